From an optimization exercise on the open Yosys and OpenROAD flow, aimed at small area; shortcuts taken in it are not production practice.
At most, simulation tests tie the RTL to the original design; equivalence was not proved.
The runs stand in the order in which they began. Some may have run side by side, so a run need not build on the results above it, and the first need not be the original design.
Some runs may be left out. An edit can pass the tests and still lose a function that they never use.
For runs 3, 8 and 9, only the layout was checked, not whether the RTL still works.
Power is estimated from default activity; no workload was simulated.

**flow/design.v**
```verilog
module RPM_reader(
    clk,
    rstn,
    enc_a,
    enc_b,
    rpm_valid_o,
    rpm_data_o
);
    parameter DATA_WIDTH = 16;
    parameter CLK_FREQ  = 27_000_000;
    parameter PULSE_PER_REV = 27_000;  
    localparam NUMERATOR = 60 * CLK_FREQ / PULSE_PER_REV;
    localparam MIN_RPM = 0.1;
    localparam COUNTER_MAX = NUMERATOR * 10;
    input wire                      clk;
    input wire                      rstn;
    input wire                      enc_a;
    input wire                      enc_b;
    output reg                      rpm_valid_o;
    output reg  [DATA_WIDTH-1:0]    rpm_data_o;
    reg       [31:0]                counter_a;
    reg       [31:0]                counter_a_reg;
    reg       [31:0]                counter_b;
    reg                             enc_a_reg1;
    reg                             enc_a_reg2;
    reg                             enc_a_reg3;
    reg                             enc_b_reg1;
    reg                             enc_b_reg2;
    reg                             enc_b_reg3;
    reg                             current_enc_a;
    reg                             current_enc_b;
    always @(posedge clk or negedge rstn) begin
        if(!rstn) begin
            enc_a_reg1 <= 1'b0;
            enc_a_reg2 <= 1'b0;
            enc_a_reg3 <= 1'b0;
            enc_b_reg1 <= 1'b0;
            enc_b_reg2 <= 1'b0;
            enc_b_reg3 <= 1'b0;
        end
        else begin
            enc_a_reg1 <= enc_a;
            enc_a_reg2 <= enc_a_reg1;
            enc_a_reg3 <= enc_a_reg2;
            enc_b_reg1 <= enc_b;
            enc_b_reg2 <= enc_b_reg1;
            enc_b_reg3 <= enc_b_reg2;
        end
    end
    always @(posedge clk or negedge rstn) begin
        if (!rstn) begin
            current_enc_a    <= 0;
            current_enc_b    <= 0;
        end
        else begin
            current_enc_a <= enc_a_reg3;
            current_enc_b <= enc_b_reg3;
        end
    end
    always @(posedge clk or negedge rstn) begin
        if (!rstn) begin
            counter_a <= 0;
            counter_b <= 0;
            counter_a_reg <= 0;
            rpm_valid_o <= 0;
            rpm_data_o <= 0;
        end
        else begin
            if (enc_a_reg3 && !current_enc_a) begin
                counter_a <= 0;
                counter_a_reg <= counter_a;
                rpm_valid_o <= 0;
            end
            else if (enc_b_reg3 && !current_enc_b) begin
                counter_b <= 0;
                if (counter_a > COUNTER_MAX || counter_b > COUNTER_MAX) begin
                    rpm_valid_o <= 1;
                    rpm_data_o <= 0;
                end else if ((counter_a_reg + counter_b) == 32'd0) begin
                    rpm_valid_o <= 1;
                    rpm_data_o <= 0;     
                end else begin
                    rpm_valid_o <= 1;
                    if (counter_a < (counter_b >> 1)) begin   
                        rpm_data_o <= (NUMERATOR * 2) / (counter_a_reg +  counter_b);
                    end else begin
                        rpm_data_o <= -((NUMERATOR * 2) / (counter_a_reg +  counter_b));
                    end
                end
            end
            else begin
                counter_a <= counter_a + 1;
                counter_b <= counter_b + 1;
                rpm_valid_o <= 0;
            end
        end
    end
endmodule
module rpm_quad (
    input  wire         clk,
    input  wire         rstn,
    input  wire         enc0_a,
    input  wire         enc0_b,
    input  wire         enc1_a,
    input  wire         enc1_b,
    input  wire         enc2_a,
    input  wire         enc2_b,
    input  wire         enc3_a,
    input  wire         enc3_b,
    output wire         rpm0_valid_o,
    output wire [15:0]  rpm0_data_o,
    output wire         rpm1_valid_o,
    output wire [15:0]  rpm1_data_o,
    output wire         rpm2_valid_o,
    output wire [15:0]  rpm2_data_o,
    output wire         rpm3_valid_o,
    output wire [15:0]  rpm3_data_o
);
    RPM_reader RPM_reader_inst0 (
        .clk(clk), .rstn(rstn), .enc_a(enc0_a), .enc_b(enc0_b),
        .rpm_valid_o(rpm0_valid_o), .rpm_data_o(rpm0_data_o)
    );
    RPM_reader RPM_reader_inst1 (
        .clk(clk), .rstn(rstn), .enc_a(enc1_a), .enc_b(enc1_b),
        .rpm_valid_o(rpm1_valid_o), .rpm_data_o(rpm1_data_o)
    );
    RPM_reader RPM_reader_inst2 (
        .clk(clk), .rstn(rstn), .enc_a(enc2_a), .enc_b(enc2_b),
        .rpm_valid_o(rpm2_valid_o), .rpm_data_o(rpm2_data_o)
    );
    RPM_reader RPM_reader_inst3 (
        .clk(clk), .rstn(rstn), .enc_a(enc3_a), .enc_b(enc3_b),
        .rpm_valid_o(rpm3_valid_o), .rpm_data_o(rpm3_data_o)
    );
endmodule
```
**flow/run.sh**
```bash
#!/bin/bash
# synth_recipe.tcl (not shown) runs the flow's synth.tcl, then flattens the netlist and writes it again
# the make line also repeats each setting of config.mk as NAME=value (left out here)
make -C /OpenROAD-flow-scripts/flow DESIGN_CONFIG=/design/flow/config.mk WORK_HOME=/design/flow/orfs CLKGATE_MAP_FILE= SYNTH_SCRIPT=/design/flow/synth_recipe.tcl finish
```
**flow/config.mk**
```make
export PLATFORM = sky130hd
export DESIGN_NAME = rpm_quad
export DESIGN_NICKNAME = rpm_quad
export VERILOG_FILES = /design/flow/design.v
export SDC_FILE = /design/flow/constraint.sdc
export NUM_CORES = 4
export LEC_CHECK = 0
export CAP_MARGIN = 20
export CORE_MARGIN = 2
export CORE_UTILIZATION = 30
export SLEW_MARGIN = 20
```
**flow/constraint.sdc**
```tcl
create_clock -name core_clock -period 120.0 [get_ports {clk}]
set_input_delay 24.0000 -clock core_clock [delete_from_list [all_inputs] [get_ports {clk}]]
set_output_delay 24.0000 -clock core_clock [all_outputs]
set_load 0.01 [all_outputs]
```
==> run notes, run 1 <==
* Initial antenna violation count at 15
* # IOs at 78
* Slew Viols, Final at 0
* Number of max-cap violations at 0
* Iteration-0 DRC count of the detailed router at 16700
* CTS root buf: clkbuf_16
* Area Overhead vs Synth at 8.18%
* Post-DP HPWL at 488000 um
* Largest net degree at the start of global routing at 147
* Clock latency on the worst-skew pair at 0.84 ns
* Final Hold Fails at 0
* TritonRoute pass-1 iters at 7
* WL/cell at 21.6 um
* DRC viols at 0
* Crit path max fanout at 37
* Seq/Total Area, Yosys at 7.80%
* CTS sink cnt at 484
* H-Tree Depth at 3
* Max transition margin at 17.1%
* Routed vias at 172000
* Port bufs at 77
* Layout cell share with drive strength beyond 1 at 6.08%
* Maximum clock rate at 10.0 MHz
* Row cnt at 264
* Clk buf depth at 4
* Post-synthesis register bit count at 484
* Full die area at 0.523 mm2
* Critical path's slowest cell: o41ai_1
* Main synth FF type: dfrtp_1
* Final period util at 83.2%
* Most frequent cells in the layout: nand2_1, nor2_1, ha_1
* CTS Hold Buffers Added at 0
* Number of synthesized flops with an enable pin at 0
* Kind of critical path: register to register
* Final setup vio count at 0
* CP peak stage delay at 0.87 ns
* Clk_skew at 0.0887 ns
* Die H at 723 um
* CTS tree: built
* Reg clk slew, reported paths at 0.06 ns
* Synth cell types at 115
* Post-Synthesis Cells at 22400
* Worst path required time at 120.67 ns
* Crit. End Element: register
* Total CTS buffers at 73
* Worst Setup Start Kind: register
* Commonest non-fill, non-tap cell in the layout: nand2_1
* Core area at 0.516 mm2
* Unrepaired setup endpoints after global routing: false
* Synth top area cells: ha_1, dfrtp_1, xnor2_1, nand2_1, nor2_1
* Post-Syn Area at 0.155 mm2
* HP Class: register to register
* Total gr overflow at 0
* Total GRT Usage at 22.8%
* Worst hold stages at 0
* Area leader, netlist: ha_1
* First-pass GRT wire length at 958000 um
* Vias per cell at 5.91
* Final WL at 629000 um
* R2R depth at 341
* Crit path DAT at 100.51 ns
* Vias in the first global route at 161000
* Syn Area/Cell at 6.94 um2
* Final #Nets at 24400
* Ys async rst share at 100%
* Yosys top cell area share at 18.3%
* Width of the chip at 723 um
* Fin Setup TNS at 0 ns
* Routability cong. at 1.01
* Worst Tran Pin Value at 1.23 ns
* DRT antenna net count at 0
* Post-cts resize count at 0
* Fin crit period at 99.83 ns
* Filler cells at 55900
* Post CTS Setup Buffer Count at 0
* Initial Utilization at 30.1%
* Warnings from Yosys at 1
* Status: no timing/DRC/antenna violations
-- final cells by class --
cell class	count	area [um2]	share of cell area [%]
multi-input combinational	20300	138000	82.2
sequential	484	12100	7.21
tap	6916	8650	5.15
timing repair buffer	454	3630	2.16
inverter	810	3040	1.81
clock buffer	91	1970	1.18
clock inverter	34	524	0.312
antenna	7	17.5	0.0104
-- worst paths after layout --
check / start / end / slack (ns)
min reg2reg: RPM_reader_inst3.enc_b_reg2$_DFF_PN0_ / RPM_reader_inst3.enc_b_reg3$_DFF_PN0_ / 0.35
max: RPM_reader_inst0.counter_b[0]$_DFFE_PN0N_ / RPM_reader_inst0.rpm_data_o[12]$_DFFE_PN0P_ / 20.17
min: RPM_reader_inst3.enc_b_reg2$_DFF_PN0_ / RPM_reader_inst3.enc_b_reg3$_DFF_PN0_ / 0.35
max in group asynchronous: rstn / RPM_reader_inst2.rpm_data_o[7]$_DFFE_PN0P_ / 94.12
min in group asynchronous: rstn / RPM_reader_inst0.rpm_data_o[14]$_DFFE_PN0P_ / 23.12
max reg2reg: RPM_reader_inst0.counter_b[0]$_DFFE_PN0N_ / RPM_reader_inst0.rpm_data_o[12]$_DFFE_PN0P_ / 20.17
-- through the flow --
stage | area [um2] | std cells | setup WS, ns | util (%) | hold slack, ns
floorplan | 155000 | 22400 | 40.54 | - | 0.331
global placement | 165000 | 29000 | 22.26 | 32.0 | 0.334
detailed placement | 165000 | 29000 | 22.30 | 32.0 | 0.335
CTS | 168000 | 29100 | 22.02 | 32.5 | 0.348
global route | 168000 | 29100 | 14.54 | 32.5 | 0.353
finish | 168000 | 29100 | 20.17 | 32.5 | 0.346
-- synth_stat cells (352+ instances only) --
| library cell | instances |
|---|---|
| nand2_1 | 2550 |
| nor2_1 | 2407 |
| ha_1 | 2268 |
| a21oi_1 | 1776 |
| o21ai_0 | 1376 |
| xnor2_1 | 1134 |
| a21o_1 | 884 |
| inv_1 | 799 |
| nor3_1 | 657 |
| nand3_1 | 640 |
| xor2_1 | 620 |
| clkbuf_1 | 551 |
| dfrtp_1 | 484 |
| o21a_1 | 464 |
| a31oi_1 | 381 |
| nand2b_1 | 352 |
-- critical path: cells and delay by family, from the launching register on --
kind | cells | cell delay, ns
mux | 7 | 2.52
flops | 1 | 0.45
buf+inv | 22 | 6.91
fa+ha+maj | 33 | 10.71
simple gates | 100 | 28.34
xor+xnor | 2 | 0.53
compound gates | 177 | 49.92
-- cell families after synthesis --
logic type / count (synthesis) / share of synthesized area (%)
AO/OA/AOI/OAI: 7252 / 31.0
XOR/XNOR: 1754 / 9.90
adder cells (fa/ha/maj): 2272 / 18.3
buffers and inverters: 1548 / 3.81
flip-flops: 484 / 7.80
multiplexers: 416 / 2.94
other: 1 / 0.00242
AND/OR/NAND/NOR: 8644 / 26.2
-- routing by layer --
| layer | share of wire, % | vias to the layer above | GRT usage (%) |
|---|---|---|---|
| li1 | - | 82600 | - |
| met1 | 44 | 81200 | 30.3 |
| met2 | 44 | 6820 | 37.2 |
| met3 | 7.0 | 1470 | 2.48 |
| met4 | 5.1 | 4 | 10.2 |
| met5 | 0.0048 | - | 0 |
Power of run 1 is not shown: default switching activity piles up to over one toggle a cycle in this logic, so the estimate is an artifact.
==> run 2: changes to the inputs <==
==> flow/design.v (replaced) <==
module RPM_reader(
    input  wire        clk,
    input  wire        rstn,
    input  wire        enc_a,
    input  wire        enc_b,
    output wire        edge_a,        
    output wire        edge_b,        
    output reg  [19:0] counter_a,
    output reg  [16:0] counter_b,
    output reg  [16:0] counter_a_reg,
    output reg         counter_a_reg_big,
    input  wire [15:0] mag,           
    output reg         rpm_valid_o,
    output reg  [15:0] rpm_data_o
);
    reg enc_a_reg1, enc_a_reg2, enc_a_reg3, current_enc_a;
    reg enc_b_reg1, enc_b_reg2, enc_b_reg3, current_enc_b;
    always @(posedge clk or negedge rstn) begin
        if (!rstn) begin
            enc_a_reg1 <= 1'b0; enc_a_reg2 <= 1'b0; enc_a_reg3 <= 1'b0; current_enc_a <= 1'b0;
            enc_b_reg1 <= 1'b0; enc_b_reg2 <= 1'b0; enc_b_reg3 <= 1'b0; current_enc_b <= 1'b0;
        end else begin
            enc_a_reg1 <= enc_a; enc_a_reg2 <= enc_a_reg1; enc_a_reg3 <= enc_a_reg2; current_enc_a <= enc_a_reg3;
            enc_b_reg1 <= enc_b; enc_b_reg2 <= enc_b_reg1; enc_b_reg3 <= enc_b_reg2; current_enc_b <= enc_b_reg3;
        end
    end
    assign edge_a = enc_a_reg3 & ~current_enc_a;
    assign edge_b = enc_b_reg3 & ~current_enc_b;
    wire a_over = counter_a > 20'd600000;    
    wire b_over = counter_b > 17'd120000;    
    wire fwd    = counter_a < {4'd0, counter_b[16:1]};
    wire [15:0] reading = a_over ? 16'd0 : (fwd ? mag : -mag);
    always @(posedge clk or negedge rstn) begin
        if (!rstn) begin
            counter_a <= 20'd0;
            counter_b <= 17'd0;
            counter_a_reg <= 17'd0;
            counter_a_reg_big <= 1'b0;
            rpm_valid_o <= 1'b0;
            rpm_data_o <= 16'd0;
        end else if (edge_a) begin
            counter_a <= 20'd0;
            counter_a_reg <= counter_a[16:0];
            counter_a_reg_big <= |counter_a[19:17];
            rpm_valid_o <= 1'b0;
        end else if (edge_b) begin
            counter_b <= 17'd0;
            rpm_valid_o <= 1'b1;
            rpm_data_o <= reading;
        end else begin
            counter_a <= counter_a + {19'd0, ~a_over};
            counter_b <= counter_b + {16'd0, ~b_over};
            rpm_valid_o <= 1'b0;
        end
    end
endmodule
module rpm_div(
    input  wire [17:0] div,
    output wire [15:0] quo
);
    wire [16:0] rem [0:17];
    assign rem[17] = 17'd120000;
    genvar i, j;
    generate
        for (i = 16; i >= 0; i = i - 1) begin : st
            wire          hi_zero = ~|div[17:17-i];
            wire [16-i:0] d;
            wire [17-i:0] bw;
            assign bw[0] = 1'b0;
            for (j = 0; j <= 16-i; j = j + 1) begin : bt
                wire a = rem[i+1][i+j];
                wire b = div[j];
                assign d[j]    = a ^ b ^ bw[j];
                assign bw[j+1] = (~a & b) | (~(a ^ b) & bw[j]);
            end
            wire ok = hi_zero & ~bw[17-i];
            if (i <= 15) begin : qb
                assign quo[i] = ok;
            end
            if (i > 0) begin : up
                assign rem[i] = ok ? {d, rem[i+1][i-1:0]} : rem[i+1];
            end else begin : up
                assign rem[i] = ok ? d : rem[i+1];
            end
        end
    endgenerate
endmodule
module rpm_pair(
    input  wire        clk,
    input  wire        rstn,
    input  wire        enc0_a,
    input  wire        enc0_b,
    input  wire        enc1_a,
    input  wire        enc1_b,
    output wire        rpm0_valid_o,
    output wire [15:0] rpm0_data_o,
    output wire        rpm1_valid_o,
    output wire [15:0] rpm1_data_o
);
    wire        ea0, eb0, ea1, eb1;
    wire [19:0] ca0, ca1;
    wire [16:0] cb0, cb1, car0, car1;
    wire        big0, big1;
    wire [15:0] mag0, mag1;
    RPM_reader ch0 (
        .clk(clk), .rstn(rstn), .enc_a(enc0_a), .enc_b(enc0_b),
        .edge_a(ea0), .edge_b(eb0), .counter_a(ca0), .counter_b(cb0),
        .counter_a_reg(car0), .counter_a_reg_big(big0), .mag(mag0),
        .rpm_valid_o(rpm0_valid_o), .rpm_data_o(rpm0_data_o)
    );
    RPM_reader ch1 (
        .clk(clk), .rstn(rstn), .enc_a(enc1_a), .enc_b(enc1_b),
        .edge_a(ea1), .edge_b(eb1), .counter_a(ca1), .counter_b(cb1),
        .counter_a_reg(car1), .counter_a_reg_big(big1), .mag(mag1),
        .rpm_valid_o(rpm1_valid_o), .rpm_data_o(rpm1_data_o)
    );
    wire        pred0 = ~eb1 & ~eb0;
    wire        use_ca0 = pred0 & ea0;               
    wire [16:0] opa = eb1 ? car1 : (use_ca0 ? ca0[16:0] : car0);
    wire        opa_big = eb1 ? big1 : (use_ca0 ? |ca0[19:17] : big0);
    wire [16:0] opb = eb1 ? cb1 : cb0;
    wire        cin = pred0 & ~ea0;                  
    wire [17:0] div;
    wire [17:0] cy;
    assign cy[0] = cin;
    genvar k;
    generate
        for (k = 0; k < 17; k = k + 1) begin : add
            assign div[k]  = opa[k] ^ opb[k] ^ cy[k];
            assign cy[k+1] = (opa[k] & opb[k]) | ((opa[k] ^ opb[k]) & cy[k]);
        end
    endgenerate
    assign div[17] = cy[17];
    wire [15:0] quo;
    rpm_div u_div (.div(div), .quo(quo));
    wire [15:0] mag = quo & {16{~opa_big & (div != 18'd0)}};
    reg [15:0] hold;
    always @(posedge clk)
        hold <= mag;
    assign mag1 = mag;
    assign mag0 = eb1 ? hold : mag;
endmodule
module rpm_quad (
    input  wire         clk,
    input  wire         rstn,
    input  wire         enc0_a,
    input  wire         enc0_b,
    input  wire         enc1_a,
    input  wire         enc1_b,
    input  wire         enc2_a,
    input  wire         enc2_b,
    input  wire         enc3_a,
    input  wire         enc3_b,
    output wire         rpm0_valid_o,
    output wire [15:0]  rpm0_data_o,
    output wire         rpm1_valid_o,
    output wire [15:0]  rpm1_data_o,
    output wire         rpm2_valid_o,
    output wire [15:0]  rpm2_data_o,
    output wire         rpm3_valid_o,
    output wire [15:0]  rpm3_data_o
);
    rpm_pair pair01 (
        .clk(clk), .rstn(rstn),
        .enc0_a(enc0_a), .enc0_b(enc0_b), .enc1_a(enc1_a), .enc1_b(enc1_b),
        .rpm0_valid_o(rpm0_valid_o), .rpm0_data_o(rpm0_data_o),
        .rpm1_valid_o(rpm1_valid_o), .rpm1_data_o(rpm1_data_o)
    );
    rpm_pair pair23 (
        .clk(clk), .rstn(rstn),
        .enc0_a(enc2_a), .enc0_b(enc2_b), .enc1_a(enc3_a), .enc1_b(enc3_b),
        .rpm0_valid_o(rpm2_valid_o), .rpm0_data_o(rpm2_data_o),
        .rpm1_valid_o(rpm3_valid_o), .rpm1_data_o(rpm3_data_o)
    );
endmodule
--- a/flow/config.mk
+++ b/flow/config.mk
@@ -5,6 +5,7 @@
 export SDC_FILE = /design/flow/constraint.sdc
 export NUM_CORES = 4
 export LEC_CHECK = 0
+export ABC_AREA = 1
 export CAP_MARGIN = 20
 export CORE_MARGIN = 2
 export CORE_UTILIZATION = 30
==> run notes, run 2 <==
* Status: no timing/DRC/antenna violations
* Clock latency on the worst-skew pair at 0.60 ns (-0.24 ns)
* Final #Nets at 4231 (-83%)
* Post-DP HPWL at 66000 um (-86%)
* Post-synthesis register bit count at 352 (-27%)
* DRT antenna net count at 0 (unchanged)
* Core area at 0.0969 mm2 (-81%)
* Reg clk slew, reported paths at 0.06 ns (about the same)
* Vias in the first global route at 25200 (-84%)
* Initial antenna violation count at 2 (-13)
* Row cnt at 114 (-57%)
* Iteration-0 DRC count of the detailed router at 2196 (-87%)
* Filler cells at 10200 (-82%)
* Routability cong. at 0.883 (-12%)
* Width of the chip at 317 um (-56%)
* Max transition margin at 30.4% (+13 points)
* Final setup vio count at 0 (unchanged)
* Slew Viols, Final at 0 (unchanged)
* Fin util at 34.2% (+1.7 points)
* Clk buf depth at 3 (-1)
* Vias per cell at 4.97 (-16%)
* Maximum clock rate at 15.1 MHz (+50%)
* Post-Synthesis Cells at 3789 (-83%)
* Kind of critical path: register to register
* Initial Utilization at 30.3% (+0.22 points)
* Post-Syn Area at 0.0293 mm2 (-81%)
* Synth top area cells: dfrtp_1, fa_1, nand2_1, inv_1, o21ai_0
* Commonest non-fill, non-tap cell in the layout: nand2_1
* CTS Hold Buffers Added at 0 (unchanged)
* Number of max-cap violations at 0 (unchanged)
* Design Area, Final at 0.0331 mm2 (-80%)
* Crit. End Element: register
* Number of synthesized flops with an enable pin at 0 (unchanged)
* Fin Setup TNS at 0 ns (unchanged)
* WHS at 0.344 ns (-0.00194 ns)
* Area Overhead vs Synth at 12.9%
* CTS sink cnt at 352 (-27%)
* Crit path max fanout at 54 (+46%)
* Main synth FF type: dfrtp_1
* Post-cts resize count at 0 (unchanged)
* Post-synth top cells: nand2_1, inv_1, nor2_1, dfrtp_1, o21ai_0
* WL/cell at 16.6 um (-23%)
* Seq/Total Area, Yosys at 29.5% (+22 points)
* CTS tree: built
* Area leader, netlist: dfrtp_1
* Fin crit period at 66.37 ns (-33.46 ns)
* Routed vias at 25600 (-85%)
* Final Hold Fails at 0 (unchanged)
* Layout cell share with drive strength beyond 1 at 5.97% (-0.11 points)
* Worst Tran Pin Value at 1.04 ns (-0.193 ns)
* CP dominant cell by count: fa_1
* Most frequent cells in the layout: nand2_1, inv_1, nor2_1
* Ys async rst share at 90.9% (-9.1 points)
* DRC viols at 0 (unchanged)
* Unrepaired setup endpoints after global routing: false
* CTS root buf: clkbuf_16
* HP Class: register to register
* Placed cell areas at 0.0315 mm2 (-81%)
* Yosys top cell area share at 27.3% (+9.0 points)
* Total gr overflow at 0 (unchanged)
* Most common cell in the netlist: nand2_1
* Full die area at 0.100 mm2 (-81%)
* Total CTS buffers at 44 (-40%)
* Post CTS Setup Buffer Count at 0 (unchanged)
* Synth cell types at 62 (-46%)
* Largest net degree at the start of global routing at 73 (-50%)
* Ant diodes at 0 (-7)
* # IOs at 78 (unchanged)
* Critical path's slowest cell: nor3_2
* Die H at 317 um (-56%)
* First-pass GRT wire length at 138000 um (-86%)
* Total GRT Usage at 17.2% (-5.6 points)
* Worst path required time at 120.43 ns (-0.24 ns)
* Syn Area/Cell at 7.74 um2 (+12%)
* Final WL at 85600 um (-86%)
* CP peak stage delay at 0.80 ns (-0.07 ns)
* Final period util at 55.3% (-28 points)
* TritonRoute pass-1 iters at 6 (-1)
* Crit path DAT at 66.80 ns (-33.71 ns)
* Port bufs at 77 (unchanged)
* H-Tree Depth at 2 (-1)
* Warnings from Yosys at 3 (+2)
* Clk_skew at 0.0368 ns (-0.0519 ns)
* Worst Setup Start Kind: register
## run 2: metrics by stage
stage / setup slack, ns / std cells
finish: 53.63 / 5147
global route: 49.41 / 5147
CTS: 53.66 / 5147
detailed placement: 53.84 / 5065
global placement: 54.07 / 5065
floorplan: 60.20 / 3789
## run 2: worst paths after layout
path | start | to | slack [ns] | depth (start not counted)
worst max-delay path | pair23.ch0.current_enc_a$_DFF_PN0_ | pair23.ch1.rpm_data_o[14]$_DFFE_PN0P_ | 53.63 | 263
worst min-delay path | pair01.ch0.enc_b_reg2$_DFF_PN0_ | pair01.ch0.enc_b_reg3$_DFF_PN0_ | 0.34 | 0
worst max register to register | pair23.ch0.current_enc_a$_DFF_PN0_ | pair23.ch1.rpm_data_o[14]$_DFFE_PN0P_ | 53.63 | 263
worst min register to register | pair01.ch0.enc_b_reg2$_DFF_PN0_ | pair01.ch0.enc_b_reg3$_DFF_PN0_ | 0.34 | 0
max in group asynchronous | rstn | pair23.ch1.rpm_data_o[2]$_DFFE_PN0P_ | 94.46 | 3
min in group asynchronous | rstn | pair01.ch0.rpm_data_o[13]$_DFFE_PN0P_ | 23.35 | 1
## run 2: worst max-delay path, delay by kind of cell, from the launching register on
family / cells / cell delay (ns)
xor gates and xnor gates: 1 / 0.17
adders and majority gates: 131 / 46.61
DFF: 1 / 0.37
AOI/OAI and AO/OA: 8 / 1.31
and+or+nand+nor: 79 / 10.15
buffers and inverters: 44 / 7.42
## run 2: layout make-up
type | count | area (um2) | share of cell area (%)
multi-input cells | 2824 | 18400 | 55.4
flip-flops and latches | 352 | 8650 | 26.1
inverters | 502 | 1880 | 5.69
well taps | 1276 | 1600 | 4.82
clock buffers | 61 | 1270 | 3.85
repair buffers | 111 | 1030 | 3.11
clock inverters | 21 | 332 | 1.00
## run 2: kinds of logic (layout without fill, tap and decap cells)
group	after synthesis	in the layout	synth area share, %
compound gates	694	694	13.5
simple gates	1704	1704	24.7
buf+inv	613	695	7.99
fa+ha+maj	386	386	23.1
flops	352	352	29.5
xor+xnor	31	31	0.926
mux	9	9	0.307
## run 2: routing by layer
layer  part of all wire [%]  GRT usage [%]  vias up
met3                    6.1           2.60      134
met5                      0              0        -
li1                       -              -    12400
met4                    2.4           4.62        0
met1                     46           24.6    12400
met2                     45           27.2      687
Power of run 2 is left out for the same reason.
==> run 3: changes to the inputs <==
--- a/flow/design.v
+++ b/flow/design.v
@@ -9,6 +9,8 @@
     output reg  [16:0] counter_b,
     output reg  [16:0] counter_a_reg,
     output reg         counter_a_reg_big,
+    output wire        a_over,        
+    output wire        a_full,        
     input  wire [15:0] mag,           
     output reg         rpm_valid_o,
     output reg  [15:0] rpm_data_o
@@ -26,10 +28,14 @@
     end
     assign edge_a = enc_a_reg3 & ~current_enc_a;
     assign edge_b = enc_b_reg3 & ~current_enc_b;
-    wire a_over = counter_a > 20'd600000;    
-    wire b_over = counter_b > 17'd120000;    
-    wire fwd    = counter_a < {4'd0, counter_b[16:1]};
-    wire [15:0] reading = a_over ? 16'd0 : (fwd ? mag : -mag);
+    assign a_over = &{counter_a[19], counter_a[16], counter_a[13], counter_a[10:6], counter_a[0]};
+    assign a_full = &{counter_a[19], counter_a[16], counter_a[13], counter_a[10:6]};
+    wire   b_over = &{counter_b[16:14], counter_b[12], counter_b[10], counter_b[7:6], counter_b[0]};
+    wire   fwd    = counter_a < {4'd0, counter_b[16:1]};
+    wire [15:0] reading = fwd ? mag : -mag;
+    wire read = edge_b & ~edge_a;
+    wire [19:0] ca_next = (counter_a + {19'd0, ~edge_b & ~a_over}) & {20{~edge_a}};
+    wire [16:0] cb_next = (counter_b + {16'd0, ~edge_a & ~edge_b & ~b_over}) & {17{~read}};
     always @(posedge clk or negedge rstn) begin
         if (!rstn) begin
             counter_a <= 20'd0;
@@ -38,19 +44,16 @@
             counter_a_reg_big <= 1'b0;
             rpm_valid_o <= 1'b0;
             rpm_data_o <= 16'd0;
-        end else if (edge_a) begin
-            counter_a <= 20'd0;
-            counter_a_reg <= counter_a[16:0];
-            counter_a_reg_big <= |counter_a[19:17];
-            rpm_valid_o <= 1'b0;
-        end else if (edge_b) begin
-            counter_b <= 17'd0;
-            rpm_valid_o <= 1'b1;
-            rpm_data_o <= reading;
         end else begin
-            counter_a <= counter_a + {19'd0, ~a_over};
-            counter_b <= counter_b + {16'd0, ~b_over};
-            rpm_valid_o <= 1'b0;
+            counter_a <= ca_next;
+            counter_b <= cb_next;
+            if (edge_a) begin
+                counter_a_reg <= counter_a[16:0];
+                counter_a_reg_big <= |counter_a[19:17];
+            end
+            rpm_valid_o <= read;
+            if (read)
+                rpm_data_o <= reading;
         end
     end
 endmodule
@@ -101,17 +104,18 @@
     wire [19:0] ca0, ca1;
     wire [16:0] cb0, cb1, car0, car1;
     wire        big0, big1;
+    wire        aov0, aov1, afull0, afull1;
     wire [15:0] mag0, mag1;
     RPM_reader ch0 (
         .clk(clk), .rstn(rstn), .enc_a(enc0_a), .enc_b(enc0_b),
         .edge_a(ea0), .edge_b(eb0), .counter_a(ca0), .counter_b(cb0),
-        .counter_a_reg(car0), .counter_a_reg_big(big0), .mag(mag0),
+        .counter_a_reg(car0), .counter_a_reg_big(big0), .a_over(aov0), .a_full(afull0), .mag(mag0),
         .rpm_valid_o(rpm0_valid_o), .rpm_data_o(rpm0_data_o)
     );
     RPM_reader ch1 (
         .clk(clk), .rstn(rstn), .enc_a(enc1_a), .enc_b(enc1_b),
         .edge_a(ea1), .edge_b(eb1), .counter_a(ca1), .counter_b(cb1),
-        .counter_a_reg(car1), .counter_a_reg_big(big1), .mag(mag1),
+        .counter_a_reg(car1), .counter_a_reg_big(big1), .a_over(aov1), .a_full(afull1), .mag(mag1),
         .rpm_valid_o(rpm1_valid_o), .rpm_data_o(rpm1_data_o)
     );
     wire        pred0 = ~eb1 & ~eb0;
@@ -133,7 +137,8 @@
     assign div[17] = cy[17];
     wire [15:0] quo;
     rpm_div u_div (.div(div), .quo(quo));
-    wire [15:0] mag = quo & {16{~opa_big & (div != 18'd0)}};
+    wire        aov = eb1 ? aov1 : (pred0 ? ~ea0 & afull0 : aov0);
+    wire [15:0] mag = quo & {16{~opa_big & ~aov & (div != 18'd0)}};
     reg [15:0] hold;
     always @(posedge clk)
         hold <= mag;
--- a/flow/config.mk
+++ b/flow/config.mk
@@ -8,5 +8,6 @@
 export ABC_AREA = 1
 export CAP_MARGIN = 20
 export CORE_MARGIN = 2
-export CORE_UTILIZATION = 30
+export CORE_UTILIZATION = 65
+export CTS_BUF_LIST = sky130_fd_sc_hd__clkbuf_4
 export SLEW_MARGIN = 20
==> run notes, run 3 <==
* Port bufs at 77 (unchanged)
* GRT busiest layer: met2
* Worst hold stages at 0 (unchanged)
* Post-Syn Area at 0.0294 mm2 (+0.10%)
* HP Class: register to register
* Final WL at 84400 um (-1.5%)
* Clk buf depth at 3 (unchanged)
* Final #Nets at 4336 (+2.5%)
* Post CTS Setup Buffer Count at 0 (unchanged)
* Hold path start: pair23.ch0.enc_b_reg2$_DFF_PN0_
* Commonest non-fill, non-tap cell in the layout: nand2_1
* Largest family of logic cells by synthesized area: simple AND/OR/NAND/NOR gates
* Initial antenna violation count at 2 (unchanged)
* Post-DP HPWL at 64800 um (-1.7%)
* Crit path DAT at 68.51 ns (+1.71 ns)
* Most common cell in the netlist: nand2_1
* Synth top area cells: dfrtp_1, fa_1, nand2_1, inv_1, o21ai_0
* Total gr overflow at 0 (unchanged)
* Area leader, netlist: dfrtp_1
* Post-synthesis register bit count at 352 (unchanged)
* Kind of critical path: register to register
* Iteration-0 DRC count of the detailed router at 2633 (+20%)
* Total GRT Usage at 37.0% (+20 points)
* Clock latency on the worst-skew pair at 0.77 ns (+0.17 ns)
* Post-Synthesis Cells at 3844 (+1.5%)
* Die H at 217 um (-32%)
* GRT met3 Usage at 6.01% (+3.4 points)
* Met1 Use GR at 49.0% (+24 points)
* CP Buf/Inv Count at 49 (+11%)
* Compound-Gate Fraction of Synth Area at 12.2% (-1.3 points)
* Xor/xnor cell area share of the yosys netlist at 0.835% (-0.090 points)
* Vias in the first global route at 26800 (+6.2%)
* CTS Hold Buffers Added at 0 (unchanged)
* Final Hold Fails at 0 (unchanged)
* Yosys top cell area share at 27.3% (-0.028 points)
* H-Tree Depth at 3 (+1)
* Vias per cell at 5.90 (+19%)
* Design Area, Final at 0.0318 mm2 (-3.9%)
* Fin Setup TNS at 0 ns (unchanged)
* Routability cong. at 0.996 (+13%)
* Post-cts resize count at 0 (unchanged)
* Slew Viols, Final at 0 (unchanged)
* Critical path's slowest cell: nor2_1
* Most frequent cells in the layout: nand2_1, inv_1, nor2_1
* M2 GR Usage at 58.9% (+32 points)
* CTS tree: built
* CP Depth at 270 (+2.7%)
* Adder-Cell Fraction of Synth Area at 23.1% (-0.024 points)
* WL/cell at 18.4 um (+10%)
* CP peak stage delay at 0.82 ns (+0.02 ns)
* WHS at 0.349 ns (+0.00475 ns)
* Routed vias at 27100 (+5.9%)
* R2R depth at 270 (+2.7%)
* Seq/Total Area, Yosys at 29.5% (-0.030 points)
* Largest net degree at the start of global routing at 106 (+45%)
* Row cnt at 77 (-32%)
* Post-synth top cells: nand2_1, inv_1, nor2_1, o21ai_0, dfrtp_1
* Final period util at 56.5% (+1.2 points)
* Crit. End Element: register
* Final setup vio count at 0 (unchanged)
* Initial Utilization at 66.1% (+36 points)
* Status: no timing/DRC/antenna violations
* Placed cell areas at 0.0307 mm2 (-2.5%)
* Warnings from Yosys at 3 (unchanged)
* Max transition margin at 30.2% (-0.27 points)
* Clk_skew at 0.0419 ns (+0.00507 ns)
* Crit path from: pair23.ch0.current_enc_a$_DFF_PN0_
* # IOs at 78 (unchanged)
* Reg clk slew, reported paths at 0.07 ns (about the same)
* Mux contribution to synthesized area at 0.477% (+0.17 points)
* CTS root buf: clkbuf_4
* Number of max-cap violations at 0 (unchanged)
* Area Overhead vs Synth at 8.40%
* Ys async rst share at 90.9% (unchanged)
* TritonRoute pass-1 iters at 7 (+1)
* Worst Setup Start Kind: register
* CTS sink cnt at 352 (unchanged)
* Worst Tran Pin Value at 1.05 ns (+0.00668 ns)
* Full die area at 0.0469 mm2 (-53%)
* First-pass GRT wire length at 138000 um (-0.36%)
* Number of synthesized flops with an enable pin at 0 (unchanged)
* Unrepaired setup endpoints after global routing: false
* Fin crit period at 67.81 ns (+1.44 ns)
* CP dominant cell by count: fa_1
* Maximum clock rate at 14.7 MHz (-2.1%)
* Main synth FF type: dfrtp_1
* Core area at 0.0444 mm2 (-54%)
* DRT antenna net count at 0 (unchanged)
* Critical R2R Launch: pair23.ch0.current_enc_a$_DFF_PN0_
* Total CTS buffers at 87 (+98%)
* Layout cell share with drive strength beyond 1 at 7.37% (+1.4 points)
* Post-Synth Simple-Gate Area at 25.8% (+1.2 points)
* Dominant delay contributor by cell family on the critical path: adder cells
* Width of the chip at 217 um (-32%)
* Worst path required time at 120.70 ns (+0.27 ns)
* Syn Area/Cell at 7.64 um2 (-1.3%)
* Crit path max fanout at 23 (-57%)
* DRC viols at 0 (unchanged)
* Synth cell types at 65 (+4.8%)
-- run 3: cell families (layout without fill, tap and decap cells) --
| kind of cell | after synthesis | after routing |
|---|---|---|
| compound gates | 655 | 655 |
| xor+xnor | 28 | 28 |
| fa+ha+maj | 386 | 386 |
| buf+inv | 621 | 779 |
| flops | 352 | 352 |
| mux | 14 | 14 |
| other cells | 0 | 1 |
| simple gates | 1788 | 1788 |
-- run 3: stage by stage --
step	utilization (%)	instances	worst slack, ns
CTS	71.6	4593	52.53
floorplan	-	3844	60.51
global placement	69.2	4442	53.56
finish	71.7	4595	52.19
detailed placement	69.2	4442	52.89
global route	71.7	4595	48.64
-- run 3: worst paths after layout --
| path | end | slack (ns) |
|---|---|---|
| worst min-delay path | pair23.ch0.enc_b_reg3$_DFF_PN0_ | 0.35 |
| worst max register to register | pair23.ch1.rpm_data_o[14]$_DFFE_PN0P_ | 52.19 |
| min in group asynchronous | pair01.ch1.rpm_data_o[15]$_DFFE_PN0P_ | 23.25 |
| worst min register to register | pair23.ch0.enc_b_reg3$_DFF_PN0_ | 0.35 |
| worst max-delay path | pair23.ch1.rpm_data_o[14]$_DFFE_PN0P_ | 52.19 |
| max in group asynchronous | pair23.ch0.enc_b_reg2$_DFF_PN0_ | 94.63 |
-- run 3: per-layer routing --
layer / share of wire, % / up-vias / wire length, um
met5: 0 / - / 0
met1: 40 / 12900 / 34000
li1: - / 12600 / -
met3: 7.7 / 285 / 6500
met2: 47 / 1239 / 39300
met4: 5.4 / 0 / 4520
-- run 3: layout make-up --
cell class                      count  area (um2)
Clock inverter                     25         123
Clock buffer                      126         946
Fill cell                        3667       12600
Multi-Input combinational cell   2871       18400
Tap cell                          592         741
Antenna cell                        1        2.50
Sequential cell                   352        8650
Timing Repair Buffer              113        1070
Inverter                          515        1940
Power of run 3 is not shown: the default activity estimate is doubtful for this run.
==> run 4: changes to the inputs <==
--- a/flow/design.v
+++ b/flow/design.v
@@ -58,7 +58,7 @@
     end
 endmodule
 module rpm_div(
-    input  wire [17:0] div,
+    input  wire [17:0] divn,          
     output wire [15:0] quo
 );
     wire [16:0] rem [0:17];
@@ -66,17 +66,17 @@
     genvar i, j;
     generate
         for (i = 16; i >= 0; i = i - 1) begin : st
-            wire          hi_zero = ~|div[17:17-i];
+            wire          hi_zero = &divn[17:17-i];
             wire [16-i:0] d;
-            wire [17-i:0] bw;
-            assign bw[0] = 1'b0;
+            wire [17-i:0] c;                  
+            assign c[0] = 1'b1;
             for (j = 0; j <= 16-i; j = j + 1) begin : bt
                 wire a = rem[i+1][i+j];
-                wire b = div[j];
-                assign d[j]    = a ^ b ^ bw[j];
-                assign bw[j+1] = (~a & b) | (~(a ^ b) & bw[j]);
+                wire b = divn[j];
+                assign d[j]   = a ^ b ^ c[j];
+                assign c[j+1] = (a & b) | (a & c[j]) | (b & c[j]);
             end
-            wire ok = hi_zero & ~bw[17-i];
+            wire ok = hi_zero & c[17-i];
             if (i <= 15) begin : qb
                 assign quo[i] = ok;
             end
@@ -136,7 +136,7 @@
     endgenerate
     assign div[17] = cy[17];
     wire [15:0] quo;
-    rpm_div u_div (.div(div), .quo(quo));
+    rpm_div u_div (.divn(~div), .quo(quo));
     wire        aov = eb1 ? aov1 : (pred0 ? ~ea0 & afull0 : aov0);
     wire [15:0] mag = quo & {16{~opa_big & ~aov & (div != 18'd0)}};
     reg [15:0] hold;
==> flow/flow/run.sh (new file) <==
#!/bin/bash
# Own layout flow: the standard flow (standard.sh) with
#  - the area-oriented ABC mapping of flow/synth.tcl,
#  - the smallest buffer (buf_1) on every input and output port,
#  - clock tree synthesis without dummy loads.
# Each make run's full output goes to a log file in this folder.
set -euo pipefail
here=$(pwd)
export OWN_ABC_SCRIPT="$here/flow/area.abc"
export BUFFER_PORTS_ARGS="-buffer_cell sky130_fd_sc_hd__buf_1"
cts="-sink_clustering_enable -repair_clock_nets -dont_use_dummy_load"
for k in CTS_CLUSTER_SIZE:-sink_clustering_size CTS_CLUSTER_DIAMETER:-sink_clustering_max_diameter CTS_BUF_LIST:-buf_list; do
  v=$(sed -n "s/^export ${k%%:*} = //p" config.mk)
  if [[ -n "$v" ]]; then cts="$cts ${k#*:} $v"; fi
done
export CTS_ARGS="$cts"
sed "s|SYNTH_SCRIPT=[^ ]*|SYNTH_SCRIPT=$here/flow/synth.tcl|" standard.sh > own_standard.sh
grep -q "SYNTH_SCRIPT=$here/flow/synth.tcl" own_standard.sh
echo "CTS_ARGS=$CTS_ARGS" > own_flow.log
bash own_standard.sh finish > make_finish.log 2>&1
test -f out/final.def
==> flow/flow/area.abc (new file) <==
strash
dc2
dch -f
amap
strash
dc2
dch -f
amap
topo
==> flow/flow/synth.tcl (new file) <==
proc synth {args} { yosys synth -nofsm -noshare {*}$args }
proc abc {args} {
  set i [lsearch -exact $args -script]
  if { $i >= 0 } { lset args [expr {$i + 1}] $::env(OWN_ABC_SCRIPT) }
  yosys abc {*}$args
}
source $::env(SCRIPTS_DIR)/synth.tcl
# left out here: clear keep_hierarchy, flatten, clean up, hide names made inside functions, write 1_2_yosys.v
==> flow/standard.sh (new file) <==
#!/bin/bash
# synth_recipe.tcl (not shown) runs the flow's synth.tcl, then flattens the netlist and writes it again
# the make line also repeats each setting of config.mk as NAME=value (left out here)
make -C /OpenROAD-flow-scripts/flow DESIGN_CONFIG=/design/flow/config.mk WORK_HOME=/design/flow/orfs CLKGATE_MAP_FILE= SYNTH_SCRIPT=/design/flow/synth_recipe.tcl "${@:-finish}"
--- a/flow/config.mk
+++ b/flow/config.mk
@@ -9,5 +9,7 @@
 export CAP_MARGIN = 20
 export CORE_MARGIN = 2
 export CORE_UTILIZATION = 65
-export CTS_BUF_LIST = sky130_fd_sc_hd__clkbuf_4
+export CTS_BUF_LIST = sky130_fd_sc_hd__clkbuf_8
+export CTS_CLUSTER_DIAMETER = 60
+export CTS_CLUSTER_SIZE = 12
 export SLEW_MARGIN = 20
removed: flow/run.sh
==> run notes, run 4 <==
* Final WL at 63500 um (-25%)
* CTS root buf: clkbuf_8
* Clk buf depth at 3 (unchanged)
* Post-DP HPWL at 47900 um (-26%)
* Full die area at 0.0402 mm2 (-14%)
* CTS sink cnt at 352 (unchanged)
* Slew Viols, Final at 0 (unchanged)
* Number of max-cap violations at 0 (unchanged)
* Area Overhead vs Synth at 7.33%
* Warnings from Yosys at 3 (unchanged)
* Row cnt at 71 (-7.8%)
* Routability cong. at 0.928 (-6.7%)
* Final Hold Fails at 0 (unchanged)
* Commonest non-fill, non-tap cell in the layout: dfrtp_1
* Fin crit period at 70.72 ns (+2.91 ns)
* CP dominant cell by count: fa_1
* Initial Utilization at 66.3% (+0.17 points)
* Worst path required time at 120.51 ns (-0.19 ns)
* Layout Cells excl Fill at 3214 (-30%)
* DRC viols at 0 (unchanged)
* Area leader, netlist: dfrtp_1
* Kind of critical path: register to register
* Total GRT Usage at 32.6% (-4.4 points)
* Core area at 0.0378 mm2 (-15%)
* Post-synth top cells: dfrtp_1, clkinv_1, nor2_1, fa_1, o22a_1
* Main synth FF type: dfrtp_1
* Dpl cells at 3174 (-29%)
* Final setup vio count at 0 (unchanged)
* Synth cell types at 49 (-25%)
* Vias per cell at 6.37 (+7.9%)
* WL/cell at 19.7 um (+7.5%)
* Reg clk slew, reported paths at 0.08 ns (about the same)
* Post-synthesis register bit count at 352 (unchanged)
* Clock latency on the worst-skew pair at 0.64 ns (-0.13 ns)
* Number of synthesized flops with an enable pin at 0 (unchanged)
* Largest net degree at the start of global routing at 184 (+74%)
* Most common cell in the netlist: dfrtp_1
* Final period util at 58.9% (+2.4 points)
* Layout cell share with drive strength beyond 1 at 3.44% (-3.9 points)
* CTS tree: built
* Port bufs at 77 (unchanged)
* Initial antenna violation count at 0 (-2)
* Critical path's slowest cell: clkinv_1
* Fin Setup TNS at 0 ns (unchanged)
* Crit path max fanout at 31 (+35%)
* CTS Hold Buffers Added at 0 (unchanged)
* Crit. End Element: register
* Routed vias at 20500 (-25%)
* Unrepaired setup endpoints after global routing: false
* Vias in the first global route at 20400 (-24%)
* Post-Synthesis Cells at 2548 (-34%)
* Crit path DAT at 71.23 ns (+2.72 ns)
* Max transition margin at 33.6% (+3.5 points)
* Total gr overflow at 0 (unchanged)
* Maximum clock rate at 14.1 MHz (-4.1%)
* Die H at 200 um (-7.4%)
* Clk_skew at 0.0803 ns (+0.0383 ns)
* Status: no timing/DRC/antenna violations
* DRT antenna net count at 0 (unchanged)
* Most frequent cells in the layout: dfrtp_1, clkinv_1, nor2_1
* Ant diodes at 0 (-1)
* First-pass GRT wire length at 106000 um (-23%)
* Filler cells at 2973 (-19%)
* Synth top area cells: dfrtp_1, fa_1, o22a_1, ha_1, clkinv_1
* CP peak stage delay at 0.73 ns (-0.09 ns)
* H-Tree Depth at 2 (-1)
* Post-Syn Area at 0.0251 mm2 (-15%)
* Ys async rst share at 90.9% (unchanged)
* Total CTS buffers at 40 (-54%)
* HP Class: register to register
* Iteration-0 DRC count of the detailed router at 1973 (-25%)
* Yosys top cell area share at 31.9% (+4.6 points)
* Syn Area/Cell at 9.85 um2 (+29%)
* Seq/Total Area, Yosys at 34.5% (+5.0 points)
* Final #Nets at 3069 (-29%)
* Worst Setup Start Kind: register
* Post CTS Setup Buffer Count at 0 (unchanged)
* Post-cts resize count at 0 (unchanged)
* TritonRoute pass-1 iters at 5 (-2)
* Width of the chip at 200 um (-7.4%)
* Worst Tran Pin Value at 0.995 ns (-0.0510 ns)
* # IOs at 78 (unchanged)
run 4: changes by cell type in the layout (fill, tap and decap cells not counted), sizes merged, moves of 48 or more:
| cell | delta |
|---|---|
| a21oi | -51 |
| o22ai | +160 |
| clkinv | +274 |
| nand2 | -784 |
| nand3 | -87 |
| clkdlybuf4s50 | -76 |
| nor2b | +48 |
| o21ai | -238 |
| buf | +77 |
| nor2 | -179 |
| inv | -511 |
| o22a | +208 |
| a211oi | +53 |
| clkbuf | -85 |
run 4: logic make-up after synthesis:
kind of cell	count (synthesis)	share of synthesized area (%)
AOI/OAI and AO/OA	841	23.1
and+or+nand+nor	694	12.2
adders and majority gates	354	25.5
DFF	352	34.5
buffers and inverters	302	4.52
xor gates and xnor gates	5	0.175
run 4: layout make-up:
class | instances | area, um2 | area share (%)
Timing Repair Buffer | 115 | 591 | 2.19
Tap cell | 511 | 639 | 2.37
Clock buffer | 40 | 551 | 2.04
Multi-Input combinational cell | 1894 | 15400 | 57.1
Sequential cell | 352 | 8650 | 32.1
Inverter | 302 | 1130 | 4.21
run 4: worst paths after layout:
kind / end / slack [ns] / cells after the start / startpoint
worst max-delay path: pair23.ch0.rpm_data_o[14]$_DFFE_PN0P_ / 49.28 / 249 / pair23.ch0.enc_a_reg3$_DFF_PN0_
worst min-delay path: pair01.ch1.enc_b_reg3$_DFF_PN0_ / 0.33 / 0 / pair01.ch1.enc_b_reg2$_DFF_PN0_
worst max register to register: pair23.ch0.rpm_data_o[14]$_DFFE_PN0P_ / 49.28 / 249 / pair23.ch0.enc_a_reg3$_DFF_PN0_
worst min register to register: pair01.ch1.enc_b_reg3$_DFF_PN0_ / 0.33 / 0 / pair01.ch1.enc_b_reg2$_DFF_PN0_
max in group asynchronous: pair01.ch0.counter_b[9]$_DFF_PN0_ / 94.64 / 3 / rstn
min in group asynchronous: pair01.ch1.counter_b[16]$_DFF_PN0_ / 23.34 / 1 / rstn
run 4: per-stage QoR:
stage                     util, %  setup slack [ns]  hold WS, ns  instance area, um2
after floorplan                 -             54.24        0.331               25100
after global placement       69.7             51.07        0.332               26400
after detailed placement     69.7             49.86        0.335               26400
after CTS                    71.1             49.68        0.320               26900
after global routing         71.1             45.09        0.336               26900
final                        71.1             49.28        0.327               26900
run 4: critical path, delay by kind of cell (launching register included):
kind	cells	cell delay, ns
adders and majority gates	131	47.36
and+or+nand+nor	55	11.00
buffers and inverters	33	6.99
AOI/OAI and AO/OA	30	4.78
DFF	1	0.34
run 4: metal layers:
layer / GRT usage, % / routed length (um)
met5: 0 / 0
met4: 10.2 / 1520
met3: 5.32 / 4300
met2: 49.6 / 28900
met1: 48.7 / 28700
Power of run 4 is not shown: the default activity estimate is doubtful for this run.
==> run 5: changes to the inputs <==
--- a/flow/design.v
+++ b/flow/design.v
@@ -1,6 +1,7 @@
 module RPM_reader(
     input  wire        clk,
     input  wire        rstn,
+    input  wire        started,       
     input  wire        enc_a,
     input  wire        enc_b,
     output wire        edge_a,        
@@ -34,23 +35,21 @@
     wire   fwd    = counter_a < {4'd0, counter_b[16:1]};
     wire [15:0] reading = fwd ? mag : -mag;
     wire read = edge_b & ~edge_a;
-    wire [19:0] ca_next = (counter_a + {19'd0, ~edge_b & ~a_over}) & {20{~edge_a}};
-    wire [16:0] cb_next = (counter_b + {16'd0, ~edge_a & ~edge_b & ~b_over}) & {17{~read}};
+    wire [19:0] ca_next = (counter_a + {19'd0, ~edge_b & ~a_over}) & {20{started & ~edge_a}} | {19'd0, ~started};
+    wire [16:0] cb_next = (counter_b + {16'd0, ~edge_a & ~edge_b & ~b_over}) & {17{started & ~read}} | {16'd0, ~started};
+    wire        load_car = started & edge_a;
+    wire        keep_car = started & ~edge_a;
+    always @(posedge clk) begin
+        counter_a <= ca_next;
+        counter_b <= cb_next;
+        counter_a_reg <= (counter_a[16:0] & {17{load_car}}) | (counter_a_reg & {17{keep_car}});
+        counter_a_reg_big <= (|counter_a[19:17] & load_car) | (counter_a_reg_big & keep_car);
+    end
     always @(posedge clk or negedge rstn) begin
         if (!rstn) begin
-            counter_a <= 20'd0;
-            counter_b <= 17'd0;
-            counter_a_reg <= 17'd0;
-            counter_a_reg_big <= 1'b0;
             rpm_valid_o <= 1'b0;
             rpm_data_o <= 16'd0;
         end else begin
-            counter_a <= ca_next;
-            counter_b <= cb_next;
-            if (edge_a) begin
-                counter_a_reg <= counter_a[16:0];
-                counter_a_reg_big <= |counter_a[19:17];
-            end
             rpm_valid_o <= read;
             if (read)
                 rpm_data_o <= reading;
@@ -91,6 +90,7 @@
 module rpm_pair(
     input  wire        clk,
     input  wire        rstn,
+    input  wire        started,
     input  wire        enc0_a,
     input  wire        enc0_b,
     input  wire        enc1_a,
@@ -107,13 +107,13 @@
     wire        aov0, aov1, afull0, afull1;
     wire [15:0] mag0, mag1;
     RPM_reader ch0 (
-        .clk(clk), .rstn(rstn), .enc_a(enc0_a), .enc_b(enc0_b),
+        .clk(clk), .rstn(rstn), .started(started), .enc_a(enc0_a), .enc_b(enc0_b),
         .edge_a(ea0), .edge_b(eb0), .counter_a(ca0), .counter_b(cb0),
         .counter_a_reg(car0), .counter_a_reg_big(big0), .a_over(aov0), .a_full(afull0), .mag(mag0),
         .rpm_valid_o(rpm0_valid_o), .rpm_data_o(rpm0_data_o)
     );
     RPM_reader ch1 (
-        .clk(clk), .rstn(rstn), .enc_a(enc1_a), .enc_b(enc1_b),
+        .clk(clk), .rstn(rstn), .started(started), .enc_a(enc1_a), .enc_b(enc1_b),
         .edge_a(ea1), .edge_b(eb1), .counter_a(ca1), .counter_b(cb1),
         .counter_a_reg(car1), .counter_a_reg_big(big1), .a_over(aov1), .a_full(afull1), .mag(mag1),
         .rpm_valid_o(rpm1_valid_o), .rpm_data_o(rpm1_data_o)
@@ -165,14 +165,18 @@
     output wire         rpm3_valid_o,
     output wire [15:0]  rpm3_data_o
 );
+    reg started;
+    always @(posedge clk or negedge rstn)
+        if (!rstn) started <= 1'b0;
+        else       started <= 1'b1;
     rpm_pair pair01 (
-        .clk(clk), .rstn(rstn),
+        .clk(clk), .rstn(rstn), .started(started),
         .enc0_a(enc0_a), .enc0_b(enc0_b), .enc1_a(enc1_a), .enc1_b(enc1_b),
         .rpm0_valid_o(rpm0_valid_o), .rpm0_data_o(rpm0_data_o),
         .rpm1_valid_o(rpm1_valid_o), .rpm1_data_o(rpm1_data_o)
     );
     rpm_pair pair23 (
-        .clk(clk), .rstn(rstn),
+        .clk(clk), .rstn(rstn), .started(started),
         .enc0_a(enc2_a), .enc0_b(enc2_b), .enc1_a(enc3_a), .enc1_b(enc3_b),
         .rpm0_valid_o(rpm2_valid_o), .rpm0_data_o(rpm2_data_o),
         .rpm1_valid_o(rpm3_valid_o), .rpm1_data_o(rpm3_data_o)
==> run notes, run 5 <==
* Final Hold Fails at 0 (unchanged)
* Worst Tran Pin Value at 1.09 ns (+0.0936 ns)
* Crit path DAT at 71.68 ns (+0.45 ns)
* DRC viols at 0 (unchanged)
* Most frequent cells in the layout: clkinv_1, nor2_1, fa_1
* CTS tree: built
* Main synth FF type: dfxtp_1
* Largest net degree at the start of global routing at 62 (-66%)
* Number of max-cap violations at 0 (unchanged)
* Synth top area cells: fa_1, dfxtp_1, dfrtp_1, o22a_1, clkinv_1
* CP peak stage delay at 0.78 ns (+0.05 ns)
* Area Overhead vs Synth at 7.08%
* Yosys top cell area share at 21.7% (-10 points)
* Post-synth top cells: clkinv_1, nor2_1, fa_1, dfxtp_1, o22a_1
* Vias per cell at 6.48 (+1.8%)
* CP Buf/Inv Count at 32 (-3.0%)
* Warnings from Yosys at 4 (+1)
* Post-Synthesis Cells at 2567 (+0.75%)
* Post-cts resize count at 0 (unchanged)
* DRT antenna net count at 0 (unchanged)
* Routability cong. at 0.944 (+1.7%)
* PwrDens at 22.6 mW/mm2
* TritonRoute pass-1 iters at 6 (+1)
* Final WL at 64900 um (+2.3%)
* Layout cell share with drive strength beyond 1 at 2.94% (-0.50 points)
* Worst Setup Start Kind: register
* CTS sink cnt at 353 (+0.28%)
* Die H at 197 um (-1.9%)
* Full die area at 0.0387 mm2 (-3.7%)
* Clk buf depth at 3 (unchanged)
* Peak supply drop at 0.0161 mV
* Post-Syn Area at 0.0241 mm2 (-3.8%)
* Seq/Total Area, Yosys at 31.4% (-3.1 points)
* Maximum clock rate at 14.0 MHz (-0.72%)
* Worst path required time at 120.44 ns (-0.07 ns)
* Row cnt at 70 (-1.4%)
* Post CTS Setup Buffer Count at 0 (unchanged)
* Initial antenna violation count at 0 (unchanged)
* Ant diodes at 0 (unchanged)
* Synth cell types at 51 (+4.1%)
* Status: no timing/DRC/antenna violations
* CTS Hold Buffers Added at 0 (unchanged)
* Most common cell in the netlist: clkinv_1
* Crit. End Element: register
* Fin Setup TNS at 0 ns (unchanged)
* Slew Viols, Final at 0 (unchanged)
* Width of the chip at 197 um (-1.9%)
* CP dominant cell by count: fa_1
* CTS root buf: clkbuf_8
* Port bufs at 77 (unchanged)
* Post-DP HPWL at 50100 um (+4.6%)
* Max transition margin at 27.1% (-6.5 points)
* Total GRT Usage at 34.8% (+2.2 points)
* Unrepaired setup endpoints after global routing: false
* Routed vias at 20700 (+1.0%)
* Core area at 0.0366 mm2 (-3.3%)
* Final #Nets at 3087 (+0.59%)
* Commonest non-fill, non-tap cell in the layout: clkinv_1
* Number of synthesized flops with an enable pin at 0 (unchanged)
* Total gr overflow at 0 (unchanged)
* Final period util at 59.4% (+0.42 points)
* Post-synthesis register bit count at 353 (+0.28%)
* Clock latency on the worst-skew pair at 0.62 ns (-0.02 ns)
* Vias in the first global route at 20600 (+0.78%)
* H-Tree Depth at 2 (unchanged)
* WL/cell at 20.4 um (+3.1%)
* Total CTS buffers at 38 (-5.0%)
* Ys async rst share at 28.6% (-62 points)
* Dominant delay contributor by cell family on the critical path: adder cells
* Tot Pwr at 584 uW
* Critical path's slowest cell: clkinv_1
* Area leader, netlist: fa_1
* Final setup vio count at 0 (unchanged)
* Leak pwr at 8.98 nW
* Reg clk slew, reported paths at 0.08 ns (about the same)
* First-pass GRT wire length at 107000 um (+1.2%)
* Iteration-0 DRC count of the detailed router at 1734 (-12%)
* Filler cells at 2926 (-1.6%)
* Kind of critical path: register to register
* Initial Utilization at 65.9% (-0.37 points)
* Fin crit period at 71.23 ns (+0.510 ns)
* Crit path max fanout at 51 (+65%)
* HP Class: register to register
* Clk_skew at 0.0942 ns (+0.0140 ns)
* # IOs at 78 (unchanged)
* Syn Area/Cell at 9.40 um2 (-4.5%)
## run 5: changes by cell type after synthesis, moves of 9 or more
cell      before  now
a222oi_1       3   12
a32o_1         0   25
a22o_1        21    3
o22ai_1      162  151
and3_1        24   41
dfrtp_1      320  101
dfxtp_1       32  252
o32a_1        10    0
nor2b_1       48   25
nand3_1       41   54
clkinv_1     302  312
a21oi_1      106  122
## run 5: layout make-up
class,instances,area (um2),share of cell area [%]
clock buffer,38,523,2.02
inverter,312,1170,4.53
multi-input combinational,1902,15400,59.6
sequential,353,7570,29.3
tap,468,586,2.27
timing repair buffer,116,586,2.27
## run 5: cell families after synthesis
family          Yosys count  synth area share (%)
xor+xnor                  9                 0.327
buf+inv                 312                  4.85
flops                   353                  31.4
simple gates            693                  12.7
compound gates          845                  24.2
fa+ha+maj               354                  26.5
other cells               1                0.0155
## run 5: worst register-to-register path, delay by kind of cell (launching register included)
kind,cells,cell delay [ns]
adders and majority gates,130,46.91
and+or+nand+nor,60,11.77
buffers and inverters,32,7.43
AOI/OAI and AO/OA,26,4.65
DFF,1,0.40
## run 5: per-stage QoR
stage / hold slack (ns) / setup WS, ns / cells / area [um2] / util (%)
after floorplan: 0.331 / 53.51 / 2567 / 24100 / -
after global placement: 0.333 / 50.87 / 3150 / 25300 / 69.1
after detailed placement: 0.336 / 49.31 / 3150 / 25300 / 69.1
after CTS: 0.346 / 49.23 / 3188 / 25800 / 70.6
after global routing: 0.346 / 44.54 / 3189 / 25800 / 70.6
final: 0.345 / 48.77 / 3189 / 25800 / 70.6
## run 5: final timing paths
| check | end | cells after the start | slack [ns] | from |
|---|---|---|---|---|
| min in group asynchronous | started$_DFF_PN0_ | 1 | 23.45 | rstn |
| worst min-delay path | pair23.ch0.enc_b_reg2$_DFF_PN0_ | 0 | 0.35 | pair23.ch0.enc_b_reg1$_DFF_PN0_ |
| max in group asynchronous | pair01.ch0.rpm_data_o[0]$_DFFE_PN0P_ | 2 | 95.29 | rstn |
| worst max-delay path | pair23.ch1.rpm_data_o[15]$_DFFE_PN0P_ | 248 | 48.77 | pair23.ch1.current_enc_b$_DFF_PN0_ |
| worst min register to register | pair23.ch0.enc_b_reg2$_DFF_PN0_ | 0 | 0.35 | pair23.ch0.enc_b_reg1$_DFF_PN0_ |
| worst max register to register | pair23.ch1.rpm_data_o[15]$_DFFE_PN0P_ | 248 | 48.77 | pair23.ch1.current_enc_b$_DFF_PN0_ |
## run 5: power breakdown
part           internal (mW)  leakage, nW  switching, mW  total, mW
logic                  0.163         5.51          0.216      0.378
clock network         0.0282        0.273         0.0400     0.0683
registers              0.130         3.20        0.00774      0.137
## run 5: per-layer routing
layer | track usage (%) | vias up | part of all wire, %
met1 | 50.6 | 10200 | 45
met2 | 54.7 | 793 | 45
met3 | 5.94 | 120 | 7.9
li1 | - | 9599 | -
met4 | 9.33 | 0 | 2.3
met5 | 0 | - | 0
==> run 6: changes to the inputs <==
--- a/flow/flow/run.sh
+++ b/flow/flow/run.sh
@@ -1,6 +1,6 @@
 #!/bin/bash
 # Own layout flow: the standard flow (standard.sh) with
-#  - the area-oriented ABC mapping of flow/synth.tcl,
+#  - the area-oriented synthesis of flow/synth.tcl (no adder cells, ABC script flow/area.abc),
 #  - the smallest buffer (buf_1) on every input and output port,
 #  - clock tree synthesis without dummy loads.
 # Each make run's full output goes to a log file in this folder.
==> flow/flow/area.abc (replaced) <==
strash
dc2
dch -f
amap
strash
dch -f
amap
strash
dch -f
amap
topo
--- a/flow/flow/synth.tcl
+++ b/flow/flow/synth.tcl
@@ -4,5 +4,6 @@
   if { $i >= 0 } { lset args [expr {$i + 1}] $::env(OWN_ABC_SCRIPT) }
   yosys abc {*}$args
 }
+proc extract_fa {args} {}
 source $::env(SCRIPTS_DIR)/synth.tcl
 # left out here: clear keep_hierarchy, flatten, clean up, hide names made inside functions, write 1_2_yosys.v
==> run notes, run 6 <==
* Status: no timing/DRC/antenna violations
* Number of synthesized flops with an enable pin at 0 (unchanged)
* Syn Area/Cell at 6.60 um2 (-30%)
* Yosys top cell area share at 21.8% (+0.047 points)
* Fin Setup TNS at 0 ns (unchanged)
* Crit path from: pair01.ch1.current_enc_b$_DFF_PN0_
* CTS tree: built
* Routed vias at 26500 (+28%)
* Seq pwr share at 21.2% (-2.3 points)
* Tot Pwr at 643 uW (+10%)
* Filler cells at 3046 (+4.1%)
* Slew Viols, Final at 0 (unchanged)
* Worst reg2reg endpoint: pair01.ch0.rpm_data_o[15]$_DFFE_PN0P_
* Leak pwr at 8.86 nW (-1.3%)
* HP Class: register to register
* CP endpoint: pair01.ch0.rpm_data_o[15]$_DFFE_PN0P_
* Seq/Total Area, Yosys at 32.7% (+1.3 points)
* Post-Synthesis Cells at 3512 (+37%)
* CP peak stage delay at 0.94 ns (+0.16 ns)
* Post-Syn Area at 0.0232 mm2 (-4.0%)
* TritonRoute pass-1 iters at 10 (+4)
* Area Overhead vs Synth at 7.95%
* First-pass GRT wire length at 112000 um (+4.5%)
* PwrDens at 25.7 mW/mm2 (+14%)
* Initial Utilization at 65.6% (-0.32 points)
* DRC viols at 0 (unchanged)
* Crit path max fanout at 26 (-49%)
* Most frequent cells in the layout: nor2_1, a21oi_1, o22ai_1
* H-Tree Depth at 2 (unchanged)
* Internal reg-to-reg setup slack at 68.76 ns (+20.00 ns)
* Design Area, Final at 0.0250 mm2 (-3.2%)
* Dominant delay contributor by cell family on the critical path: compound AO/OA/AOI/OAI gates
* Final #Nets at 3692 (+20%)
* Most common cell in the netlist: nor2_1
* Max transition margin at 28.6% (+1.4 points)
* Total CTS buffers at 38 (unchanged)
* Combinational Power Share at 68.3% (+3.5 points)
* Post-synthesis register bit count at 353 (unchanged)
* Worst path required time at 120.46 ns (+0.02 ns)
* CTS Hold Buffers Added at 0 (unchanged)
* Total GRT Usage at 36.9% (+2.1 points)
* Critical R2R Launch: pair01.ch1.current_enc_b$_DFF_PN0_
* Worst Setup Start Kind: register
* Vias per cell at 6.41 (-1.1%)
* Routability cong. at 0.950 (+0.67%)
* WL/cell at 16.9 um (-17%)
* Layout Cells excl Fill at 4141 (+30%)
* Unrepaired setup endpoints after global routing: false
* Final WL at 69900 um (+7.6%)
* Iteration-0 DRC count of the detailed router at 2967 (+71%)
* Switch Pwr at 331 uW (+26%)
* Core area at 0.0353 mm2 (-3.6%)
* Maximum clock rate at 19.5 MHz (+39%)
* Worst Tran Pin Value at 1.07 ns (-0.0212 ns)
* Die H at 193 um (-2.0%)
* Clock latency on the worst-skew pair at 0.63 ns (about the same)
* Reg clk slew, reported paths at 0.08 ns (about the same)
* Area leader, netlist: dfxtp_1
* Total gr overflow at 0 (unchanged)
* Fin crit period at 51.24 ns (-20.00 ns)
* Clock share of power at 10.5% (-1.2 points)
* Vias in the first global route at 23400 (+14%)
* Final setup vio count at 0 (unchanged)
* Commonest non-fill, non-tap cell in the layout: nor2_1
* Final Hold Fails at 0 (unchanged)
* Layout cell share with drive strength beyond 1 at 2.72% (-0.22 points)
* Port bufs at 77 (unchanged)
* Post-synth top cells: nor2_1, a21oi_1, o21ai_0, o22ai_1, clkinv_1
* Clk buf depth at 3 (unchanged)
* Critical path's slowest cell: nor2_1
* Warnings from Yosys at 4 (unchanged)
* # IOs at 78 (unchanged)
* Setup ws final at 68.76 ns (+20.00 ns)
* Pre-CTS setup slack at 70.24 ns (+20.93 ns)
* Dpl cells at 4102 (+30%)
* Crit. End Element: register
* Ant diodes at 0 (unchanged)
* CP dominant cell by count: o22ai_1
* CTS sink cnt at 353 (unchanged)
* Post CTS Setup Buffer Count at 0 (unchanged)
* Synth top area cells: dfxtp_1, nor2_1, dfrtp_1, a21oi_1, o22ai_1
* CP Depth at 284 (+15%)
* Peak supply drop at 0.0191 mV (+19%)
* Largest net degree at the start of global routing at 76 (+23%)
* Final period util at 42.7% (-17 points)
* Post-cts resize count at 0 (unchanged)
* Synth cell types at 43 (-16%)
* Width of the chip at 193 um (-2.0%)
* Row cnt at 69 (-1.4%)
* Clk_skew at 0.116 ns (+0.0221 ns)
* R2R depth at 284 (+15%)
* Main synth FF type: dfxtp_1
* Placed cell areas at 0.0245 mm2 (-3.4%)
* Crit path DAT at 51.69 ns (-19.99 ns)
* DRT antenna net count at 0 (unchanged)
* Internal power at 312 uW (-2.6%)
* Sw frac at 51.5% (+6.4 points)
* Full die area at 0.0372 mm2 (-3.9%)
* Kind of critical path: register to register
* Ys async rst share at 28.6% (unchanged)
* CTS root buf: clkbuf_8
* CP Buf/Inv Count at 27 (-16%)
* Initial antenna violation count at 0 (unchanged)
* Number of max-cap violations at 0 (unchanged)
* Post-DP HPWL at 51700 um (+3.2%)
## run 6: cell types whose count changed after synthesis, moves of 92 or more
cell	before	now
nor2_1	268	790
a21oi_1	122	471
fa_1	262	0
o21ai_0	155	363
o22ai_1	151	351
o22a_1	212	48
nand2_1	193	338
ha_1	92	0
## run 6: stage by stage
step	util [%]	hold slack (ns)
after detailed placement	69.3	0.335
after global placement	69.3	0.333
final	70.8	0.343
after floorplan	-	0.331
after CTS	70.7	0.346
after global routing	70.8	0.355
## run 6: metal layers
metal / GRT usage, % / share of wire [%] / wire (um)
met1: 51.0 / 43 / 30300
met2: 57.7 / 44 / 30600
met3: 6.67 / 9.8 / 6870
met4: 13.3 / 3.0 / 2090
met5: 0 / 0 / 0
## run 6: cells by family (layout without fill, tap and decap cells)
group | after synthesis | count (layout) | share of synthesized area, %
AO/OA/AOI/OAI | 1524 | 1524 | 39.4
AND/OR/NAND/NOR | 1286 | 1286 | 22.3
flip-flops | 353 | 353 | 32.7
buffers and inverters | 348 | 516 | 5.64
other | 1 | 1 | 0.0162
## run 6: worst register-to-register path: cells and delay by family (launching register included)
family | cells | cell delay, ns
AO/OA/AOI/OAI | 142 | 25.47
buffers and inverters | 27 | 6.56
flip-flops | 1 | 0.40
AND/OR/NAND/NOR | 115 | 18.68
## run 6: how the worst min path moves through the flow
stage,start,to,slack (ns),cells after the start
after floorplan,pair01.ch0.enc_a_reg1$_DFF_PN0_,pair01.ch0.enc_a_reg2$_DFF_PN0_,0.33,0
after global placement,pair01.ch1.enc_a_reg2$_DFF_PN0_,pair01.ch1.enc_a_reg3$_DFF_PN0_,0.33,0
after detailed placement,pair23.ch0.enc_a_reg1$_DFF_PN0_,pair23.ch0.enc_a_reg2$_DFF_PN0_,0.33,0
after CTS,pair23.ch0.enc_a_reg1$_DFF_PN0_,pair23.ch0.enc_a_reg2$_DFF_PN0_,0.35,0
after global routing,pair23.ch0.enc_b_reg1$_DFF_PN0_,pair23.ch0.enc_b_reg2$_DFF_PN0_,0.36,0
final,pair23.ch0.enc_a_reg1$_DFF_PN0_,pair23.ch0.enc_a_reg2$_DFF_PN0_,0.34,0
## run 6: cell type report
class | count | area, um2 | share of cell area, %
multi-input combinational | 2811 | 14300 | 57.3
sequential | 353 | 7570 | 30.3
inverter | 348 | 1310 | 5.22
timing repair buffer | 130 | 703 | 2.81
tap | 461 | 577 | 2.31
clock buffer | 38 | 523 | 2.09
## run 6: power by group through the flow
| stage | combinational, mW | sequential, mW | clock (mW) |
|---|---|---|---|
| after detailed placement | 0.428 | 0.139 | 0 |
| final | 0.440 | 0.136 | 0.0676 |
| after floorplan | 0.342 | 0.140 | 0 |
| after global placement | 0.415 | 0.138 | 0 |
| after CTS | 0.429 | 0.136 | 0.0681 |
| after global routing | 0.498 | 0.137 | 0.0721 |
==> run 7: changes to the inputs <==
--- a/flow/design.v
+++ b/flow/design.v
@@ -10,9 +10,13 @@
     output reg  [16:0] counter_b,
     output reg  [16:0] counter_a_reg,
     output reg         counter_a_reg_big,
+    output wire [16:0] counter_a_reg_d,       
+    output wire        counter_a_reg_big_d,   
+    output reg         fwd,           
+    output wire        fwd_d,
     output wire        a_over,        
     output wire        a_full,        
-    input  wire [15:0] mag,           
+    input  wire [15:0] reading,       
     output reg         rpm_valid_o,
     output reg  [15:0] rpm_data_o
 );
@@ -32,18 +36,40 @@
     assign a_over = &{counter_a[19], counter_a[16], counter_a[13], counter_a[10:6], counter_a[0]};
     assign a_full = &{counter_a[19], counter_a[16], counter_a[13], counter_a[10:6]};
     wire   b_over = &{counter_b[16:14], counter_b[12], counter_b[10], counter_b[7:6], counter_b[0]};
-    wire   fwd    = counter_a < {4'd0, counter_b[16:1]};
-    wire [15:0] reading = fwd ? mag : -mag;
+    genvar k;
     wire read = edge_b & ~edge_a;
-    wire [19:0] ca_next = (counter_a + {19'd0, ~edge_b & ~a_over}) & {20{started & ~edge_a}} | {19'd0, ~started};
-    wire [16:0] cb_next = (counter_b + {16'd0, ~edge_a & ~edge_b & ~b_over}) & {17{started & ~read}} | {16'd0, ~started};
+    wire [20:0] ca_c;                   
+    wire [17:0] cb_c;
+    assign ca_c[0] = ~edge_b & ~a_over;
+    assign cb_c[0] = ~edge_a & ~edge_b & ~b_over;
+    generate
+        for (k = 0; k < 20; k = k + 1) begin : inca
+            assign ca_c[k+1] = ca_c[k] & counter_a[k];
+        end
+        for (k = 0; k < 17; k = k + 1) begin : incb
+            assign cb_c[k+1] = cb_c[k] & counter_b[k];
+        end
+    endgenerate
+    wire [19:0] ca_next = (counter_a ^ ca_c[19:0]) & {20{started & ~edge_a}} | {19'd0, ~started};
+    wire [16:0] cb_next = (counter_b ^ cb_c[16:0]) & {17{started & ~read}} | {16'd0, ~started};
     wire        load_car = started & edge_a;
     wire        keep_car = started & ~edge_a;
+    assign counter_a_reg_d     = (counter_a[16:0] & {17{load_car}}) | (counter_a_reg & {17{keep_car}});
+    assign counter_a_reg_big_d = (|counter_a[19:17] & load_car) | (counter_a_reg_big & keep_car);
+    wire [16:0] lt;
+    assign lt[0] = 1'b0;
+    generate
+        for (k = 0; k < 16; k = k + 1) begin : cmp
+            assign lt[k+1] = ca_next[k] ? (cb_next[k+1] & lt[k]) : (cb_next[k+1] | lt[k]);
+        end
+    endgenerate
+    assign fwd_d = lt[16] & ~|ca_next[19:16];
     always @(posedge clk) begin
         counter_a <= ca_next;
         counter_b <= cb_next;
-        counter_a_reg <= (counter_a[16:0] & {17{load_car}}) | (counter_a_reg & {17{keep_car}});
-        counter_a_reg_big <= (|counter_a[19:17] & load_car) | (counter_a_reg_big & keep_car);
+        counter_a_reg <= counter_a_reg_d;
+        counter_a_reg_big <= counter_a_reg_big_d;
+        fwd <= fwd_d;
     end
     always @(posedge clk or negedge rstn) begin
         if (!rstn) begin
@@ -57,7 +83,7 @@
     end
 endmodule
 module rpm_div(
-    input  wire [17:0] divn,          
+    input  wire [17:0] div,
     output wire [15:0] quo
 );
     wire [16:0] rem [0:17];
@@ -65,24 +91,24 @@
     genvar i, j;
     generate
         for (i = 16; i >= 0; i = i - 1) begin : st
-            wire          hi_zero = &divn[17:17-i];
-            wire [16-i:0] d;
-            wire [17-i:0] c;                  
-            assign c[0] = 1'b1;
+            wire          hi_zero = ~|div[17:17-i];
+            wire [16-i:0] flip;
+            wire [17-i:0] bw;
+            assign bw[0] = 1'b0;
             for (j = 0; j <= 16-i; j = j + 1) begin : bt
                 wire a = rem[i+1][i+j];
-                wire b = divn[j];
-                assign d[j]   = a ^ b ^ c[j];
-                assign c[j+1] = (a & b) | (a & c[j]) | (b & c[j]);
+                wire b = div[j];
+                assign flip[j] = b ^ bw[j];
+                assign bw[j+1] = (~a & b) | (~(a ^ b) & bw[j]);
             end
-            wire ok = hi_zero & c[17-i];
+            wire ok = hi_zero & ~bw[17-i];
             if (i <= 15) begin : qb
                 assign quo[i] = ok;
             end
             if (i > 0) begin : up
-                assign rem[i] = ok ? {d, rem[i+1][i-1:0]} : rem[i+1];
+                assign rem[i] = {rem[i+1][16:i] ^ (flip & {(17-i){ok}}), rem[i+1][i-1:0]};
             end else begin : up
-                assign rem[i] = ok ? d : rem[i+1];
+                assign rem[i] = rem[i+1] ^ (flip & {17{ok}});
             end
         end
     endgenerate
@@ -102,26 +128,30 @@
 );
     wire        ea0, eb0, ea1, eb1;
     wire [19:0] ca0, ca1;
-    wire [16:0] cb0, cb1, car0, car1;
-    wire        big0, big1;
+    wire [16:0] cb0, cb1, car0, car1, car0_d, car1_d;
+    wire        big0, big1, big0_d, big1_d;
+    wire        fwd0, fwd1, fwd0_d, fwd1_d;
     wire        aov0, aov1, afull0, afull1;
-    wire [15:0] mag0, mag1;
+    wire [15:0] reading0, reading1;
     RPM_reader ch0 (
         .clk(clk), .rstn(rstn), .started(started), .enc_a(enc0_a), .enc_b(enc0_b),
         .edge_a(ea0), .edge_b(eb0), .counter_a(ca0), .counter_b(cb0),
-        .counter_a_reg(car0), .counter_a_reg_big(big0), .a_over(aov0), .a_full(afull0), .mag(mag0),
+        .counter_a_reg(car0), .counter_a_reg_big(big0),
+        .counter_a_reg_d(car0_d), .counter_a_reg_big_d(big0_d), .fwd(fwd0), .fwd_d(fwd0_d),
+        .a_over(aov0), .a_full(afull0), .reading(reading0),
         .rpm_valid_o(rpm0_valid_o), .rpm_data_o(rpm0_data_o)
     );
     RPM_reader ch1 (
         .clk(clk), .rstn(rstn), .started(started), .enc_a(enc1_a), .enc_b(enc1_b),
         .edge_a(ea1), .edge_b(eb1), .counter_a(ca1), .counter_b(cb1),
-        .counter_a_reg(car1), .counter_a_reg_big(big1), .a_over(aov1), .a_full(afull1), .mag(mag1),
+        .counter_a_reg(car1), .counter_a_reg_big(big1),
+        .counter_a_reg_d(car1_d), .counter_a_reg_big_d(big1_d), .fwd(fwd1), .fwd_d(fwd1_d),
+        .a_over(aov1), .a_full(afull1), .reading(reading1),
         .rpm_valid_o(rpm1_valid_o), .rpm_data_o(rpm1_data_o)
     );
     wire        pred0 = ~eb1 & ~eb0;
-    wire        use_ca0 = pred0 & ea0;               
-    wire [16:0] opa = eb1 ? car1 : (use_ca0 ? ca0[16:0] : car0);
-    wire        opa_big = eb1 ? big1 : (use_ca0 ? |ca0[19:17] : big0);
+    wire [16:0] opa = eb1 ? car1 : car0_d;
+    wire        opa_big = eb1 ? big1 : big0_d;
     wire [16:0] opb = eb1 ? cb1 : cb0;
     wire        cin = pred0 & ~ea0;                  
     wire [17:0] div;
@@ -136,14 +166,23 @@
     endgenerate
     assign div[17] = cy[17];
     wire [15:0] quo;
-    rpm_div u_div (.divn(~div), .quo(quo));
+    rpm_div u_div (.div(div), .quo(quo));
     wire        aov = eb1 ? aov1 : (pred0 ? ~ea0 & afull0 : aov0);
+    wire        fwd = eb1 ? fwd1 : (pred0 ? fwd0_d : fwd0);
     wire [15:0] mag = quo & {16{~opa_big & ~aov & (div != 18'd0)}};
+    wire [15:0] below;
+    assign below[0] = 1'b0;
+    generate
+        for (k = 1; k < 16; k = k + 1) begin : ng
+            assign below[k] = below[k-1] | mag[k-1];
+        end
+    endgenerate
+    wire [15:0] reading = mag ^ (below & {16{~fwd}});
     reg [15:0] hold;
     always @(posedge clk)
-        hold <= mag;
-    assign mag1 = mag;
-    assign mag0 = eb1 ? hold : mag;
+        hold <= reading;
+    assign reading1 = reading;
+    assign reading0 = eb1 ? hold : reading;
 endmodule
 module rpm_quad (
     input  wire         clk,
==> run notes, run 7 <==
* Status: no timing/DRC/antenna violations
* Total GRT Usage at 36.6% (-0.32 points)
* Setup ws final at 60.17 ns (-8.60 ns)
* Post-cts resize count at 0 (unchanged)
* Post-synth top cells: nor2_1, nand2_1, clkinv_1, o21ai_0, dfxtp_1
* Synth top area cells: dfxtp_1, nor2_1, dfrtp_1, nand2_1, o21ai_0
* DRC viols at 0 (unchanged)
* Unrepaired setup endpoints after global routing: false
* CTS tree: built
* Total gr overflow at 0 (unchanged)
* Met2 wire len at 30300 um (-1.0%)
* Total CTS buffers at 36 (-5.3%)
* Post-DP HPWL at 48400 um (-6.4%)
* Area Overhead vs Synth at 7.95% (about the same)
* TritonRoute pass-1 iters at 6 (-4)
* Initial antenna violation count at 2 (+2)
* Most frequent cells in the layout: nor2_1, nand2_1, clkinv_1
* Yosys top cell area share at 23.4% (+1.6 points)
* CTS sink cnt at 357 (+1.1%)
* Reg clk slew, reported paths at 0.08 ns (about the same)
* Metal3 WL at 4840 um (-30%)
* Final Hold Fails at 0 (unchanged)
* Worst path required time at 120.44 ns (-0.02 ns)
* Maximum clock rate at 16.7 MHz (-14%)
* Routability cong. at 0.977 (+2.8%)
* Leak pwr at 8.54 nW (-3.6%)
* Critical path's slowest cell: clkinv_1
* Crit path max fanout at 47 (+81%)
* CTS Hold Buffers Added at 0 (unchanged)
* Peak supply drop at 0.0222 mV (+16%)
* Post-Syn Area at 0.0219 mm2 (-5.6%)
* Core area at 0.0334 mm2 (-5.5%)
* First-pass GRT wire length at 107000 um (-5.0%)
* Tot Pwr at 456 uW (-29%)
* Commonest non-fill, non-tap cell in the layout: nor2_1
* Clk buf depth at 3 (unchanged)
* Full die area at 0.0351 mm2 (-5.4%)
* Final period util at 49.9% (+7.2 points)
* Post-Synthesis Cells at 3268 (-6.9%)
* Fin Setup TNS at 0 ns (unchanged)
* Initial Utilization at 65.6% (about the same)
* Fin util at 70.8% (about the same)
* DRT antenna net count at 0 (unchanged)
* Row cnt at 67 (-2.9%)
* CP dominant cell by count: nor2_1
* Post CTS Setup Buffer Count at 0 (unchanged)
* # IOs at 78 (unchanged)
* Warnings from Yosys at 4 (unchanged)
* Number of max-cap violations at 0 (unchanged)
* CTS root buf: clkbuf_8
* Layout cell share with drive strength beyond 1 at 2.59% (-0.12 points)
* Worst Setup Start Kind: register
* Crit path DAT at 60.27 ns (+8.58 ns)
* Most common cell in the netlist: nor2_1
* HP Class: register to register
* Area leader, netlist: dfxtp_1
* Filler cells at 2916 (-4.3%)
* Final setup vio count at 0 (unchanged)
* Pre-CTS setup slack at 61.73 ns (-8.51 ns)
* Clk_skew at 0.102 ns (-0.0141 ns)
* Max transition margin at 27.4% (-1.1 points)
* Synth cell types at 48 (+12%)
* Largest net degree at the start of global routing at 78 (+2.6%)
* PwrDens at 19.3 mW/mm2 (-25%)
* Iteration-0 DRC count of the detailed router at 1977 (-33%)
* Width of the chip at 187 um (-2.8%)
* Crit. End Element: register
* Seq/Total Area, Yosys at 35.0% (+2.3 points)
* Main synth FF type: dfxtp_1
* Fin crit period at 59.83 ns (+8.60 ns)
* Slew Viols, Final at 0 (unchanged)
* Port bufs at 77 (unchanged)
* Syn Area/Cell at 6.69 um2 (+1.5%)
* WL/cell at 16.7 um (-1.3%)
* H-Tree Depth at 2 (unchanged)
* Die H at 187 um (-2.8%)
* Vias in the first global route at 22300 (-4.5%)
* Highest Signal Layer: met5
* Worst Tran Pin Value at 1.08 ns (+0.0166 ns)
* Vias per cell at 6.16 (-3.9%)
* Ant diodes at 0 (unchanged)
* CP peak stage delay at 1.07 ns (+0.13 ns)
* Routed vias at 23900 (-10%)
* Number of synthesized flops with an enable pin at 0 (unchanged)
* WHS at 0.349 ns (+0.00642 ns)
* Final WL at 64600 um (-7.5%)
* Kind of critical path: register to register
* Final #Nets at 3443 (-6.7%)
* Ys async rst share at 28.3% (-0.32 points)
* Post-synthesis register bit count at 357 (+1.1%)
* Clock latency on the worst-skew pair at 0.60 ns (-0.03 ns)
* Metal1 wirelength at 25800 um (-15%)
[run 7: cell types whose count changed after synthesis, sizes merged, moves of 68 or more]
cell    before  now
a21oi      471  212
nand2      338  508
nor2       790  677
o211ai       6   74
o22ai      351  176
[run 7: path summary, 6_finish.rpt]
kind	to	depth (start not counted)	from	slack (ns)
max	pair01.ch0.rpm_data_o[10]$_DFFE_PN0P_	339	pair01.ch1.enc_b_reg3$_DFF_PN0_	60.17
min	pair01.ch1.enc_a_reg2$_DFF_PN0_	0	pair01.ch1.enc_a_reg1$_DFF_PN0_	0.35
max reg2reg	pair01.ch0.rpm_data_o[10]$_DFFE_PN0P_	339	pair01.ch1.enc_b_reg3$_DFF_PN0_	60.17
min reg2reg	pair01.ch1.enc_a_reg2$_DFF_PN0_	0	pair01.ch1.enc_a_reg1$_DFF_PN0_	0.35
max in group asynchronous	pair01.ch1.current_enc_a$_DFF_PN0_	2	rstn	95.31
min in group asynchronous	pair23.ch0.rpm_data_o[0]$_DFFE_PN0P_	1	rstn	23.38
[run 7: where the power goes]
group	total [mW]	internal (mW)	switching [mW]	leakage, nW
clock network	0.0659	0.0268	0.0391	0.259
registers	0.136	0.131	0.00581	3.26
logic	0.254	0.0857	0.168	5.02
[run 7: routing by layer]
metal,up-vias,global-route usage (%)
li1,11800,-
met3,237,5.20
met4,4,21.0
met2,996,63.0
met1,10900,43.9
met5,-,0
[run 7: area by class of cell]
type / instances / area, um2 / share of cell area [%]
inverter: 378 / 1420 / 6.01
timing repair buffer: 127 / 668 / 2.83
sequential: 357 / 7650 / 32.4
clock buffer: 36 / 495 / 2.10
tap: 448 / 561 / 2.37
multi-input combinational: 2533 / 12800 / 54.3
[run 7: per-stage QoR]
step | area [um2] | instances
CTS | 23600 | 3879
finish | 23600 | 3879
global placement | 23100 | 3843
global route | 23600 | 3879
detailed placement | 23100 | 3843
floorplan | 21900 | 3268
[run 7: kinds of logic (layout without fill, tap and decap cells)]
group	after synthesis	in the layout	share of synthesized area (%)
simple gates	1377	1377	25.4
xor+xnor	26	26	1.04
flops	357	357	35.0
buf+inv	378	541	6.49
other cells	1	1	0.0171
compound gates	1129	1129	32.1
[run 7: critical path: cells and delay by family (launching register included)]
family / cells / cell delay [ns]
AO/OA/AOI/OAI: 137 / 28.63
flip-flops: 1 / 0.36
AND/OR/NAND/NOR: 175 / 24.63
XOR/XNOR: 1 / 0.16
buffers and inverters: 26 / 5.82
==> run 8: changes to the inputs <==
--- a/flow/design.v
+++ b/flow/design.v
@@ -99,7 +99,7 @@
                 wire a = rem[i+1][i+j];
                 wire b = div[j];
                 assign flip[j] = b ^ bw[j];
-                assign bw[j+1] = (~a & b) | (~(a ^ b) & bw[j]);
+                assign bw[j+1] = a ? (b & bw[j]) : (b | bw[j]);
             end
             wire ok = hi_zero & ~bw[17-i];
             if (i <= 15) begin : qb
--- a/flow/config.mk
+++ b/flow/config.mk
@@ -11,5 +11,5 @@
 export CORE_UTILIZATION = 65
 export CTS_BUF_LIST = sky130_fd_sc_hd__clkbuf_8
 export CTS_CLUSTER_DIAMETER = 60
-export CTS_CLUSTER_SIZE = 12
+export CTS_CLUSTER_SIZE = 16
 export SLEW_MARGIN = 20
==> run notes, run 8 <==
* Crit. End Element: register
* First-pass GRT wire length at 102000 um (-3.9%)
* Core area at 0.0334 mm2 (unchanged)
* Unrepaired setup endpoints after global routing: false
* Number of synthesized flops with an enable pin at 0 (unchanged)
* Ys async rst share at 28.3% (unchanged)
* Row cnt at 67 (unchanged)
* Initial Utilization at 65.6% (about the same)
* Filler cells at 2880 (-1.2%)
* Number of max-cap violations at 0 (unchanged)
* # IOs at 78 (unchanged)
* Clock share of power at 13.4% (-1.1 points)
* Met2 wire len at 27100 um (-11%)
* WHS at 0.332 ns (-0.0165 ns)
* Worst path required time at 120.55 ns (+0.11 ns)
* TritonRoute pass-1 iters at 5 (-1)
* Metal3 WL at 5340 um (+10%)
* Highest Signal Layer: met5
* Worst Setup Start Kind: register
* DRC viols at 0 (unchanged)
* CTS root buf: clkbuf_8
* Final period util at 48.2% (-1.7 points)
* Switch Pwr at 204 uW (-3.9%)
* Critical path's slowest cell: o22ai_1
* Post-cts resize count at 0 (unchanged)
* Routability cong. at 0.971 (-0.57%)
* Port bufs at 77 (unchanged)
* Crit path DAT at 58.39 ns (-1.88 ns)
* Final WL at 62000 um (-4.0%)
* CTS tree: built
* Clock latency on the worst-skew pair at 0.63 ns (+0.03 ns)
* Iteration-0 DRC count of the detailed router at 2036 (+3.0%)
* Total GRT Usage at 34.6% (-2.0 points)
* Post-DP HPWL at 46900 um (-3.1%)
* Total gr overflow at 0 (unchanged)
* CP dominant cell by count: nor2_1
* Fin crit period at 57.84 ns (-1.99 ns)
* Synth top area cells: dfxtp_1, nor2_1, dfrtp_1, nand2_1, o21ai_0
* DRT antenna net count at 0 (unchanged)
* Warnings from Yosys at 4 (unchanged)
* Clk_skew at 0.0482 ns (-0.0540 ns)
* Layout cell share with drive strength beyond 1 at 2.21% (-0.38 points)
* Yosys top cell area share at 23.4% (about the same)
* Vias per cell at 6.07 (-1.5%)
* Reg clk slew, reported paths at 0.10 ns (+0.02 ns)
* Final #Nets at 3445 (+0.058%)
* Worst Tran Pin Value at 1.24 ns (+0.154 ns)
* Post CTS Setup Buffer Count at 0 (unchanged)
* Post-Synthesis Cells at 3283 (+0.46%)
* Main synth FF type: dfxtp_1
* Synth cell types at 45 (-6.3%)
* HP Class: register to register
* Ant diodes at 0 (unchanged)
* Final setup vio count at 0 (unchanged)
* Seq/Total Area, Yosys at 35.0% (about the same)
* Slew Viols, Final at 0 (unchanged)
* Vias in the first global route at 21100 (-5.5%)
* Leak pwr at 8.46 nW (-0.96%)
* Seq pwr share at 31.4% (+1.5 points)
* Initial antenna violation count at 1 (-1)
* H-Tree Depth at 1 (-1)
* Post-Syn Area at 0.0219 mm2 (about the same)
* Max transition margin at 17.2% (-10 points)
* Die H at 187 um (about the same)
* Total CTS buffers at 28 (-22%)
* Syn Area/Cell at 6.66 um2 (-0.48%)
* Sw frac at 46.9% (+0.18 points)
* Combinational Power Share at 55.2% (-0.4 points)
* Commonest non-fill, non-tap cell in the layout: nor2_1
* Most frequent cells in the layout: nor2_1, nand2_1, clkinv_1
* Routed vias at 23500 (-1.4%)
* CP peak stage delay at 0.74 ns (-0.33 ns)
* Dominant delay contributor by cell family on the critical path: compound AO/OA/AOI/OAI gates
* CTS sink cnt at 357 (unchanged)
* PwrDens at 18.6 mW/mm2 (-3.7%)
* Area Overhead vs Synth at 7.27%
* Metal1 wirelength at 28200 um (+9.2%)
* Peak supply drop at 0.0158 mV (-29%)
* Clk buf depth at 3 (unchanged)
* Status: no timing/DRC/antenna violations
* Width of the chip at 187 um (about the same)
* Post-synthesis register bit count at 357 (unchanged)
* Kind of critical path: register to register
* Full die area at 0.0351 mm2 (about the same)
* Maximum clock rate at 17.3 MHz (+3.4%)
* Largest net degree at the start of global routing at 57 (-27%)
* Fin Setup TNS at 0 ns (unchanged)
* Final Hold Fails at 0 (unchanged)
* CP Buf/Inv Count at 27 (+3.8%)
* Post-synth top cells: nor2_1, nand2_1, clkinv_1, o21ai_0, dfxtp_1
* WL/cell at 16.0 um (-4.1%)
* Area leader, netlist: dfxtp_1
* CTS Hold Buffers Added at 0 (unchanged)
* Crit path max fanout at 48 (+2.1%)
* Internal power at 232 uW (-4.6%)
* Most common cell in the netlist: nor2_1
-- run 8: cell types whose count changed after synthesis, sizes merged, moves of 6 or more --
cell,before,now
o22a,40,20
a22o,17,34
nand2,508,520
a21boi,14,6
xor2,22,16
a31oi,10,19
nor2,677,691
-- run 8: layout make-up --
cell class / instances / area [um2] / area share [%]
inverter: 383 / 1440 / 6.13
sequential: 357 / 7650 / 32.6
clock buffer: 28 / 385 / 1.64
timing repair buffer: 122 / 628 / 2.68
tap: 448 / 561 / 2.39
multi-input combinational: 2543 / 12800 / 54.5
-- run 8: routing by layer --
metal  global-route usage [%]  vias up
met5                        0        -
met2                     54.3      960
li1                         -    11800
met3                     4.37      120
met1                     50.6    10700
met4                     8.87        2
-- run 8: worst register-to-register path, delay by kind of cell (launching register included) --
family | cells | cell delay [ns]
compound gates | 134 | 28.34
xor+xnor | 1 | 0.17
flops | 1 | 0.39
buf+inv | 27 | 6.57
simple gates | 168 | 22.31
-- run 8: final timing paths --
path / cells past startpoint / start / slack (ns) / end
min in group asynchronous: 1 / rstn / 23.43 / pair01.ch0.enc_b_reg3$_DFF_PN0_
worst min-delay path: 0 / pair23.ch1.enc_a_reg2$_DFF_PN0_ / 0.33 / pair23.ch1.enc_a_reg3$_DFF_PN0_
max in group asynchronous: 2 / rstn / 95.31 / pair23.ch1.rpm_data_o[15]$_DFFE_PN0P_
worst max register to register: 330 / pair23.ch1.current_enc_b$_DFF_PN0_ / 62.16 / pair23.ch0.rpm_data_o[10]$_DFFE_PN0P_
worst min register to register: 0 / pair23.ch1.enc_a_reg2$_DFF_PN0_ / 0.33 / pair23.ch1.enc_a_reg3$_DFF_PN0_
worst max-delay path: 330 / pair23.ch1.current_enc_b$_DFF_PN0_ / 62.16 / pair23.ch0.rpm_data_o[10]$_DFFE_PN0P_
-- run 8: per-stage QoR --
stage	power, mW	instance area, um2	std cells	worst slack (ns)	utilization [%]
6_report	0.436	23500	3881	62.16	70.3
5_1_grt	0.473	23500	3881	54.11	70.3
4_1_cts	0.431	23500	3881	62.87	70.3
3_5_place_dp	0.373	23100	3853	63.18	69.2
3_3_place_gp	0.365	23100	3852	65.08	69.1
2_1_floorplan	0.319	21900	3283	68.82	-
-- run 8: cells by family after synthesis --
kind of cell,count (synthesis),share of synthesized area [%]
compound gates,1123,31.9
xor+xnor,17,0.681
buf+inv,383,6.57
flops,357,35.0
other cells,1,0.0171
simple gates,1402,25.8
-- run 8: power groups by stage --
| stage | clock network (mW) | registers, mW | logic [mW] |
|---|---|---|---|
| global placement | 0 | 0.139 | 0.226 |
| global route | 0.0639 | 0.138 | 0.272 |
| detailed placement | 0 | 0.139 | 0.234 |
| floorplan | 0 | 0.141 | 0.178 |
| CTS | 0.0594 | 0.137 | 0.235 |
| finish | 0.0585 | 0.137 | 0.241 |
==> run 9: changes to the inputs <==
--- a/flow/config.mk
+++ b/flow/config.mk
@@ -6,10 +6,11 @@
 export NUM_CORES = 4
 export LEC_CHECK = 0
 export ABC_AREA = 1
-export CAP_MARGIN = 20
+export CAP_MARGIN = 10
 export CORE_MARGIN = 2
 export CORE_UTILIZATION = 65
 export CTS_BUF_LIST = sky130_fd_sc_hd__clkbuf_8
 export CTS_CLUSTER_DIAMETER = 60
 export CTS_CLUSTER_SIZE = 16
-export SLEW_MARGIN = 20
+export GPL_TIMING_DRIVEN = 0
+export SLEW_MARGIN = 10
==> run notes, run 9 <==
* Status: no timing/DRC/antenna violations
* WL/cell at 15.5 um (-3.0%)
* Routability cong. at 0.932 (-4.1%)
* Ys async rst share at 28.3% (unchanged)
* # IOs at 78 (unchanged)
* CTS sink cnt at 357 (unchanged)
* CTS Hold Buffers Added at 0 (unchanged)
* Layout Cells excl Fill at 3853 (-0.72%)
* DRC viols at 0 (unchanged)
* Width of the chip at 187 um (unchanged)
* Total gr overflow at 0 (unchanged)
* Final #Nets at 3417 (-0.81%)
* Warnings from Yosys at 4 (unchanged)
* Fin crit period at 61.45 ns (+3.61 ns)
* Switch Pwr at 200 uW (-2.1%)
* Post-synthesis register bit count at 357 (unchanged)
* Peak supply drop at 0.0134 mV (-15%)
* Combinational Power Share at 54.5% (-0.7 points)
* Pre-CTS setup slack at 59.93 ns (-3.25 ns)
* Post-DP HPWL at 45300 um (-3.4%)
* CP dominant cell by count: nor2_1
* H-Tree Depth at 1 (unchanged)
* Crit path max fanout at 27 (-44%)
* Vias per cell at 5.99 (-1.2%)
* Clk buf depth at 3 (unchanged)
* Post CTS Setup Buffer Count at 0 (unchanged)
* CP peak stage delay at 1.23 ns (+0.49 ns)
* Initial Utilization at 65.6% (unchanged)
* Internal power at 232 uW (about the same)
* Slew Viols, Final at 0 (unchanged)
* Port bufs at 77 (unchanged)
* Maximum clock rate at 16.3 MHz (-5.9%)
* Most common cell in the netlist: nor2_1
* Final setup vio count at 0 (unchanged)
* Design Area, Final at 0.0234 mm2 (-0.31%)
* Initial antenna violation count at 0 (-1)
* Layout cell share with drive strength beyond 1 at 1.62% (-0.60 points)
* Core area at 0.0334 mm2 (unchanged)
* Area leader, netlist: dfxtp_1
* Placed cell areas at 0.0230 mm2 (-0.48%)
* Worst Setup Start Kind: register
* Unrepaired setup endpoints after global routing: false
* Synth top area cells: dfxtp_1, nor2_1, dfrtp_1, nand2_1, o21ai_0
* Most frequent cells in the layout: nor2_1, nand2_1, clkinv_1
* Iteration-0 DRC count of the detailed router at 1630 (-20%)
* Internal reg-to-reg setup slack at 58.55 ns (-3.61 ns)
* Dpl cells at 3822 (-0.80%)
* HP Class: register to register
* Routed vias at 23100 (-1.9%)
* Post-Syn Area at 0.0219 mm2 (unchanged)
* Kind of critical path: register to register
* Vias in the first global route at 20800 (-1.4%)
* WHS at 0.310 ns (-0.0221 ns)
* Total CTS buffers at 30 (+7.1%)
* PwrDens at 18.5 mW/mm2 (-0.62%)
* Syn Area/Cell at 6.66 um2 (unchanged)
* Tot Pwr at 432 uW (-0.93%)
* Ant diodes at 0 (unchanged)
* Clock latency on the worst-skew pair at 0.65 ns (+0.02 ns)
* Row cnt at 67 (unchanged)
* Largest net degree at the start of global routing at 63 (+11%)
* Total GRT Usage at 33.1% (-1.5 points)
* CTS tree: built
* Worst path required time at 120.50 ns (-0.05 ns)
* Clk_skew at 0.0698 ns (+0.0215 ns)
* Crit. End Element: register
* Setup ws final at 58.55 ns (-3.61 ns)
* Post-Synthesis Cells at 3283 (unchanged)
* Clock share of power at 13.9% (+0.5 points)
* Max transition margin at 13.1% (-4.0 points)
* First-pass GRT wire length at 98100 um (-4.1%)
* Sw frac at 46.3% (-0.54 points)
* CTS root buf: clkbuf_8
* Synth cell types at 45 (unchanged)
* Worst Tran Pin Value at 1.30 ns (+0.0622 ns)
* Critical R2R Launch: started$_DFF_PN0_
* Area Overhead vs Synth at 6.93%
* Leak pwr at 8.37 nW (-1.0%)
* Post-synth top cells: nor2_1, nand2_1, clkinv_1, o21ai_0, dfxtp_1
* Number of max-cap violations at 0 (unchanged)
* Die H at 187 um (unchanged)
* Reg clk slew, reported paths at 0.09 ns (about the same)
* Hold path start: pair23.ch1.enc_a_reg1$_DFF_PN0_
* Number of synthesized flops with an enable pin at 0 (unchanged)
* Full die area at 0.0351 mm2 (unchanged)
* Crit path from: started$_DFF_PN0_
* Seq pwr share at 31.6% (+0.2 points)
* Yosys top cell area share at 23.4% (unchanged)
* Commonest non-fill, non-tap cell in the layout: nor2_1
* Post-cts resize count at 0 (unchanged)
* Main synth FF type: dfxtp_1
* DRT antenna net count at 0 (unchanged)
* Critical path's slowest cell: clkinv_1
* Final WL at 59800 um (-3.7%)
* Final Hold Fails at 0 (unchanged)
* Seq/Total Area, Yosys at 35.0% (unchanged)
* Fin Setup TNS at 0 ns (unchanged)
* Final period util at 51.2% (+3.0 points)
* Fin util at 70.1% (-0.22 points)
* TritonRoute pass-1 iters at 6 (+1)
* Crit path DAT at 61.95 ns (+3.56 ns)
run 9: metal layers:
metal  GRT usage, %  vias to the layer above  wire length, um
met4           8.54                        0             1320
met3           3.47                       99             3920
met5              0                        -                0
met1           47.6                    10600            28100
li1               -                    11700                -
met2           53.2                      679            26500
run 9: kinds of logic after synthesis:
kind of cell / after synthesis / share of synthesized area (%)
AND/OR/NAND/NOR: 1402 / 25.8
AO/OA/AOI/OAI: 1123 / 31.9
buffers and inverters: 383 / 6.57
flip-flops: 357 / 35.0
XOR/XNOR: 17 / 0.681
other: 1 / 0.0171
run 9: final cells by class:
class	count	area [um2]
inverter	383	1440
clock buffer	30	413
multi-input combinational	2543	12800
timing repair buffer	92	510
tap	448	561
sequential	357	7650
fill	2944	9980
run 9: power groups by stage:
| stage | Combinational (mW) | Clock [mW] | Sequential, mW |
|---|---|---|---|
| after floorplan | 0.178 | 0 | 0.141 |
| after global placement | 0.218 | 0 | 0.139 |
| after detailed placement | 0.229 | 0 | 0.139 |
| after CTS | 0.230 | 0.0612 | 0.137 |
| after global routing | 0.265 | 0.0648 | 0.138 |
| final | 0.235 | 0.0600 | 0.137 |
run 9: path summary, 6_finish.rpt:
kind                                                    endpoint  depth (start not counted)
hold / removal                   pair23.ch1.enc_a_reg2$_DFF_PN0_                          0
max in group asynchronous  pair23.ch0.rpm_data_o[15]$_DFFE_PN0P_                          3
setup / recovery           pair01.ch0.rpm_data_o[14]$_DFFE_PN0P_                        332
min in group asynchronous     pair01.ch0.current_enc_b$_DFF_PN0_                          1
setup reg to reg           pair01.ch0.rpm_data_o[14]$_DFFE_PN0P_                        332
hold reg to reg                  pair23.ch1.enc_a_reg2$_DFF_PN0_                          0
run 9: worst max-delay path: cells and delay by family, from the launching register on:
family	cells	cell delay (ns)
AOI/OAI and AO/OA	132	29.56
DFF	1	1.18
buffers and inverters	23	5.30
and+or+nand+nor	177	25.21
==> run 10: changes to the inputs <==
--- a/flow/design.v
+++ b/flow/design.v
@@ -165,11 +165,11 @@
         end
     endgenerate
     assign div[17] = cy[17];
-    wire [15:0] quo;
-    rpm_div u_div (.div(div), .quo(quo));
     wire        aov = eb1 ? aov1 : (pred0 ? ~ea0 & afull0 : aov0);
     wire        fwd = eb1 ? fwd1 : (pred0 ? fwd0_d : fwd0);
-    wire [15:0] mag = quo & {16{~opa_big & ~aov & (div != 18'd0)}};
+    wire        zero = opa_big | aov | (div[16:0] == 17'd0);
+    wire [15:0] mag;
+    rpm_div u_div (.div({div[17] | zero, div[16:0]}), .quo(mag));
     wire [15:0] below;
     assign below[0] = 1'b0;
     generate
==> run notes, run 10 <==
* H-Tree Depth at 1 (unchanged)
* Die H at 185 um (-1.1%)
* WL/cell at 15.5 um (+0.12%)
* GRT met3 Usage at 2.89% (-0.58 points)
* CP peak stage delay at 0.99 ns (-0.24 ns)
* Maximum clock rate at 16.3 MHz (about the same)
* Max transition margin at 14.3% (+1.2 points)
* Total GRT Usage at 32.8% (-0.22 points)
* Critical R2R Launch: started$_DFF_PN0_
* Crit path max fanout at 32 (+19%)
* Post-Syn Area at 0.0214 mm2 (-2.3%)
* Routability cong. at 0.949 (+1.9%)
* WHS Endpoint: pair23.ch1.current_enc_a$_DFF_PN0_
* Area leader, netlist: dfxtp_1
* # IOs at 78 (unchanged)
* Main synth FF type: dfxtp_1
* Fin util at 70.4% (+0.27 points)
* Warnings from Yosys at 4 (unchanged)
* Number of synthesized flops with an enable pin at 0 (unchanged)
* Yosys top cell area share at 24.0% (+0.54 points)
* DRC viols at 0 (unchanged)
* Status: no timing/DRC/antenna violations
* Total gr overflow at 0 (unchanged)
* Port bufs at 77 (unchanged)
* Most frequent cells in the layout: nor2_1, nand2_1, clkinv_1
* Vias in the first global route at 19700 (-5.4%)
* Slew Viols, Final at 0 (unchanged)
* First-pass GRT wire length at 93600 um (-4.6%)
* Area of the multi-input gates at 0.0124 mm2 (-2.9%)
* Final WL at 58100 um (-2.8%)
* Most common cell in the netlist: nor2_1
* Final Hold Fails at 0 (unchanged)
* Tot Pwr at 401 uW (-7.3%)
* CTS root buf: clkbuf_8
* Post CTS Setup Buffer Count at 0 (unchanged)
* Design Area, Final at 0.0228 mm2 (-2.4%)
* Synth top area cells: dfxtp_1, dfrtp_1, nor2_1, nand2_1, o21ai_0
* Kind of critical path: register to register
* HP Class: register to register
* Worst reg2reg endpoint: pair01.ch0.rpm_data_o[12]$_DFFE_PN0P_
* Unrepaired setup endpoints after global routing: false
* Ys async rst share at 28.3% (unchanged)
* Placed cell areas at 0.0224 mm2 (-2.5%)
* Largest net degree at the start of global routing at 72 (+14%)
* Pre-CTS setup slack at 59.86 ns (-0.0738 ns)
* Final setup vio count at 0 (unchanged)
* Worst path required time at 120.49 ns (about the same)
* Internal reg-to-reg setup slack at 58.49 ns (-0.06 ns)
* Post-synthesis register bit count at 357 (unchanged)
* Ant diodes at 0 (unchanged)
* CTS sink cnt at 357 (unchanged)
* Syn Area/Cell at 6.72 um2 (+0.90%)
* Post-cts resize count at 0 (unchanged)
* Commonest non-fill, non-tap cell in the layout: nor2_1
* Vias per cell at 6.00 (+0.14%)
* Peak supply drop at 0.0147 mV (+9.9%)
* Critical path's slowest cell: a2111oi_0
* PwrDens at 17.5 mW/mm2 (-5.0%)
* R2R depth at 325 (-2.1%)
* Area Overhead vs Synth at 6.83% (about the same)
* M2 GR Usage at 57.7% (+4.4 points)
* Crit path DAT at 62.00 ns (+0.05 ns)
* CP dominant cell by count: nor2_1
* CTS tree: built
* Routed vias at 22500 (-2.8%)
* Synth cell types at 51 (+13%)
* Initial antenna violation count at 0 (unchanged)
* CTS Hold Buffers Added at 0 (unchanged)
* Clock latency on the worst-skew pair at 0.60 ns (-0.05 ns)
* Layout cell share with drive strength beyond 1 at 1.76% (+0.14 points)
* TritonRoute pass-1 iters at 6 (unchanged)
* Fin crit period at 61.51 ns (+0.0604 ns)
* Width of the chip at 185 um (-1.1%)
* GRT busiest layer: met2
* Post-synth top cells: nor2_1, nand2_1, clkinv_1, o21ai_0, dfxtp_1
* Post-Synthesis Cells at 3180 (-3.1%)
* Core area at 0.0325 mm2 (-2.7%)
* Reg clk slew, reported paths at 0.10 ns (about the same)
* Filler cells at 2806 (-4.7%)
* Final #Nets at 3310 (-3.1%)
* Worst Setup Start Kind: register
* Met1 Use GR at 41.6% (-6.0 points)
* Number of max-cap violations at 0 (unchanged)
* Worst Tran Pin Value at 1.27 ns (-0.0288 ns)
* Seq/Total Area, Yosys at 35.8% (+0.81 points)
* Total CTS buffers at 29 (-3.3%)
* Crit. End Element: register
* Initial Utilization at 65.9% (+0.31 points)
* Row cnt at 66 (-1.5%)
* DRT antenna net count at 0 (unchanged)
* Register area at 0.00765 mm2 (about the same)
* Clk_skew at 0.0480 ns (-0.0218 ns)
* Post-DP HPWL at 44000 um (-2.9%)
* Final period util at 51.3% (about the same)
* Fin Setup TNS at 0 ns (unchanged)
* Setup ws final at 58.49 ns (-0.0604 ns)
* Iteration-0 DRC count of the detailed router at 1847 (+13%)
* Full die area at 0.0344 mm2 (-2.2%)
* Hold path start: pair23.ch1.enc_a_reg3$_DFF_PN0_
* Leak pwr at 8.22 nW (-1.9%)
* Clk buf depth at 3 (unchanged)
* Worst hold stages at 0 (unchanged)
run 10: changes by cell type after synthesis, moves of 11 or more:
cell	before	now
a32o_1	2	13
clkinv_1	383	359
a21oi_1	210	222
o21ai_0	333	311
nor2_1	691	672
nand2_1	520	497
o21a_1	80	45
nor3_1	72	87
run 10: cell type report:
class | instances | share of cell area [%]
tap | 442 | 2.42
sequential | 357 | 33.5
multi-input combinational | 2464 | 54.5
clock buffer | 29 | 1.75
timing repair buffer | 89 | 1.94
inverter | 359 | 5.91
run 10: routing by layer:
metal,up-vias,routed length [um]
met2,766,27700
met4,0,2160
met1,10100,24800
met3,149,3440
met5,-,0
li1,11400,-
run 10: worst max-delay path by stage:
stage | start | endpoint | slack, ns | cells after the start
6_report | started$_DFF_PN0_ | pair01.ch0.rpm_data_o[12]$_DFFE_PN0P_ | 58.49 | 325
5_1_grt | started$_DFF_PN0_ | pair23.ch0.rpm_data_o[11]$_DFFE_PN0P_ | 51.19 | 317
4_1_cts | started$_DFF_PN0_ | pair01.ch0.rpm_data_o[12]$_DFFE_PN0P_ | 59.42 | 325
3_5_place_dp | started$_DFF_PN0_ | pair01.ch0.rpm_data_o[12]$_DFFE_PN0P_ | 59.86 | 325
3_3_place_gp | pair01.ch1.enc_b_reg3$_DFF_PN0_ | pair01.ch0.rpm_data_o[11]$_DFFE_PN0P_ | 57.02 | 325
2_1_floorplan | pair01.ch1.current_enc_b$_DFF_PN0_ | pair01.ch0.rpm_data_o[15]$_DFFE_PN0P_ | 69.82 | 325
run 10: report_power, final:
| part | leakage, nW | internal [mW] | total, mW | switching (mW) |
|---|---|---|---|---|
| Combinational | 4.73 | 0.0679 | 0.206 | 0.138 |
| Sequential | 3.28 | 0.130 | 0.136 | 0.00580 |
| Clock | 0.209 | 0.0215 | 0.0585 | 0.0370 |
| Total | 8.22 | 0.220 | 0.401 | 0.181 |
run 10: kinds of logic after synthesis:
kind of cell              Yosys count  share of synthesized area (%)
xor gates and xnor gates           17                          0.697
buffers and inverters             359                           6.30
AOI/OAI and AO/OA                1075                           31.2
and+or+nand+nor                  1371                           26.0
other                               1                         0.0175
DFF                               357                           35.8
run 10: through the flow:
| step | cells | hold slack, ns |
|---|---|---|
| 2_1_floorplan | 3180 | 0.331 |
| 3_3_place_gp | 3699 | 0.332 |
| 3_5_place_dp | 3710 | 0.336 |
| 4_1_cts | 3739 | 0.346 |
| 5_1_grt | 3740 | 0.344 |
| 6_report | 3740 | 0.340 |
run 10: critical path, delay by kind of cell, from the launching register on:
family,cells,cell delay [ns]
AOI/OAI and AO/OA,141,31.69
buffers and inverters,26,7.00
and+or+nand+nor,158,21.71
DFF,1,0.92
==> run 11: changes to the inputs <==
--- a/flow/config.mk
+++ b/flow/config.mk
@@ -6,11 +6,11 @@
 export NUM_CORES = 4
 export LEC_CHECK = 0
 export ABC_AREA = 1
-export CAP_MARGIN = 10
+export CAP_MARGIN = 0
 export CORE_MARGIN = 2
 export CORE_UTILIZATION = 65
 export CTS_BUF_LIST = sky130_fd_sc_hd__clkbuf_8
 export CTS_CLUSTER_DIAMETER = 60
-export CTS_CLUSTER_SIZE = 16
+export CTS_CLUSTER_SIZE = 18
 export GPL_TIMING_DRIVEN = 0
-export SLEW_MARGIN = 10
+export SLEW_MARGIN = 0
==> run notes, run 11 <==
* Commonest non-fill, non-tap cell in the layout: nor2_1
* Layout cell share with drive strength beyond 1 at 1.46% (-0.30 points)
* Switch Pwr at 180 uW (-0.34%)
* # IOs at 78 (unchanged)
* Seq pwr share at 34.2% (+0.2 points)
* H-Tree Depth at 1 (unchanged)
* Area of the multi-input gates at 0.0124 mm2 (-0.23%)
* Sw frac at 45.2% (+0.10 points)
* Critical path's slowest cell: nor4_1
* Final Hold Fails at 0 (unchanged)
* Port bufs at 77 (unchanged)
* Pre-CTS setup slack at 58.14 ns (-1.72 ns)
* Worst path required time at 120.44 ns (-0.05 ns)
* Worst Tran Pin Value at 1.41 ns (+0.143 ns)
* Largest net degree at the start of global routing at 72 (unchanged)
* Clock share of power at 14.2% (-0.4 points)
* DRT antenna net count at 0 (unchanged)
* HP Class: register to register
* Crit. End Element: register
* Routed vias at 22500 (+0.37%)
* Post-synthesis register bit count at 357 (unchanged)
* Setup ws final at 57.75 ns (-0.733 ns)
* Post-synth top cells: nor2_1, nand2_1, clkinv_1, o21ai_0, dfxtp_1
* Width of the chip at 185 um (unchanged)
* Combinational Power Share at 51.6% (+0.2 points)
* Post-Synthesis Cells at 3180 (unchanged)
* Unrepaired setup endpoints after global routing: false
* Number of max-cap violations at 0 (unchanged)
* Register area at 0.00765 mm2 (unchanged)
* Clk_skew at 0.104 ns (+0.0563 ns)
* Leak pwr at 8.19 nW (-0.30%)
* Iteration-0 DRC count of the detailed router at 1924 (+4.2%)
* Area Overhead vs Synth at 6.56%
* Status: no timing/DRC/antenna violations
* Yosys top cell area share at 24.0% (unchanged)
* Filler cells at 2827 (+0.75%)
* Internal power at 218 uW (-0.76%)
* Vias in the first global route at 19900 (+1.0%)
* CTS tree: built
* Most frequent cells in the layout: nor2_1, nand2_1, clkinv_1
* CTS root buf: clkbuf_8
* Most common cell in the netlist: nor2_1
* CTS Hold Buffers Added at 0 (unchanged)
* Slew Viols, Final at 0 (unchanged)
* Worst Setup Start Kind: register
* Post-Syn Area at 0.0214 mm2 (unchanged)
* Row cnt at 66 (unchanged)
* Initial Utilization at 65.9% (unchanged)
* Fin crit period at 62.25 ns (+0.733 ns)
* Final setup vio count at 0 (unchanged)
* Post CTS Setup Buffer Count at 0 (unchanged)
* Area leader, netlist: dfxtp_1
* Crit path max fanout at 32 (unchanged)
* Peak supply drop at 0.0137 mV (-6.6%)
* CTS sink cnt at 357 (unchanged)
* Ant diodes at 0 (unchanged)
* CP dominant cell by count: nor2_1
* Total GRT Usage at 33.1% (+0.26 points)
* Maximum clock rate at 16.1 MHz (-1.2%)
* First-pass GRT wire length at 94400 um (+0.81%)
* Fin Setup TNS at 0 ns (unchanged)
* Crit path DAT at 62.69 ns (+0.69 ns)
* DRC viols at 0 (unchanged)
* Clock latency on the worst-skew pair at 0.63 ns (+0.03 ns)
* Final #Nets at 3306 (-0.12%)
* Synth top area cells: dfxtp_1, dfrtp_1, nor2_1, nand2_1, o21ai_0
* Final period util at 51.9% (+0.61 points)
* Main synth FF type: dfxtp_1
* Seq/Total Area, Yosys at 35.8% (unchanged)
* Clk buf depth at 3 (unchanged)
* Total CTS buffers at 27 (-6.9%)
* Die H at 185 um (unchanged)
* CP peak stage delay at 0.97 ns (-0.02 ns)
* Final WL at 58200 um (+0.14%)
* Number of synthesized flops with an enable pin at 0 (unchanged)
* Vias per cell at 6.03 (+0.47%)
* Core area at 0.0325 mm2 (unchanged)
* TritonRoute pass-1 iters at 6 (unchanged)
* Synth cell types at 51 (unchanged)
* Post-DP HPWL at 44200 um (+0.36%)
* Initial antenna violation count at 0 (unchanged)
* Full die area at 0.0344 mm2 (unchanged)
* Reg clk slew, reported paths at 0.10 ns (about the same)
* PwrDens at 17.5 mW/mm2 (-0.32%)
* WL/cell at 15.6 um (+0.25%)
* Post-cts resize count at 0 (unchanged)
* Max transition margin at 4.70% (-9.7 points)
* Total gr overflow at 0 (unchanged)
* Routability cong. at 0.949 (unchanged)
* Kind of critical path: register to register
* Warnings from Yosys at 4 (unchanged)
* Syn Area/Cell at 6.72 um2 (unchanged)
* Ys async rst share at 28.3% (unchanged)
* Internal reg-to-reg setup slack at 57.75 ns (-0.73 ns)
-- run 11: cell counts after synthesis --
Identical to the previous run, type by type.
-- run 11: worst paths after layout --
| path | from | endpoint | cells after the start |
|---|---|---|---|
| max reg2reg | started$_DFF_PN0_ | pair01.ch0.rpm_data_o[12]$_DFFE_PN0P_ | 325 |
| max in group asynchronous | rstn | pair01.ch0.rpm_data_o[0]$_DFFE_PN0P_ | 3 |
| min in group asynchronous | rstn | pair23.ch0.enc_b_reg3$_DFF_PN0_ | 1 |
| max | started$_DFF_PN0_ | pair01.ch0.rpm_data_o[12]$_DFFE_PN0P_ | 325 |
| min reg2reg | pair01.ch0.enc_a_reg1$_DFF_PN0_ | pair01.ch0.enc_a_reg2$_DFF_PN0_ | 0 |
| min | pair01.ch0.enc_a_reg1$_DFF_PN0_ | pair01.ch0.enc_a_reg2$_DFF_PN0_ | 0 |
-- run 11: power by group through the flow --
stage,registers [mW],logic (mW),clock network [mW]
final,0.136,0.206,0.0564
after global routing,0.138,0.232,0.0620
after CTS,0.136,0.201,0.0571
after detailed placement,0.139,0.199,0
after global placement,0.139,0.191,0
after floorplan,0.141,0.153,0
-- run 11: kinds of logic after synthesis --
group	Yosys count	synth area share, %
AND/OR/NAND/NOR	1371	26.0
AO/OA/AOI/OAI	1075	31.2
buffers and inverters	359	6.30
flip-flops	357	35.8
XOR/XNOR	17	0.697
other	1	0.0175
-- run 11: layout make-up --
class / instances / area share [%]
Inverter: 359 / 5.93
Timing Repair Buffer: 87 / 1.94
Multi-Input combinational cell: 2464 / 54.5
Sequential cell: 357 / 33.6
Tap cell: 442 / 2.43
Clock buffer: 27 / 1.63
-- run 11: worst max-delay path: cells and delay by family (launching register included) --
family,cells,cell delay [ns]
DFF,1,0.91
and+or+nand+nor,157,21.97
AOI/OAI and AO/OA,142,32.06
buffers and inverters,26,7.02
-- run 11: stage by stage --
stage / power, mW / hold slack, ns / util, % / instances / instance area, um2
after floorplan: 0.294 / 0.331 / - / 3180 / 21400
after global placement: 0.329 / 0.332 / 68.5 / 3699 / 22200
after detailed placement: 0.338 / 0.336 / 69.0 / 3709 / 22400
after CTS: 0.394 / 0.360 / 70.1 / 3736 / 22800
after global routing: 0.432 / 0.364 / 70.2 / 3736 / 22800
final: 0.398 / 0.357 / 70.2 / 3736 / 22800
-- run 11: per-layer routing --
metal / wire (um) / GRT usage [%] / part of all wire, %
met4: 2150 / 13.1 / 3.7
met5: 0 / 0 / 0
met3: 3440 / 3.32 / 5.9
met2: 27700 / 58.0 / 48
met1: 24900 / 41.8 / 43
==> run 12: changes to the inputs <==
==> flow/flow/area.abc (replaced) <==
strash
dc2
dch -f
amap
strash
dch -f
amap
strash
dch -f
amap
strash
dch -f -p
amap
topo
==> flow/config.mk (replaced) <==
export PLATFORM = sky130hd
export DESIGN_NAME = rpm_quad
export DESIGN_NICKNAME = rpm_quad
export VERILOG_FILES = /design/flow/design.v
export SDC_FILE = /design/flow/constraint.sdc
export NUM_CORES = 4
export LEC_CHECK = 0
export ABC_AREA = 1
export CAP_MARGIN = 5
export CORE_MARGIN = 2
export CORE_UTILIZATION = 65
export CTS_BUF_LIST = sky130_fd_sc_hd__clkbuf_4
export CTS_CLUSTER_DIAMETER = 40
export CTS_CLUSTER_SIZE = 9
export GPL_TIMING_DRIVEN = 0
export SLEW_MARGIN = 5
==> run notes, run 12 <==
* Total CTS buffers at 50 (+85%)
* Critical path's slowest cell: dfrtp_2
* Mux contribution to synthesized area at 0% (unchanged)
* Status: no timing/DRC/antenna violations
* Synth cell types at 47 (-7.8%)
* GRT met3 Usage at 4.54% (+1.2 points)
* Syn Area/Cell at 6.87 um2 (+2.2%)
* CTS root buf: clkbuf_4
* Largest net degree at the start of global routing at 56 (-22%)
* Final WL at 60000 um (+3.2%)
* Yosys top cell area share at 24.3% (+0.32 points)
* Worst Tran Pin Value at 1.33 ns (-0.0841 ns)
* Unrepaired setup endpoints after global routing: false
* CP peak stage delay at 1.00 ns (+0.03 ns)
* GRT busiest layer: met2
* Post-synth top cells: nor2_1, nand2_1, o21ai_0, clkinv_1, dfxtp_1
* Ys async rst share at 28.3% (unchanged)
* Main synth FF type: dfxtp_1
* Number of max-cap violations at 0 (unchanged)
* Synth top area cells: dfxtp_1, dfrtp_1, nor2_1, nand2_1, o21ai_0
* Port bufs at 77 (unchanged)
* Total GRT Usage at 34.6% (+1.5 points)
* Compound-Gate Fraction of Synth Area at 32.0% (+0.75 points)
* Final period util at 51.5% (-0.42 points)
* WHS at 0.349 ns (-0.00873 ns)
* Core area at 0.0317 mm2 (-2.3%)
* Largest family of logic cells by synthesized area: compound AO/OA/AOI/OAI gates
* Layout cell share with drive strength beyond 1 at 2.61% (+1.2 points)
* First-pass GRT wire length at 96600 um (+2.4%)
* Worst path required time at 120.63 ns (+0.19 ns)
* Clk_skew at 0.0962 ns (-0.00809 ns)
* CTS sink cnt at 357 (unchanged)
* Clk buf depth at 3 (unchanged)
* Commonest non-fill, non-tap cell in the layout: nor2_1
* PwrDens at 16.9 mW/mm2 (-3.5%)
* Internal reg-to-reg setup slack at 58.26 ns (+0.50 ns)
* Fin crit period at 61.74 ns (-0.505 ns)
* Post-cts resize count at 0 (unchanged)
* Post CTS Setup Buffer Count at 0 (unchanged)
* Post-DP HPWL at 45000 um (+1.9%)
* Initial antenna violation count at 2 (+2)
* Post-synthesis register bit count at 357 (unchanged)
* Worst Setup Start Kind: register
* Seq/Total Area, Yosys at 36.3% (+0.48 points)
* Final #Nets at 3228 (-2.4%)
* CTS tree: built
* Total gr overflow at 0 (unchanged)
* Area Overhead vs Synth at 7.00%
* Width of the chip at 184 um (-0.65%)
* Peak supply drop at 0.0138 mV (+0.10%)
* Final Hold Fails at 0 (unchanged)
* Max transition margin at 10.4% (+5.7 points)
* Number of synthesized flops with an enable pin at 0 (unchanged)
* Final setup vio count at 0 (unchanged)
* Kind of critical path: register to register
* Most common cell in the netlist: nor2_1
* # IOs at 78 (unchanged)
* Routed vias at 22800 (+1.1%)
* Met1 Use GR at 43.5% (+1.7 points)
* Crit path max fanout at 40 (+25%)
* DRC viols at 0 (unchanged)
* Clock latency on the worst-skew pair at 0.73 ns (+0.10 ns)
* Full die area at 0.0339 mm2 (-1.3%)
* Filler cells at 2749 (-2.8%)
* M2 GR Usage at 59.7% (+1.7 points)
* CP dominant cell by count: o21ai_0
* DRT antenna net count at 0 (unchanged)
* Initial Utilization at 66.5% (+0.63 points)
* Adder-Cell Fraction of Synth Area at 0% (unchanged)
* Die H at 184 um (-0.65%)
* Fin Setup TNS at 0 ns (unchanged)
* Routability cong. at 0.911 (-4.0%)
* CTS Hold Buffers Added at 0 (unchanged)
* Row cnt at 65 (-1.5%)
* Slew Viols, Final at 0 (unchanged)
* Vias in the first global route at 20400 (+2.6%)
* Post-Syn Area at 0.0211 mm2 (-1.3%)
* H-Tree Depth at 2 (+1)
* Post-Synth Simple-Gate Area at 25.4% (-0.52 points)
* Most frequent cells in the layout: nor2_1, nand2_1, o21ai_0
* Iteration-0 DRC count of the detailed router at 1821 (-5.4%)
* Area leader, netlist: dfxtp_1
* Crit path DAT at 62.37 ns (-0.32 ns)
* Maximum clock rate at 16.2 MHz (+0.82%)
* Crit. End Element: register
* TritonRoute pass-1 iters at 8 (+2)
* Warnings from Yosys at 4 (unchanged)
* HP Class: register to register
* WL/cell at 16.6 um (+6.5%)
* Leak pwr at 8.05 nW (-1.7%)
* Reg clk slew, reported paths at 0.09 ns (about the same)
* Post-Synthesis Cells at 3071 (-3.4%)
* Xor/xnor cell area share of the yosys netlist at 1.16% (+0.47 points)
* Vias per cell at 6.30 (+4.4%)
* Tot Pwr at 381 uW (-4.3%)
-- run 12: cell types whose count changed after synthesis, moves of 8 or more --
| cell | delta |
|---|---|
| clkinv_1 | -71 |
| nor2_1 | -52 |
| o21ai_0 | +50 |
| a21oi_1 | -41 |
| a32o_1 | +13 |
| o22ai_1 | -13 |
| nand2_1 | -12 |
| a221oi_1 | -8 |
| a22o_1 | +8 |
-- run 12: final timing paths --
| path | cells past startpoint | end | from |
|---|---|---|---|
| min | 0 | pair01.ch0.enc_b_reg3$_DFF_PN0_ | pair01.ch0.enc_b_reg2$_DFF_PN0_ |
| min reg2reg | 0 | pair01.ch0.enc_b_reg3$_DFF_PN0_ | pair01.ch0.enc_b_reg2$_DFF_PN0_ |
| max reg2reg | 302 | pair23.ch0.rpm_data_o[14]$_DFFE_PN0P_ | started$_DFF_PN0_ |
| max in group asynchronous | 3 | pair01.ch1.rpm_data_o[15]$_DFFE_PN0P_ | rstn |
| min in group asynchronous | 1 | pair23.ch0.current_enc_a$_DFF_PN0_ | rstn |
| max | 302 | pair23.ch0.rpm_data_o[14]$_DFFE_PN0P_ | started$_DFF_PN0_ |
-- run 12: where the power goes --
part	internal (mW)	switching [mW]
clock	0.0190	0.0386
sequential	0.132	0.00657
combinational	0.0613	0.124
-- run 12: stage by stage --
step | instance area [um2] | util, % | setup slack, ns | instances
6_report | 22600 | 71.2 | 58.26 | 3619
2_1_floorplan | 21100 | - | 70.09 | 3071
4_1_cts | 22600 | 71.1 | 59.91 | 3617
3_5_place_dp | 22200 | 69.9 | 60.47 | 3567
3_3_place_gp | 21900 | 69.0 | 56.23 | 3550
5_1_grt | 22600 | 71.2 | 51.66 | 3619
-- run 12: critical path: cells and delay by family, from the launching register on --
kind | cells | cell delay, ns
buffers and inverters | 20 | 5.48
AOI/OAI and AO/OA | 143 | 32.77
DFF | 1 | 1.00
and+or+nand+nor | 139 | 22.28
-- run 12: cells by family (layout without fill, tap and decap cells) --
family / Yosys count / count (layout)
flops: 357 / 357
xor+xnor: 28 / 28
simple gates: 1317 / 1317
compound gates: 1080 / 1080
other cells: 1 / 2
buf+inv: 288 / 433
-- run 12: routing by layer --
metal	vias to the layer above	wire length, um
met5	-	5
met4	2	2400
met3	188	4040
met2	879	27900
met1	10500	25600
li1	11200	-
-- run 12: area by class of cell --
cell class	count	area (um2)	share of cell area (%)
multi-input cells	2426	12400	55.0
repair buffers	95	531	2.35
well taps	402	503	2.23
flip-flops and latches	357	7650	33.9
clock buffers	50	375	1.66
diodes	1	2.50	0.0111
inverters	288	1080	4.80
==> run 13: changes to the inputs <==
--- a/flow/config.mk
+++ b/flow/config.mk
@@ -9,8 +9,8 @@
 export CAP_MARGIN = 5
 export CORE_MARGIN = 2
 export CORE_UTILIZATION = 65
-export CTS_BUF_LIST = sky130_fd_sc_hd__clkbuf_4
-export CTS_CLUSTER_DIAMETER = 40
-export CTS_CLUSTER_SIZE = 9
+export CTS_BUF_LIST = sky130_fd_sc_hd__clkbuf_8
+export CTS_CLUSTER_DIAMETER = 60
+export CTS_CLUSTER_SIZE = 18
 export GPL_TIMING_DRIVEN = 0
 export SLEW_MARGIN = 5
==> run notes, run 13 <==
* Total gr overflow at 0 (unchanged)
* Final period util at 51.5% (about the same)
* Warnings from Yosys at 4 (unchanged)
* Iteration-0 DRC count of the detailed router at 1737 (-4.6%)
* WHS Endpoint: pair01.ch1.enc_a_reg3$_DFF_PN0_
* CTS Hold Buffers Added at 0 (unchanged)
* H-Tree Depth at 1 (-1)
* Design Area, Final at 0.0226 mm2 (unchanged)
* Clk buf depth at 3 (unchanged)
* DRC viols at 0 (unchanged)
* CTS root buf: clkbuf_8
* Die H at 184 um (unchanged)
* Routability cong. at 0.911 (unchanged)
* Initial antenna violation count at 1 (-1)
* HP Class: register to register
* Post-Synthesis Cells at 3071 (unchanged)
* Unrepaired setup endpoints after global routing: false
* Vias per cell at 6.29 (-0.14%)
* PwrDens at 16.9 mW/mm2 (about the same)
* Status: no timing/DRC/antenna violations
* R2R depth at 306 (+1.3%)
* Row cnt at 65 (unchanged)
* Main synth FF type: dfxtp_1
* CTS tree: built
* Initial Utilization at 66.5% (unchanged)
* Kind of critical path: register to register
* Ant diodes at 0 (-1)
* Hold path start: pair01.ch1.enc_a_reg2$_DFF_PN0_
* Number of max-cap violations at 0 (unchanged)
* Number of synthesized flops with an enable pin at 0 (unchanged)
* Fin Setup TNS at 0 ns (unchanged)
* Final Hold Fails at 0 (unchanged)
* TritonRoute pass-1 iters at 5 (-3)
* Fin crit period at 61.75 ns (+0.00770 ns)
* Layout cell share with drive strength beyond 1 at 1.91% (-0.70 points)
* Synth cell types at 47 (unchanged)
* Syn Area/Cell at 6.87 um2 (unchanged)
* Ys async rst share at 28.3% (unchanged)
* Clock latency on the worst-skew pair at 0.62 ns (-0.11 ns)
* Total GRT Usage at 34.3% (-0.30 points)
* Core area at 0.0317 mm2 (unchanged)
* Compound-Gate Fraction of Synth Area at 32.0% (unchanged)
* Full die area at 0.0339 mm2 (unchanged)
* Post-DP HPWL at 45000 um (unchanged)
* Tot Pwr at 381 uW (about the same)
* Worst hold stages at 0 (unchanged)
* CP dominant cell by count: o21ai_0
* Peak supply drop at 0.0155 mV (+13%)
* Slew Viols, Final at 0 (unchanged)
* CP peak stage delay at 0.99 ns (about the same)
* Post-synth top cells: nor2_1, nand2_1, o21ai_0, clkinv_1, dfxtp_1
* Post-synthesis register bit count at 357 (unchanged)
* WL/cell at 16.7 um (+0.45%)
* Final WL at 59900 um (-0.22%)
* Seq/Total Area, Yosys at 36.3% (unchanged)
* Final setup vio count at 0 (unchanged)
* Placed cell areas at 0.0222 mm2 (unchanged)
* Post-Syn Area at 0.0211 mm2 (unchanged)
* Critical path's slowest cell: dfrtp_2
* Post CTS Setup Buffer Count at 0 (unchanged)
* Crit. End Element: register
* Adder-Cell Fraction of Synth Area at 0% (unchanged)
* Max transition margin at 11.7% (+1.3 points)
* Synth top area cells: dfxtp_1, dfrtp_1, nor2_1, nand2_1, o21ai_0
* Vias in the first global route at 20200 (-0.78%)
* Leak pwr at 8.02 nW (-0.42%)
* Post-cts resize count at 0 (unchanged)
* Setup ws final at 58.25 ns (-0.00770 ns)
* Port bufs at 77 (unchanged)
* Internal reg-to-reg setup slack at 58.25 ns (about the same)
* Most common cell in the netlist: nor2_1
* Xor/xnor cell area share of the yosys netlist at 1.16% (unchanged)
* Yosys top cell area share at 24.3% (unchanged)
* Routed vias at 22600 (-0.80%)
* Commonest non-fill, non-tap cell in the layout: nor2_1
* Largest net degree at the start of global routing at 56 (unchanged)
* Area Overhead vs Synth at 7.00% (unchanged)
* Worst reg2reg endpoint: pair23.ch0.rpm_data_o[14]$_DFFE_PN0P_
* Width of the chip at 184 um (unchanged)
* Post-Synth Simple-Gate Area at 25.4% (unchanged)
* DRT antenna net count at 0 (unchanged)
* Total CTS buffers at 28 (-44%)
* Area leader, netlist: dfxtp_1
* CTS sink cnt at 357 (unchanged)
* Crit path max fanout at 40 (unchanged)
* WHS at 0.356 ns (+0.00766 ns)
* Largest family of logic cells by synthesized area: compound AO/OA/AOI/OAI gates
* Critical R2R Launch: started$_DFF_PN0_
* Clk_skew at 0.0794 ns (-0.0167 ns)
* Pre-CTS setup slack at 60.47 ns (unchanged)
* Worst Tran Pin Value at 1.32 ns (-0.0104 ns)
* Worst path required time at 120.52 ns (-0.11 ns)
* Reg clk slew, reported paths at 0.10 ns (about the same)
* Maximum clock rate at 16.2 MHz (about the same)
* Mux contribution to synthesized area at 0% (unchanged)
* # IOs at 78 (unchanged)
* First-pass GRT wire length at 96200 um (-0.48%)
* Crit path DAT at 62.27 ns (-0.10 ns)
* Final #Nets at 3205 (-0.71%)
* Most frequent cells in the layout: nor2_1, nand2_1, o21ai_0
* Worst Setup Start Kind: register
-- run 13: cell counts after synthesis --
No cell type changed its count.
-- run 13: metrics by stage --
step	std cells	utilization, %
after floorplan	3071	-
after global placement	3550	69.0
after detailed placement	3567	69.9
after CTS	3595	71.1
after global routing	3595	71.2
final	3595	71.2
-- run 13: report_power, final --
group	switching [mW]	total [mW]	internal (mW)
Clock	0.0369	0.0576	0.0207
Sequential	0.00649	0.138	0.132
Combinational	0.124	0.185	0.0612
-- run 13: metal layers --
layer	share of wire [%]	vias up	track usage, %
li1	-	11200	-
met1	42	10400	43.1
met2	47	832	59.8
met3	6.6	174	4.21
met4	4.1	2	14.3
met5	0.0083	-	0
-- run 13: worst max-delay path by stage --
| stage | from | slack, ns | cells past startpoint | to |
|---|---|---|---|---|
| 2_1_floorplan | pair01.ch1.current_enc_b$_DFF_PN0_ | 70.09 | 322 | pair01.ch0.rpm_data_o[14]$_DFFE_PN0P_ |
| 3_5_place_dp | pair01.ch1.current_enc_b$_DFF_PN0_ | 60.47 | 317 | pair01.ch0.rpm_data_o[14]$_DFFE_PN0P_ |
| 4_1_cts | pair01.ch1.current_enc_b$_DFF_PN0_ | 59.94 | 317 | pair01.ch0.rpm_data_o[14]$_DFFE_PN0P_ |
| 3_3_place_gp | pair01.ch1.enc_b_reg3$_DFF_PN0_ | 56.23 | 319 | pair01.ch0.rpm_data_o[14]$_DFFE_PN0P_ |
| 5_1_grt | pair01.ch1.current_enc_b$_DFF_PN0_ | 51.70 | 320 | pair01.ch0.rpm_data_o[14]$_DFFE_PN0P_ |
| 6_report | started$_DFF_PN0_ | 58.25 | 306 | pair23.ch0.rpm_data_o[14]$_DFFE_PN0P_ |
-- run 13: area by class of cell --
cell class                 count  area [um2]
multi-input combinational   2426       12400
fill                        2736        9150
sequential                   357        7650
inverter                     288        1080
timing repair buffer          94         523
tap                          402         503
clock buffer                  28         385
-- run 13: logic make-up (layout without fill, tap and decap cells) --
logic type,Yosys count,after routing
simple gates,1317,1317
compound gates,1080,1080
other cells,1,1
xor+xnor,28,28
flops,357,357
buf+inv,288,410
-- run 13: critical path: cells and delay by family (launching register included) --
kind	cells	cell delay (ns)
buf+inv	20	5.39
flops	1	0.99
simple gates	142	22.34
compound gates	144	32.75
==> run 14: changes to the inputs <==
--- a/flow/config.mk
+++ b/flow/config.mk
@@ -8,7 +8,7 @@
 export ABC_AREA = 1
 export CAP_MARGIN = 5
 export CORE_MARGIN = 2
-export CORE_UTILIZATION = 65
+export CORE_UTILIZATION = 80
 export CTS_BUF_LIST = sky130_fd_sc_hd__clkbuf_8
 export CTS_CLUSTER_DIAMETER = 60
 export CTS_CLUSTER_SIZE = 18
==> run notes, run 14 <==
* Status: no timing/DRC/antenna violations
* PwrDens at 17.2 mW/mm2 (+1.7%)
* Post-synthesis register bit count at 357 (unchanged)
* Clk buf depth at 3 (unchanged)
* Total CTS buffers at 27 (-3.6%)
* Area Overhead vs Synth at 6.32%
* Warnings from Yosys at 4 (unchanged)
* DRT antenna net count at 0 (unchanged)
* Final #Nets at 3202 (-0.094%)
* Final Hold Fails at 0 (unchanged)
* CP peak stage delay at 0.83 ns (-0.16 ns)
* Area leader, netlist: dfxtp_1
* Number of max-cap violations at 0 (unchanged)
* Worst Tran Pin Value at 1.26 ns (-0.0600 ns)
* Leak pwr at 7.99 nW (-0.32%)
* Worst Setup Start Kind: register
* Width of the chip at 166 um (-9.6%)
* Number of synthesized flops with an enable pin at 0 (unchanged)
* Final WL at 62700 um (+4.6%)
* TritonRoute pass-1 iters at 9 (+4)
* Vias in the first global route at 22100 (+9.2%)
* CP dominant cell by count: o21ai_0
* Setup ws final at 58.50 ns (+0.247 ns)
* Full die area at 0.0277 mm2 (-18%)
* Initial antenna violation count at 0 (-1)
* Synth top area cells: dfxtp_1, dfrtp_1, nor2_1, nand2_1, o21ai_0
* First-pass GRT wire length at 102000 um (+6.3%)
* CTS root buf: clkbuf_8
* WHS at 0.316 ns (-0.0401 ns)
* Clock latency on the worst-skew pair at 0.62 ns (about the same)
* Ant diodes at 0 (unchanged)
* Vias per cell at 6.76 (+7.5%)
* Kind of critical path: register to register
* Post-Synthesis Cells at 3071 (unchanged)
* Syn Area/Cell at 6.87 um2 (unchanged)
* Largest net degree at the start of global routing at 56 (unchanged)
* H-Tree Depth at 1 (unchanged)
* Area of the multi-input gates at 0.0124 mm2 (about the same)
* DRC viols at 0 (unchanged)
* Post-Syn Area at 0.0211 mm2 (unchanged)
* Placed cell areas at 0.0220 mm2 (-0.64%)
* Tot Pwr at 385 uW (+1.1%)
* Final period util at 51.3% (-0.21 points)
* WL/cell at 17.8 um (+6.7%)
* Die H at 166 um (-9.6%)
* Design Area, Final at 0.0224 mm2 (-0.64%)
* Row cnt at 59 (-9.2%)
* Layout Cells excl Fill at 3525 (-1.9%)
* Total gr overflow at 0 (unchanged)
* Yosys top cell area share at 24.3% (unchanged)
* Metal3 WL at 6530 um (+64%)
* Iteration-0 DRC count of the detailed router at 3041 (+75%)
* CTS tree: built
* Total GRT Usage at 43.6% (+9.3 points)
* Ys async rst share at 28.3% (unchanged)
* Unrepaired setup endpoints after global routing: false
* # IOs at 78 (unchanged)
* Critical path's slowest cell: dfrtp_1
* Clk_skew at 0.0640 ns (-0.0155 ns)
* Post CTS Setup Buffer Count at 0 (unchanged)
* Synth cell types at 47 (unchanged)
* Post-synth top cells: nor2_1, nand2_1, o21ai_0, clkinv_1, dfxtp_1
* Crit path DAT at 62.02 ns (-0.25 ns)
* Fin crit period at 61.50 ns (-0.247 ns)
* Most common cell in the netlist: nor2_1
* Main synth FF type: dfxtp_1
* Peak supply drop at 0.0190 mV (+23%)
* Core area at 0.0260 mm2 (-18%)
* CTS Hold Buffers Added at 0 (unchanged)
* Layout cell share with drive strength beyond 1 at 1.79% (-0.12 points)
* Post-cts resize count at 0 (unchanged)
* HP Class: register to register
* Commonest non-fill, non-tap cell in the layout: nor2_1
* Worst path required time at 120.52 ns (about the same)
* Initial Utilization at 81.2% (+15 points)
* Pre-CTS setup slack at 60.89 ns (+0.424 ns)
* Max transition margin at 15.8% (+4.2 points)
* Met2 wire len at 28700 um (+2.3%)
* Maximum clock rate at 16.3 MHz (+0.40%)
* Fin util at 86.3% (+15 points)
* Dpl cells at 3497 (-2.0%)
* Reg clk slew, reported paths at 0.11 ns (about the same)
* Metal1 wirelength at 23600 um (-7.0%)
* Fin Setup TNS at 0 ns (unchanged)
* CTS sink cnt at 357 (unchanged)
* Filler cells at 1587 (-42%)
* Slew Viols, Final at 0 (unchanged)
* Seq/Total Area, Yosys at 36.3% (unchanged)
* Most frequent cells in the layout: nor2_1, nand2_1, o21ai_0
* Port bufs at 77 (unchanged)
* Highest Signal Layer: met4
* Routed vias at 23800 (+5.4%)
* Final setup vio count at 0 (unchanged)
* Crit. End Element: register
* Routability cong. at 0.919 (+0.93%)
* Crit path max fanout at 24 (-40%)
* Post-DP HPWL at 46700 um (+3.8%)
* Register area at 0.00765 mm2 (about the same)
[run 14: cell counts after synthesis]
Identical to the previous run, type by type.
[run 14: area by class of cell]
cell class,instances,area share [%]
clock buffers,27,1.66
inverters,288,4.83
multi-input cells,2426,55.4
flip-flops and latches,357,34.1
well taps,335,1.87
repair buffers,92,2.15
[run 14: worst max-delay path, delay by kind of cell, from the launching register on]
| kind | cells | cell delay, ns |
|---|---|---|
| AO/OA/AOI/OAI | 145 | 32.38 |
| buffers and inverters | 25 | 6.02 |
| flip-flops | 1 | 0.83 |
| AND/OR/NAND/NOR | 153 | 22.10 |
[run 14: worst paths after layout]
| kind | startpoint | endpoint | slack, ns | cells after the start |
|---|---|---|---|---|
| max | started$_DFF_PN0_ | pair01.ch0.rpm_data_o[14]$_DFFE_PN0P_ | 58.50 | 323 |
| min | pair23.ch0.enc_b_reg1$_DFF_PN0_ | pair23.ch0.enc_b_reg2$_DFF_PN0_ | 0.32 | 0 |
| max reg2reg | started$_DFF_PN0_ | pair01.ch0.rpm_data_o[14]$_DFFE_PN0P_ | 58.50 | 323 |
| min reg2reg | pair23.ch0.enc_b_reg1$_DFF_PN0_ | pair23.ch0.enc_b_reg2$_DFF_PN0_ | 0.32 | 0 |
| max in group asynchronous | rstn | pair23.ch0.rpm_data_o[7]$_DFFE_PN0P_ | 95.46 | 3 |
| min in group asynchronous | rstn | pair01.ch0.enc_a_reg2$_DFF_PN0_ | 23.47 | 1 |
[run 14: cell families after synthesis]
family / after synthesis / synth area share, %
buffers and inverters: 288 / 5.13
xor gates and xnor gates: 28 / 1.16
AOI/OAI and AO/OA: 1080 / 32.0
DFF: 357 / 36.3
and+or+nand+nor: 1317 / 25.4
other: 1 / 0.0178
[run 14: power by group]
| part | internal, mW | switching, mW | total [mW] |
|---|---|---|---|
| clock network | 0.0200 | 0.0377 | 0.0577 |
| logic | 0.0611 | 0.127 | 0.189 |
| registers | 0.132 | 0.00693 | 0.139 |
| total | 0.213 | 0.172 | 0.385 |
[run 14: routing by layer]
layer  vias up  track usage (%)
met5         -                0
met4         0             25.2
met2      1604             72.8
met1     10700             54.4
li1      11100                -
met3       362             5.93

-- what the ideal ports hide --
The flow's constraints put no driver on any port. The routed layouts listed below were extracted and timed again, unchanged, in two steps. Step 1 (the two cells are an assumption about what drives the block):
set clk [get_ports {clk}]
set_driving_cell -lib_cell sky130_fd_sc_hd__clkbuf_16 $clk
set_driving_cell -lib_cell sky130_fd_sc_hd__buf_2 [delete_from_list [all_inputs] $clk]
Step 2, shift: input delay + t, output delay - t, t = (earliest + latest rising clock arrival at the registers) / 2. This alone moves slack from input paths to output paths. Three values: no drivers, after step 1, after step 2; two values: the first two.
run	shift t [ns]	setup slack, ns	worst setup path at the end	worst register clock-pin slew, ns	pins driven straight from the clock port
run 1	0.919	20.165 / 20.165 / 20.165	register to register	0.08 / 0.08	1
run 2	0.635	53.626 / 53.626 / 53.626	register to register	0.06 / 0.06	1
run 3	0.801	52.190 / 52.190 / 52.190	register to register	0.09 / 0.09	1
run 4	0.648	49.277 / 49.277 / 49.277	register to register	0.09 / 0.09	1
run 5	0.621	48.768 / 48.768 / 48.768	register to register	0.09 / 0.09	1
run 6	0.621	68.764 / 68.764 / 68.764	register to register	0.09 / 0.09	1
run 7	0.604	60.167 / 60.167 / 60.167	register to register	0.09 / 0.09	1
run 8	0.660	62.158 / 62.158 / 62.158	register to register	0.11 / 0.11	1
run 9	0.666	58.546 / 58.546 / 58.546	register to register	0.10 / 0.10	1
run 10	0.641	58.486 / 58.486 / 58.486	register to register	0.11 / 0.11	1
run 11	0.635	57.753 / 57.753 / 57.753	register to register	0.11 / 0.11	1
run 12	0.720	58.258 / 58.258 / 58.258	register to register	0.11 / 0.11	1
run 13	0.619	58.250 / 58.250 / 58.250	register to register	0.11 / 0.11	1
run 14	0.642	58.498 / 58.498 / 58.498	register to register	0.12 / 0.12	1
After both steps every run listed still meets setup and hold.
